This is an optimization exercise on Yosys and OpenROAD, whose aim is small area, not a production implementation.
Only simulation tests tie the RTL to the original design; equivalence was not proved.
Order is by start time. A run may have started before the one above it ended, and the first run may already hold edits.
Some runs may be left out. An edit can pass the tests and still lose a function that they never use.
The flow treats the clock pin as an ideal source, which a real chip does not have.
Power figures rest on the tool's default switching activity, not on a simulated workload.

## flow/design.v

```verilog
`timescale 1ns / 1ps
module vga_ctl
	(
	input			pix_clk,
	input           reset_n,
	input  [23:0]   VGA_RGB,
	output          VGA_CLK,
	output [11:0]   hcount,
	output [11:0]   vcount,
	output [7:0]	VGA_R,
	output [7:0]	VGA_G,
	output [7:0]	VGA_B,
	output			VGA_HS,
	output			VGA_VS,
	output			VGA_DE,
	output          BLK
	);
        parameter H_Total        =    1056; 
        parameter H_Sync        =    128;  
        parameter H_Back        =    88; 
        parameter H_Active        =  800;          
        parameter H_Front        =   40;      
        parameter H_Start        =    216; 
        parameter H_End          =    1016; 
        parameter V_Total       =    628;
        parameter V_Sync        =    4;
        parameter V_Back        =    23;
        parameter V_Active      =    600;
        parameter V_Front       =    1;
        parameter V_Start       =    27; 
        parameter V_End         =    627; 
reg[11:0]	x_cnt;
reg[11:0]	y_cnt;
reg	        hsync_r;
reg	        hs_de;
reg	        vsync_r;
reg	        vs_de;
always @(posedge pix_clk or negedge reset_n)	  
begin
	if(!reset_n)
	  x_cnt	<=	1;
	else if(x_cnt==H_Total)
	  x_cnt	<=	1;
	else
	  x_cnt	<=	x_cnt+1;
end
always @(posedge pix_clk or negedge reset_n)  
begin
	if(!reset_n)
	  hsync_r	<=	1'b1;
	else if(x_cnt==1)
	  hsync_r	<=	1'b0;
	else if(x_cnt==H_Sync)
	  hsync_r	<=	1'b1;
end
always @(posedge pix_clk or negedge reset_n)  
begin
	if(!reset_n)
	  hs_de	<=	1'b0;
	else if(x_cnt==H_Start)
	  hs_de	<=	1'b1;
	else if(x_cnt==H_End)
	  hs_de	<=	1'b0;
end
always @(posedge pix_clk or negedge reset_n)  
begin
	if(!reset_n)
	  y_cnt	<=	1;
	else if(y_cnt==V_Total)
	  y_cnt	<=	1;
	else if(x_cnt==H_Total)
	  y_cnt	<=	y_cnt+1;
end
always @(posedge pix_clk or negedge reset_n)  
begin
	if(!reset_n)
	  vsync_r	<=	1'b1;
	else if(y_cnt==1)
	  vsync_r	<=	1'b0;
	else if(y_cnt==V_Sync)
	  vsync_r	<=	1'b1;
end
always @(posedge pix_clk or negedge reset_n)  
begin
	if(!reset_n)
	  vs_de	<=	1'b0;
	else if(y_cnt==V_Start)
	  vs_de	<=	1'b1;
	else if(y_cnt==V_End)
	  vs_de	<=	1'b0;
end
assign BLK      =   1'b1;
assign VGA_HS	=	hsync_r;
assign VGA_VS	=	vsync_r;
assign VGA_DE	=	hs_de & vs_de;
assign VGA_CLK  =   pix_clk;
assign VGA_R	=	(hs_de & vs_de)? VGA_RGB[23:16]:8'h0; 
assign VGA_G	=	(hs_de & vs_de)? VGA_RGB[15:8]:8'h0;  
assign VGA_B	=	(hs_de & vs_de)? VGA_RGB[7:0]:8'h0;   
assign hcount   =   (hs_de & vs_de)? (x_cnt - H_Start):12'd0;
assign vcount   =   (hs_de & vs_de)? (y_cnt - V_Start):12'd0;
endmodule
`timescale 1ns/1ps
module	rgb_to_ycbcr(
						input								clk,
						input				[7 : 0]		i_r_8b,
						input				[7 : 0]		i_g_8b,
						input				[7 : 0]		i_b_8b,
						input						      i_h_sync,
						input							   i_v_sync,
						input							   i_data_en,
						output			[7 : 0]		o_y_8b,
						output			[7 : 0]		o_cb_8b,
						output			[7 : 0]		o_cr_8b,
						output							o_h_sync,
						output							o_v_sync,                                                                                                  
						output						   o_data_en                                                                                                
						);
parameter	para_0183_10b = 10'd47;     
parameter	para_0614_10b = 10'd157;
parameter	para_0062_10b = 10'd16;
parameter	para_0101_10b = 10'd26;
parameter	para_0338_10b = 10'd86;
parameter	para_0439_10b = 10'd112;
parameter	para_0399_10b = 10'd102;
parameter	para_0040_10b = 10'd10;
parameter	para_16_18b = 18'd4096;
parameter	para_128_18b = 18'd32768;
wire				sign_cb;
wire				sign_cr;
reg[17: 0]	mult_r_for_y_18b;
reg[17: 0]	mult_r_for_cb_18b;
reg[17: 0]	mult_r_for_cr_18b;
reg[17: 0]	mult_g_for_y_18b;
reg[17: 0]	mult_g_for_cb_18b;
reg[17: 0]	mult_g_for_cr_18b;
reg[17: 0]	mult_b_for_y_18b;
reg[17: 0]	mult_b_for_cb_18b;
reg[17: 0]	mult_b_for_cr_18b;
reg[17: 0]	add_y_0_18b;
reg[17: 0]	add_cb_0_18b;
reg[17: 0]	add_cr_0_18b;
reg[17: 0]	add_y_1_18b;
reg[17: 0]	add_cb_1_18b;
reg[17: 0]	add_cr_1_18b;
reg[17: 0] 	result_y_18b;
reg[17: 0]	result_cb_18b;
reg[17: 0]	result_cr_18b;
reg[9:0] y_tmp;
reg[9:0] cb_tmp;
reg[9:0] cr_tmp;
reg					i_h_sync_delay_1;
reg					i_v_sync_delay_1;
reg					i_data_en_delay_1;
reg					i_h_sync_delay_2;
reg					i_v_sync_delay_2;
reg					i_data_en_delay_2;
reg					i_h_sync_delay_3;
reg					i_v_sync_delay_3;
reg					i_data_en_delay_3;
reg					i_h_sync_delay_4;
reg					i_v_sync_delay_4;
reg					i_data_en_delay_4;
always @ (posedge	clk)
begin
	mult_r_for_y_18b <= i_r_8b * para_0183_10b;
	mult_r_for_cb_18b <= i_r_8b * para_0101_10b;
	mult_r_for_cr_18b <= i_r_8b * para_0439_10b;
end
always @ (posedge	clk)
begin
	mult_g_for_y_18b <= i_g_8b * para_0614_10b;
	mult_g_for_cb_18b <= i_g_8b * para_0338_10b;
	mult_g_for_cr_18b <= i_g_8b * para_0399_10b;
end
always @ (posedge	clk)
begin
	mult_b_for_y_18b <= i_b_8b * para_0062_10b;
	mult_b_for_cb_18b <= i_b_8b * para_0439_10b;
	mult_b_for_cr_18b <= i_b_8b * para_0040_10b;
end
always @ (posedge	clk)
begin
	add_y_0_18b <= mult_r_for_y_18b + mult_g_for_y_18b;
	add_y_1_18b <= mult_b_for_y_18b + para_16_18b;
	add_cb_0_18b <= mult_b_for_cb_18b + para_128_18b;
	add_cb_1_18b <= mult_r_for_cb_18b + mult_g_for_cb_18b;
	add_cr_0_18b <= mult_r_for_cr_18b + para_128_18b;
	add_cr_1_18b <= mult_g_for_cr_18b + mult_b_for_cr_18b;
end
assign	sign_cb = (add_cb_0_18b >= add_cb_1_18b);
assign	sign_cr = (add_cr_0_18b >= add_cr_1_18b);
always @ (posedge	clk)
begin
	result_y_18b <= add_y_0_18b + add_y_1_18b;
	result_cb_18b <= sign_cb ? (add_cb_0_18b - add_cb_1_18b) : 18'd0;
	result_cr_18b <= sign_cr ? (add_cr_0_18b - add_cr_1_18b) : 18'd0;
end
always @ (posedge	clk)
begin
	y_tmp <= result_y_18b[17:8] + {9'd0,result_y_18b[7]};
	cb_tmp <= result_cb_18b[17:8] + {9'd0,result_cb_18b[7]};
	cr_tmp <= result_cr_18b[17:8] + {9'd0,result_cr_18b[7]};
end
assign	o_y_8b 	= (y_tmp[9:8] == 2'b00) ? y_tmp[7 : 0] : 8'hFF;
assign	o_cb_8b 	= (cb_tmp[9:8] == 2'b00) ? cb_tmp[7 : 0] : 8'hFF;
assign	o_cr_8b 	= (cr_tmp[9:8] == 2'b00) ? cr_tmp[7 : 0] : 8'hFF;
always @ (posedge	clk)
begin
	i_h_sync_delay_1 <= i_h_sync;
	i_v_sync_delay_1 <= i_v_sync;
	i_data_en_delay_1 <= i_data_en;
	i_h_sync_delay_2 <= i_h_sync_delay_1;
	i_v_sync_delay_2 <= i_v_sync_delay_1;
	i_data_en_delay_2 <= i_data_en_delay_1;
	i_h_sync_delay_3 <= i_h_sync_delay_2;
	i_v_sync_delay_3 <= i_v_sync_delay_2;
	i_data_en_delay_3 <= i_data_en_delay_2;
	i_h_sync_delay_4 <= i_h_sync_delay_3;
	i_v_sync_delay_4 <= i_v_sync_delay_3;
	i_data_en_delay_4 <= i_data_en_delay_3;
end	
assign	o_h_sync = i_h_sync_delay_4;
assign	o_v_sync = i_v_sync_delay_4;
assign 	o_data_en = i_data_en_delay_4;
endmodule 
`timescale 1ns / 1ps
module vga_ycbcr
	(
	input           clk,
	input           reset_n,
	input  [23:0]   i_rgb,
	output [11:0]   o_hcount,
	output [11:0]   o_vcount,
	output [7:0]    o_y,
	output [7:0]    o_cb,
	output [7:0]    o_cr,
	output          o_hs,
	output          o_vs,
	output          o_de
	);
wire [7:0] vga_r;
wire [7:0] vga_g;
wire [7:0] vga_b;
wire       vga_hs;
wire       vga_vs;
wire       vga_de;
wire       vga_clk;
wire       blk;
vga_ctl U_VGA(
	.pix_clk(clk),
	.reset_n(reset_n),
	.VGA_RGB(i_rgb),
	.VGA_CLK(vga_clk),
	.hcount(o_hcount),
	.vcount(o_vcount),
	.VGA_R(vga_r),
	.VGA_G(vga_g),
	.VGA_B(vga_b),
	.VGA_HS(vga_hs),
	.VGA_VS(vga_vs),
	.VGA_DE(vga_de),
	.BLK(blk)
	);
rgb_to_ycbcr U_YCBCR(
	.clk(clk),
	.i_r_8b(vga_r),
	.i_g_8b(vga_g),
	.i_b_8b(vga_b),
	.i_h_sync(vga_hs),
	.i_v_sync(vga_vs),
	.i_data_en(vga_de),
	.o_y_8b(o_y),
	.o_cb_8b(o_cb),
	.o_cr_8b(o_cr),
	.o_h_sync(o_hs),
	.o_v_sync(o_vs),
	.o_data_en(o_de)
	);
endmodule
```

## flow/run.sh

```bash
#!/bin/bash
# synth_recipe.tcl (not shown) runs the flow's synth.tcl, then flattens the netlist and writes it again
# the make line also repeats each setting of config.mk as NAME=value (left out here)
make -C /OpenROAD-flow-scripts/flow DESIGN_CONFIG=/design/flow/config.mk WORK_HOME=/design/flow/orfs CLKGATE_MAP_FILE= SYNTH_SCRIPT=/design/flow/synth_recipe.tcl finish
```

## flow/config.mk

```make
export PLATFORM = sky130hd
export DESIGN_NAME = vga_ycbcr
export DESIGN_NICKNAME = vga_ycbcr
export VERILOG_FILES = /design/flow/design.v
export SDC_FILE = /design/flow/constraint.sdc
export NUM_CORES = 4
export LEC_CHECK = 0
export CAP_MARGIN = 20
export CORE_MARGIN = 2
export CORE_UTILIZATION = 40
export SLEW_MARGIN = 20
```

## flow/constraint.sdc

```tcl
create_clock -name core_clock -period 10.0 [get_ports {clk}]
set_input_delay 2.0000 -clock core_clock [delete_from_list [all_inputs] [get_ports {clk}]]
set_output_delay 2.0000 -clock core_clock [all_outputs]
set_load 0.01 [all_outputs]
```

==> results of run 1 <==
-- final cells by class --
class,count,area (sq um)
inverters,183,687
fillers,3712,20700
clock inverters,12,148
repair buffers,77,768
flip-flops and latches,275,5650
clock buffers,44,906
well taps,518,648
multi-input cells,1129,9440
-- cell usage in the layout (no fill, tap or decap), types with 9 or more instances in the layout --
master,synthesis,routed
dfxtp_1,247,247
ha_1,238,238
inv_1,183,183
nor2_1,123,123
xnor2_1,115,115
clkdlybuf4s50_1,0,76
nand2_1,75,75
a21oi_1,74,74
fa_1,63,63
xor2_1,55,55
o21ai_0,52,52
nand3_1,36,36
or3_1,32,32
clkbuf_16,0,32
and3_1,29,29
dfrtp_1,24,24
a21o_1,20,20
nor3_1,19,19
and2_1,16,16
nand4_1,15,15
nor2b_1,14,14
nand2b_1,13,13
o21bai_1,12,12
o21a_1,10,10
or2_2,9,9
-- sequential cells by signal, indices dropped and copies added (netlist names), 8 cells and up --
signal,count
U_YCBCR.mult_r_for_y_18b,11
U_YCBCR.mult_g_for_cr_18b,11
U_YCBCR.add_y_1_18b,8
U_YCBCR.add_cr_1_18b,15
U_YCBCR.y_tmp,10
U_YCBCR.mult_g_for_y_18b,16
U_YCBCR.result_cr_18b,11
U_VGA.x_cnt,12
U_YCBCR.mult_b_for_cr_18b,9
U_YCBCR.add_cb_1_18b,14
U_YCBCR.add_y_0_18b,14
U_YCBCR.add_cr_0_18b,11
U_YCBCR.mult_b_for_y_18b,8
U_YCBCR.add_cb_0_18b,10
U_VGA.y_cnt,12
U_YCBCR.mult_b_for_cb_18b,10
U_YCBCR.result_y_18b,11
U_YCBCR.cr_tmp,10
U_YCBCR.result_cb_18b,11
U_YCBCR.mult_r_for_cb_18b,11
U_YCBCR.mult_r_for_cr_18b,11
U_YCBCR.cb_tmp,10
U_YCBCR.mult_g_for_cb_18b,13
-- worst register-to-register path: cells and delay by family (launching register included) --
family          cells  cell delay, ns
buf+inv             4            1.11
compound gates      4            0.97
flops               1            0.83
simple gates        2            0.93
fa+ha+maj           5            2.15
-- routing by layer --
| layer | track usage | up-vias |
|---|---|---|
| li1 | - | 5617 |
| met5 | 0 | - |
| met2 | 0.291 | 136 |
| met3 | 0.0214 | 35 |
| met1 | 0.204 | 5125 |
| met4 | 0.0417 | 0 |
-- worst paths after layout --
check                                                     from                                   end  slack (ns)
max in group asynchronous                              reset_n            U_VGA.y_cnt[0]$_DFFE_PN1P_        7.83
min in group asynchronous                              reset_n            U_VGA.y_cnt[4]$_DFFE_PN0P_        1.82
max                                    U_VGA.vs_de$_DFFE_PN0P_  U_YCBCR.mult_g_for_y_18b[14]$_DFF_P_        3.81
min                        U_YCBCR.mult_b_for_y_18b[6]$_DFF_P_        U_YCBCR.add_y_1_18b[6]$_DFF_P_        0.32
max reg2reg                            U_VGA.vs_de$_DFFE_PN0P_  U_YCBCR.mult_g_for_y_18b[14]$_DFF_P_        3.81
min reg2reg                U_YCBCR.mult_b_for_y_18b[6]$_DFF_P_        U_YCBCR.add_y_1_18b[6]$_DFF_P_        0.32
-- cell families after synthesis --
| family | after synthesis | share of synthesized area |
|---|---|---|
| compound gates | 244 | 0.102 |
| xor+xnor | 170 | 0.0938 |
| fa+ha+maj | 301 | 0.267 |
| buf+inv | 208 | 0.0494 |
| flops | 275 | 0.356 |
| mux | 3 | 0.00189 |
| other cells | 1 | 0.000236 |
| simple gates | 407 | 0.129 |
-- through the flow --
step                      hold WS, ns  cells   util  worst slack [ns]  area [sq um]
final                           0.325   2238  0.469              3.81         18300
after global routing            0.328   2238  0.469              3.37         18300
after global placement          0.310   2182  0.442              3.71         17200
after floorplan                 0.310   1612      -              4.42         15900
after CTS                       0.326   2238  0.469              3.77         18300
after detailed placement        0.312   2182  0.442              3.63         17200
==> impl_metrics.csv, run 1 <==
group,metric,value,unit
routing,dr_wl_met2,15.8,mm
setup_path,path_buf_inv,4,
setup_path,critPathLaunchType,"register",
outcome,status,"no timing/DRC/antenna violations",
hold_path,hold_path_class,"register to register",
setup_path,cpMostUsedCell,"inv_1",
floorplan,die_w,203,um
clocking,post-cts-setup-buffer-count,0,
synth,ys_seq_area_frac,0.356,
sta,fmax,162,MHz
routing,drc,0,
setup_path,cp.depth,15,
routing,wirelength,32.6,mm
sta,fin_crit_sh,0.619,
clocking,cts_resized,0,
clocking,cts_hold_buf,0,
global_routing,antenna_found_initial,0,
synth,synthMostInstantiatedCell,"dfxtp_1",
clocking,htreeDepth,1,
routing,highest_layer,"met4",
setup_path,crit_path_top_delay_cell,"dfrtp_1",
synth,synthesis.area,15900,sq um
setup_path,crit_arrival,6.57,ns
sta,hold_viol_final,0,
setup_path,ff2ff_path_depth,15,
setup_path,worstSetupEndpointType,"register",
sta,slew_headroom,0.445,
routing,wl_met3,1.02,mm
global_routing,grt_pass1_vias,11100,
clocking,clk_pin_slew,0.07,ns
synth,synth-main-ff-cell,"dfxtp_1",
sta,timing.final.crit_period,6.19,ns
hold_path,min_path_cells,0,
global_routing,grt_overflow,0,
floorplan,core_area,38900,sq um
synth,synth.top_cells.by_count,"247 x dfxtp_1, 238 x ha_1, 183 x inv_1",
routing,drtIter0Drc,337,
synth,async_flop_share,0.102,
routing,vias,10900,
layout,nNetsFinal,2024,
synth,syn_avg_cell_area,9.86,sq um
floorplan,placementRows,72,
setup_path,path_class,"register to register",
sta,slew_viol_final,0,
routing,drt.antenna.violating_nets,0,
layout,area_delta_synth_final,15.0,%
setup_path,worstPathMaxFanout,26,
routing,wl_per_cell,14.6,um
routing,vias_per_cell,4.88,
synth,synth-edff-count,0,
floorplan,die_height,203,um
synth,netlist_top_cells_area,"dfxtp_1 31%, ha_1 19%, fa_1 7.9%",
synth,synthDistinctLibCells,79,
job,cap_violations,0,
layout,antenna_cells,0,
clocking,clock_latency,0.57,ns
clocking,cts_buffers,31,
setup_path,worstPathRequired,10.39,ns
synth,netlist_instances,1609,
floorplan,start_util,0.408,
placed_design,dp.final_hpwl,26.5,mm
placed_design,io_buffers,76,
clocking,cts_tree,"done",
clocking,clock-sinks,275,
sta,rsz0062_at_grt,"false",
sta,finClkSkew,0.0421,ns
setup_path,path_cells,"nand2_1, inv_1, nand2_1, inv_1, fa_1, ha_1, inv_1, fa_1, fa_1, inv_1, ha_1, o21ai_0, a21oi_1, o41ai_1, o311ai_0",
sta,fin_tns_setup,0,ns
clocking,clock_path_buffers,3,
floorplan,die-area,41300,sq um
placed_design,gp_congestion,0.875,
synth,yosysTopAreaCell,"dfxtp_1",
sta,setup-violations-final,0,
routing,dr.pass1.iters,5,
layout,drive_gt1_frac,0.0500,
setup_path,critical-path-top-delay-family,"adder cells",
synth,ys_ff_latch,275,
sta,worst_slew_pin_slew,0.831,ns
global_routing,track_usage,0.162,
synth,yosysWarnings,2,
synth,yosysTopAreaCellShare,0.312,
global_routing,grt_pass1_wl,54.0,mm
global_routing,grt_max_degree,29,
floorplan,io-pin-count,77,
setup_path,slowest_delay,0.83,ns
clocking,ctsRootBufferMaster,"clkbuf_16",
routing,wl_met1,15.1,mm
Power of run 1 is not shown: the default activity estimate is doubtful for this run.
==> run 2, diff against run 1 <==
==> flow/design.v (replaced) <==
`timescale 1ns / 1ps
module vga_ctl
	(
	input         pix_clk,
	input         reset_n,
	output [11:0] hcount,
	output [11:0] vcount,
	output        VGA_HS,
	output        VGA_VS,
	output        VGA_DE
	);
reg [10:0] hc;    
reg [9:0]  vc;    
reg        hsync_r;
reg        hs_de;
reg        vsync_r;
reg        vs_de;
wire h_end = (hc == 11'd840);           
wire v_end = (vc == 10'd601);           
always @(posedge pix_clk or negedge reset_n)
	if (!reset_n)   hc <= 11'd1833;         
	else if (h_end) hc <= 11'd1833;
	else            hc <= hc + 11'd1;
always @(posedge pix_clk or negedge reset_n)
	if (!reset_n)   vc <= 10'd998;          
	else if (v_end) vc <= 10'd998;
	else if (h_end) vc <= vc + 10'd1;
always @(posedge pix_clk or negedge reset_n)
	if (!reset_n)               hsync_r <= 1'b1;
	else if (hc == 11'd1833)    hsync_r <= 1'b0;    
	else if (hc == 11'd1960)    hsync_r <= 1'b1;    
always @(posedge pix_clk or negedge reset_n)
	if (!reset_n)               hs_de <= 1'b0;
	else if (hc == 11'd0)       hs_de <= 1'b1;      
	else if (hc == 11'd800)     hs_de <= 1'b0;      
always @(posedge pix_clk or negedge reset_n)
	if (!reset_n)               vsync_r <= 1'b1;
	else if (vc == 10'd998)     vsync_r <= 1'b0;    
	else if (vc == 10'd1001)    vsync_r <= 1'b1;    
always @(posedge pix_clk or negedge reset_n)
	if (!reset_n)               vs_de <= 1'b0;
	else if (vc == 10'd0)       vs_de <= 1'b1;      
	else if (vc == 10'd600)     vs_de <= 1'b0;      
wire de = hs_de & vs_de;
assign VGA_HS = hsync_r;
assign VGA_VS = vsync_r;
assign VGA_DE = de;
assign hcount = {1'b0, de ? hc : 11'd0};
assign vcount = {2'b0, de ? vc : 10'd0};
endmodule
`timescale 1ns/1ps
module rgb_to_ycbcr(
	input         clk,
	input  [23:0] i_rgb,
	input         i_h_sync,
	input         i_v_sync,
	input         i_data_en,
	output [7:0]  o_y_8b,
	output [7:0]  o_cb_8b,
	output [7:0]  o_cr_8b,
	output        o_h_sync,
	output        o_v_sync,
	output        o_data_en
	);
reg [23:0] p1;
reg [8:0]  e1, e2;
reg [7:0]  gg;
reg [23:0] q3, q4;
reg [3:0]  hs_d, vs_d, de_d;
always @(posedge clk) begin
	hs_d <= {hs_d[2:0], i_h_sync};
	vs_d <= {vs_d[2:0], i_v_sync};
	de_d <= {de_d[2:0], i_data_en};
end
wire [7:0] r = de_d[0] ? p1[23:16] : 8'd0;
wire [7:0] g = de_d[0] ? p1[15:8]  : 8'd0;
wire [7:0] b = de_d[0] ? p1[7:0]   : 8'd0;
wire t1 = ~(r[0] ^ ~g[0]);
wire t2 = r[0] | ~g[0];
wire t3 = r[1] ^ ~g[1] ^ t2;
wire t4 = (r[1] & ~g[1]) | (r[1] & t2) | (~g[1] & t2);
wire t5 = r[2] ^ ~g[2] ^ t4;
wire t6 = (r[2] & ~g[2]) | (r[2] & t4) | (~g[2] & t4);
wire t7 = r[3] ^ ~g[3] ^ t6;
wire t8 = (r[3] & ~g[3]) | (r[3] & t6) | (~g[3] & t6);
wire t9 = r[4] ^ ~g[4] ^ t8;
wire t10 = (r[4] & ~g[4]) | (r[4] & t8) | (~g[4] & t8);
wire t11 = r[5] ^ ~g[5] ^ t10;
wire t12 = (r[5] & ~g[5]) | (r[5] & t10) | (~g[5] & t10);
wire t13 = r[6] ^ ~g[6] ^ t12;
wire t14 = (r[6] & ~g[6]) | (r[6] & t12) | (~g[6] & t12);
wire t15 = r[7] ^ ~g[7] ^ t14;
wire t16 = (r[7] & ~g[7]) | (r[7] & t14) | (~g[7] & t14);
wire t17 = ~(b[0] ^ ~g[0]);
wire t18 = b[0] | ~g[0];
wire t19 = b[1] ^ ~g[1] ^ t18;
wire t20 = (b[1] & ~g[1]) | (b[1] & t18) | (~g[1] & t18);
wire t21 = b[2] ^ ~g[2] ^ t20;
wire t22 = (b[2] & ~g[2]) | (b[2] & t20) | (~g[2] & t20);
wire t23 = b[3] ^ ~g[3] ^ t22;
wire t24 = (b[3] & ~g[3]) | (b[3] & t22) | (~g[3] & t22);
wire t25 = b[4] ^ ~g[4] ^ t24;
wire t26 = (b[4] & ~g[4]) | (b[4] & t24) | (~g[4] & t24);
wire t27 = b[5] ^ ~g[5] ^ t26;
wire t28 = (b[5] & ~g[5]) | (b[5] & t26) | (~g[5] & t26);
wire t29 = b[6] ^ ~g[6] ^ t28;
wire t30 = (b[6] & ~g[6]) | (b[6] & t28) | (~g[6] & t28);
wire t31 = b[7] ^ ~g[7] ^ t30;
wire t32 = (b[7] & ~g[7]) | (b[7] & t30) | (~g[7] & t30);
wire [8:0] e1_n = {t16, t15, t13, t11, t9, t7, t5, t3, t1};
wire [8:0] e2_n = {t32, t31, t29, t27, t25, t23, t21, t19, t17};
wire t33 = e1[1] ^ e1[0];
wire t34 = e1[1] & e1[0];
wire t35 = e1[2] ^ e1[1] ^ t34;
wire t36 = (e1[2] & e1[1]) | (e1[2] & t34) | (e1[1] & t34);
wire t37 = e1[3] ^ e1[2] ^ t36;
wire t38 = (e1[3] & e1[2]) | (e1[3] & t36) | (e1[2] & t36);
wire t39 = e1[4] ^ e1[3] ^ t38;
wire t40 = (e1[4] & e1[3]) | (e1[4] & t38) | (e1[3] & t38);
wire t41 = e1[5] ^ e1[4] ^ t40;
wire t42 = (e1[5] & e1[4]) | (e1[5] & t40) | (e1[4] & t40);
wire t43 = e1[6] ^ e1[5] ^ t42;
wire t44 = (e1[6] & e1[5]) | (e1[6] & t42) | (e1[5] & t42);
wire t45 = e1[7] ^ e1[6] ^ t44;
wire t46 = (e1[7] & e1[6]) | (e1[7] & t44) | (e1[6] & t44);
wire t47 = e1[8] ^ e1[7] ^ t46;
wire t48 = (e1[8] & e1[7]) | (e1[8] & t46) | (e1[7] & t46);
wire t49 = e1[8] ^ t48;
wire t50 = e1[8] & t48;
wire t51 = ~(~gg[0] ^ ~gg[3]);
wire t52 = ~gg[0] | ~gg[3];
wire t53 = ~gg[1] ^ ~gg[4] ^ t35;
wire t54 = (~gg[1] & ~gg[4]) | (~gg[1] & t35) | (~gg[4] & t35);
wire t55 = ~(~gg[2] ^ ~gg[5]);
wire t56 = ~gg[2] | ~gg[5];
wire t57 = t37 ^ ~e1[7];
wire t58 = t37 & ~e1[7];
wire t59 = ~gg[0] ^ ~gg[3] ^ ~gg[6];
wire t60 = (~gg[0] & ~gg[3]) | (~gg[0] & ~gg[6]) | (~gg[3] & ~gg[6]);
wire t61 = t39 ^ ~e1[8] ^ e2[4];
wire t62 = (t39 & ~e1[8]) | (t39 & e2[4]) | (~e1[8] & e2[4]);
wire t63 = gg[0] ^ ~gg[1] ^ ~gg[4];
wire t64 = (gg[0] & ~gg[1]) | (gg[0] & ~gg[4]) | (~gg[1] & ~gg[4]);
wire t65 = ~gg[7] ^ t41 ^ e2[5];
wire t66 = (~gg[7] & t41) | (~gg[7] & e2[5]) | (t41 & e2[5]);
wire t67 = gg[1] ^ gg[2] ^ ~gg[5];
wire t68 = (gg[1] & gg[2]) | (gg[1] & ~gg[5]) | (gg[2] & ~gg[5]);
wire t69 = t43 ^ e2[6];
wire t70 = t43 & e2[6];
wire t71 = ~(gg[3] ^ ~gg[6]);
wire t72 = gg[3] | ~gg[6];
wire t73 = t45 ^ e2[7];
wire t74 = t45 & e2[7];
wire t75 = gg[4] ^ ~gg[7] ^ t47;
wire t76 = (gg[4] & ~gg[7]) | (gg[4] & t47) | (~gg[7] & t47);
wire t77 = ~gg[2] ^ e1[0];
wire t78 = ~gg[2] & e1[0];
wire t79 = t51 ^ t33 ^ ~e1[5];
wire t80 = (t51 & t33) | (t51 & ~e1[5]) | (t33 & ~e1[5]);
wire t81 = t52 ^ t53 ^ ~e1[6];
wire t82 = (t52 & t53) | (t52 & ~e1[6]) | (t53 & ~e1[6]);
wire t83 = t54 ^ t55 ^ t57;
wire t84 = (t54 & t55) | (t54 & t57) | (t55 & t57);
wire t85 = t56 ^ t58 ^ t59;
wire t86 = (t56 & t58) | (t56 & t59) | (t58 & t59);
wire t87 = t60 ^ t62 ^ t63;
wire t88 = (t60 & t62) | (t60 & t63) | (t62 & t63);
wire t89 = t64 ^ t66 ^ t67;
wire t90 = (t64 & t66) | (t64 & t67) | (t66 & t67);
wire t91 = t68 ^ t70 ^ t71;
wire t92 = (t68 & t70) | (t68 & t71) | (t70 & t71);
wire t93 = t72 ^ t74 ^ t75;
wire t94 = (t72 & t74) | (t72 & t75) | (t74 & t75);
wire t95 = ~(t76 ^ gg[5]);
wire t96 = t76 | gg[5];
wire t97 = ~gg[1] ^ ~e1[3];
wire t98 = ~gg[1] & ~e1[3];
wire t99 = t77 ^ ~e1[4] ^ e2[0];
wire t100 = (t77 & ~e1[4]) | (t77 & e2[0]) | (~e1[4] & e2[0]);
wire t101 = t78 ^ t79 ^ e2[1];
wire t102 = (t78 & t79) | (t78 & e2[1]) | (t79 & e2[1]);
wire t103 = t80 ^ t81 ^ e2[2];
wire t104 = (t80 & t81) | (t80 & e2[2]) | (t81 & e2[2]);
wire t105 = t82 ^ t83 ^ e2[3];
wire t106 = (t82 & t83) | (t82 & e2[3]) | (t83 & e2[3]);
wire t107 = t84 ^ t85 ^ t61;
wire t108 = (t84 & t85) | (t84 & t61) | (t85 & t61);
wire t109 = t86 ^ t87 ^ t65;
wire t110 = (t86 & t87) | (t86 & t65) | (t87 & t65);
wire t111 = t88 ^ t89 ^ t69;
wire t112 = (t88 & t89) | (t88 & t69) | (t89 & t69);
wire t113 = t90 ^ t91 ^ t73;
wire t114 = (t90 & t91) | (t90 & t73) | (t91 & t73);
wire t115 = t92 ^ t93 ^ e2[8];
wire t116 = (t92 & t93) | (t92 & e2[8]) | (t93 & e2[8]);
wire t117 = t94 ^ t95 ^ t49;
wire t118 = (t94 & t95) | (t94 & t49) | (t95 & t49);
wire t119 = t96 ^ gg[6] ^ t50;
wire t120 = (t96 & gg[6]) | (t96 & t50) | (gg[6] & t50);
wire t121 = ~e1[1] & ~e1[0];
wire t122 = (gg[0] & ~e1[2]) | (gg[0] & t121) | (~e1[2] & t121);
wire t123 = (~gg[0] & t97) | (~gg[0] & t122) | (t97 & t122);
wire t124 = (t98 & t99) | (t98 & t123) | (t99 & t123);
wire t125 = (t100 & t101) | (t100 & t124) | (t101 & t124);
wire t126 = (t102 & t103) | (t102 & t125) | (t103 & t125);
wire t127 = (t104 & t105) | (t104 & t126) | (t105 & t126);
wire t128 = t106 ^ t107 ^ t127;
wire t129 = (t106 & t107) | (t106 & t127) | (t107 & t127);
wire t130 = t108 ^ t109 ^ t129;
wire t131 = (t108 & t109) | (t108 & t129) | (t109 & t129);
wire t132 = t110 ^ t111 ^ t131;
wire t133 = (t110 & t111) | (t110 & t131) | (t111 & t131);
wire t134 = t112 ^ t113 ^ t133;
wire t135 = (t112 & t113) | (t112 & t133) | (t113 & t133);
wire t136 = t114 ^ t115 ^ t135;
wire t137 = (t114 & t115) | (t114 & t135) | (t115 & t135);
wire t138 = t116 ^ t117 ^ t137;
wire t139 = (t116 & t117) | (t116 & t137) | (t117 & t137);
wire t140 = t118 ^ t119 ^ t139;
wire t141 = (t118 & t119) | (t118 & t139) | (t119 & t139);
wire t142 = t120 ^ ~gg[7] ^ t141;
wire t143 = e2[1] ^ ~e2[4];
wire t144 = e2[1] & ~e2[4];
wire t145 = ~(e2[2] ^ ~e2[5]);
wire t146 = e2[2] | ~e2[5];
wire t147 = e2[3] ^ ~e2[6];
wire t148 = e2[3] & ~e2[6];
wire t149 = ~(e2[4] ^ ~e2[7]);
wire t150 = e2[4] | ~e2[7];
wire t151 = ~e2[2] ^ t41;
wire t152 = ~e2[2] & t41;
wire t153 = ~e2[0] ^ ~e2[3] ^ t43;
wire t154 = (~e2[0] & ~e2[3]) | (~e2[0] & t43) | (~e2[3] & t43);
wire t155 = e2[0] ^ t143 ^ t45;
wire t156 = (e2[0] & t143) | (e2[0] & t45) | (t143 & t45);
wire t157 = t144 ^ t145 ^ t47;
wire t158 = (t144 & t145) | (t144 & t47) | (t145 & t47);
wire t159 = t146 ^ t147 ^ t49;
wire t160 = (t146 & t147) | (t146 & t49) | (t147 & t49);
wire t161 = t148 ^ t149 ^ t50;
wire t162 = (t148 & t149) | (t148 & t50) | (t149 & t50);
wire t163 = t150 ^ e2[5] ^ ~e2[8];
wire t164 = (t150 & e2[5]) | (t150 & ~e2[8]) | (e2[5] & ~e2[8]);
wire t165 = e2[1] ^ t39 ^ ~e1[0];
wire t166 = (e2[1] & t39) | (e2[1] & ~e1[0]) | (t39 & ~e1[0]);
wire t167 = ~e2[1] ^ t151 ^ ~e1[1];
wire t168 = (~e2[1] & t151) | (~e2[1] & ~e1[1]) | (t151 & ~e1[1]);
wire t169 = t152 ^ t153 ^ ~e1[2];
wire t170 = (t152 & t153) | (t152 & ~e1[2]) | (t153 & ~e1[2]);
wire t171 = t154 ^ t155 ^ ~e1[3];
wire t172 = (t154 & t155) | (t154 & ~e1[3]) | (t155 & ~e1[3]);
wire t173 = t156 ^ t157 ^ ~e1[4];
wire t174 = (t156 & t157) | (t156 & ~e1[4]) | (t157 & ~e1[4]);
wire t175 = t158 ^ t159 ^ ~e1[5];
wire t176 = (t158 & t159) | (t158 & ~e1[5]) | (t159 & ~e1[5]);
wire t177 = t160 ^ t161 ^ ~e1[6];
wire t178 = (t160 & t161) | (t160 & ~e1[6]) | (t161 & ~e1[6]);
wire t179 = t162 ^ t163 ^ ~e1[7];
wire t180 = (t162 & t163) | (t162 & ~e1[7]) | (t163 & ~e1[7]);
wire t181 = t164 ^ e2[6] ^ ~e1[8];
wire t182 = (t164 & e2[6]) | (t164 & ~e1[8]) | (e2[6] & ~e1[8]);
wire t183 = e2[0] & t37;
wire t184 = (~e2[0] & t165) | (~e2[0] & t183) | (t165 & t183);
wire t185 = (t166 & t167) | (t166 & t184) | (t167 & t184);
wire t186 = (t168 & t169) | (t168 & t185) | (t169 & t185);
wire t187 = t170 ^ t171 ^ t186;
wire t188 = (t170 & t171) | (t170 & t186) | (t171 & t186);
wire t189 = t172 ^ t173 ^ t188;
wire t190 = (t172 & t173) | (t172 & t188) | (t173 & t188);
wire t191 = t174 ^ t175 ^ t190;
wire t192 = (t174 & t175) | (t174 & t190) | (t175 & t190);
wire t193 = t176 ^ t177 ^ t192;
wire t194 = (t176 & t177) | (t176 & t192) | (t177 & t192);
wire t195 = t178 ^ t179 ^ t194;
wire t196 = (t178 & t179) | (t178 & t194) | (t179 & t194);
wire t197 = t180 ^ t181 ^ t196;
wire t198 = (t180 & t181) | (t180 & t196) | (t181 & t196);
wire t199 = t182 ^ ~e2[7] ^ t198;
wire t200 = (t182 & ~e2[7]) | (t182 & t198) | (~e2[7] & t198);
wire t201 = e2[7] ^ ~e2[8] ^ t200;
wire t202 = e1[1] ^ ~e1[4];
wire t203 = e1[1] & ~e1[4];
wire t204 = ~(e1[2] ^ ~e1[5]);
wire t205 = e1[2] | ~e1[5];
wire t206 = ~e1[1] ^ ~e2[2];
wire t207 = ~e1[1] & ~e2[2];
wire t208 = ~e1[2] ^ ~e2[3];
wire t209 = ~e1[2] & ~e2[3];
wire t210 = ~e1[0] ^ ~e1[3] ^ ~e2[4];
wire t211 = (~e1[0] & ~e1[3]) | (~e1[0] & ~e2[4]) | (~e1[3] & ~e2[4]);
wire t212 = e1[0] ^ t202 ^ ~e2[5];
wire t213 = (e1[0] & t202) | (e1[0] & ~e2[5]) | (t202 & ~e2[5]);
wire t214 = t203 ^ t204 ^ ~e2[6];
wire t215 = (t203 & t204) | (t203 & ~e2[6]) | (t204 & ~e2[6]);
wire t216 = t205 ^ ~e1[3] ^ ~e1[6];
wire t217 = (t205 & ~e1[3]) | (t205 & ~e1[6]) | (~e1[3] & ~e1[6]);
wire t218 = e1[3] ^ e1[4] ^ ~e1[7];
wire t219 = (e1[3] & e1[4]) | (e1[3] & ~e1[7]) | (e1[4] & ~e1[7]);
wire t220 = e1[0] ^ ~e2[1] ^ ~e2[3];
wire t221 = (e1[0] & ~e2[1]) | (e1[0] & ~e2[3]) | (~e2[1] & ~e2[3]);
wire t222 = ~e1[0] ^ t206 ^ ~e2[4];
wire t223 = (~e1[0] & t206) | (~e1[0] & ~e2[4]) | (t206 & ~e2[4]);
wire t224 = t207 ^ t208 ^ ~e2[5];
wire t225 = (t207 & t208) | (t207 & ~e2[5]) | (t208 & ~e2[5]);
wire t226 = t209 ^ t210 ^ ~e2[6];
wire t227 = (t209 & t210) | (t209 & ~e2[6]) | (t210 & ~e2[6]);
wire t228 = t211 ^ t212 ^ ~e2[7];
wire t229 = (t211 & t212) | (t211 & ~e2[7]) | (t212 & ~e2[7]);
wire t230 = t213 ^ t214 ^ ~e2[8];
wire t231 = (t213 & t214) | (t213 & ~e2[8]) | (t214 & ~e2[8]);
wire t232 = t215 ^ t216 ^ ~e2[7];
wire t233 = (t215 & t216) | (t215 & ~e2[7]) | (t216 & ~e2[7]);
wire t234 = t217 ^ t218 ^ ~e2[8];
wire t235 = (t217 & t218) | (t217 & ~e2[8]) | (t218 & ~e2[8]);
wire t236 = t219 ^ e1[5] ^ ~e1[8];
wire t237 = (t219 & e1[5]) | (t219 & ~e1[8]) | (e1[5] & ~e1[8]);
wire t238 = ~e2[1] & ~e2[0];
wire t239 = (e2[0] & ~e2[2]) | (e2[0] & t238) | (~e2[2] & t238);
wire t240 = (~e2[0] & t220) | (~e2[0] & t239) | (t220 & t239);
wire t241 = (t221 & t222) | (t221 & t240) | (t222 & t240);
wire t242 = (t223 & t224) | (t223 & t241) | (t224 & t241);
wire t243 = (t225 & t226) | (t225 & t242) | (t226 & t242);
wire t244 = t227 ^ t228 ^ t243;
wire t245 = (t227 & t228) | (t227 & t243) | (t228 & t243);
wire t246 = t229 ^ t230 ^ t245;
wire t247 = (t229 & t230) | (t229 & t245) | (t230 & t245);
wire t248 = t231 ^ t232 ^ t247;
wire t249 = (t231 & t232) | (t231 & t247) | (t232 & t247);
wire t250 = t233 ^ t234 ^ t249;
wire t251 = (t233 & t234) | (t233 & t249) | (t234 & t249);
wire t252 = t235 ^ t236 ^ t251;
wire t253 = (t235 & t236) | (t235 & t251) | (t236 & t251);
wire t254 = t237 ^ ~e1[6] ^ t253;
wire t255 = (t237 & ~e1[6]) | (t237 & t253) | (~e1[6] & t253);
wire t256 = e1[6] ^ ~e1[7] ^ t255;
wire t257 = (e1[6] & ~e1[7]) | (e1[6] & t255) | (~e1[7] & t255);
wire t258 = e1[7] ^ ~e1[8] ^ t257;
wire [23:0] ycc_n = {t142, t140, t138, t136, t134, t132, t130, t128, t201, t199, t197, t195, t193, t191, t189, t187, t258, t256, t254, t252, t250, t248, t246, t244};
always @(posedge clk) begin
	p1 <= i_rgb;
	e1 <= e1_n;
	e2 <= e2_n;
	gg <= g;
	q3 <= ycc_n;
	q4 <= q3;
end
assign o_y_8b    = q4[23:16];
assign o_cb_8b   = q4[15:8];
assign o_cr_8b   = q4[7:0];
assign o_h_sync  = hs_d[3];
assign o_v_sync  = vs_d[3];
assign o_data_en = de_d[3];
endmodule
`timescale 1ns / 1ps
module vga_ycbcr
	(
	input           clk,
	input           reset_n,
	input  [23:0]   i_rgb,
	output [11:0]   o_hcount,
	output [11:0]   o_vcount,
	output [7:0]    o_y,
	output [7:0]    o_cb,
	output [7:0]    o_cr,
	output          o_hs,
	output          o_vs,
	output          o_de
	);
wire vga_hs, vga_vs, vga_de;
vga_ctl U_VGA(
	.pix_clk(clk),
	.reset_n(reset_n),
	.hcount(o_hcount),
	.vcount(o_vcount),
	.VGA_HS(vga_hs),
	.VGA_VS(vga_vs),
	.VGA_DE(vga_de)
	);
rgb_to_ycbcr U_YCBCR(
	.clk(clk),
	.i_rgb(i_rgb),
	.i_h_sync(vga_hs),
	.i_v_sync(vga_vs),
	.i_data_en(vga_de),
	.o_y_8b(o_y),
	.o_cb_8b(o_cb),
	.o_cr_8b(o_cr),
	.o_h_sync(o_hs),
	.o_v_sync(o_vs),
	.o_data_en(o_de)
	);
endmodule
==> impl_metrics.csv, run 2 <==
group,metric,value,unit
outcome,status,"no timing/DRC/antenna violations",
setup_path,reg2reg_to,"U_YCBCR.q3[15]$_DFF_P_",
setup_path,ff2ff_path_depth,23,
layout,nFillCells,1471,
synth,synth.top_cells.by_count,"110 x dfxtp_1, 110 x inv_1, 95 x fa_1",
job,cap_violations,0,
synth,syn_avg_cell_area,12.1,sq um
routing,dr_wl_met2,6.29,mm
clocking,clock-sinks,135,
sta,slew_headroom,0.526,
floorplan,core_area,16500,sq um
layout,seq_area,2850,sq um
routing,highest_layer,"met4",
global_routing,grt_pass1_wl,22.0,mm
synth,ys_ff_latch,135,
synth,synthesis.area,6740,sq um
clocking,htreeDepth,4,
floorplan,placementRows,47,
sta,fin_crit_sh,0.744,
sta,fin_tns_setup,0,ns
clocking,cts_buffers,17,
setup_path,path_class,"register to register",
clocking,ctsRootBufferMaster,"clkbuf_16",
clocking,cts_hold_buf,0,
routing,dr.pass1.iters,4,
sta,timing.final.crit_period,7.44,ns
placed_design,place_inst,841,
layout,multi_input_area,3430,sq um
routing,wirelength,12.8,mm
clocking,clock_latency,0.42,ns
floorplan,die_w,134,um
layout,drive_gt1_frac,0.0781,
sta,setup-violations-final,0,
placed_design,io_buffers,73,
synth,yosysWarnings,2,
clocking,cts_tree,"done",
layout,nNetsFinal,798,
synth,netlist_instances,558,
synth,async_flop_share,0.185,
hold_path,hold_path_class,"register to register",
routing,wl_met3,484,um
layout,finalNonFillerCells,873,
layout,stdcell_area,8260,sq um
placed_design,dp.final_hpwl,10.1,mm
clocking,clk_pin_slew,0.06,ns
synth,synth-main-ff-cell,"dfxtp_1",
setup_path,reg2reg_slack,2.56,ns
setup_path,crit_arrival,7.73,ns
setup_path,crit_path_end,"U_YCBCR.q3[15]$_DFF_P_",
floorplan,die_height,134,um
setup_path,r2r-start,"U_YCBCR.e1[0]$_DFF_P_",
routing,vias,3956,
routing,drtIter0Drc,183,
setup_path,critPathLaunchType,"register",
sta,slew_viol_final,0,
layout,top_regs,"U_YCBCR.p1 (24), U_YCBCR.q3 (24), U_YCBCR.q4 (24)",
layout,area_delta_synth_final,22.5,%
clocking,clock_path_buffers,2,
floorplan,die-area,17900,sq um
routing,wl_met1,5.82,mm
power,power_density,313,nW/um^2
floorplan,start_util,0.408,
sta,worst_slew_pin_slew,0.710,ns
power,finalPower,2.58,mW
power,p_leak,3.73,nW
clocking,cts_resized,0,
setup_path,crit_path_start,"U_YCBCR.e1[0]$_DFF_P_",
global_routing,antenna_found_initial,0,
routing,drc,0,
setup_path,worstSetupEndpointType,"register",
setup_path,worstPathRequired,10.29,ns
sta,fmax,134,MHz
synth,yosysTopAreaCell,"dfxtp_1",
synth,ys_seq_area_frac,0.422,
sta,hold_viol_final,0,
global_routing,grt_max_degree,26,
synth,yosysTopAreaCellShare,0.327,
global_routing,grt_pass1_vias,4443,
sta,finClkSkew,0.00831,ns
placed_design,post_dp_cell_area,7680,sq um
layout,layout_common_cells,"110 x dfxtp_1, 110 x inv_1, 95 x fa_1",
layout,antenna_cells,0,
global_routing,grt_overflow,0,
routing,vias_per_cell,4.53,
floorplan,io-pin-count,77,
synth,netlist_top_cells_area,"dfxtp_1 33%, fa_1 28%, ha_1 6.9%",
global_routing,track_usage,0.160,
synth,synthDistinctLibCells,46,
power,peakVddDrop,143,uV
setup_path,worstPathMaxFanout,8,
placed_design,gp_congestion,0.868,
routing,wl_per_cell,14.6,um
sta,rsz0062_at_grt,"false",
synth,synth-edff-count,0,
routing,drt.antenna.violating_nets,0,
clocking,post-cts-setup-buffer-count,0,
## run 2: cell types whose count changed after synthesis, sizes merged, moves of 49 or more
| cell | delta |
|---|---|
| xor2 | -49 |
| dfxtp | -137 |
| ha | -201 |
| inv | -73 |
| nor2 | -111 |
| a21oi | -70 |
| xnor2 | -100 |
## run 2: area by class of cell
type / count / share of cell area
Clock inverter: 12 / 0.0159
Inverter: 110 / 0.0500
Sequential cell: 135 / 0.345
Clock buffer: 20 / 0.0529
Timing Repair Buffer: 73 / 0.0879
Tap cell: 220 / 0.0333
Multi-Input combinational cell: 303 / 0.415
## run 2: per-layer routing
layer,GRT usage,vias up
met3,0.0450,16
met2,0.264,73
met4,0.0473,0
met5,0,-
met1,0.207,1991
li1,-,1876
## run 2: worst min-delay path by stage
stage	start	to	slack [ns]	cells past startpoint
6_report	U_YCBCR.q3[12]$_DFF_P_	U_YCBCR.q4[12]$_DFF_P_	0.32	0
4_1_cts	U_YCBCR.q3[8]$_DFF_P_	U_YCBCR.q4[8]$_DFF_P_	0.32	0
5_1_grt	U_YCBCR.q3[21]$_DFF_P_	U_YCBCR.q4[21]$_DFF_P_	0.33	0
2_1_floorplan	U_YCBCR.de_d[1]$_DFF_P_	U_YCBCR.de_d[2]$_DFF_P_	0.31	0
3_5_place_dp	U_YCBCR.q3[22]$_DFF_P_	U_YCBCR.q4[22]$_DFF_P_	0.31	0
3_3_place_gp	U_YCBCR.q3[12]$_DFF_P_	U_YCBCR.q4[12]$_DFF_P_	0.31	0
## run 2: cells by family (layout without fill, tap and decap cells)
family                   Yosys count  after routing  synth area share
AO/OA/AOI/OAI                     35             35            0.0319
XOR/XNOR                          21             21            0.0273
adder cells (fa/ha/maj)          135            135             0.355
buffers and inverters            122            215            0.0713
flip-flops                       135            135             0.422
other                              1              3          0.000556
AND/OR/NAND/NOR                  109            109            0.0915
## run 2: per-stage QoR
stage,util,hold WS (ns),setup slack (ns)
floorplan,-,0.310,2.93
finish,0.500,0.319,2.56
CTS,0.499,0.322,2.52
global placement,0.465,0.309,2.71
detailed placement,0.465,0.312,2.53
global route,0.500,0.328,2.13
## run 2: worst max-delay path, stage by stage, from the launching register on
cell and delay (ns):
dfxtp_1 0.58, ha_1 0.27, a211oi_1 0.11, fa_1 0.46, fa_1 0.47, fa_1 0.47
fa_1 0.46, fa_1 0.43, inv_1 0.09, fa_1 0.38, inv_1 0.14, fa_1 0.41
inv_1 0.09, fa_1 0.44, fa_1 0.41, fa_1 0.39, fa_1 0.36, inv_1 0.07
fa_1 0.15, inv_1 0.05, fa_1 0.38, fa_1 0.41, xnor2_1 0.15, xnor2_1 0.13
## run 2: report_power, final
group          switching [mW]  internal, mW
Sequential             0.0529         0.700
Combinational           0.638         0.597
Clock                   0.229         0.366
Total                   0.919          1.66
==> run 3, diff against run 2 <==
--- a/flow/config.mk
+++ b/flow/config.mk
@@ -10,2 +10,5 @@
 export CORE_UTILIZATION = 40
+export CTS_BUF_LIST = sky130_fd_sc_hd__clkbuf_8
+export CTS_CLUSTER_DIAMETER = 100
+export CTS_CLUSTER_SIZE = 30
 export SLEW_MARGIN = 20
==> impl_metrics.csv, run 3 <==
group,metric,value,unit
floorplan,die_w,134,um
routing,drtIter0Drc,177,
sta,fmax,134,MHz
synth,ys_ff_latch,135,
layout,top_regs,"U_YCBCR.p1 (24), U_YCBCR.q3 (24), U_YCBCR.q4 (24)",
synth,synthDistinctLibCells,46,
clocking,post-cts-setup-buffer-count,0,
floorplan,die_height,134,um
layout,antenna_cells,0,
layout,drive_gt1_frac,0.0781,
synth,netlist_top_cells_area,"dfxtp_1 33%, fa_1 28%, ha_1 6.9%",
setup_path,critPathLaunchType,"register",
synth,async_flop_share,0.185,
sta,setup-violations-final,0,
clocking,clock_latency,0.44,ns
routing,drc,0,
clocking,cts_hold_buf,0,
synth,yosysWarnings,2,
floorplan,io-pin-count,77,
routing,vias,3975,
hold_path,hold_end,"U_YCBCR.q4[12]$_DFF_P_",
setup_path,crit_arrival,7.76,ns
power,finalPower,2.42,mW
layout,final_common_cell,"inv_1",
global_routing,grt_pass1_vias,4430,
global_routing,grt_pass1_wl,21.9,mm
synth,yosysTopAreaCell,"dfxtp_1",
layout,multi_input_area,3430,sq um
sta,hold_viol_final,0,
floorplan,placementRows,47,
layout,layout_common_cells,"113 x inv_1, 110 x dfxtp_1, 95 x fa_1",
global_routing,track_usage,0.159,
synth,netlist_instances,558,
sta,worst_slew_pin_slew,0.703,ns
clocking,ctsRootBufferMaster,"clkbuf_8",
routing,drt.antenna.violating_nets,0,
sta,fin_tns_setup,0,ns
synth,ys_seq_area_frac,0.422,
layout,nFillCells,1497,
layout,nNetsFinal,798,
layout,seq_area,2850,sq um
setup_path,reg2reg_slack,2.56,ns
setup_path,cpMostUsedCell,"fa_1",
layout,area_delta_synth_final,19.6,%
floorplan,die-area,17900,sq um
setup_path,worstPathRequired,10.32,ns
global_routing,grt_overflow,0,
synth,synth-main-ff-cell,"dfxtp_1",
routing,wirelength,12.8,mm
placed_design,io_buffers,73,
sta,slew_viol_final,0,
placed_design,dp.final_hpwl,10.1,mm
setup_path,path_cells,"ha_1, a211oi_1, fa_1, fa_1, fa_1, fa_1, fa_1, inv_1, fa_1, inv_1, fa_1, inv_1, fa_1, fa_1, fa_1, fa_1, inv_1, fa_1, inv_1, fa_1, fa_1, xnor2_1, xnor2_1",
global_routing,grt_max_degree,26,
hold_path,min-delay-start,"U_YCBCR.q3[12]$_DFF_P_",
sta,rsz0062_at_grt,"false",
synth,synth.top_cells.by_count,"110 x dfxtp_1, 110 x inv_1, 95 x fa_1",
outcome,status,"no timing/DRC/antenna violations",
routing,wl_per_cell,14.6,um
setup_path,slowest_delay,0.59,ns
routing,vias_per_cell,4.55,
floorplan,core_area,16500,sq um
clocking,clk_pin_slew,0.08,ns
sta,slew_headroom,0.528,
clocking,htreeDepth,4,
job,cap_violations,0,
setup_path,ff2ff_path_depth,23,
setup_path,crit_path_top_delay_cell,"dfxtp_1",
setup_path,path_class,"register to register",
setup_path,r2r-start,"U_YCBCR.e1[0]$_DFF_P_",
sta,fin_crit_sh,0.744,
synth,yosysTopAreaCellShare,0.327,
setup_path,reg2reg_to,"U_YCBCR.q3[15]$_DFF_P_",
synth,syn_avg_cell_area,12.1,sq um
hold_path,min_path_cells,0,
synth,synthesis.area,6740,sq um
global_routing,antenna_found_initial,0,
setup_path,worstSetupEndpointType,"register",
routing,dr.pass1.iters,4,
clocking,cts_buffers,17,
clocking,cts_tree,"done",
clocking,clock_path_buffers,2,
clocking,cts_resized,0,
power,peakVddDrop,140,uV
power,p_leak,3.66,nW
sta,finClkSkew,0.0123,ns
clocking,clock-sinks,135,
placed_design,gp_congestion,0.868,
setup_path,worstPathMaxFanout,8,
synth,synth-edff-count,0,
sta,timing.final.crit_period,7.44,ns
floorplan,start_util,0.408,
hold_path,hold_path_class,"register to register",
power,power_density,299,nW/um^2
-- run 3: cell count changes in the layout (fill, tap and decap cells not counted) --
cell       change
clkbuf_16     -17
clkbuf_8      +17
clkbuf_1       -3
inv_1          +3
-- run 3: worst max path at each step --
stage	depth (start not counted)	slack, ns	from	endpoint
after global routing	23	2.13	U_YCBCR.e1[0]$_DFF_P_	U_YCBCR.q3[15]$_DFF_P_
final	23	2.56	U_YCBCR.e1[0]$_DFF_P_	U_YCBCR.q3[15]$_DFF_P_
after floorplan	23	2.93	U_YCBCR.e1[0]$_DFF_P_	U_YCBCR.q3[15]$_DFF_P_
after detailed placement	23	2.53	U_YCBCR.e1[0]$_DFF_P_	U_YCBCR.q3[15]$_DFF_P_
after global placement	23	2.71	U_YCBCR.e1[0]$_DFF_P_	U_YCBCR.q3[15]$_DFF_P_
after CTS	23	2.51	U_YCBCR.e1[0]$_DFF_P_	U_YCBCR.q3[15]$_DFF_P_
-- run 3: logic make-up (layout without fill, tap and decap cells) --
| kind of cell | count (synthesis) | count (layout) | share of synthesized area |
|---|---|---|---|
| adders and majority gates | 135 | 135 | 0.355 |
| other | 1 | 3 | 0.000556 |
| DFF | 135 | 135 | 0.422 |
| buffers and inverters | 122 | 215 | 0.0713 |
| AOI/OAI and AO/OA | 35 | 35 | 0.0319 |
| xor gates and xnor gates | 21 | 21 | 0.0273 |
| and+or+nand+nor | 109 | 109 | 0.0915 |
-- run 3: cell type report --
type / instances / area share
inverters: 110 / 0.0512
flip-flops and latches: 135 / 0.353
well taps: 220 / 0.0341
repair buffers: 73 / 0.0900
multi-input cells: 303 / 0.425
clock buffers: 17 / 0.0290
clock inverters: 15 / 0.0177
-- run 3: routing by layer --
metal | global-route usage | vias up | share of wire
met1 | 0.205 | 1995 | 0.45
met2 | 0.263 | 85 | 0.49
met3 | 0.0416 | 17 | 0.042
met5 | 0 | - | 0
met4 | 0.0550 | 0 | 0.016
li1 | - | 1878 | -
-- run 3: critical path, delay by kind of cell, from the launching register on --
kind	cells	cell delay (ns)
fa+ha+maj	15	5.90
flops	1	0.59
buf+inv	5	0.43
xor+xnor	2	0.28
compound gates	1	0.11
-- run 3: where the power goes --
group          internal, mW  switching [mW]  leakage [nW]  total, mW
Combinational         0.598           0.640          2.26       1.24
Sequential            0.700          0.0528          1.20      0.752
Clock                 0.218           0.207         0.191      0.424
Total                  1.52           0.900          3.66       2.42
-- run 3: per-stage QoR --
step	cells	setup slack [ns]	util	area [sq um]	hold WS, ns
after floorplan	560	2.93	-	6750	0.310
after global routing	873	2.13	0.488	8070	0.330
after detailed placement	841	2.53	0.465	7680	0.312
after CTS	873	2.51	0.488	8060	0.322
after global placement	841	2.71	0.465	7690	0.309
final	873	2.56	0.488	8070	0.321
==> run 4, diff against run 3 <==
--- a/flow/config.mk
+++ b/flow/config.mk
@@ -10,5 +10,5 @@
 export CORE_UTILIZATION = 40
-export CTS_BUF_LIST = sky130_fd_sc_hd__clkbuf_8
-export CTS_CLUSTER_DIAMETER = 100
-export CTS_CLUSTER_SIZE = 30
+export CTS_BUF_LIST = sky130_fd_sc_hd__clkbuf_8 sky130_fd_sc_hd__clkbuf_4
+export CTS_CLUSTER_DIAMETER = 60
+export CTS_CLUSTER_SIZE = 20
 export SLEW_MARGIN = 20
==> impl_metrics.csv, run 4 <==
group,metric,value,unit
outcome,status,"no timing/DRC/antenna violations",
clocking,clk_pin_slew,0.08,ns
clocking,clock_path_buffers,2,
power,peakVddDrop,140,uV
floorplan,io-pin-count,77,
synth,synth.top_cells.by_count,"110 x dfxtp_1, 110 x inv_1, 95 x fa_1",
sta,fmax,134,MHz
clocking,ctsRootBufferMaster,"clkbuf_8",
routing,drtIter0Drc,191,
clocking,htreeDepth,4,
floorplan,placementRows,47,
sta,worst_slew_pin_slew,1.03,ns
floorplan,die_height,134,um
sta,timing.final.crit_period,7.44,ns
global_routing,track_usage,0.160,
placed_design,dpl_worst_slack,2.53,ns
placed_design,io_buffers,73,
sta,slew_headroom,0.301,
floorplan,die_w,134,um
routing,dr.pass1.iters,4,
synth,synth-edff-count,0,
synth,syn_avg_cell_area,12.1,sq um
setup_path,cpMostUsedCell,"fa_1",
setup_path,slowest_delay,0.59,ns
placed_design,place_inst,841,
layout,nNetsFinal,798,
setup_path,worstPathMaxFanout,8,
setup_path,crit_arrival,7.77,ns
hold_path,hold_path_class,"register to register",
clocking,cts_buffers,17,
clocking,cts_resized,0,
global_routing,grt_overflow,0,
synth,netlist_top_cells_area,"dfxtp_1 33%, fa_1 28%, ha_1 6.9%",
synth,ys_ff_latch,135,
setup_path,crit_path_top_delay_cell,"dfxtp_1",
power,p_leak,3.65,nW
clocking,clock_latency,0.44,ns
placed_design,gp_congestion,0.868,
job,cap_violations,0,
layout,antenna_cells,0,
power,finalPower,2.43,mW
power,power_density,301,nW/um^2
layout,final_util,0.488,
sta,fin_tns_setup,0,ns
sta,finClkSkew,0.0121,ns
global_routing,grt_max_degree,26,
sta,setup-violations-final,0,
sta,holdWs,0.321,ns
synth,yosysTopAreaCell,"dfxtp_1",
global_routing,grt_pass1_vias,4442,
sta,hold_viol_final,0,
synth,ys_seq_area_frac,0.422,
global_routing,grt_pass1_wl,21.9,mm
layout,finalNonFillerCells,873,
layout,drive_gt1_frac,0.0812,
synth,synthDistinctLibCells,46,
layout,layout_common_cells,"110 x dfxtp_1, 110 x inv_1, 95 x fa_1",
global_routing,antenna_found_initial,0,
layout,area_delta_synth_final,19.7,%
setup_path,worstPathRequired,10.32,ns
floorplan,start_util,0.408,
setup_path,path_class,"register to register",
synth,synthesis.area,6740,sq um
synth,async_flop_share,0.185,
routing,drt.antenna.violating_nets,0,
routing,vias_per_cell,4.56,
synth,netlist_instances,558,
synth,yosysTopAreaCellShare,0.327,
routing,vias,3982,
layout,stdcell_area,8070,sq um
setup_path,critPathLaunchType,"register",
placed_design,dp.final_hpwl,10.1,mm
clocking,post-cts-setup-buffer-count,0,
setup_path,worstSetupEndpointType,"register",
sta,setup_ws,2.56,ns
clocking,cts_hold_buf,0,
sta,rsz0062_at_grt,"false",
setup_path,path_cells,"ha_1, a211oi_1, fa_1, fa_1, fa_1, fa_1, fa_1, inv_1, fa_1, inv_1, fa_1, inv_1, fa_1, fa_1, fa_1, fa_1, inv_1, fa_1, inv_1, fa_1, fa_1, xnor2_1, xnor2_1",
clocking,cts_tree,"done",
floorplan,die-area,17900,sq um
synth,synth-main-ff-cell,"dfxtp_1",
clocking,clock-sinks,135,
sta,fin_crit_sh,0.744,
synth,yosysWarnings,2,
floorplan,core_area,16500,sq um
routing,drc,0,
sta,slew_viol_final,0,
routing,wirelength,12.8,mm
routing,wl_per_cell,14.6,um
layout,top_regs,"U_YCBCR.p1 (24), U_YCBCR.q3 (24), U_YCBCR.q4 (24)",
placed_design,post_dp_cell_area,7680,sq um
==> run 4: cell families (layout without fill, tap and decap cells) <==
logic type / Yosys count / count (layout) / share of synthesized area
adder cells (fa/ha/maj): 135 / 135 / 0.355
flip-flops: 135 / 135 / 0.422
buffers and inverters: 122 / 215 / 0.0713
AND/OR/NAND/NOR: 109 / 109 / 0.0915
AO/OA/AOI/OAI: 35 / 35 / 0.0319
XOR/XNOR: 21 / 21 / 0.0273
other: 1 / 3 / 0.000556
==> run 4: per-layer routing <==
metal | routed length [um] | GRT usage | up-vias
met5 | 0 | 0 | -
met4 | 206 | 0.0567 | 0
met2 | 6320 | 0.265 | 86
met3 | 536 | 0.0416 | 18
li1 | - | - | 1878
met1 | 5710 | 0.203 | 2000
==> run 4: area by class of cell <==
class                           count  area (sq um)
Tap cell                          220           275
Sequential cell                   135          2850
Clock buffer                       20           256
Clock inverter                     12           131
Fill cell                        1495          8450
Inverter                          110           413
Multi-Input combinational cell    303          3420
Timing Repair Buffer               73           726
==> run 4: path summary, 6_finish.rpt <==
kind	start	endpoint	slack, ns	cells past startpoint
hold reg to reg	U_YCBCR.q3[12]$_DFF_P_	U_YCBCR.q4[12]$_DFF_P_	0.32	0
min in group asynchronous	reset_n	U_VGA.vc[4]$_DFFE_PN0P_	1.53	1
max in group asynchronous	reset_n	U_VGA.hc[10]$_DFF_PN1_	8.08	1
setup / recovery	U_YCBCR.e1[0]$_DFF_P_	U_YCBCR.q3[15]$_DFF_P_	2.56	23
hold / removal	U_YCBCR.q3[12]$_DFF_P_	U_YCBCR.q4[12]$_DFF_P_	0.32	0
setup reg to reg	U_YCBCR.e1[0]$_DFF_P_	U_YCBCR.q3[15]$_DFF_P_	2.56	23
==> run 4: report_power, final <==
part	switching [mW]	internal, mW	total, mW
combinational	0.640	0.598	1.24
clock	0.207	0.229	0.436
sequential	0.0529	0.700	0.752
==> run 4: critical path: cells and delay by family (launching register included) <==
kind                       cells  cell delay, ns
AOI/OAI and AO/OA              1            0.11
DFF                            1            0.59
adders and majority gates     15            5.90
buffers and inverters          5            0.43
xor gates and xnor gates       2            0.28
==> run 5, diff against run 4 <==
==> flow/flow/run.sh (new file) <==
#!/bin/bash
# Layout flow: the standard synthesis, a netlist clean-up that removes
# inverters around full adders (flow/fixinv.py: same logic function, same
# registers), then the standard ORFS flow with the ports buffered by the
# smallest buffer and a clock tree without dummy loads.
set -euo pipefail
R=orfs/results/${FLOW_PLATFORM}/vga_ycbcr/base

bash standard.sh synth > synth.log 2>&1

cp $R/1_2_yosys.v yosys_netlist.v
python3 flow/fixinv.py yosys_netlist.v $R/1_2_yosys.v > fixinv.log 2>&1
rm -f $R/1_synth.odb $R/1_synth.sdc

export BUFFER_PORTS_ARGS="-buffer_cell sky130_fd_sc_hd__buf_1"
export CTS_ARGS="-sink_clustering_enable -repair_clock_nets -dont_use_dummy_load -buf_list ${CTS_LEAF_BUF:-sky130_fd_sc_hd__clkbuf_8} -root_buf sky130_fd_sc_hd__clkbuf_8"
bash standard.sh finish > layout.log 2>&1
==> flow/flow/fixinv.py (new file) <==
#!/usr/bin/env python3
"""Post-synthesis clean-up of a flat sky130hd netlist written by Yosys.

A full adder computes the same function with all inputs and both outputs
inverted, so each fa_1 cell may be "flipped": fed the complements of its
inputs, giving the complements of its outputs. Yosys's full-adder extraction
often leaves inverters around fa_1 cells; this script chooses, for every
fa_1, the polarity that needs the fewest inverters, then rebuilds the
inverters that are still needed. It also replaces half adders with one
unused output by a single gate, and deletes half adders with none used.
The logic function of the netlist is unchanged.

usage: fixinv.py IN.v OUT.v
"""
import re
import sys
from collections import defaultdict

INV_RE = re.compile(r'^sky130_fd_sc_hd__(clk)?inv_\d+$')
OUT_PINS = {'X', 'Y', 'Q', 'Q_N', 'SUM', 'COUT', 'HI', 'LO'}


def parse(text):
    m = re.search(r'\bmodule\b.*?;', text, re.S)
    head_end = m.end()
    end = text.rindex('endmodule')
    body = text[head_end:end]
    cell_re = re.compile(r'\s*(sky130_fd_sc_hd__\w+)\s+(\\\S+\s|\S+)\s*\((.*?)\);', re.S)
    decls = []
    cells = []
    pos = 0
    stmts = re.split(r'(?<=;)', body)
    for st in stmts:
        s = st.strip()
        if not s:
            continue
        if s.startswith('sky130_fd_sc_hd__'):
            cm = cell_re.match(st)
            assert cm, st
            typ, name, pins = cm.group(1), cm.group(2).strip(), cm.group(3)
            pd = {}
            for pm in re.finditer(r'\.(\w+)\(\s*(.*?)\s*\)(?=\s*,|\s*$)', pins, re.S):
                pd[pm.group(1)] = pm.group(2).strip()
            cells.append([typ, name, pd])
        else:
            decls.append(st)
    return text[:head_end], decls, cells, text[end:]


def main(inp, outp):
    text = open(inp).read()
    head, decls, cells, tail = parse(text)
    ports_out = set()
    ports_in = set()
    for d in decls:
        mm = re.match(r'\s*(input|output)\s+(\[(\d+):(\d+)\]\s*)?(\S+)\s*;', d)
        if mm:
            nm = mm.group(5)
            if mm.group(2):
                hi, lo = int(mm.group(3)), int(mm.group(4))
                bits = [f'{nm}[{i}]' for i in range(min(hi, lo), max(hi, lo) + 1)]
            else:
                bits = [nm]
            (ports_out if mm.group(1) == 'output' else ports_in).update(bits)
    driver = {}
    for ci, (typ, name, pd) in enumerate(cells):
        for p, n in pd.items():
            if p in OUT_PINS:
                driver[n] = (ci, p)
    users = defaultdict(list)
    for ci, (typ, name, pd) in enumerate(cells):
        for p, n in pd.items():
            if p not in OUT_PINS:
                users[n].append((ci, p))

    def is_inv(ci):
        typ, name, pd = cells[ci]
        return INV_RE.match(typ) and pd['Y'] not in ports_out

    # root literal of a net through inverter chains
    memo = {}
    def root(n):
        if n in memo:
            return memo[n]
        d = driver.get(n)
        if d is not None and is_inv(d[0]) and d[1] == 'Y':
            b, par = root(cells[d[0]][2]['A'])
            r = (b, par ^ 1)
        else:
            r = (n, 0)
        memo[n] = r
        return r

    fa_ids = [ci for ci, c in enumerate(cells) if c[0].startswith('sky130_fd_sc_hd__fa_')]
    # a fa may be flipped unless one of its output nets is a port
    flippable = set(ci for ci in fa_ids if not any(cells[ci][2][p] in ports_out for p in ('SUM', 'COUT')))
    flip = defaultdict(int)                       # ci -> 0/1
    base_owner = {}                               # base net -> fa ci whose output it is
    for ci in fa_ids:
        for p in ('SUM', 'COUT'):
            base_owner[cells[ci][2][p]] = ci
    # needs: list of (consumer ci or None, base, par) for every non-inverter input pin
    need = defaultdict(list)                       # base -> list of (ci, par) ; ci None = port
    for ci, (typ, name, pd) in enumerate(cells):
        if is_inv(ci):
            continue
        for p, n in pd.items():
            if p in OUT_PINS:
                continue
            b, par = root(n)
            need[b].append((ci, par))
    for n in ports_out:
        d = driver.get(n)
        if d is None:
            continue
        if is_inv(d[0]):
            pass
        # a port net driven by a non-inverter is its own base; consumers none
    # inverters driving ports are kept as cells (is_inv false), so their input is in need

    def phys(b):
        ci = base_owner.get(b)
        return flip[ci] if ci is not None else 0

    def cost_base(b):
        f = phys(b)
        pols = set()
        for ci, par in need[b]:
            q = par ^ (flip[ci] if ci in flippable and cells[ci][0].startswith('sky130_fd_sc_hd__fa_') else 0)
            pols.add(q)
        return 1 if (f ^ 1) in pols else 0

    def bases_of(ci):
        pd = cells[ci][2]
        s = set()
        for p in ('A', 'B', 'CIN'):
            s.add(root(pd[p])[0])
        for p in ('SUM', 'COUT'):
            s.add(pd[p])
        return s

    import random
    rng = random.Random(1)
    order = sorted(flippable)
    allb = set()
    for ci in order:
        allb |= bases_of(ci)
    bases_cache = {ci: bases_of(ci) for ci in order}

    def total():
        return sum(cost_base(b) for b in allb)

    def greedy():
        improved = True
        while improved:
            improved = False
            for ci in order:
                bs = bases_cache[ci]
                before = sum(cost_base(b) for b in bs)
                flip[ci] ^= 1
                if sum(cost_base(b) for b in bs) < before:
                    improved = True
                else:
                    flip[ci] ^= 1

    greedy()
    best = total()
    best_flip = {ci: flip[ci] for ci in order}
    if order:
        cur = best
        steps = 40000
        for k in range(steps):
            temp = 1.5 * (1 - k / steps) + 0.05
            ci = rng.choice(order)
            bs = bases_cache[ci]
            before = sum(cost_base(b) for b in bs)
            flip[ci] ^= 1
            d = sum(cost_base(b) for b in bs) - before
            if d <= 0 or rng.random() < pow(2.718, -d / temp):
                cur += d
                if cur < best:
                    best = cur
                    best_flip = {c: flip[c] for c in order}
            else:
                flip[ci] ^= 1
        for c in order:
            flip[c] = best_flip[c]
        greedy()

    # rebuild
    newdecl = []
    invnet = {}
    newcells = []
    cnt = [0]
    pname = {}
    for ci in fa_ids:
        if ci in flippable and flip[ci]:
            for p in ('SUM', 'COUT'):
                cnt[0] += 1
                nm = f'_fixflip_{cnt[0]}_'
                newdecl.append(f'  wire {nm};\n')
                pname[cells[ci][2][p]] = nm

    def lit_net(b, q):
        """net carrying base b xor q (q relative to the true base value)."""
        f = phys(b)
        if (q ^ f) == 0:
            return pname.get(b, b)
        if b not in invnet:
            cnt[0] += 1
            nm = f'_fixinv_{cnt[0]}_'
            newdecl.append(f'  wire {nm};\n')
            newcells.append(['sky130_fd_sc_hd__inv_1', f'_fixinv_cell_{cnt[0]}_', {'A': pname.get(b, b), 'Y': nm}])
            invnet[b] = nm
        return invnet[b]

    stats = defaultdict(int)
    for ci, (typ, name, pd) in enumerate(cells):
        if is_inv(ci):
            stats['inv_removed'] += 1
            continue
        isfa = typ.startswith('sky130_fd_sc_hd__fa_')
        fl = flip[ci] if (isfa and ci in flippable) else 0
        npd = {}
        for p, n in pd.items():
            if p in OUT_PINS:
                npd[p] = n
            else:
                b, par = root(n)
                npd[p] = lit_net(b, par ^ fl)
        if typ.startswith('sky130_fd_sc_hd__ha_'):
            su = pd['SUM']; co = pd['COUT']
            used_s = bool(users.get(su)) or su in ports_out
            used_c = bool(users.get(co)) or co in ports_out
            if not used_s and not used_c:
                stats['ha_deleted'] += 1
                continue
            if not used_s:
                newcells.append(['sky130_fd_sc_hd__and2_1', name, {'A': npd['A'], 'B': npd['B'], 'X': co}])
                stats['ha_to_and'] += 1
                continue
            if not used_c:
                newcells.append(['sky130_fd_sc_hd__xor2_1', name, {'A': npd['A'], 'B': npd['B'], 'X': su}])
                stats['ha_to_xor'] += 1
                continue
        if isfa and fl:
            stats['fa_flipped'] += 1
            for p in ('SUM', 'COUT'):
                npd[p] = pname[pd[p]]
        if npd != pd:
            name = (name[:-1] if name.endswith('_') else name) + '_fx'
        newcells.append([typ, name, npd])
    # sanity: every net used by a cell must be driven or be an input port
    driven = set(ports_in)
    for typ, name, pd in newcells:
        for p, n in pd.items():
            if p in OUT_PINS:
                driven.add(n)
    for typ, name, pd in newcells:
        for p, n in pd.items():
            if p not in OUT_PINS and n not in driven and not re.match(r"^\d+'", n):
                raise SystemExit(f'undriven net {n} at {name}.{p}')
    for n in ports_out:
        assert n in driven or n in ports_in, n
    stats['inv_added'] = len(invnet)
    out = [head]
    out.extend(decls)
    out.extend(newdecl)
    for typ, name, pd in newcells:
        pins = ',\n'.join(f'    .{p}({n}' + (' ' if n.startswith('\\') else '') + ')' for p, n in pd.items())
        nm = name if not name.startswith('\\') else name + ' '
        out.append(f'\n  {typ} {nm} (\n{pins}\n  );')
    out.append('\n')
    out.append(tail)
    open(outp, 'w').write(''.join(out))
    print(dict(stats), file=sys.stderr)


if __name__ == '__main__':
    main(sys.argv[1], sys.argv[2])
==> flow/standard.sh (new file) <==
#!/bin/bash
# synth_recipe.tcl (not shown) runs the flow's synth.tcl, then flattens the netlist and writes it again
# the make line also repeats each setting of config.mk as NAME=value (left out here)
make -C /OpenROAD-flow-scripts/flow DESIGN_CONFIG=/design/flow/config.mk WORK_HOME=/design/flow/orfs CLKGATE_MAP_FILE= SYNTH_SCRIPT=/design/flow/synth_recipe.tcl "${@:-finish}"
--- a/flow/config.mk
+++ b/flow/config.mk
@@ -10,5 +10,2 @@
 export CORE_UTILIZATION = 40
-export CTS_BUF_LIST = sky130_fd_sc_hd__clkbuf_8 sky130_fd_sc_hd__clkbuf_4
-export CTS_CLUSTER_DIAMETER = 60
-export CTS_CLUSTER_SIZE = 20
 export SLEW_MARGIN = 20
removed: flow/run.sh
==> impl_metrics.csv, run 5 <==
group,metric,value,unit
outcome,status,"no timing/DRC/antenna violations",
power,power_density,304,nW/um^2
floorplan,die_height,132,um
routing,drtIter0Drc,173,
layout,nNetsFinal,744,
clocking,htreeDepth,4,
sta,fmax,135,MHz
setup_path,path_class,"register to register",
sta,finClkSkew,0.0386,ns
sta,rsz0062_at_grt,"false",
clocking,cts_resized,0,
placed_design,dp.final_hpwl,9.81,mm
power,p_leak,3.12,nW
power,finalPower,2.20,mW
layout,antenna_cells,0,
sta,timing.final.crit_period,7.43,ns
routing,wirelength,12.2,mm
global_routing,grt_pass1_wl,20.8,mm
sta,worst_slew_pin_slew,0.880,ns
floorplan,die_w,132,um
clocking,cts_hold_buf,0,
sta,setup-violations-final,0,
sta,slew_headroom,0.405,
synth,synthesis.area,6510,sq um
setup_path,crit_arrival,7.75,ns
layout,final_common_cell,"dfxtp_1",
layout,final_util,0.456,
global_routing,antenna_found_initial,0,
global_routing,grt_pass1_vias,4247,
layout,layout_common_cells,"110 x dfxtp_1, 95 x fa_1, 73 x buf_1",
placed_design,gp_congestion,0.859,
layout,finalNonFillerCells,814,
clocking,ctsRootBufferMaster,"clkbuf_8",
placed_design,io_buffers,73,
synth,yosysWarnings,2,
routing,wl_per_cell,15.0,um
clocking,clk_pin_slew,0.07,ns
layout,top_regs,"U_YCBCR.p1 (24), U_YCBCR.q4 (24), U_YCBCR.q3 (22)",
placed_design,place_inst,797,
sta,fin_crit_sh,0.743,
synth,syn_avg_cell_area,12.6,sq um
global_routing,grt_max_degree,26,
setup_path,worstPathRequired,10.32,ns
sta,hold_viol_final,0,
floorplan,start_util,0.410,
routing,vias,3727,
floorplan,die-area,17300,sq um
sta,fin_tns_setup,0,ns
global_routing,grt_overflow,0,
hold_path,hold_path_class,"register to register",
layout,drive_gt1_frac,0.0652,
routing,dr.pass1.iters,4,
routing,drc,0,
job,cap_violations,0,
floorplan,core_area,15900,sq um
layout,nFillCells,1545,
sta,slew_viol_final,0,
routing,vias_per_cell,4.58,
routing,drt.antenna.violating_nets,0,
clocking,cts_tree,"done",
setup_path,worstSetupEndpointType,"register",
clocking,clock_path_buffers,2,
power,peakVddDrop,132,uV
setup_path,critPathLaunchType,"register",
floorplan,placementRows,46,
synth,netlist_instances,516,
global_routing,track_usage,0.156,
setup_path,worstPathMaxFanout,6,
clocking,clock-sinks,135,
clocking,post-cts-setup-buffer-count,0,
floorplan,io-pin-count,77,
clocking,clock_latency,0.45,ns
layout,area_delta_synth_final,11.3,%
clocking,cts_buffers,17,
==> run 5: worst paths after layout <==
path | cells past startpoint | from | slack (ns) | endpoint
min in group asynchronous | 2 | reset_n | 1.53 | U_VGA.vc[4]$_DFFE_PN0P_
worst max register to register | 19 | U_YCBCR.e1[0]$_DFF_P_fx | 2.57 | U_YCBCR.q3[15]$_DFF_P_
worst min-delay path | 0 | U_YCBCR.q3[8]$_DFF_P_ | 0.31 | U_YCBCR.q4[8]$_DFF_P_
worst max-delay path | 19 | U_YCBCR.e1[0]$_DFF_P_fx | 2.57 | U_YCBCR.q3[15]$_DFF_P_
max in group asynchronous | 2 | reset_n | 8.17 | U_VGA.hc[5]$_DFF_PN1_
worst min register to register | 0 | U_YCBCR.q3[8]$_DFF_P_ | 0.31 | U_YCBCR.q4[8]$_DFF_P_
==> run 5: cell type report <==
type                    count  area [sq um]  share of cell area
repair buffers             75           289              0.0399
inverters                  68           255              0.0353
well taps                 216           270              0.0373
clock buffers              17           234              0.0323
flip-flops and latches    135          2850               0.393
multi-input cells         303          3340               0.462
==> run 5: metal layers <==
metal | share of wire | vias up | GRT usage
met5 | 0 | - | 0
met4 | 0.022 | 0 | 0.0682
met3 | 0.031 | 17 | 0.0370
met2 | 0.50 | 68 | 0.262
met1 | 0.45 | 1856 | 0.191
li1 | - | 1786 | -
==> run 5: power by group <==
group	leakage, nW	internal [mW]	switching [mW]
registers	1.20	0.700	0.0505
clock network	0.122	0.149	0.171
logic	1.80	0.532	0.597
total	3.12	1.38	0.819
==> run 5: worst max-delay path: stages (launching register included) <==
cell and delay (ns):
dfxtp_1 0.38, and2_1 0.19, a211oi_1 0.34, fa_1 0.24, inv_1 0.06, fa_1 0.45
fa_1 0.46, fa_1 0.46, fa_1 0.46, fa_1 0.56, fa_1 0.58, fa_1 0.44
fa_1 0.42, fa_1 0.39, fa_1 0.38, fa_1 0.40, fa_1 0.40, fa_1 0.41
xnor2_1 0.14, xnor2_1 0.13
==> run 5: through the flow <==
stage          setup WS [ns]  cell area [sq um]  hold WS, ns
3_5_place_dp            2.54               7010        0.312
5_1_grt                 2.16               7240        0.326
2_1_floorplan           2.82               6510        0.310
3_3_place_gp            2.66               7010        0.311
4_1_cts                 2.51               7240        0.309
6_report                2.57               7240        0.310
==> run 6, diff against run 5 <==
==> flow/design.v (replaced) <==
`timescale 1ns / 1ps
module vga_ctl
	(
	input         pix_clk,
	input         reset_n,
	output [11:0] hcount,
	output [11:0] vcount,
	output        VGA_HS,
	output        VGA_VS,
	output        VGA_DE
	);
reg [10:0] hc;    
reg [9:0]  vc;    
reg        vsync_r;
wire h_end = ~hc[10] & hc[9] & hc[8] & hc[6] & hc[3];           
wire v_end = vc[9] & vc[6] & ~vc[5] & vc[4] & vc[3] & vc[0];      
wire y_1   = vc[9] & vc[6] & vc[5] & ~vc[4] & ~vc[3] & ~vc[0];    
wire y_4   = vc[9] & vc[6] & vc[5] & ~vc[4] & ~vc[2] & ~vc[1] & vc[0];  
wire [10:0] hn;
wire [10:0] hcy;
assign hn[0] = ~hc[0];
assign hcy[0] = hc[0];
genvar i;
generate for (i = 1; i < 11; i = i + 1) begin : g_hinc
	ycc_ha u_ha (.a(hc[i]), .b(hcy[i-1]), .s(hn[i]), .co(hcy[i]));
end endgenerate
wire [9:0] vn;
wire [9:0] vcy;
generate for (i = 0; i < 10; i = i + 1) begin : g_vinc
	ycc_ha u_ha (.a(vc[i]), .b(i == 0 ? h_end : vcy[i-1]), .s(vn[i]), .co(vcy[i]));
end endgenerate
always @(posedge pix_clk or negedge reset_n)
	if (!reset_n) hc <= 11'd1833;         
	else          hc <= {hn[10] | h_end, hn[9:7], hn[6] & ~h_end, hn[5] | h_end, hn[4:0]};
always @(posedge pix_clk or negedge reset_n)
	if (!reset_n)   vc <= 10'd998;        
	else if (v_end) vc <= 10'd998;
	else            vc <= vn;
always @(posedge pix_clk or negedge reset_n)
	if (!reset_n)  vsync_r <= 1'b1;
	else if (y_1)  vsync_r <= 1'b0;
	else if (y_4)  vsync_r <= 1'b1;
wire hs_low = hc[10] & (hc[9:0] > 10'd809) & (hc[9:0] < 10'd937);
wire hde = ~hc[10] & (|hc[9:0]) & ~(hc[9] & hc[8] & (hc[6] | (hc[5] & (|hc[4:0]))));
wire vde = ~(vc[9] & (vc[8] | (vc[6] & vc[4] & vc[3])));
wire de = hde & vde;
assign VGA_HS = ~hs_low;
assign VGA_VS = vsync_r;
assign VGA_DE = de;
assign hcount = {2'b0, hc[9:0] & {10{de}}};
assign vcount = {2'b0, vc[9:0] & {10{de}}};
endmodule
`timescale 1ns/1ps
module rgb_to_ycbcr(
	input         clk,
	input  [23:0] i_rgb,
	input         i_h_sync,
	input         i_v_sync,
	input         i_data_en,
	output [7:0]  o_y_8b,
	output [7:0]  o_cb_8b,
	output [7:0]  o_cr_8b,
	output        o_h_sync,
	output        o_v_sync,
	output        o_data_en
	);
reg [23:0] p1;
reg [8:0]  e1, e2;
reg [7:0]  gg;
reg [23:0] q3, q4;
reg [3:0]  hs_d, vs_d, de_d;
always @(posedge clk) begin
	hs_d <= {hs_d[2:0], i_h_sync};
	vs_d <= {vs_d[2:0], i_v_sync};
	de_d <= {de_d[2:0], i_data_en};
end
wire [7:0] r = de_d[0] ? p1[23:16] : 8'd0;
wire [7:0] g = de_d[0] ? p1[15:8]  : 8'd0;
wire [7:0] b = de_d[0] ? p1[7:0]   : 8'd0;
wire t1 = ~(r[0] ^ ~g[0]);
wire t2 = r[0] | ~g[0];
wire t3, t4;
ycc_fa u_t3 (.a(r[1]), .b(~g[1]), .c(t2), .s(t3), .co(t4));
wire t5, t6;
ycc_fa u_t5 (.a(r[2]), .b(~g[2]), .c(t4), .s(t5), .co(t6));
wire t7, t8;
ycc_fa u_t7 (.a(r[3]), .b(~g[3]), .c(t6), .s(t7), .co(t8));
wire t9, t10;
ycc_fa u_t9 (.a(r[4]), .b(~g[4]), .c(t8), .s(t9), .co(t10));
wire t11, t12;
ycc_fa u_t11 (.a(r[5]), .b(~g[5]), .c(t10), .s(t11), .co(t12));
wire t13, t14;
ycc_fa u_t13 (.a(r[6]), .b(~g[6]), .c(t12), .s(t13), .co(t14));
wire t15, t16;
ycc_fa u_t15 (.a(r[7]), .b(~g[7]), .c(t14), .s(t15), .co(t16));
wire t17 = ~(b[0] ^ ~g[0]);
wire t18 = b[0] | ~g[0];
wire t19, t20;
ycc_fa u_t19 (.a(b[1]), .b(~g[1]), .c(t18), .s(t19), .co(t20));
wire t21, t22;
ycc_fa u_t21 (.a(b[2]), .b(~g[2]), .c(t20), .s(t21), .co(t22));
wire t23, t24;
ycc_fa u_t23 (.a(b[3]), .b(~g[3]), .c(t22), .s(t23), .co(t24));
wire t25, t26;
ycc_fa u_t25 (.a(b[4]), .b(~g[4]), .c(t24), .s(t25), .co(t26));
wire t27, t28;
ycc_fa u_t27 (.a(b[5]), .b(~g[5]), .c(t26), .s(t27), .co(t28));
wire t29, t30;
ycc_fa u_t29 (.a(b[6]), .b(~g[6]), .c(t28), .s(t29), .co(t30));
wire t31, t32;
ycc_fa u_t31 (.a(b[7]), .b(~g[7]), .c(t30), .s(t31), .co(t32));
wire [8:0] e1_n = {t16, t15, t13, t11, t9, t7, t5, t3, t1};
wire [8:0] e2_n = {t32, t31, t29, t27, t25, t23, t21, t19, t17};
wire t33, t34;
ycc_ha u_t33 (.a(e1[1]), .b(e1[0]), .s(t33), .co(t34));
wire t35, t36;
ycc_fa u_t35 (.a(e1[2]), .b(e1[1]), .c(t34), .s(t35), .co(t36));
wire t37, t38;
ycc_fa u_t37 (.a(e1[3]), .b(e1[2]), .c(t36), .s(t37), .co(t38));
wire t39, t40;
ycc_fa u_t39 (.a(e1[4]), .b(e1[3]), .c(t38), .s(t39), .co(t40));
wire t41, t42;
ycc_fa u_t41 (.a(e1[5]), .b(e1[4]), .c(t40), .s(t41), .co(t42));
wire t43, t44;
ycc_fa u_t43 (.a(e1[6]), .b(e1[5]), .c(t42), .s(t43), .co(t44));
wire t45, t46;
ycc_fa u_t45 (.a(e1[7]), .b(e1[6]), .c(t44), .s(t45), .co(t46));
wire t47, t48;
ycc_fa u_t47 (.a(e1[8]), .b(e1[7]), .c(t46), .s(t47), .co(t48));
wire t49, t50;
ycc_ha u_t49 (.a(e1[8]), .b(t48), .s(t49), .co(t50));
wire t51 = ~(~gg[0] ^ ~gg[3]);
wire t52 = ~gg[0] | ~gg[3];
wire t53, t54;
ycc_fa u_t53 (.a(~gg[1]), .b(~gg[4]), .c(t35), .s(t53), .co(t54));
wire t55 = ~(~gg[2] ^ ~gg[5]);
wire t56 = ~gg[2] | ~gg[5];
wire t57, t58;
ycc_ha u_t57 (.a(t37), .b(~e1[7]), .s(t57), .co(t58));
wire t59, t60;
ycc_fa u_t59 (.a(~gg[0]), .b(~gg[3]), .c(~gg[6]), .s(t59), .co(t60));
wire t61, t62;
ycc_fa u_t61 (.a(t39), .b(~e1[8]), .c(e2[4]), .s(t61), .co(t62));
wire t63, t64;
ycc_fa u_t63 (.a(gg[0]), .b(~gg[1]), .c(~gg[4]), .s(t63), .co(t64));
wire t65, t66;
ycc_fa u_t65 (.a(~gg[7]), .b(t41), .c(e2[5]), .s(t65), .co(t66));
wire t67, t68;
ycc_fa u_t67 (.a(gg[1]), .b(gg[2]), .c(~gg[5]), .s(t67), .co(t68));
wire t69, t70;
ycc_ha u_t69 (.a(t43), .b(e2[6]), .s(t69), .co(t70));
wire t71 = ~(gg[3] ^ ~gg[6]);
wire t72 = gg[3] | ~gg[6];
wire t73, t74;
ycc_ha u_t73 (.a(t45), .b(e2[7]), .s(t73), .co(t74));
wire t75, t76;
ycc_fa u_t75 (.a(gg[4]), .b(~gg[7]), .c(t47), .s(t75), .co(t76));
wire t77, t78;
ycc_ha u_t77 (.a(~gg[2]), .b(e1[0]), .s(t77), .co(t78));
wire t79, t80;
ycc_fa u_t79 (.a(t51), .b(t33), .c(~e1[5]), .s(t79), .co(t80));
wire t81, t82;
ycc_fa u_t81 (.a(t52), .b(t53), .c(~e1[6]), .s(t81), .co(t82));
wire t83, t84;
ycc_fa u_t83 (.a(t54), .b(t55), .c(t57), .s(t83), .co(t84));
wire t85, t86;
ycc_fa u_t85 (.a(t56), .b(t58), .c(t59), .s(t85), .co(t86));
wire t87, t88;
ycc_fa u_t87 (.a(t60), .b(t62), .c(t63), .s(t87), .co(t88));
wire t89, t90;
ycc_fa u_t89 (.a(t64), .b(t66), .c(t67), .s(t89), .co(t90));
wire t91, t92;
ycc_fa u_t91 (.a(t68), .b(t70), .c(t71), .s(t91), .co(t92));
wire t93, t94;
ycc_fa u_t93 (.a(t72), .b(t74), .c(t75), .s(t93), .co(t94));
wire t95 = ~(t76 ^ gg[5]);
wire t96 = t76 | gg[5];
wire t97, t98;
ycc_ha u_t97 (.a(~gg[1]), .b(~e1[3]), .s(t97), .co(t98));
wire t99, t100;
ycc_fa u_t99 (.a(t77), .b(~e1[4]), .c(e2[0]), .s(t99), .co(t100));
wire t101, t102;
ycc_fa u_t101 (.a(t78), .b(t79), .c(e2[1]), .s(t101), .co(t102));
wire t103, t104;
ycc_fa u_t103 (.a(t80), .b(t81), .c(e2[2]), .s(t103), .co(t104));
wire t105, t106;
ycc_fa u_t105 (.a(t82), .b(t83), .c(e2[3]), .s(t105), .co(t106));
wire t107, t108;
ycc_fa u_t107 (.a(t84), .b(t85), .c(t61), .s(t107), .co(t108));
wire t109, t110;
ycc_fa u_t109 (.a(t86), .b(t87), .c(t65), .s(t109), .co(t110));
wire t111, t112;
ycc_fa u_t111 (.a(t88), .b(t89), .c(t69), .s(t111), .co(t112));
wire t113, t114;
ycc_fa u_t113 (.a(t90), .b(t91), .c(t73), .s(t113), .co(t114));
wire t115, t116;
ycc_fa u_t115 (.a(t92), .b(t93), .c(e2[8]), .s(t115), .co(t116));
wire t117, t118;
ycc_fa u_t117 (.a(t94), .b(t95), .c(t49), .s(t117), .co(t118));
wire t119, t120;
ycc_fa u_t119 (.a(t96), .b(gg[6]), .c(t50), .s(t119), .co(t120));
wire t121 = ~e1[1] & ~e1[0];
wire t122 = (gg[0] & ~e1[2]) | (gg[0] & t121) | (~e1[2] & t121);
wire t123 = (~gg[0] & t97) | (~gg[0] & t122) | (t97 & t122);
wire t124 = (t98 & t99) | (t98 & t123) | (t99 & t123);
wire t125 = (t100 & t101) | (t100 & t124) | (t101 & t124);
wire t126 = (t102 & t103) | (t102 & t125) | (t103 & t125);
wire t127 = (t104 & t105) | (t104 & t126) | (t105 & t126);
wire t128, t129;
ycc_fa u_t128 (.a(t106), .b(t107), .c(t127), .s(t128), .co(t129));
wire t130, t131;
ycc_fa u_t130 (.a(t108), .b(t109), .c(t129), .s(t130), .co(t131));
wire t132, t133;
ycc_fa u_t132 (.a(t110), .b(t111), .c(t131), .s(t132), .co(t133));
wire t134, t135;
ycc_fa u_t134 (.a(t112), .b(t113), .c(t133), .s(t134), .co(t135));
wire t136, t137;
ycc_fa u_t136 (.a(t114), .b(t115), .c(t135), .s(t136), .co(t137));
wire t138, t139;
ycc_fa u_t138 (.a(t116), .b(t117), .c(t137), .s(t138), .co(t139));
wire t140, t141;
ycc_fa u_t140 (.a(t118), .b(t119), .c(t139), .s(t140), .co(t141));
wire t142 = t120 ^ ~gg[7] ^ t141;
wire t143, t144;
ycc_ha u_t143 (.a(e2[1]), .b(~e2[4]), .s(t143), .co(t144));
wire t145 = ~(e2[2] ^ ~e2[5]);
wire t146 = e2[2] | ~e2[5];
wire t147, t148;
ycc_ha u_t147 (.a(e2[3]), .b(~e2[6]), .s(t147), .co(t148));
wire t149 = ~(e2[4] ^ ~e2[7]);
wire t150 = e2[4] | ~e2[7];
wire t151, t152;
ycc_ha u_t151 (.a(~e2[2]), .b(t41), .s(t151), .co(t152));
wire t153, t154;
ycc_fa u_t153 (.a(~e2[0]), .b(~e2[3]), .c(t43), .s(t153), .co(t154));
wire t155, t156;
ycc_fa u_t155 (.a(e2[0]), .b(t143), .c(t45), .s(t155), .co(t156));
wire t157, t158;
ycc_fa u_t157 (.a(t144), .b(t145), .c(t47), .s(t157), .co(t158));
wire t159, t160;
ycc_fa u_t159 (.a(t146), .b(t147), .c(t49), .s(t159), .co(t160));
wire t161, t162;
ycc_fa u_t161 (.a(t148), .b(t149), .c(t50), .s(t161), .co(t162));
wire t163, t164;
ycc_fa u_t163 (.a(t150), .b(e2[5]), .c(~e2[8]), .s(t163), .co(t164));
wire t165, t166;
ycc_fa u_t165 (.a(e2[1]), .b(t39), .c(~e1[0]), .s(t165), .co(t166));
wire t167, t168;
ycc_fa u_t167 (.a(~e2[1]), .b(t151), .c(~e1[1]), .s(t167), .co(t168));
wire t169, t170;
ycc_fa u_t169 (.a(t152), .b(t153), .c(~e1[2]), .s(t169), .co(t170));
wire t171, t172;
ycc_fa u_t171 (.a(t154), .b(t155), .c(~e1[3]), .s(t171), .co(t172));
wire t173, t174;
ycc_fa u_t173 (.a(t156), .b(t157), .c(~e1[4]), .s(t173), .co(t174));
wire t175, t176;
ycc_fa u_t175 (.a(t158), .b(t159), .c(~e1[5]), .s(t175), .co(t176));
wire t177, t178;
ycc_fa u_t177 (.a(t160), .b(t161), .c(~e1[6]), .s(t177), .co(t178));
wire t179, t180;
ycc_fa u_t179 (.a(t162), .b(t163), .c(~e1[7]), .s(t179), .co(t180));
wire t181, t182;
ycc_fa u_t181 (.a(t164), .b(e2[6]), .c(~e1[8]), .s(t181), .co(t182));
wire t183 = e2[0] & t37;
wire t184 = (~e2[0] & t165) | (~e2[0] & t183) | (t165 & t183);
wire t185 = (t166 & t167) | (t166 & t184) | (t167 & t184);
wire t186 = (t168 & t169) | (t168 & t185) | (t169 & t185);
wire t187, t188;
ycc_fa u_t187 (.a(t170), .b(t171), .c(t186), .s(t187), .co(t188));
wire t189, t190;
ycc_fa u_t189 (.a(t172), .b(t173), .c(t188), .s(t189), .co(t190));
wire t191, t192;
ycc_fa u_t191 (.a(t174), .b(t175), .c(t190), .s(t191), .co(t192));
wire t193, t194;
ycc_fa u_t193 (.a(t176), .b(t177), .c(t192), .s(t193), .co(t194));
wire t195, t196;
ycc_fa u_t195 (.a(t178), .b(t179), .c(t194), .s(t195), .co(t196));
wire t197, t198;
ycc_fa u_t197 (.a(t180), .b(t181), .c(t196), .s(t197), .co(t198));
wire t199, t200;
ycc_fa u_t199 (.a(t182), .b(~e2[7]), .c(t198), .s(t199), .co(t200));
wire t201 = e2[7] ^ ~e2[8] ^ t200;
wire t202, t203;
ycc_ha u_t202 (.a(e1[1]), .b(~e1[4]), .s(t202), .co(t203));
wire t204 = ~(e1[2] ^ ~e1[5]);
wire t205 = e1[2] | ~e1[5];
wire t206, t207;
ycc_ha u_t206 (.a(~e1[1]), .b(~e2[2]), .s(t206), .co(t207));
wire t208, t209;
ycc_ha u_t208 (.a(~e1[2]), .b(~e2[3]), .s(t208), .co(t209));
wire t210, t211;
ycc_fa u_t210 (.a(~e1[0]), .b(~e1[3]), .c(~e2[4]), .s(t210), .co(t211));
wire t212, t213;
ycc_fa u_t212 (.a(e1[0]), .b(t202), .c(~e2[5]), .s(t212), .co(t213));
wire t214, t215;
ycc_fa u_t214 (.a(t203), .b(t204), .c(~e2[6]), .s(t214), .co(t215));
wire t216, t217;
ycc_fa u_t216 (.a(t205), .b(~e1[3]), .c(~e1[6]), .s(t216), .co(t217));
wire t218, t219;
ycc_fa u_t218 (.a(e1[3]), .b(e1[4]), .c(~e1[7]), .s(t218), .co(t219));
wire t220, t221;
ycc_fa u_t220 (.a(e1[0]), .b(~e2[1]), .c(~e2[3]), .s(t220), .co(t221));
wire t222, t223;
ycc_fa u_t222 (.a(~e1[0]), .b(t206), .c(~e2[4]), .s(t222), .co(t223));
wire t224, t225;
ycc_fa u_t224 (.a(t207), .b(t208), .c(~e2[5]), .s(t224), .co(t225));
wire t226, t227;
ycc_fa u_t226 (.a(t209), .b(t210), .c(~e2[6]), .s(t226), .co(t227));
wire t228, t229;
ycc_fa u_t228 (.a(t211), .b(t212), .c(~e2[7]), .s(t228), .co(t229));
wire t230, t231;
ycc_fa u_t230 (.a(t213), .b(t214), .c(~e2[8]), .s(t230), .co(t231));
wire t232, t233;
ycc_fa u_t232 (.a(t215), .b(t216), .c(~e2[7]), .s(t232), .co(t233));
wire t234, t235;
ycc_fa u_t234 (.a(t217), .b(t218), .c(~e2[8]), .s(t234), .co(t235));
wire t236, t237;
ycc_fa u_t236 (.a(t219), .b(e1[5]), .c(~e1[8]), .s(t236), .co(t237));
wire t238 = ~e2[1] & ~e2[0];
wire t239 = (e2[0] & ~e2[2]) | (e2[0] & t238) | (~e2[2] & t238);
wire t240 = (~e2[0] & t220) | (~e2[0] & t239) | (t220 & t239);
wire t241 = (t221 & t222) | (t221 & t240) | (t222 & t240);
wire t242 = (t223 & t224) | (t223 & t241) | (t224 & t241);
wire t243 = (t225 & t226) | (t225 & t242) | (t226 & t242);
wire t244, t245;
ycc_fa u_t244 (.a(t227), .b(t228), .c(t243), .s(t244), .co(t245));
wire t246, t247;
ycc_fa u_t246 (.a(t229), .b(t230), .c(t245), .s(t246), .co(t247));
wire t248, t249;
ycc_fa u_t248 (.a(t231), .b(t232), .c(t247), .s(t248), .co(t249));
wire t250, t251;
ycc_fa u_t250 (.a(t233), .b(t234), .c(t249), .s(t250), .co(t251));
wire t252, t253;
ycc_fa u_t252 (.a(t235), .b(t236), .c(t251), .s(t252), .co(t253));
wire t254, t255;
ycc_fa u_t254 (.a(t237), .b(~e1[6]), .c(t253), .s(t254), .co(t255));
wire t256, t257;
ycc_fa u_t256 (.a(e1[6]), .b(~e1[7]), .c(t255), .s(t256), .co(t257));
wire t258 = e1[7] ^ ~e1[8] ^ t257;
wire [23:0] ycc_n = {t142, t140, t138, t136, t134, t132, t130, t128, t201, t199, t197, t195, t193, t191, t189, t187, t258, t256, t254, t252, t250, t248, t246, t244};
always @(posedge clk) begin
	p1 <= i_rgb;
	e1 <= e1_n;
	e2 <= e2_n;
	gg <= g;
	q3 <= ycc_n;
	q4 <= q3;
end
assign o_y_8b    = q4[23:16];
assign o_cb_8b   = q4[15:8];
assign o_cr_8b   = q4[7:0];
assign o_h_sync  = hs_d[3];
assign o_v_sync  = vs_d[3];
assign o_data_en = de_d[3];
endmodule
module ycc_fa(input a, input b, input c, output s, output co);
assign s = a ^ b ^ c;
assign co = (a & b) | (a & c) | (b & c);
endmodule
module ycc_ha(input a, input b, output s, output co);
assign s = a ^ b;
assign co = a & b;
endmodule
`timescale 1ns / 1ps
module vga_ycbcr
	(
	input           clk,
	input           reset_n,
	input  [23:0]   i_rgb,
	output [11:0]   o_hcount,
	output [11:0]   o_vcount,
	output [7:0]    o_y,
	output [7:0]    o_cb,
	output [7:0]    o_cr,
	output          o_hs,
	output          o_vs,
	output          o_de
	);
wire vga_hs, vga_vs, vga_de;
vga_ctl U_VGA(
	.pix_clk(clk),
	.reset_n(reset_n),
	.hcount(o_hcount),
	.vcount(o_vcount),
	.VGA_HS(vga_hs),
	.VGA_VS(vga_vs),
	.VGA_DE(vga_de)
	);
rgb_to_ycbcr U_YCBCR(
	.clk(clk),
	.i_rgb(i_rgb),
	.i_h_sync(vga_hs),
	.i_v_sync(vga_vs),
	.i_data_en(vga_de),
	.o_y_8b(o_y),
	.o_cb_8b(o_cb),
	.o_cr_8b(o_cr),
	.o_h_sync(o_hs),
	.o_v_sync(o_vs),
	.o_data_en(o_de)
	);
endmodule
--- a/flow/flow/run.sh
+++ b/flow/flow/run.sh
@@ -15,3 +15,3 @@
 export BUFFER_PORTS_ARGS="-buffer_cell sky130_fd_sc_hd__buf_1"
-export CTS_ARGS="-sink_clustering_enable -repair_clock_nets -dont_use_dummy_load -buf_list ${CTS_LEAF_BUF:-sky130_fd_sc_hd__clkbuf_8} -root_buf sky130_fd_sc_hd__clkbuf_8"
+export CTS_ARGS="-sink_clustering_enable -repair_clock_nets -dont_use_dummy_load -buf_list ${CTS_LEAF_BUF:-sky130_fd_sc_hd__clkbuf_4} -root_buf sky130_fd_sc_hd__clkbuf_8"
 bash standard.sh finish > layout.log 2>&1
--- a/flow/flow/fixinv.py
+++ b/flow/flow/fixinv.py
@@ -101,2 +101,9 @@
             base_owner[cells[ci][2][p]] = ci
+    ha_ids = [ci for ci, c in enumerate(cells) if c[0].startswith('sky130_fd_sc_hd__ha_')]
+    ha_base = {}                                  # ha output net -> ci (outputs that are not ports)
+    for ci in ha_ids:
+        for p in ('SUM', 'COUT'):
+            if cells[ci][2][p] not in ports_out:
+                ha_base[cells[ci][2][p]] = ci
+    hphys = {}                                    # ha output net -> 1 if it will carry the complement
     # needs: list of (consumer ci or None, base, par) for every non-inverter input pin
@@ -121,2 +128,4 @@
     def phys(b):
+        if b in hphys:
+            return hphys[b]
         ci = base_owner.get(b)
@@ -124,4 +133,3 @@
 
-    def cost_base(b):
-        f = phys(b)
+    def pols_of(b):
         pols = set()
@@ -130,2 +138,10 @@
             pols.add(q)
+        return pols
+
+    def cost_base(b):
+        pols = pols_of(b)
+        if b in ha_base:
+            # a half adder output can be made in either polarity (xnor2 / nand2)
+            return 1 if len(pols) == 2 else 0
+        f = phys(b)
         return 1 if (f ^ 1) in pols else 0
@@ -189,2 +205,6 @@
 
+    for b in ha_base:
+        if pols_of(b) == {1}:
+            hphys[b] = 1
+
     # rebuild
@@ -195,2 +215,7 @@
     pname = {}
+    for b in hphys:
+        cnt[0] += 1
+        nm = f'_fixha_{cnt[0]}_'
+        newdecl.append(f'  wire {nm};\n')
+        pname[b] = nm
     for ci in fa_ids:
@@ -237,10 +262,20 @@
                 continue
-            if not used_s:
-                newcells.append(['sky130_fd_sc_hd__and2_1', name, {'A': npd['A'], 'B': npd['B'], 'X': co}])
-                stats['ha_to_and'] += 1
+            ps = hphys.get(su, 0); pc = hphys.get(co, 0)
+            if used_s and used_c and ps == 0 and pc == 0:
+                newcells.append([typ, name if npd == pd else (name[:-1] if name.endswith('_') else name) + '_fx', npd])
                 continue
-            if not used_c:
-                newcells.append(['sky130_fd_sc_hd__xor2_1', name, {'A': npd['A'], 'B': npd['B'], 'X': su}])
-                stats['ha_to_xor'] += 1
-                continue
+            base = name[:-1] if name.endswith('_') else name
+            if used_s:
+                if ps:
+                    newcells.append(['sky130_fd_sc_hd__xnor2_1', base + '_fs', {'A': npd['A'], 'B': npd['B'], 'Y': pname[su]}])
+                else:
+                    newcells.append(['sky130_fd_sc_hd__xor2_1', base + '_fs', {'A': npd['A'], 'B': npd['B'], 'X': su}])
+                stats['ha_sum_gate'] += 1
+            if used_c:
+                if pc:
+                    newcells.append(['sky130_fd_sc_hd__nand2_1', base + '_fc', {'A': npd['A'], 'B': npd['B'], 'Y': pname[co]}])
+                else:
+                    newcells.append(['sky130_fd_sc_hd__and2_1', base + '_fc', {'A': npd['A'], 'B': npd['B'], 'X': co}])
+                stats['ha_carry_gate'] += 1
+            continue
         if isfa and fl:
@@ -249,3 +284,4 @@
                 npd[p] = pname[pd[p]]
-        if npd != pd:
+        if npd != pd and '__df' not in typ and '__sdf' not in typ and '__edf' not in typ:
+            # a changed combinational cell gets a new name; registers keep theirs
             name = (name[:-1] if name.endswith('_') else name) + '_fx'
--- a/flow/config.mk
+++ b/flow/config.mk
@@ -9,3 +9,4 @@
 export CORE_MARGIN = 2
-export CORE_UTILIZATION = 40
+export CORE_UTILIZATION = 65
 export SLEW_MARGIN = 20
+export SYNTH_HIERARCHICAL = 1
==> impl_metrics.csv, run 6 <==
group,metric,value,unit
outcome,status,"no timing/DRC/antenna violations",
global_routing,track_usage,0.230,
clocking,clk_pin_slew,0.12,ns
synth,yosysWarnings,8,
floorplan,start_util,0.671,
sta,fin_tns_setup,0,ns
floorplan,die_height,102,um
sta,setup_ws,2.85,ns
layout,drive_gt1_frac,0.0792,
global_routing,grt_pass1_wl,17.4,mm
sta,finClkSkew,0.0416,ns
sta,rsz0062_at_grt,"false",
hold_path,hold_path_class,"register to register",
routing,wirelength,10.4,mm
global_routing,grt_max_degree,26,
sta,holdWs,0.292,ns
sta,worst_slew_pin_slew,0.641,ns
floorplan,core_area,9280,sq um
power,power_density,314,nW/um^2
sta,fin_crit_sh,0.715,
setup_path,path_class,"register to register",
layout,layout_common_cells,"110 x dfxtp_1, 97 x fa_1, 72 x buf_1",
setup_path,worstPathMaxFanout,6,
power,p_leak,2.93,nW
clocking,cts_resized,0,
setup_path,crit_arrival,7.41,ns
layout,final_common_cell,"dfxtp_1",
clocking,clock-sinks,132,
job,cap_violations,0,
placed_design,dpl_worst_slack,2.81,ns
layout,nFillCells,665,
placed_design,gp_congestion,0.843,
clocking,cts_hold_buf,0,
routing,wl_per_cell,15.8,um
global_routing,grt_pass1_vias,3688,
routing,vias,3412,
placed_design,io_buffers,72,
clocking,post-cts-setup-buffer-count,0,
placed_design,dp.final_hpwl,8.37,mm
synth,netlist_instances,445,
global_routing,antenna_found_initial,0,
sta,setup-violations-final,0,
power,peakVddDrop,141,uV
clocking,cts_tree,"done",
floorplan,placementRows,35,
layout,nNetsFinal,686,
sta,timing.final.crit_period,7.15,ns
floorplan,io-pin-count,77,
routing,vias_per_cell,5.18,
clocking,cts_buffers,17,
setup_path,worstPathRequired,10.26,ns
sta,hold_viol_final,0,
sta,slew_viol_final,0,
sta,slew_headroom,0.572,
global_routing,grt_overflow,0,
sta,fmax,140,MHz
setup_path,critPathLaunchType,"register",
layout,multi_input_area,3260,sq um
routing,drtIter0Drc,95,
floorplan,die_w,102,um
layout,antenna_cells,0,
synth,synthesis.area,6230,sq um
setup_path,worstSetupEndpointType,"register",
clocking,clock_latency,0.41,ns
layout,top_regs,"U_YCBCR.p1 (24), U_YCBCR.q3 (24), U_YCBCR.q4 (24)",
routing,dr.pass1.iters,4,
clocking,htreeDepth,4,
hold_path,min_path_cells,0,
clocking,ctsRootBufferMaster,"clkbuf_8",
clocking,clock_path_buffers,2,
synth,syn_avg_cell_area,14.0,sq um
floorplan,die-area,10400,sq um
layout,seq_area,2770,sq um
setup_path,ff2ff_path_depth,18,
layout,area_delta_synth_final,8.42,%
routing,drc,0,
routing,drt.antenna.violating_nets,0,
## run 6: changes by cell type in the layout (fill, tap and decap cells not counted), moves of 9 or more
cell | previous run | this run
o21ai_0 | 12 | 1
and3_1 | 24 | 4
clkbuf_8 | 17 | 1
nand2_1 | 31 | 22
nor3_1 | 1 | 10
clkbuf_4 | 0 | 16
inv_1 | 68 | 40
## run 6: cell type report
| class | count | share of cell area |
|---|---|---|
| clock buffers | 17 | 0.0198 |
| inverters | 40 | 0.0222 |
| multi-input cells | 268 | 0.483 |
| flip-flops and latches | 132 | 0.410 |
| well taps | 129 | 0.0239 |
| repair buffers | 73 | 0.0411 |
## run 6: worst max-delay path, cell delays in order, from the launching register on
cell     delay (ns)
dfxtp_1        0.39
ha_1           0.23
fa_1           0.38
fa_1           0.39
fa_1           0.39
fa_1           0.39
fa_1           0.39
fa_1           0.39
fa_1           0.55
fa_1           0.45
fa_1           0.50
fa_1           0.42
fa_1           0.39
fa_1           0.38
fa_1           0.38
fa_1           0.38
fa_1           0.38
xnor2_1        0.15
xnor2_1        0.12
## run 6: report_power, final
group | switching (mW) | leakage, nW | internal [mW]
sequential | 0.0503 | 1.18 | 0.686
combinational | 0.597 | 1.67 | 0.546
clock | 0.156 | 0.0808 | 0.0835
total | 0.803 | 2.93 | 1.32
## run 6: through the flow
step / power [mW] / area [sq um] / util / instances
after global placement: 1.87 / 6620 / 0.713 / 642
after floorplan: 1.52 / 6240 / - / 448
after CTS: 2.15 / 6750 / 0.727 / 659
after detailed placement: 1.91 / 6620 / 0.713 / 642
final: 2.12 / 6750 / 0.727 / 659
after global routing: 2.35 / 6750 / 0.727 / 659
## run 6: metal layers
| layer | track usage | wire length (um) | vias up |
|---|---|---|---|
| met3 | 0.0547 | 493 | 17 |
| li1 | - | - | 1591 |
| met1 | 0.272 | 4140 | 1708 |
| met2 | 0.401 | 5530 | 96 |
| met5 | 0 | 0 | - |
| met4 | 0.104 | 225 | 0 |
## run 6: path summary, 6_finish.rpt
check,start,endpoint,slack (ns)
max in group asynchronous,reset_n,U_VGA.vc[9]$_DFF_PN1_,8.15
max,U_YCBCR.e1[0]$_DFF_P_,U_YCBCR.q3[15]$_DFF_P_,2.85
max reg2reg,U_YCBCR.e1[0]$_DFF_P_,U_YCBCR.q3[15]$_DFF_P_,2.85
min,U_YCBCR.q3[15]$_DFF_P_,U_YCBCR.q4[15]$_DFF_P_,0.29
min in group asynchronous,reset_n,U_VGA.vc[4]$_DFF_PN0_,1.54
min reg2reg,U_YCBCR.q3[15]$_DFF_P_,U_YCBCR.q4[15]$_DFF_P_,0.29
==> run 7, diff against run 6 <==
--- a/flow/design.v
+++ b/flow/design.v
@@ -76,37 +76,37 @@
 end
-wire [7:0] r = de_d[0] ? p1[23:16] : 8'd0;
-wire [7:0] g = de_d[0] ? p1[15:8]  : 8'd0;
-wire [7:0] b = de_d[0] ? p1[7:0]   : 8'd0;
-wire t1 = ~(r[0] ^ ~g[0]);
-wire t2 = r[0] | ~g[0];
+wire [7:0] nr = ~(p1[23:16] & {8{de_d[0]}});
+wire [7:0] g  = p1[15:8] & {8{de_d[0]}};
+wire [7:0] nb = ~(p1[7:0] & {8{de_d[0]}});
+wire t1, t2;
+ycc_ha u_t1 (.a(nr[0]), .b(g[0]), .s(t1), .co(t2));
 wire t3, t4;
-ycc_fa u_t3 (.a(r[1]), .b(~g[1]), .c(t2), .s(t3), .co(t4));
+ycc_fa u_t3 (.a(nr[1]), .b(g[1]), .c(t2), .s(t3), .co(t4));
 wire t5, t6;
-ycc_fa u_t5 (.a(r[2]), .b(~g[2]), .c(t4), .s(t5), .co(t6));
+ycc_fa u_t5 (.a(nr[2]), .b(g[2]), .c(t4), .s(t5), .co(t6));
 wire t7, t8;
-ycc_fa u_t7 (.a(r[3]), .b(~g[3]), .c(t6), .s(t7), .co(t8));
+ycc_fa u_t7 (.a(nr[3]), .b(g[3]), .c(t6), .s(t7), .co(t8));
 wire t9, t10;
-ycc_fa u_t9 (.a(r[4]), .b(~g[4]), .c(t8), .s(t9), .co(t10));
+ycc_fa u_t9 (.a(nr[4]), .b(g[4]), .c(t8), .s(t9), .co(t10));
 wire t11, t12;
-ycc_fa u_t11 (.a(r[5]), .b(~g[5]), .c(t10), .s(t11), .co(t12));
+ycc_fa u_t11 (.a(nr[5]), .b(g[5]), .c(t10), .s(t11), .co(t12));
 wire t13, t14;
-ycc_fa u_t13 (.a(r[6]), .b(~g[6]), .c(t12), .s(t13), .co(t14));
+ycc_fa u_t13 (.a(nr[6]), .b(g[6]), .c(t12), .s(t13), .co(t14));
 wire t15, t16;
-ycc_fa u_t15 (.a(r[7]), .b(~g[7]), .c(t14), .s(t15), .co(t16));
-wire t17 = ~(b[0] ^ ~g[0]);
-wire t18 = b[0] | ~g[0];
+ycc_fa u_t15 (.a(nr[7]), .b(g[7]), .c(t14), .s(t15), .co(t16));
+wire t17, t18;
+ycc_ha u_t17 (.a(nb[0]), .b(g[0]), .s(t17), .co(t18));
 wire t19, t20;
-ycc_fa u_t19 (.a(b[1]), .b(~g[1]), .c(t18), .s(t19), .co(t20));
+ycc_fa u_t19 (.a(nb[1]), .b(g[1]), .c(t18), .s(t19), .co(t20));
 wire t21, t22;
-ycc_fa u_t21 (.a(b[2]), .b(~g[2]), .c(t20), .s(t21), .co(t22));
+ycc_fa u_t21 (.a(nb[2]), .b(g[2]), .c(t20), .s(t21), .co(t22));
 wire t23, t24;
-ycc_fa u_t23 (.a(b[3]), .b(~g[3]), .c(t22), .s(t23), .co(t24));
+ycc_fa u_t23 (.a(nb[3]), .b(g[3]), .c(t22), .s(t23), .co(t24));
 wire t25, t26;
-ycc_fa u_t25 (.a(b[4]), .b(~g[4]), .c(t24), .s(t25), .co(t26));
+ycc_fa u_t25 (.a(nb[4]), .b(g[4]), .c(t24), .s(t25), .co(t26));
 wire t27, t28;
-ycc_fa u_t27 (.a(b[5]), .b(~g[5]), .c(t26), .s(t27), .co(t28));
+ycc_fa u_t27 (.a(nb[5]), .b(g[5]), .c(t26), .s(t27), .co(t28));
 wire t29, t30;
-ycc_fa u_t29 (.a(b[6]), .b(~g[6]), .c(t28), .s(t29), .co(t30));
+ycc_fa u_t29 (.a(nb[6]), .b(g[6]), .c(t28), .s(t29), .co(t30));
 wire t31, t32;
-ycc_fa u_t31 (.a(b[7]), .b(~g[7]), .c(t30), .s(t31), .co(t32));
+ycc_fa u_t31 (.a(nb[7]), .b(g[7]), .c(t30), .s(t31), .co(t32));
 wire [8:0] e1_n = {t16, t15, t13, t11, t9, t7, t5, t3, t1};
@@ -114,19 +114,19 @@
 wire t33, t34;
-ycc_ha u_t33 (.a(e1[1]), .b(e1[0]), .s(t33), .co(t34));
+ycc_ha u_t33 (.a(~e1[1]), .b(~e1[0]), .s(t33), .co(t34));
 wire t35, t36;
-ycc_fa u_t35 (.a(e1[2]), .b(e1[1]), .c(t34), .s(t35), .co(t36));
+ycc_fa u_t35 (.a(~e1[2]), .b(~e1[1]), .c(t34), .s(t35), .co(t36));
 wire t37, t38;
-ycc_fa u_t37 (.a(e1[3]), .b(e1[2]), .c(t36), .s(t37), .co(t38));
+ycc_fa u_t37 (.a(~e1[3]), .b(~e1[2]), .c(t36), .s(t37), .co(t38));
 wire t39, t40;
-ycc_fa u_t39 (.a(e1[4]), .b(e1[3]), .c(t38), .s(t39), .co(t40));
+ycc_fa u_t39 (.a(~e1[4]), .b(~e1[3]), .c(t38), .s(t39), .co(t40));
 wire t41, t42;
-ycc_fa u_t41 (.a(e1[5]), .b(e1[4]), .c(t40), .s(t41), .co(t42));
+ycc_fa u_t41 (.a(~e1[5]), .b(~e1[4]), .c(t40), .s(t41), .co(t42));
 wire t43, t44;
-ycc_fa u_t43 (.a(e1[6]), .b(e1[5]), .c(t42), .s(t43), .co(t44));
+ycc_fa u_t43 (.a(~e1[6]), .b(~e1[5]), .c(t42), .s(t43), .co(t44));
 wire t45, t46;
-ycc_fa u_t45 (.a(e1[7]), .b(e1[6]), .c(t44), .s(t45), .co(t46));
+ycc_fa u_t45 (.a(~e1[7]), .b(~e1[6]), .c(t44), .s(t45), .co(t46));
 wire t47, t48;
-ycc_fa u_t47 (.a(e1[8]), .b(e1[7]), .c(t46), .s(t47), .co(t48));
+ycc_fa u_t47 (.a(~e1[8]), .b(~e1[7]), .c(t46), .s(t47), .co(t48));
 wire t49, t50;
-ycc_ha u_t49 (.a(e1[8]), .b(t48), .s(t49), .co(t50));
+ycc_ha u_t49 (.a(~e1[8]), .b(t48), .s(t49), .co(t50));
 wire t51 = ~(~gg[0] ^ ~gg[3]);
@@ -138,3 +138,3 @@
 wire t57, t58;
-ycc_ha u_t57 (.a(t37), .b(~e1[7]), .s(t57), .co(t58));
+ycc_ha u_t57 (.a(t37), .b(e1[7]), .s(t57), .co(t58));
 wire t59, t60;
@@ -142,3 +142,3 @@
 wire t61, t62;
-ycc_fa u_t61 (.a(t39), .b(~e1[8]), .c(e2[4]), .s(t61), .co(t62));
+ycc_fa u_t61 (.a(t39), .b(e1[8]), .c(~e2[4]), .s(t61), .co(t62));
 wire t63, t64;
@@ -146,3 +146,3 @@
 wire t65, t66;
-ycc_fa u_t65 (.a(~gg[7]), .b(t41), .c(e2[5]), .s(t65), .co(t66));
+ycc_fa u_t65 (.a(~gg[7]), .b(t41), .c(~e2[5]), .s(t65), .co(t66));
 wire t67, t68;
@@ -150,3 +150,3 @@
 wire t69, t70;
-ycc_ha u_t69 (.a(t43), .b(e2[6]), .s(t69), .co(t70));
+ycc_ha u_t69 (.a(t43), .b(~e2[6]), .s(t69), .co(t70));
 wire t71 = ~(gg[3] ^ ~gg[6]);
@@ -154,3 +154,3 @@
 wire t73, t74;
-ycc_ha u_t73 (.a(t45), .b(e2[7]), .s(t73), .co(t74));
+ycc_ha u_t73 (.a(t45), .b(~e2[7]), .s(t73), .co(t74));
 wire t75, t76;
@@ -158,7 +158,7 @@
 wire t77, t78;
-ycc_ha u_t77 (.a(~gg[2]), .b(e1[0]), .s(t77), .co(t78));
+ycc_ha u_t77 (.a(~gg[2]), .b(~e1[0]), .s(t77), .co(t78));
 wire t79, t80;
-ycc_fa u_t79 (.a(t51), .b(t33), .c(~e1[5]), .s(t79), .co(t80));
+ycc_fa u_t79 (.a(t51), .b(t33), .c(e1[5]), .s(t79), .co(t80));
 wire t81, t82;
-ycc_fa u_t81 (.a(t52), .b(t53), .c(~e1[6]), .s(t81), .co(t82));
+ycc_fa u_t81 (.a(t52), .b(t53), .c(e1[6]), .s(t81), .co(t82));
 wire t83, t84;
@@ -178,11 +178,11 @@
 wire t97, t98;
-ycc_ha u_t97 (.a(~gg[1]), .b(~e1[3]), .s(t97), .co(t98));
+ycc_ha u_t97 (.a(~gg[1]), .b(e1[3]), .s(t97), .co(t98));
 wire t99, t100;
-ycc_fa u_t99 (.a(t77), .b(~e1[4]), .c(e2[0]), .s(t99), .co(t100));
+ycc_fa u_t99 (.a(t77), .b(e1[4]), .c(~e2[0]), .s(t99), .co(t100));
 wire t101, t102;
-ycc_fa u_t101 (.a(t78), .b(t79), .c(e2[1]), .s(t101), .co(t102));
+ycc_fa u_t101 (.a(t78), .b(t79), .c(~e2[1]), .s(t101), .co(t102));
 wire t103, t104;
-ycc_fa u_t103 (.a(t80), .b(t81), .c(e2[2]), .s(t103), .co(t104));
+ycc_fa u_t103 (.a(t80), .b(t81), .c(~e2[2]), .s(t103), .co(t104));
 wire t105, t106;
-ycc_fa u_t105 (.a(t82), .b(t83), .c(e2[3]), .s(t105), .co(t106));
+ycc_fa u_t105 (.a(t82), .b(t83), .c(~e2[3]), .s(t105), .co(t106));
 wire t107, t108;
@@ -196,3 +196,3 @@
 wire t115, t116;
-ycc_fa u_t115 (.a(t92), .b(t93), .c(e2[8]), .s(t115), .co(t116));
+ycc_fa u_t115 (.a(t92), .b(t93), .c(~e2[8]), .s(t115), .co(t116));
 wire t117, t118;
@@ -201,4 +201,4 @@
 ycc_fa u_t119 (.a(t96), .b(gg[6]), .c(t50), .s(t119), .co(t120));
-wire t121 = ~e1[1] & ~e1[0];
-wire t122 = (gg[0] & ~e1[2]) | (gg[0] & t121) | (~e1[2] & t121);
+wire t121 = e1[1] & e1[0];
+wire t122 = (gg[0] & e1[2]) | (gg[0] & t121) | (e1[2] & t121);
 wire t123 = (~gg[0] & t97) | (~gg[0] & t122) | (t97 & t122);
@@ -224,15 +224,15 @@
 wire t143, t144;
-ycc_ha u_t143 (.a(e2[1]), .b(~e2[4]), .s(t143), .co(t144));
-wire t145 = ~(e2[2] ^ ~e2[5]);
-wire t146 = e2[2] | ~e2[5];
+ycc_ha u_t143 (.a(~e2[1]), .b(e2[4]), .s(t143), .co(t144));
+wire t145 = ~(~e2[2] ^ e2[5]);
+wire t146 = ~e2[2] | e2[5];
 wire t147, t148;
-ycc_ha u_t147 (.a(e2[3]), .b(~e2[6]), .s(t147), .co(t148));
-wire t149 = ~(e2[4] ^ ~e2[7]);
-wire t150 = e2[4] | ~e2[7];
+ycc_ha u_t147 (.a(~e2[3]), .b(e2[6]), .s(t147), .co(t148));
+wire t149 = ~(~e2[4] ^ e2[7]);
+wire t150 = ~e2[4] | e2[7];
 wire t151, t152;
-ycc_ha u_t151 (.a(~e2[2]), .b(t41), .s(t151), .co(t152));
+ycc_ha u_t151 (.a(e2[2]), .b(t41), .s(t151), .co(t152));
 wire t153, t154;
-ycc_fa u_t153 (.a(~e2[0]), .b(~e2[3]), .c(t43), .s(t153), .co(t154));
+ycc_fa u_t153 (.a(e2[0]), .b(e2[3]), .c(t43), .s(t153), .co(t154));
 wire t155, t156;
-ycc_fa u_t155 (.a(e2[0]), .b(t143), .c(t45), .s(t155), .co(t156));
+ycc_fa u_t155 (.a(~e2[0]), .b(t143), .c(t45), .s(t155), .co(t156));
 wire t157, t158;
@@ -244,23 +244,23 @@
 wire t163, t164;
-ycc_fa u_t163 (.a(t150), .b(e2[5]), .c(~e2[8]), .s(t163), .co(t164));
+ycc_fa u_t163 (.a(t150), .b(~e2[5]), .c(e2[8]), .s(t163), .co(t164));
 wire t165, t166;
-ycc_fa u_t165 (.a(e2[1]), .b(t39), .c(~e1[0]), .s(t165), .co(t166));
+ycc_fa u_t165 (.a(~e2[1]), .b(t39), .c(e1[0]), .s(t165), .co(t166));
 wire t167, t168;
-ycc_fa u_t167 (.a(~e2[1]), .b(t151), .c(~e1[1]), .s(t167), .co(t168));
+ycc_fa u_t167 (.a(e2[1]), .b(t151), .c(e1[1]), .s(t167), .co(t168));
 wire t169, t170;
-ycc_fa u_t169 (.a(t152), .b(t153), .c(~e1[2]), .s(t169), .co(t170));
+ycc_fa u_t169 (.a(t152), .b(t153), .c(e1[2]), .s(t169), .co(t170));
 wire t171, t172;
-ycc_fa u_t171 (.a(t154), .b(t155), .c(~e1[3]), .s(t171), .co(t172));
+ycc_fa u_t171 (.a(t154), .b(t155), .c(e1[3]), .s(t171), .co(t172));
 wire t173, t174;
-ycc_fa u_t173 (.a(t156), .b(t157), .c(~e1[4]), .s(t173), .co(t174));
+ycc_fa u_t173 (.a(t156), .b(t157), .c(e1[4]), .s(t173), .co(t174));
 wire t175, t176;
-ycc_fa u_t175 (.a(t158), .b(t159), .c(~e1[5]), .s(t175), .co(t176));
+ycc_fa u_t175 (.a(t158), .b(t159), .c(e1[5]), .s(t175), .co(t176));
 wire t177, t178;
-ycc_fa u_t177 (.a(t160), .b(t161), .c(~e1[6]), .s(t177), .co(t178));
+ycc_fa u_t177 (.a(t160), .b(t161), .c(e1[6]), .s(t177), .co(t178));
 wire t179, t180;
-ycc_fa u_t179 (.a(t162), .b(t163), .c(~e1[7]), .s(t179), .co(t180));
+ycc_fa u_t179 (.a(t162), .b(t163), .c(e1[7]), .s(t179), .co(t180));
 wire t181, t182;
-ycc_fa u_t181 (.a(t164), .b(e2[6]), .c(~e1[8]), .s(t181), .co(t182));
-wire t183 = e2[0] & t37;
-wire t184 = (~e2[0] & t165) | (~e2[0] & t183) | (t165 & t183);
+ycc_fa u_t181 (.a(t164), .b(~e2[6]), .c(e1[8]), .s(t181), .co(t182));
+wire t183 = ~e2[0] & t37;
+wire t184 = (e2[0] & t165) | (e2[0] & t183) | (t165 & t183);
 wire t185 = (t166 & t167) | (t166 & t184) | (t167 & t184);
@@ -280,43 +280,43 @@
 wire t199, t200;
-ycc_fa u_t199 (.a(t182), .b(~e2[7]), .c(t198), .s(t199), .co(t200));
-wire t201 = e2[7] ^ ~e2[8] ^ t200;
+ycc_fa u_t199 (.a(t182), .b(e2[7]), .c(t198), .s(t199), .co(t200));
+wire t201 = ~e2[7] ^ e2[8] ^ t200;
 wire t202, t203;
-ycc_ha u_t202 (.a(e1[1]), .b(~e1[4]), .s(t202), .co(t203));
-wire t204 = ~(e1[2] ^ ~e1[5]);
-wire t205 = e1[2] | ~e1[5];
+ycc_ha u_t202 (.a(~e1[1]), .b(e1[4]), .s(t202), .co(t203));
+wire t204 = ~(~e1[2] ^ e1[5]);
+wire t205 = ~e1[2] | e1[5];
 wire t206, t207;
-ycc_ha u_t206 (.a(~e1[1]), .b(~e2[2]), .s(t206), .co(t207));
+ycc_ha u_t206 (.a(e1[1]), .b(e2[2]), .s(t206), .co(t207));
 wire t208, t209;
-ycc_ha u_t208 (.a(~e1[2]), .b(~e2[3]), .s(t208), .co(t209));
+ycc_ha u_t208 (.a(e1[2]), .b(e2[3]), .s(t208), .co(t209));
 wire t210, t211;
-ycc_fa u_t210 (.a(~e1[0]), .b(~e1[3]), .c(~e2[4]), .s(t210), .co(t211));
+ycc_fa u_t210 (.a(e1[0]), .b(e1[3]), .c(e2[4]), .s(t210), .co(t211));
 wire t212, t213;
-ycc_fa u_t212 (.a(e1[0]), .b(t202), .c(~e2[5]), .s(t212), .co(t213));
+ycc_fa u_t212 (.a(~e1[0]), .b(t202), .c(e2[5]), .s(t212), .co(t213));
 wire t214, t215;
-ycc_fa u_t214 (.a(t203), .b(t204), .c(~e2[6]), .s(t214), .co(t215));
+ycc_fa u_t214 (.a(t203), .b(t204), .c(e2[6]), .s(t214), .co(t215));
 wire t216, t217;
-ycc_fa u_t216 (.a(t205), .b(~e1[3]), .c(~e1[6]), .s(t216), .co(t217));
+ycc_fa u_t216 (.a(t205), .b(e1[3]), .c(e1[6]), .s(t216), .co(t217));
 wire t218, t219;
-ycc_fa u_t218 (.a(e1[3]), .b(e1[4]), .c(~e1[7]), .s(t218), .co(t219));
+ycc_fa u_t218 (.a(~e1[3]), .b(~e1[4]), .c(e1[7]), .s(t218), .co(t219));
 wire t220, t221;
-ycc_fa u_t220 (.a(e1[0]), .b(~e2[1]), .c(~e2[3]), .s(t220), .co(t221));
+ycc_fa u_t220 (.a(~e1[0]), .b(e2[1]), .c(e2[3]), .s(t220), .co(t221));
 wire t222, t223;
-ycc_fa u_t222 (.a(~e1[0]), .b(t206), .c(~e2[4]), .s(t222), .co(t223));
+ycc_fa u_t222 (.a(e1[0]), .b(t206), .c(e2[4]), .s(t222), .co(t223));
 wire t224, t225;
-ycc_fa u_t224 (.a(t207), .b(t208), .c(~e2[5]), .s(t224), .co(t225));
+ycc_fa u_t224 (.a(t207), .b(t208), .c(e2[5]), .s(t224), .co(t225));
 wire t226, t227;
-ycc_fa u_t226 (.a(t209), .b(t210), .c(~e2[6]), .s(t226), .co(t227));
+ycc_fa u_t226 (.a(t209), .b(t210), .c(e2[6]), .s(t226), .co(t227));
 wire t228, t229;
-ycc_fa u_t228 (.a(t211), .b(t212), .c(~e2[7]), .s(t228), .co(t229));
+ycc_fa u_t228 (.a(t211), .b(t212), .c(e2[7]), .s(t228), .co(t229));
 wire t230, t231;
-ycc_fa u_t230 (.a(t213), .b(t214), .c(~e2[8]), .s(t230), .co(t231));
+ycc_fa u_t230 (.a(t213), .b(t214), .c(e2[8]), .s(t230), .co(t231));
 wire t232, t233;
-ycc_fa u_t232 (.a(t215), .b(t216), .c(~e2[7]), .s(t232), .co(t233));
+ycc_fa u_t232 (.a(t215), .b(t216), .c(e2[7]), .s(t232), .co(t233));
 wire t234, t235;
-ycc_fa u_t234 (.a(t217), .b(t218), .c(~e2[8]), .s(t234), .co(t235));
+ycc_fa u_t234 (.a(t217), .b(t218), .c(e2[8]), .s(t234), .co(t235));
 wire t236, t237;
-ycc_fa u_t236 (.a(t219), .b(e1[5]), .c(~e1[8]), .s(t236), .co(t237));
-wire t238 = ~e2[1] & ~e2[0];
-wire t239 = (e2[0] & ~e2[2]) | (e2[0] & t238) | (~e2[2] & t238);
-wire t240 = (~e2[0] & t220) | (~e2[0] & t239) | (t220 & t239);
+ycc_fa u_t236 (.a(t219), .b(~e1[5]), .c(e1[8]), .s(t236), .co(t237));
+wire t238 = e2[1] & e2[0];
+wire t239 = (~e2[0] & e2[2]) | (~e2[0] & t238) | (e2[2] & t238);
+wire t240 = (e2[0] & t220) | (e2[0] & t239) | (t220 & t239);
 wire t241 = (t221 & t222) | (t221 & t240) | (t222 & t240);
@@ -335,6 +335,6 @@
 wire t254, t255;
-ycc_fa u_t254 (.a(t237), .b(~e1[6]), .c(t253), .s(t254), .co(t255));
+ycc_fa u_t254 (.a(t237), .b(e1[6]), .c(t253), .s(t254), .co(t255));
 wire t256, t257;
-ycc_fa u_t256 (.a(e1[6]), .b(~e1[7]), .c(t255), .s(t256), .co(t257));
-wire t258 = e1[7] ^ ~e1[8] ^ t257;
+ycc_fa u_t256 (.a(~e1[6]), .b(e1[7]), .c(t255), .s(t256), .co(t257));
+wire t258 = ~e1[7] ^ e1[8] ^ t257;
 wire [23:0] ycc_n = {t142, t140, t138, t136, t134, t132, t130, t128, t201, t199, t197, t195, t193, t191, t189, t187, t258, t256, t254, t252, t250, t248, t246, t244};
==> impl_metrics.csv, run 7 <==
group,metric,value,unit
clocking,post-cts-setup-buffer-count,0,
clocking,cts_resized,0,
power,finalPower,2.06,mW
clocking,htreeDepth,4,
setup_path,critPathLaunchType,"register",
sta,slew_headroom,0.510,
sta,fin_tns_setup,0,ns
synth,synthesis.area,6180,sq um
synth,syn_avg_cell_area,14.2,sq um
layout,stdcell_area,6700,sq um
placed_design,post_dp_cell_area,6570,sq um
layout,top_regs,"U_YCBCR.p1 (24), U_YCBCR.q3 (24), U_YCBCR.q4 (24)",
setup_path,worstSetupEndpointType,"register",
routing,drtIter0Drc,111,
global_routing,track_usage,0.228,
setup_path,worstPathRequired,10.26,ns
routing,drc,0,
sta,worst_slew_pin_slew,0.729,ns
clocking,cts_tree,"done",
power,power_density,307,nW/um^2
sta,fmax,133,MHz
sta,rsz0062_at_grt,"false",
synth,netlist_instances,434,
sta,hold_viol_final,0,
setup_path,ff2ff_path_depth,19,
layout,layout_common_cells,"110 x dfxtp_1, 97 x fa_1, 72 x buf_1",
floorplan,core_area,9240,sq um
clocking,cts_buffers,17,
sta,holdWs,0.294,ns
placed_design,dp.final_hpwl,8.68,mm
placed_design,gp_congestion,0.922,
job,cap_violations,0,
layout,final_util,0.725,
layout,drive_gt1_frac,0.0829,
setup_path,worstPathMaxFanout,5,
global_routing,grt_pass1_wl,17.1,mm
routing,wirelength,10.4,mm
floorplan,die_height,101,um
floorplan,placementRows,35,
routing,vias,3331,
floorplan,die_w,101,um
global_routing,grt_max_degree,26,
setup_path,crit_arrival,7.79,ns
global_routing,grt_overflow,0,
clocking,clock_path_buffers,2,
routing,dr.pass1.iters,4,
power,peakVddDrop,163,uV
floorplan,io-pin-count,77,
power,p_leak,2.91,nW
layout,final_common_cell,"dfxtp_1",
synth,yosysWarnings,8,
clocking,clock-sinks,132,
placed_design,io_buffers,72,
layout,area_delta_synth_final,8.49,%
global_routing,grt_pass1_vias,3525,
layout,nNetsFinal,677,
floorplan,die-area,10300,sq um
sta,setup-violations-final,0,
clocking,cts_hold_buf,0,
clocking,ctsRootBufferMaster,"clkbuf_8",
routing,vias_per_cell,5.14,
sta,fin_crit_sh,0.753,
clocking,clk_pin_slew,0.10,ns
layout,antenna_cells,0,
setup_path,path_class,"register to register",
clocking,clock_latency,0.39,ns
sta,finClkSkew,0.0326,ns
hold_path,min_path_cells,0,
hold_path,hold_path_class,"register to register",
sta,timing.final.crit_period,7.53,ns
floorplan,start_util,0.669,
routing,wl_per_cell,16.0,um
routing,drt.antenna.violating_nets,0,
sta,slew_viol_final,0,
outcome,status,"no timing/DRC/antenna violations",
global_routing,antenna_found_initial,0,
-- run 7: power breakdown --
| group | total (mW) | leakage (nW) | internal (mW) | switching, mW |
|---|---|---|---|---|
| logic | 1.09 | 1.65 | 0.521 | 0.566 |
| clock network | 0.228 | 0.0808 | 0.0833 | 0.144 |
| registers | 0.743 | 1.18 | 0.686 | 0.0561 |
| total | 2.06 | 2.91 | 1.29 | 0.767 |
-- run 7: per-stage QoR --
stage | worst slack (ns) | cells
floorplan | 2.80 | 437
global placement | 2.59 | 631
detailed placement | 2.51 | 631
CTS | 2.46 | 648
global route | 2.12 | 648
finish | 2.47 | 648
-- run 7: metal layers --
layer	vias to the layer above	wire length [um]	GRT usage
met5	-	0	0
met4	0	191	0.0894
met3	18	582	0.0745
met2	107	4830	0.335
met1	1649	4800	0.320
li1	1557	-	-
-- run 7: critical path, cell delays in order, from the launching register on --
cell and delay (ns):
dfxtp_1 0.49, inv_1 0.18, ha_1 0.23, fa_1 0.38, fa_1 0.40, fa_1 0.40
fa_1 0.39, fa_1 0.39, fa_1 0.40, fa_1 0.55, fa_1 0.44, fa_1 0.49
fa_1 0.42, fa_1 0.39, fa_1 0.42, fa_1 0.40, fa_1 0.39, fa_1 0.39
xnor2_1 0.15, xnor2_1 0.13
-- run 7: layout make-up --
| cell class | instances | area [sq um] |
|---|---|---|
| repair buffers | 73 | 278 |
| inverters | 33 | 124 |
| flip-flops and latches | 132 | 2770 |
| fillers | 618 | 2540 |
| clock buffers | 17 | 134 |
| well taps | 129 | 161 |
| multi-input cells | 264 | 3240 |
-- run 7: path summary, 6_finish.rpt --
| path | from | to | slack, ns |
|---|---|---|---|
| min in group asynchronous | reset_n | U_VGA.hc[4]$_DFF_PN0_ | 1.55 |
| hold reg to reg | U_YCBCR.q3[20]$_DFF_P_ | U_YCBCR.q4[20]$_DFF_P_ | 0.29 |
| max in group asynchronous | reset_n | U_VGA.hc[9]$_DFF_PN1_ | 8.16 |
| setup / recovery | U_YCBCR.e1[0]$_DFF_P_ | U_YCBCR.q3[15]$_DFF_P_ | 2.47 |
| hold / removal | U_YCBCR.q3[20]$_DFF_P_ | U_YCBCR.q4[20]$_DFF_P_ | 0.29 |
| setup reg to reg | U_YCBCR.e1[0]$_DFF_P_ | U_YCBCR.q3[15]$_DFF_P_ | 2.47 |
==> run 8, diff against run 7 <==
==> flow/flow/run.sh (replaced) <==
#!/bin/bash
# Layout flow: the standard synthesis, a netlist clean-up (flow/fixinv.py:
# same logic function, same registers) that removes inverters around full
# adders and gives combinational cells their smallest drive strength, then
# the standard ORFS flow with the ports buffered by the smallest buffer and a
# clock tree without dummy loads.
set -euo pipefail
R=orfs/results/${FLOW_PLATFORM}/vga_ycbcr/base
LIB=$FLOW_HOME/platforms/${FLOW_PLATFORM}/lib/sky130_fd_sc_hd__tt_025C_1v80.lib

bash standard.sh synth > synth.log 2>&1

cp $R/1_2_yosys.v yosys_netlist.v
python3 flow/fixinv.py yosys_netlist.v $R/1_2_yosys.v $LIB > fixinv.log 2>&1
rm -f $R/1_synth.odb $R/1_synth.sdc

export BUFFER_PORTS_ARGS="-buffer_cell sky130_fd_sc_hd__buf_1"
export CTS_ARGS="-sink_clustering_enable -repair_clock_nets -dont_use_dummy_load -buf_list sky130_fd_sc_hd__clkbuf_4 -root_buf sky130_fd_sc_hd__clkbuf_8"
bash standard.sh finish > layout.log 2>&1
--- a/flow/flow/fixinv.py
+++ b/flow/flow/fixinv.py
@@ -12,3 +12,6 @@
 
-usage: fixinv.py IN.v OUT.v
+usage: fixinv.py IN.v OUT.v [LIBERTY]
+
+With the liberty file it also gives every combinational cell its smallest
+drive strength.
 """
@@ -49,2 +52,17 @@
 
+LIB = {}
+
+
+def read_lib(path):
+    text = open(path).read()
+    for m in re.finditer(r'\bcell\s*\(\s*"?(sky130_fd_sc_hd__\w+)"?\s*\)\s*\{', text):
+        start = m.end()
+        nxt = text.find('cell (', start)
+        body = text[start:nxt if nxt > 0 else len(text)]
+        am = re.search(r'\barea\s*:\s*([\d.]+)', body)
+        pins = tuple(sorted(re.findall(r'\bpin\s*\(\s*"?(\w+)"?\s*\)', body)))
+        if am:
+            LIB[m.group(1)] = (float(am.group(1)), pins)
+
+
 def main(inp, outp):
@@ -301,2 +319,15 @@
     stats['inv_added'] = len(invnet)
+    # smallest drive strength of each combinational cell; the layout flow's
+    # repair steps size up again where a net needs it
+    if LIB:
+        for c in newcells:
+            typ = c[0]
+            m = re.match(r'^(sky130_fd_sc_hd__[a-z0-9]+)_(\d+)$', typ)
+            if not m or re.search(r'__(df|sdf|edf|dl|sdl|buf|clk|conb|tap|fill|decap|diode|probe|lpflow|ha|fa)', typ):
+                continue
+            fam = [t for t in LIB if re.match('^' + re.escape(m.group(1)) + r'_\d+$', t) and LIB[t][1] == LIB[typ][1]]
+            best = min(fam, key=lambda t: (LIB[t][0], t != m.group(1) + '_1'))
+            if LIB[best][0] < LIB[typ][0]:
+                c[0] = best
+                stats['downsized'] += 1
     out = [head]
@@ -315,2 +346,4 @@
 if __name__ == '__main__':
+    if len(sys.argv) > 3:
+        read_lib(sys.argv[3])
     main(sys.argv[1], sys.argv[2])
==> impl_metrics.csv, run 8 <==
group,metric,value,unit
layout,final_common_cell,"dfxtp_1",
global_routing,antenna_found_initial,0,
routing,vias_per_cell,5.23,
floorplan,start_util,0.664,
layout,finalNonFillerCells,630,
clocking,ctsRootBufferMaster,"clkbuf_8",
sta,holdWs,0.289,ns
clocking,cts_buffers,17,
placed_design,post_dp_cell_area,6480,sq um
layout,area_delta_synth_final,8.31,%
layout,antenna_cells,0,
global_routing,grt_pass1_vias,3534,
setup_path,path_cells,"inv_1, ha_1, fa_1, fa_1, fa_1, fa_1, fa_1, fa_1, fa_1, fa_1, fa_1, fa_1, fa_1, fa_1, fa_1, fa_1, fa_1, xnor2_1, xnor2_1",
layout,final_util,0.720,
floorplan,io-pin-count,77,
setup_path,path_class,"register to register",
clocking,clock_path_buffers,2,
routing,drt.antenna.violating_nets,0,
sta,fin_tns_setup,0,ns
global_routing,met2_usage,0.371,
routing,dr.pass1.iters,4,
routing,wirelength,10.1,mm
layout,stdcell_area,6620,sq um
power,p_clk_frac,0.114,
placed_design,gp_congestion,0.883,
setup_path,crit_path_top_delay_cell,"fa_1",
setup_path,cpMostUsedCell,"fa_1",
global_routing,use_met3,0.0485,
global_routing,grt_pass1_wl,17.3,mm
global_routing,grt_overflow,0,
setup_path,slowest_delay,0.56,ns
clocking,cts_tree,"done",
routing,vias,3296,
floorplan,placementRows,35,
clocking,clk_pin_slew,0.12,ns
layout,layout_common_cells,"110 x dfxtp_1, 97 x fa_1, 72 x buf_1",
power,p_leak,2.88,nW
power,switching_share,0.372,
routing,drtIter0Drc,128,
sta,finClkSkew,0.0503,ns
routing,drc,0,
sta,fmax,132,MHz
floorplan,die_height,101,um
synth,synthesis.area,6110,sq um
global_routing,grt_util_met1,0.325,
hold_path,hold_path_class,"register to register",
routing,wl_per_cell,16.1,um
setup_path,worstSetupEndpointType,"register",
floorplan,die_w,101,um
clocking,post-cts-setup-buffer-count,0,
synth,syn_avg_cell_area,14.1,sq um
outcome,status,"no timing/DRC/antenna violations",
sta,timing.final.crit_period,7.60,ns
global_routing,track_usage,0.233,
global_routing,top_usage_layer,"met2",
sta,fin_crit_sh,0.760,
sta,hold_viol_final,0,
sta,slew_headroom,0.451,
floorplan,die-area,10200,sq um
sta,setup-violations-final,0,
placed_design,dp.final_hpwl,8.23,mm
power,peakVddDrop,142,uV
sta,rsz0062_at_grt,"false",
power,combPwrFrac,0.521,
setup_path,worstPathRequired,10.26,ns
clocking,clock-sinks,132,
placed_design,place_inst,613,
power,p_int,1.28,mW
floorplan,core_area,9200,sq um
layout,nNetsFinal,677,
global_routing,grt_max_degree,26,
clocking,htreeDepth,4,
placed_design,io_buffers,72,
layout,drive_gt1_frac,0.0674,
setup_path,worstPathMaxFanout,5,
sta,slew_viol_final,0,
synth,netlist_instances,434,
power,p_sw,758,uW
sta,worst_slew_pin_slew,0.817,ns
power,pwr-share-seq,0.365,
clocking,clock_latency,0.41,ns
setup_path,critPathLaunchType,"register",
synth,yosysWarnings,8,
power,power_density,307,nW/um^2
setup_path,crit_arrival,7.86,ns
clocking,cts_resized,0,
job,cap_violations,0,
layout,top_regs,"U_YCBCR.p1 (24), U_YCBCR.q3 (24), U_YCBCR.q4 (24)",
clocking,cts_hold_buf,0,
==> run 8: worst max-delay path, delay by kind of cell, from the launching register on <==
family     cells  cell delay (ns)
buf+inv        1             0.19
fa+ha+maj     16             6.48
flops          1             0.49
xor+xnor       2             0.27
==> run 8: worst paths after layout <==
path | start | to | slack (ns) | cells after the start
setup reg to reg | U_YCBCR.e1[0]$_DFF_P_ | U_YCBCR.q3[15]$_DFF_P_ | 2.40 | 19
max in group asynchronous | reset_n | U_VGA.vc[1]$_DFF_PN1_ | 8.14 | 2
hold reg to reg | U_YCBCR.q3[22]$_DFF_P_ | U_YCBCR.q4[22]$_DFF_P_ | 0.29 | 0
min in group asynchronous | reset_n | U_VGA.vc[3]$_DFF_PN0_ | 1.55 | 2
hold / removal | U_YCBCR.q3[22]$_DFF_P_ | U_YCBCR.q4[22]$_DFF_P_ | 0.29 | 0
setup / recovery | U_YCBCR.e1[0]$_DFF_P_ | U_YCBCR.q3[15]$_DFF_P_ | 2.40 | 19
==> run 8: area by class of cell <==
class	count	area (sq um)
Fill cell	674	2580
Sequential cell	132	2770
Clock buffer	17	134
Tap cell	111	139
Multi-Input combinational cell	264	3170
Timing Repair Buffer	73	278
Inverter	33	124
==> run 8: stage by stage <==
stage,setup slack (ns),power [mW]
floorplan,2.80,1.51
global placement,2.58,1.77
detailed placement,2.53,1.83
CTS,2.45,2.07
global route,2.04,2.28
finish,2.40,2.03
==> run 8: layer usage <==
metal / routed length (um) / share of wire / vias up
met5: 0 / 0 / -
met3: 469 / 0.046 / 15
met1: 4650 / 0.46 / 1615
met2: 4840 / 0.48 / 109
li1: - / - / 1557
met4: 172 / 0.017 / 0
==> run 8: power groups by stage <==
stage / Sequential [mW] / Clock, mW / Combinational [mW]
after floorplan: 0.765 / 0 / 0.746
after global placement: 0.751 / 0 / 1.02
after detailed placement: 0.757 / 0 / 1.07
after CTS: 0.745 / 0.243 / 1.08
after global routing: 0.758 / 0.266 / 1.26
final: 0.743 / 0.232 / 1.06
==> run 9, diff against run 8 <==
--- a/flow/design.v
+++ b/flow/design.v
@@ -67,3 +67,3 @@
 reg [23:0] p1;
-reg [8:0]  e1, e2;
+reg [7:0]  nr2, nb2;
 reg [7:0]  gg;
@@ -80,53 +80,51 @@
 wire t1, t2;
-ycc_ha u_t1 (.a(nr[0]), .b(g[0]), .s(t1), .co(t2));
+ycc_ha u_t1 (.a(nr2[0]), .b(gg[0]), .s(t1), .co(t2));
 wire t3, t4;
-ycc_fa u_t3 (.a(nr[1]), .b(g[1]), .c(t2), .s(t3), .co(t4));
+ycc_fa u_t3 (.a(nr2[1]), .b(gg[1]), .c(t2), .s(t3), .co(t4));
 wire t5, t6;
-ycc_fa u_t5 (.a(nr[2]), .b(g[2]), .c(t4), .s(t5), .co(t6));
+ycc_fa u_t5 (.a(nr2[2]), .b(gg[2]), .c(t4), .s(t5), .co(t6));
 wire t7, t8;
-ycc_fa u_t7 (.a(nr[3]), .b(g[3]), .c(t6), .s(t7), .co(t8));
+ycc_fa u_t7 (.a(nr2[3]), .b(gg[3]), .c(t6), .s(t7), .co(t8));
 wire t9, t10;
-ycc_fa u_t9 (.a(nr[4]), .b(g[4]), .c(t8), .s(t9), .co(t10));
+ycc_fa u_t9 (.a(nr2[4]), .b(gg[4]), .c(t8), .s(t9), .co(t10));
 wire t11, t12;
-ycc_fa u_t11 (.a(nr[5]), .b(g[5]), .c(t10), .s(t11), .co(t12));
+ycc_fa u_t11 (.a(nr2[5]), .b(gg[5]), .c(t10), .s(t11), .co(t12));
 wire t13, t14;
-ycc_fa u_t13 (.a(nr[6]), .b(g[6]), .c(t12), .s(t13), .co(t14));
+ycc_fa u_t13 (.a(nr2[6]), .b(gg[6]), .c(t12), .s(t13), .co(t14));
 wire t15, t16;
-ycc_fa u_t15 (.a(nr[7]), .b(g[7]), .c(t14), .s(t15), .co(t16));
+ycc_fa u_t15 (.a(nr2[7]), .b(gg[7]), .c(t14), .s(t15), .co(t16));
 wire t17, t18;
-ycc_ha u_t17 (.a(nb[0]), .b(g[0]), .s(t17), .co(t18));
+ycc_ha u_t17 (.a(nb2[0]), .b(gg[0]), .s(t17), .co(t18));
 wire t19, t20;
-ycc_fa u_t19 (.a(nb[1]), .b(g[1]), .c(t18), .s(t19), .co(t20));
+ycc_fa u_t19 (.a(nb2[1]), .b(gg[1]), .c(t18), .s(t19), .co(t20));
 wire t21, t22;
-ycc_fa u_t21 (.a(nb[2]), .b(g[2]), .c(t20), .s(t21), .co(t22));
+ycc_fa u_t21 (.a(nb2[2]), .b(gg[2]), .c(t20), .s(t21), .co(t22));
 wire t23, t24;
-ycc_fa u_t23 (.a(nb[3]), .b(g[3]), .c(t22), .s(t23), .co(t24));
+ycc_fa u_t23 (.a(nb2[3]), .b(gg[3]), .c(t22), .s(t23), .co(t24));
 wire t25, t26;
-ycc_fa u_t25 (.a(nb[4]), .b(g[4]), .c(t24), .s(t25), .co(t26));
+ycc_fa u_t25 (.a(nb2[4]), .b(gg[4]), .c(t24), .s(t25), .co(t26));
 wire t27, t28;
-ycc_fa u_t27 (.a(nb[5]), .b(g[5]), .c(t26), .s(t27), .co(t28));
+ycc_fa u_t27 (.a(nb2[5]), .b(gg[5]), .c(t26), .s(t27), .co(t28));
 wire t29, t30;
-ycc_fa u_t29 (.a(nb[6]), .b(g[6]), .c(t28), .s(t29), .co(t30));
+ycc_fa u_t29 (.a(nb2[6]), .b(gg[6]), .c(t28), .s(t29), .co(t30));
 wire t31, t32;
-ycc_fa u_t31 (.a(nb[7]), .b(g[7]), .c(t30), .s(t31), .co(t32));
-wire [8:0] e1_n = {t16, t15, t13, t11, t9, t7, t5, t3, t1};
-wire [8:0] e2_n = {t32, t31, t29, t27, t25, t23, t21, t19, t17};
+ycc_fa u_t31 (.a(nb2[7]), .b(gg[7]), .c(t30), .s(t31), .co(t32));
 wire t33, t34;
-ycc_ha u_t33 (.a(~e1[1]), .b(~e1[0]), .s(t33), .co(t34));
+ycc_ha u_t33 (.a(~t3), .b(~t1), .s(t33), .co(t34));
 wire t35, t36;
-ycc_fa u_t35 (.a(~e1[2]), .b(~e1[1]), .c(t34), .s(t35), .co(t36));
+ycc_fa u_t35 (.a(~t5), .b(~t3), .c(t34), .s(t35), .co(t36));
 wire t37, t38;
-ycc_fa u_t37 (.a(~e1[3]), .b(~e1[2]), .c(t36), .s(t37), .co(t38));
+ycc_fa u_t37 (.a(~t7), .b(~t5), .c(t36), .s(t37), .co(t38));
 wire t39, t40;
-ycc_fa u_t39 (.a(~e1[4]), .b(~e1[3]), .c(t38), .s(t39), .co(t40));
+ycc_fa u_t39 (.a(~t9), .b(~t7), .c(t38), .s(t39), .co(t40));
 wire t41, t42;
-ycc_fa u_t41 (.a(~e1[5]), .b(~e1[4]), .c(t40), .s(t41), .co(t42));
+ycc_fa u_t41 (.a(~t11), .b(~t9), .c(t40), .s(t41), .co(t42));
 wire t43, t44;
-ycc_fa u_t43 (.a(~e1[6]), .b(~e1[5]), .c(t42), .s(t43), .co(t44));
+ycc_fa u_t43 (.a(~t13), .b(~t11), .c(t42), .s(t43), .co(t44));
 wire t45, t46;
-ycc_fa u_t45 (.a(~e1[7]), .b(~e1[6]), .c(t44), .s(t45), .co(t46));
+ycc_fa u_t45 (.a(~t15), .b(~t13), .c(t44), .s(t45), .co(t46));
 wire t47, t48;
-ycc_fa u_t47 (.a(~e1[8]), .b(~e1[7]), .c(t46), .s(t47), .co(t48));
+ycc_fa u_t47 (.a(~t16), .b(~t15), .c(t46), .s(t47), .co(t48));
 wire t49, t50;
-ycc_ha u_t49 (.a(~e1[8]), .b(t48), .s(t49), .co(t50));
+ycc_ha u_t49 (.a(~t16), .b(t48), .s(t49), .co(t50));
 wire t51 = ~(~gg[0] ^ ~gg[3]);
@@ -138,3 +136,3 @@
 wire t57, t58;
-ycc_ha u_t57 (.a(t37), .b(e1[7]), .s(t57), .co(t58));
+ycc_ha u_t57 (.a(t37), .b(t15), .s(t57), .co(t58));
 wire t59, t60;
@@ -142,3 +140,3 @@
 wire t61, t62;
-ycc_fa u_t61 (.a(t39), .b(e1[8]), .c(~e2[4]), .s(t61), .co(t62));
+ycc_fa u_t61 (.a(t39), .b(t16), .c(~t25), .s(t61), .co(t62));
 wire t63, t64;
@@ -146,3 +144,3 @@
 wire t65, t66;
-ycc_fa u_t65 (.a(~gg[7]), .b(t41), .c(~e2[5]), .s(t65), .co(t66));
+ycc_fa u_t65 (.a(~gg[7]), .b(t41), .c(~t27), .s(t65), .co(t66));
 wire t67, t68;
@@ -150,3 +148,3 @@
 wire t69, t70;
-ycc_ha u_t69 (.a(t43), .b(~e2[6]), .s(t69), .co(t70));
+ycc_ha u_t69 (.a(t43), .b(~t29), .s(t69), .co(t70));
 wire t71 = ~(gg[3] ^ ~gg[6]);
@@ -154,3 +152,3 @@
 wire t73, t74;
-ycc_ha u_t73 (.a(t45), .b(~e2[7]), .s(t73), .co(t74));
+ycc_ha u_t73 (.a(t45), .b(~t31), .s(t73), .co(t74));
 wire t75, t76;
@@ -158,7 +156,7 @@
 wire t77, t78;
-ycc_ha u_t77 (.a(~gg[2]), .b(~e1[0]), .s(t77), .co(t78));
+ycc_ha u_t77 (.a(~gg[2]), .b(~t1), .s(t77), .co(t78));
 wire t79, t80;
-ycc_fa u_t79 (.a(t51), .b(t33), .c(e1[5]), .s(t79), .co(t80));
+ycc_fa u_t79 (.a(t51), .b(t33), .c(t11), .s(t79), .co(t80));
 wire t81, t82;
-ycc_fa u_t81 (.a(t52), .b(t53), .c(e1[6]), .s(t81), .co(t82));
+ycc_fa u_t81 (.a(t52), .b(t53), .c(t13), .s(t81), .co(t82));
 wire t83, t84;
@@ -178,11 +176,11 @@
 wire t97, t98;
-ycc_ha u_t97 (.a(~gg[1]), .b(e1[3]), .s(t97), .co(t98));
+ycc_ha u_t97 (.a(~gg[1]), .b(t7), .s(t97), .co(t98));
 wire t99, t100;
-ycc_fa u_t99 (.a(t77), .b(e1[4]), .c(~e2[0]), .s(t99), .co(t100));
+ycc_fa u_t99 (.a(t77), .b(t9), .c(~t17), .s(t99), .co(t100));
 wire t101, t102;
-ycc_fa u_t101 (.a(t78), .b(t79), .c(~e2[1]), .s(t101), .co(t102));
+ycc_fa u_t101 (.a(t78), .b(t79), .c(~t19), .s(t101), .co(t102));
 wire t103, t104;
-ycc_fa u_t103 (.a(t80), .b(t81), .c(~e2[2]), .s(t103), .co(t104));
+ycc_fa u_t103 (.a(t80), .b(t81), .c(~t21), .s(t103), .co(t104));
 wire t105, t106;
-ycc_fa u_t105 (.a(t82), .b(t83), .c(~e2[3]), .s(t105), .co(t106));
+ycc_fa u_t105 (.a(t82), .b(t83), .c(~t23), .s(t105), .co(t106));
 wire t107, t108;
@@ -196,3 +194,3 @@
 wire t115, t116;
-ycc_fa u_t115 (.a(t92), .b(t93), .c(~e2[8]), .s(t115), .co(t116));
+ycc_fa u_t115 (.a(t92), .b(t93), .c(~t32), .s(t115), .co(t116));
 wire t117, t118;
@@ -201,4 +199,4 @@
 ycc_fa u_t119 (.a(t96), .b(gg[6]), .c(t50), .s(t119), .co(t120));
-wire t121 = e1[1] & e1[0];
-wire t122 = (gg[0] & e1[2]) | (gg[0] & t121) | (e1[2] & t121);
+wire t121 = t3 & t1;
+wire t122 = (gg[0] & t5) | (gg[0] & t121) | (t5 & t121);
 wire t123 = (~gg[0] & t97) | (~gg[0] & t122) | (t97 & t122);
@@ -224,15 +222,15 @@
 wire t143, t144;
-ycc_ha u_t143 (.a(~e2[1]), .b(e2[4]), .s(t143), .co(t144));
-wire t145 = ~(~e2[2] ^ e2[5]);
-wire t146 = ~e2[2] | e2[5];
+ycc_ha u_t143 (.a(~t19), .b(t25), .s(t143), .co(t144));
+wire t145 = ~(~t21 ^ t27);
+wire t146 = ~t21 | t27;
 wire t147, t148;
-ycc_ha u_t147 (.a(~e2[3]), .b(e2[6]), .s(t147), .co(t148));
-wire t149 = ~(~e2[4] ^ e2[7]);
-wire t150 = ~e2[4] | e2[7];
+ycc_ha u_t147 (.a(~t23), .b(t29), .s(t147), .co(t148));
+wire t149 = ~(~t25 ^ t31);
+wire t150 = ~t25 | t31;
 wire t151, t152;
-ycc_ha u_t151 (.a(e2[2]), .b(t41), .s(t151), .co(t152));
+ycc_ha u_t151 (.a(t21), .b(t41), .s(t151), .co(t152));
 wire t153, t154;
-ycc_fa u_t153 (.a(e2[0]), .b(e2[3]), .c(t43), .s(t153), .co(t154));
+ycc_fa u_t153 (.a(t17), .b(t23), .c(t43), .s(t153), .co(t154));
 wire t155, t156;
-ycc_fa u_t155 (.a(~e2[0]), .b(t143), .c(t45), .s(t155), .co(t156));
+ycc_fa u_t155 (.a(~t17), .b(t143), .c(t45), .s(t155), .co(t156));
 wire t157, t158;
@@ -244,23 +242,23 @@
 wire t163, t164;
-ycc_fa u_t163 (.a(t150), .b(~e2[5]), .c(e2[8]), .s(t163), .co(t164));
+ycc_fa u_t163 (.a(t150), .b(~t27), .c(t32), .s(t163), .co(t164));
 wire t165, t166;
-ycc_fa u_t165 (.a(~e2[1]), .b(t39), .c(e1[0]), .s(t165), .co(t166));
+ycc_fa u_t165 (.a(~t19), .b(t39), .c(t1), .s(t165), .co(t166));
 wire t167, t168;
-ycc_fa u_t167 (.a(e2[1]), .b(t151), .c(e1[1]), .s(t167), .co(t168));
+ycc_fa u_t167 (.a(t19), .b(t151), .c(t3), .s(t167), .co(t168));
 wire t169, t170;
-ycc_fa u_t169 (.a(t152), .b(t153), .c(e1[2]), .s(t169), .co(t170));
+ycc_fa u_t169 (.a(t152), .b(t153), .c(t5), .s(t169), .co(t170));
 wire t171, t172;
-ycc_fa u_t171 (.a(t154), .b(t155), .c(e1[3]), .s(t171), .co(t172));
+ycc_fa u_t171 (.a(t154), .b(t155), .c(t7), .s(t171), .co(t172));
 wire t173, t174;
-ycc_fa u_t173 (.a(t156), .b(t157), .c(e1[4]), .s(t173), .co(t174));
+ycc_fa u_t173 (.a(t156), .b(t157), .c(t9), .s(t173), .co(t174));
 wire t175, t176;
-ycc_fa u_t175 (.a(t158), .b(t159), .c(e1[5]), .s(t175), .co(t176));
+ycc_fa u_t175 (.a(t158), .b(t159), .c(t11), .s(t175), .co(t176));
 wire t177, t178;
-ycc_fa u_t177 (.a(t160), .b(t161), .c(e1[6]), .s(t177), .co(t178));
+ycc_fa u_t177 (.a(t160), .b(t161), .c(t13), .s(t177), .co(t178));
 wire t179, t180;
-ycc_fa u_t179 (.a(t162), .b(t163), .c(e1[7]), .s(t179), .co(t180));
+ycc_fa u_t179 (.a(t162), .b(t163), .c(t15), .s(t179), .co(t180));
 wire t181, t182;
-ycc_fa u_t181 (.a(t164), .b(~e2[6]), .c(e1[8]), .s(t181), .co(t182));
-wire t183 = ~e2[0] & t37;
-wire t184 = (e2[0] & t165) | (e2[0] & t183) | (t165 & t183);
+ycc_fa u_t181 (.a(t164), .b(~t29), .c(t16), .s(t181), .co(t182));
+wire t183 = ~t17 & t37;
+wire t184 = (t17 & t165) | (t17 & t183) | (t165 & t183);
 wire t185 = (t166 & t167) | (t166 & t184) | (t167 & t184);
@@ -280,43 +278,43 @@
 wire t199, t200;
-ycc_fa u_t199 (.a(t182), .b(e2[7]), .c(t198), .s(t199), .co(t200));
-wire t201 = ~e2[7] ^ e2[8] ^ t200;
+ycc_fa u_t199 (.a(t182), .b(t31), .c(t198), .s(t199), .co(t200));
+wire t201 = ~t31 ^ t32 ^ t200;
 wire t202, t203;
-ycc_ha u_t202 (.a(~e1[1]), .b(e1[4]), .s(t202), .co(t203));
-wire t204 = ~(~e1[2] ^ e1[5]);
-wire t205 = ~e1[2] | e1[5];
+ycc_ha u_t202 (.a(~t3), .b(t9), .s(t202), .co(t203));
+wire t204 = ~(~t5 ^ t11);
+wire t205 = ~t5 | t11;
 wire t206, t207;
-ycc_ha u_t206 (.a(e1[1]), .b(e2[2]), .s(t206), .co(t207));
+ycc_ha u_t206 (.a(t3), .b(t21), .s(t206), .co(t207));
 wire t208, t209;
-ycc_ha u_t208 (.a(e1[2]), .b(e2[3]), .s(t208), .co(t209));
+ycc_ha u_t208 (.a(t5), .b(t23), .s(t208), .co(t209));
 wire t210, t211;
-ycc_fa u_t210 (.a(e1[0]), .b(e1[3]), .c(e2[4]), .s(t210), .co(t211));
+ycc_fa u_t210 (.a(t1), .b(t7), .c(t25), .s(t210), .co(t211));
 wire t212, t213;
-ycc_fa u_t212 (.a(~e1[0]), .b(t202), .c(e2[5]), .s(t212), .co(t213));
+ycc_fa u_t212 (.a(~t1), .b(t202), .c(t27), .s(t212), .co(t213));
 wire t214, t215;
-ycc_fa u_t214 (.a(t203), .b(t204), .c(e2[6]), .s(t214), .co(t215));
+ycc_fa u_t214 (.a(t203), .b(t204), .c(t29), .s(t214), .co(t215));
 wire t216, t217;
-ycc_fa u_t216 (.a(t205), .b(e1[3]), .c(e1[6]), .s(t216), .co(t217));
+ycc_fa u_t216 (.a(t205), .b(t7), .c(t13), .s(t216), .co(t217));
 wire t218, t219;
-ycc_fa u_t218 (.a(~e1[3]), .b(~e1[4]), .c(e1[7]), .s(t218), .co(t219));
+ycc_fa u_t218 (.a(~t7), .b(~t9), .c(t15), .s(t218), .co(t219));
 wire t220, t221;
-ycc_fa u_t220 (.a(~e1[0]), .b(e2[1]), .c(e2[3]), .s(t220), .co(t221));
+ycc_fa u_t220 (.a(~t1), .b(t19), .c(t23), .s(t220), .co(t221));
 wire t222, t223;
-ycc_fa u_t222 (.a(e1[0]), .b(t206), .c(e2[4]), .s(t222), .co(t223));
+ycc_fa u_t222 (.a(t1), .b(t206), .c(t25), .s(t222), .co(t223));
 wire t224, t225;
-ycc_fa u_t224 (.a(t207), .b(t208), .c(e2[5]), .s(t224), .co(t225));
+ycc_fa u_t224 (.a(t207), .b(t208), .c(t27), .s(t224), .co(t225));
 wire t226, t227;
-ycc_fa u_t226 (.a(t209), .b(t210), .c(e2[6]), .s(t226), .co(t227));
+ycc_fa u_t226 (.a(t209), .b(t210), .c(t29), .s(t226), .co(t227));
 wire t228, t229;
-ycc_fa u_t228 (.a(t211), .b(t212), .c(e2[7]), .s(t228), .co(t229));
+ycc_fa u_t228 (.a(t211), .b(t212), .c(t31), .s(t228), .co(t229));
 wire t230, t231;
-ycc_fa u_t230 (.a(t213), .b(t214), .c(e2[8]), .s(t230), .co(t231));
+ycc_fa u_t230 (.a(t213), .b(t214), .c(t32), .s(t230), .co(t231));
 wire t232, t233;
-ycc_fa u_t232 (.a(t215), .b(t216), .c(e2[7]), .s(t232), .co(t233));
+ycc_fa u_t232 (.a(t215), .b(t216), .c(t31), .s(t232), .co(t233));
 wire t234, t235;
-ycc_fa u_t234 (.a(t217), .b(t218), .c(e2[8]), .s(t234), .co(t235));
+ycc_fa u_t234 (.a(t217), .b(t218), .c(t32), .s(t234), .co(t235));
 wire t236, t237;
-ycc_fa u_t236 (.a(t219), .b(~e1[5]), .c(e1[8]), .s(t236), .co(t237));
-wire t238 = e2[1] & e2[0];
-wire t239 = (~e2[0] & e2[2]) | (~e2[0] & t238) | (e2[2] & t238);
-wire t240 = (e2[0] & t220) | (e2[0] & t239) | (t220 & t239);
+ycc_fa u_t236 (.a(t219), .b(~t11), .c(t16), .s(t236), .co(t237));
+wire t238 = t19 & t17;
+wire t239 = (~t17 & t21) | (~t17 & t238) | (t21 & t238);
+wire t240 = (t17 & t220) | (t17 & t239) | (t220 & t239);
 wire t241 = (t221 & t222) | (t221 & t240) | (t222 & t240);
@@ -335,6 +333,6 @@
 wire t254, t255;
-ycc_fa u_t254 (.a(t237), .b(e1[6]), .c(t253), .s(t254), .co(t255));
+ycc_fa u_t254 (.a(t237), .b(t13), .c(t253), .s(t254), .co(t255));
 wire t256, t257;
-ycc_fa u_t256 (.a(~e1[6]), .b(e1[7]), .c(t255), .s(t256), .co(t257));
-wire t258 = ~e1[7] ^ e1[8] ^ t257;
+ycc_fa u_t256 (.a(~t13), .b(t15), .c(t255), .s(t256), .co(t257));
+wire t258 = ~t15 ^ t16 ^ t257;
 wire [23:0] ycc_n = {t142, t140, t138, t136, t134, t132, t130, t128, t201, t199, t197, t195, t193, t191, t189, t187, t258, t256, t254, t252, t250, t248, t246, t244};
@@ -342,4 +340,4 @@
 	p1 <= i_rgb;
-	e1 <= e1_n;
-	e2 <= e2_n;
+	nr2 <= nr;
+	nb2 <= nb;
 	gg <= g;
--- a/flow/flow/run.sh
+++ b/flow/flow/run.sh
@@ -5,3 +5,4 @@
 # the standard ORFS flow with the ports buffered by the smallest buffer and a
-# clock tree without dummy loads.
+# clock tree without dummy loads whose slow leaf buffers are strengthened
+# (flow/post_cts.tcl).
 set -euo pipefail
@@ -18,2 +19,3 @@
 export CTS_ARGS="-sink_clustering_enable -repair_clock_nets -dont_use_dummy_load -buf_list sky130_fd_sc_hd__clkbuf_4 -root_buf sky130_fd_sc_hd__clkbuf_8"
+export POST_CTS_TCL=$PWD/flow/post_cts.tcl
 bash standard.sh finish > layout.log 2>&1
==> flow/flow/post_cts.tcl (new file) <==
set_propagated_clock [all_clocks]
# After clock tree synthesis: a clock buffer whose flip-flop clock pins see a
# slew over 115 ps (estimated from placement) is replaced by the next
# stronger clkbuf, and the placement legalized again.
proc upsize_slow_clock_buffers { limit } {
  estimate_parasitics -placement
  set bufs {}
  foreach pin [get_pins -hierarchical */CLK] {
    if { [get_property $pin slew_max] <= $limit } { continue }
    set net [get_nets -of_objects $pin]
    foreach drv [get_pins -of_objects $net -filter "direction==output"] {
      set inst [get_cells -of_objects $drv]
      dict set bufs [get_full_name $inst] [get_property $inst ref_name]
    }
  }
  set n 0
  dict for {name ref} $bufs {
    set next [dict get {sky130_fd_sc_hd__clkbuf_1 sky130_fd_sc_hd__clkbuf_2 sky130_fd_sc_hd__clkbuf_2 sky130_fd_sc_hd__clkbuf_4 sky130_fd_sc_hd__clkbuf_4 sky130_fd_sc_hd__clkbuf_8 sky130_fd_sc_hd__clkbuf_8 sky130_fd_sc_hd__clkbuf_16 sky130_fd_sc_hd__clkbuf_16 sky130_fd_sc_hd__clkbuf_16} $ref]
    if { $next ne $ref } {
      replace_cell [get_cells $name] $next
      incr n
    }
  }
  return $n
}
for {set i 0} {$i < 3} {incr i} {
  set n [upsize_slow_clock_buffers 0.115]
  puts "upsized $n clock buffers"
  if { $n == 0 } { break }
  detailed_placement
}
estimate_parasitics -placement
==> impl_metrics.csv, run 9 <==
group,metric,value,unit
floorplan,io-pin-count,77,
hold_path,min_path_cells,0,
setup_path,crit_path_start,"U_YCBCR.gg[0]$_DFF_P_",
synth,syn_avg_cell_area,14.0,sq um
setup_path,slowest_delay,0.68,ns
sta,setup-violations-final,0,
power,peakVddDrop,266,uV
layout,antenna_cells,0,
synth,netlist_instances,432,
power,p_leak,2.87,nW
setup_path,worstSetupEndpointType,"register",
outcome,status,"no timing/DRC/antenna violations",
routing,wirelength,10.6,mm
layout,nFillCells,648,
setup_path,cp.depth,21,
routing,wl_per_cell,16.9,um
global_routing,track_usage,0.240,
global_routing,grt_pass1_vias,3555,
power,power_density,320,nW/um^2
clocking,clock-sinks,130,
placed_design,gp_congestion,0.919,
sta,fin_tns_setup,0,ns
sta,slew_headroom,0.424,
layout,final_common_cell,"dfxtp_1",
layout,top_regs,"U_YCBCR.p1 (24), U_YCBCR.q3 (24), U_YCBCR.q4 (24)",
layout,seq_area,2730,sq um
sta,timing.final.crit_period,8.56,ns
setup_path,r2r-start,"U_YCBCR.gg[0]$_DFF_P_",
layout,area_delta_synth_final,8.58,%
global_routing,grt_max_degree,26,
routing,drtIter0Drc,103,
global_routing,antenna_found_initial,0,
routing,vias,3320,
clocking,cts_tree,"done",
clocking,clock_latency,0.40,ns
layout,drive_gt1_frac,0.0677,
routing,drc,0,
sta,hold_viol_final,0,
routing,drt.antenna.violating_nets,0,
setup_path,worstPathMaxFanout,6,
setup_path,critical-path-top-delay-family,"adder cells",
setup_path,path_cells,"ha_1, fa_1, fa_1, fa_1, inv_1, fa_1, fa_1, fa_1, fa_1, fa_1, fa_1, fa_1, fa_1, fa_1, fa_1, fa_1, fa_1, fa_1, fa_1, xnor2_1, xnor2_1",
setup_path,path_class,"register to register",
global_routing,grt_overflow,0,
sta,finClkSkew,0.0338,ns
layout,multi_input_area,3170,sq um
clocking,clk_pin_slew,0.09,ns
sta,setup_ws,1.44,ns
floorplan,die-area,10100,sq um
setup_path,reg2reg_to,"U_YCBCR.q3[15]$_DFF_P_",
setup_path,cpMostUsedCell,"fa_1",
setup_path,crit_arrival,8.88,ns
setup_path,crit_path_end,"U_YCBCR.q3[15]$_DFF_P_",
synth,synthesis.area,6070,sq um
floorplan,die_w,101,um
floorplan,die_height,101,um
job,cap_violations,0,
sta,rsz0062_at_grt,"false",
floorplan,core_area,9150,sq um
sta,slew_viol_final,0,
sta,fin_crit_sh,0.856,
synth,yosysWarnings,8,
placed_design,io_buffers,72,
sta,worst_slew_pin_slew,0.857,ns
hold_path,hold_path_class,"register to register",
routing,vias_per_cell,5.29,
placed_design,dpl_worst_slack,1.42,ns
setup_path,crit_path_top_delay_cell,"fa_1",
layout,nNetsFinal,675,
setup_path,reg2reg_slack,1.44,ns
setup_path,ff2ff_path_depth,21,
setup_path,worstPathRequired,10.31,ns
layout,finalNonFillerCells,628,
floorplan,start_util,0.663,
placed_design,dp.final_hpwl,8.60,mm
layout,layout_common_cells,"108 x dfxtp_1, 97 x fa_1, 72 x buf_1",
placed_design,place_inst,611,
setup_path,critPathLaunchType,"register",
sta,fmax,117,MHz
routing,dr.pass1.iters,4,
global_routing,grt_pass1_wl,17.7,mm
floorplan,placementRows,35,
setup_path,path_buf_inv,1,
-- run 9: worst min-delay path by stage --
| stage | from | endpoint | slack, ns |
|---|---|---|---|
| 6_report | U_YCBCR.q3[23]$_DFF_P_ | U_YCBCR.q4[23]$_DFF_P_ | 0.31 |
| 5_1_grt | U_YCBCR.q3[23]$_DFF_P_ | U_YCBCR.q4[23]$_DFF_P_ | 0.32 |
| 3_5_place_dp | U_YCBCR.de_d[2]$_DFF_P_ | U_YCBCR.de_d[3]$_DFF_P_ | 0.31 |
| 3_3_place_gp | U_YCBCR.q3[16]$_DFF_P_ | U_YCBCR.q4[16]$_DFF_P_ | 0.31 |
| 2_1_floorplan | U_YCBCR.de_d[1]$_DFF_P_ | U_YCBCR.de_d[2]$_DFF_P_ | 0.31 |
-- run 9: cell type report --
| class | instances | share of cell area |
|---|---|---|
| multi-input combinational | 264 | 0.481 |
| sequential | 130 | 0.414 |
| timing repair buffer | 73 | 0.0421 |
| clock buffer | 17 | 0.0222 |
| tap | 111 | 0.0211 |
| inverter | 33 | 0.0188 |
-- run 9: through the flow --
stage	area, sq um	utilization	hold slack, ns	power (mW)
5_1_grt	6590	0.720	0.315	2.34
3_5_place_dp	6440	0.703	0.312	1.91
6_report	6590	0.720	0.312	2.11
2_1_floorplan	6080	-	0.310	1.50
3_3_place_gp	6440	0.703	0.310	1.90
-- run 9: worst register-to-register path, delay by kind of cell, from the launching register on --
family | cells | cell delay (ns)
xor gates and xnor gates | 2 | 0.35
adders and majority gates | 18 | 7.55
buffers and inverters | 1 | 0.19
DFF | 1 | 0.40
-- run 9: metal layers --
metal	wire [um]	up-vias	GRT usage
met5	0	-	0
met4	116	0	0.0685
met3	537	12	0.0472
met2	5190	85	0.378
met1	4780	1665	0.344
li1	-	1558	-
-- run 9: power by group --
part | internal [mW] | switching [mW]
logic | 0.547 | 0.620
registers | 0.669 | 0.0323
clock network | 0.0919 | 0.148
total | 1.31 | 0.801
==> run 10, diff against run 9 <==
--- a/flow/flow/run.sh
+++ b/flow/flow/run.sh
@@ -5,3 +5,3 @@
 # the standard ORFS flow with the ports buffered by the smallest buffer and a
-# clock tree without dummy loads whose slow leaf buffers are strengthened
+# clock tree without dummy loads whose leaf buffers are sized to the slew
 # (flow/post_cts.tcl).
@@ -18,3 +18,3 @@
 export BUFFER_PORTS_ARGS="-buffer_cell sky130_fd_sc_hd__buf_1"
-export CTS_ARGS="-sink_clustering_enable -repair_clock_nets -dont_use_dummy_load -buf_list sky130_fd_sc_hd__clkbuf_4 -root_buf sky130_fd_sc_hd__clkbuf_8"
+export CTS_ARGS="-sink_clustering_enable -repair_clock_nets -dont_use_dummy_load -buf_list sky130_fd_sc_hd__clkbuf_4 -root_buf sky130_fd_sc_hd__clkbuf_4"
 export POST_CTS_TCL=$PWD/flow/post_cts.tcl
==> flow/flow/post_cts.tcl (replaced) <==
set_propagated_clock [all_clocks]
# After clock tree synthesis: every clock buffer that drives flip-flops
# starts at clkbuf_2; one whose flip-flop clock pins see a slew over 115 ps
# (estimated from placement) is replaced by the next stronger clkbuf, and
# the placement legalized again.
set clkbuf_next {sky130_fd_sc_hd__clkbuf_1 sky130_fd_sc_hd__clkbuf_2 sky130_fd_sc_hd__clkbuf_2 sky130_fd_sc_hd__clkbuf_4 sky130_fd_sc_hd__clkbuf_4 sky130_fd_sc_hd__clkbuf_8 sky130_fd_sc_hd__clkbuf_8 sky130_fd_sc_hd__clkbuf_16 sky130_fd_sc_hd__clkbuf_16 sky130_fd_sc_hd__clkbuf_16}
proc leaf_clock_buffers { } {
  set bufs {}
  foreach pin [get_pins -hierarchical */CLK] {
    set net [get_nets -of_objects $pin]
    foreach drv [get_pins -of_objects $net -filter "direction==output"] {
      set inst [get_cells -of_objects $drv]
      if { [string match "sky130_fd_sc_hd__clkbuf_*" [get_property $inst ref_name]] } {
        dict set bufs [get_full_name $inst] 1
      }
    }
  }
  return [dict keys $bufs]
}
proc upsize_slow_clock_buffers { limit } {
  global clkbuf_next
  estimate_parasitics -placement
  set bufs {}
  foreach pin [get_pins -hierarchical */CLK] {
    if { [get_property $pin slew_max] <= $limit } { continue }
    set net [get_nets -of_objects $pin]
    foreach drv [get_pins -of_objects $net -filter "direction==output"] {
      set inst [get_cells -of_objects $drv]
      dict set bufs [get_full_name $inst] [get_property $inst ref_name]
    }
  }
  set n 0
  dict for {name ref} $bufs {
    if { ![dict exists $clkbuf_next $ref] } { continue }
    set next [dict get $clkbuf_next $ref]
    if { $next ne $ref } {
      replace_cell [get_cells $name] $next
      incr n
    }
  }
  return $n
}
foreach name [leaf_clock_buffers] {
  replace_cell [get_cells $name] sky130_fd_sc_hd__clkbuf_2
}
for {set i 0} {$i < 4} {incr i} {
  set n [upsize_slow_clock_buffers 0.115]
  puts "upsized $n clock buffers"
  if { $n == 0 } { break }
}
detailed_placement
estimate_parasitics -placement
==> impl_metrics.csv, run 10 <==
group,metric,value,unit
placed_design,place_inst,611,
floorplan,die_height,101,um
placed_design,io_buffers,72,
synth,yosysWarnings,8,
floorplan,start_util,0.663,
outcome,status,"stopped before the end",
outcome,haltStage,"4_1_cts",
synth,synthesis.area,6070,sq um
floorplan,die_w,101,um
floorplan,io-pin-count,77,
synth,syn_avg_cell_area,14.0,sq um
synth,netlist_instances,432,
placed_design,gp_congestion,0.919,
placed_design,dp.final_hpwl,8.60,mm
outcome,tool.error,"Error: cts.tcl, 90 can't read \"clkbuf_next\": no such variable",
floorplan,placementRows,35,
## run 10: stage by stage
stage,setup slack (ns),cell area (sq um)
floorplan,1.81,6080
global placement,1.57,6440
detailed placement,1.42,6440
## run 10: worst max path at each step
stage / endpoint / depth (start not counted) / slack (ns) / from
floorplan: U_YCBCR.q3[15]$_DFF_P_ / 21 / 1.81 / U_YCBCR.gg[0]$_DFF_P_
global placement: U_YCBCR.q3[15]$_DFF_P_ / 21 / 1.57 / U_YCBCR.gg[0]$_DFF_P_
detailed placement: U_YCBCR.q3[15]$_DFF_P_ / 21 / 1.42 / U_YCBCR.gg[0]$_DFF_P_
## run 10: power groups by stage
stage                     combinational, mW  clock [mW]  sequential [mW]
after detailed placement               1.19           0            0.714
after global placement                 1.18           0            0.712
after floorplan                       0.767           0            0.732
==> run 11, diff against run 10 <==
--- a/flow/flow/post_cts.tcl
+++ b/flow/flow/post_cts.tcl
@@ -5,3 +5,3 @@
 # the placement legalized again.
-set clkbuf_next {sky130_fd_sc_hd__clkbuf_1 sky130_fd_sc_hd__clkbuf_2 sky130_fd_sc_hd__clkbuf_2 sky130_fd_sc_hd__clkbuf_4 sky130_fd_sc_hd__clkbuf_4 sky130_fd_sc_hd__clkbuf_8 sky130_fd_sc_hd__clkbuf_8 sky130_fd_sc_hd__clkbuf_16 sky130_fd_sc_hd__clkbuf_16 sky130_fd_sc_hd__clkbuf_16}
+set ::clkbuf_next {sky130_fd_sc_hd__clkbuf_1 sky130_fd_sc_hd__clkbuf_2 sky130_fd_sc_hd__clkbuf_2 sky130_fd_sc_hd__clkbuf_4 sky130_fd_sc_hd__clkbuf_4 sky130_fd_sc_hd__clkbuf_8 sky130_fd_sc_hd__clkbuf_8 sky130_fd_sc_hd__clkbuf_16 sky130_fd_sc_hd__clkbuf_16 sky130_fd_sc_hd__clkbuf_16}
 proc leaf_clock_buffers { } {
@@ -20,3 +20,3 @@
 proc upsize_slow_clock_buffers { limit } {
-  global clkbuf_next
+
   estimate_parasitics -placement
@@ -33,4 +33,4 @@
   dict for {name ref} $bufs {
-    if { ![dict exists $clkbuf_next $ref] } { continue }
-    set next [dict get $clkbuf_next $ref]
+    if { ![dict exists $::clkbuf_next $ref] } { continue }
+    set next [dict get $::clkbuf_next $ref]
     if { $next ne $ref } {
==> impl_metrics.csv, run 11 <==
group,metric,value,unit
hold_path,hold_path_class,"register to register",
routing,wl_per_cell,16.9,um
synth,syn_avg_cell_area,14.0,sq um
routing,dr.pass1.iters,4,
layout,drive_gt1_frac,0.0677,
power,combPwrFrac,0.557,
floorplan,die_height,101,um
synth,yosysWarnings,8,
sta,rsz0062_at_grt,"false",
global_routing,track_usage,0.240,
outcome,status,"no timing/DRC/antenna violations",
clocking,cts_tree,"done",
placed_design,io_buffers,72,
sta,fin_tns_setup,0,ns
setup_path,worstSetupEndpointType,"register",
sta,slew_viol_final,0,
power,pwr-share-seq,0.335,
layout,nNetsFinal,675,
sta,holdWs,0.315,ns
global_routing,grt_overflow,0,
synth,netlist_instances,432,
sta,hold_viol_final,0,
routing,vias_per_cell,5.29,
setup_path,worstPathMaxFanout,6,
power,p_sw,801,uW
floorplan,placementRows,35,
power,power_density,319,nW/um^2
floorplan,start_util,0.663,
power,peakVddDrop,265,uV
clocking,clk_pin_slew,0.11,ns
power,switching_share,0.383,
floorplan,die_w,101,um
layout,final_common_cell,"dfxtp_1",
layout,nFillCells,654,
placed_design,dp.final_hpwl,8.60,mm
floorplan,core_area,9150,sq um
layout,seq_area,2730,sq um
routing,drtIter0Drc,138,
setup_path,critPathLaunchType,"register",
sta,fmax,117,MHz
sta,fin_crit_sh,0.857,
sta,slew_headroom,0.422,
routing,vias,3323,
power,p_int,1.29,mW
placed_design,gp_congestion,0.919,
sta,setup-violations-final,0,
sta,worst_slew_pin_slew,0.861,ns
routing,wirelength,10.6,mm
setup_path,path_class,"register to register",
power,p_leak,2.87,nW
clocking,clock_latency,0.50,ns
routing,drc,0,
sta,timing.final.crit_period,8.57,ns
sta,setup_ws,1.43,ns
power,p_clk_frac,0.108,
setup_path,crit_arrival,8.98,ns
global_routing,grt_max_degree,26,
synth,synthesis.area,6070,sq um
global_routing,antenna_found_initial,0,
layout,layout_common_cells,"108 x dfxtp_1, 97 x fa_1, 72 x buf_1",
layout,antenna_cells,0,
floorplan,io-pin-count,77,
routing,drt.antenna.violating_nets,0,
layout,multi_input_area,3170,sq um
sta,finClkSkew,0.0472,ns
global_routing,grt_pass1_wl,17.7,mm
layout,area_delta_synth_final,8.27,%
clocking,clock-sinks,130,
floorplan,die-area,10100,sq um
global_routing,grt_pass1_vias,3549,
layout,top_regs,"U_YCBCR.p1 (24), U_YCBCR.q3 (24), U_YCBCR.q4 (24)",
placed_design,dpl_worst_slack,1.42,ns
setup_path,worstPathRequired,10.42,ns
job,cap_violations,0,
==> run 11: final timing paths <==
| kind | start | to | slack (ns) | cells past startpoint |
|---|---|---|---|---|
| worst max-delay path | U_YCBCR.gg[0]$_DFF_P_ | U_YCBCR.q3[15]$_DFF_P_ | 1.43 | 21 |
| worst min-delay path | U_YCBCR.q3[23]$_DFF_P_ | U_YCBCR.q4[23]$_DFF_P_ | 0.31 | 0 |
| worst max register to register | U_YCBCR.gg[0]$_DFF_P_ | U_YCBCR.q3[15]$_DFF_P_ | 1.43 | 21 |
| worst min register to register | U_YCBCR.q3[23]$_DFF_P_ | U_YCBCR.q4[23]$_DFF_P_ | 0.31 | 0 |
| max in group asynchronous | reset_n | U_VGA.hc[0]$_DFF_PN1_ | 8.24 | 2 |
| min in group asynchronous | reset_n | U_VGA.hc[7]$_DFF_PN0_ | 1.45 | 2 |
==> run 11: stage by stage <==
step | total power, mW | cell area, sq um | instances | util
after floorplan | 1.50 | 6080 | 435 | -
after global placement | 1.90 | 6440 | 611 | 0.703
after detailed placement | 1.91 | 6440 | 611 | 0.703
after global routing | 2.33 | 6570 | 628 | 0.718
final | 2.09 | 6570 | 628 | 0.718
==> run 11: power by group through the flow <==
stage	clock network (mW)	logic, mW	registers (mW)
finish	0.226	1.17	0.701
global route	0.260	1.35	0.714
detailed placement	0	1.19	0.714
global placement	0	1.18	0.712
floorplan	0	0.767	0.732
==> run 11: area by class of cell <==
class / instances / area share
timing repair buffer: 73 / 0.0423
multi-input combinational: 264 / 0.483
tap: 111 / 0.0211
sequential: 130 / 0.415
inverter: 33 / 0.0188
clock buffer: 17 / 0.0194
==> run 11: layer usage <==
layer	track usage	share of wire	up-vias	wire, um
li1	-	-	1556	-
met1	0.344	0.45	1672	4770
met2	0.378	0.49	84	5210
met3	0.0472	0.049	11	518
met4	0.0685	0.012	0	123
met5	0	0	-	0
==> run 11: critical path, stage by stage, from the launching register on <==
cell     delay [ns]
dfxtp_1        0.40
ha_1           0.23
fa_1           0.38
fa_1           0.39
fa_1           0.68
inv_1          0.19
fa_1           0.47
fa_1           0.39
fa_1           0.39
fa_1           0.39
fa_1           0.54
fa_1           0.45
fa_1           0.50
fa_1           0.42
fa_1           0.39
fa_1           0.39
fa_1           0.38
fa_1           0.38
fa_1           0.38
fa_1           0.40
xnor2_1        0.20
xnor2_1        0.15
==> run 12, diff against run 11 <==
--- a/flow/design.v
+++ b/flow/design.v
@@ -49,4 +49,12 @@
 assign VGA_DE = de;
-assign hcount = {2'b0, hc[9:0] & {10{de}}};
-assign vcount = {2'b0, vc[9:0] & {10{de}}};
+wire [9:0] hq, vq;
+generate for (i = 0; i < 10; i = i + 1) begin : g_out
+	ycc_and u_h (.a(hc[i]), .b(de), .y(hq[i]));
+	ycc_and u_v (.a(vc[i]), .b(de), .y(vq[i]));
+end endgenerate
+assign hcount = {2'b0, hq};
+assign vcount = {2'b0, vq};
+endmodule
+module ycc_and(input a, input b, output y);
+assign y = a & b;
 endmodule
--- a/flow/flow/run.sh
+++ b/flow/flow/run.sh
@@ -14,3 +14,3 @@
 cp $R/1_2_yosys.v yosys_netlist.v
-python3 flow/fixinv.py yosys_netlist.v $R/1_2_yosys.v $LIB > fixinv.log 2>&1
+python3 flow/fixinv.py yosys_netlist.v $R/1_2_yosys.v $LIB > fixinv.log 2>&1 || cp yosys_netlist.v $R/1_2_yosys.v
 rm -f $R/1_synth.odb $R/1_synth.sdc
--- a/flow/flow/fixinv.py
+++ b/flow/flow/fixinv.py
@@ -67,2 +67,52 @@
 
+def expand(sig, widths):
+    """bit names (MSB first) of a signal expression: name, name[i], name[h:l] or {a, b, ...}."""
+    sig = sig.strip()
+    if sig.startswith('{'):
+        out = []
+        for part in re.split(r',(?![^\[]*\])', sig[1:-1]):
+            out.extend(expand(part, widths))
+        return out
+    m = re.match(r'^(\\\S+|[A-Za-z_][\w$]*)\s*(\[(\d+)(:(\d+))?\])?$', sig)
+    if not m:
+        return None
+    nm = m.group(1)
+    if m.group(2):
+        hi = int(m.group(3)); lo = int(m.group(5)) if m.group(5) else hi
+        return [f'{nm}[{i}]' for i in range(hi, lo - 1, -1)]
+    if nm in widths:
+        hi, lo = widths[nm]
+        return [f'{nm}[{i}]' for i in range(hi, lo - 1, -1)]
+    return [nm]
+
+
+def resolve_assigns(decls, cells):
+    """Replaces nets that assign statements alias to ports by the port bits; returns the other declarations."""
+    widths = {}
+    for d in decls:
+        mm = re.match(r'\s*(input|output|wire)\s+\[(\d+):(\d+)\]\s*(\S+)\s*;', d)
+        if mm:
+            widths[mm.group(4)] = (int(mm.group(2)), int(mm.group(3)))
+    keep = []
+    alias = {}
+    for d in decls:
+        mm = re.match(r'\s*assign\s+(.*?)\s*=\s*(.*?)\s*;\s*$', d, re.S)
+        if not mm:
+            keep.append(d)
+            continue
+        lhs = expand(mm.group(1), widths)
+        rhs = expand(mm.group(2), widths)
+        if lhs is None or rhs is None or len(lhs) != len(rhs) or any("'" in r for r in rhs):
+            raise SystemExit(f'cannot handle: {d.strip()}')
+        for l, r in zip(lhs, rhs):
+            alias[r] = l
+    for c in cells:
+        for p in c[2]:
+            n = c[2][p]
+            key = n if not n.startswith('\\') else n
+            if key in alias:
+                c[2][p] = alias[key]
+    return keep
+
+
 def main(inp, outp):
@@ -70,2 +120,3 @@
     head, decls, cells, tail = parse(text)
+    decls = resolve_assigns(decls, cells)
     ports_out = set()
==> impl_metrics.csv, run 12 <==
group,metric,value,unit
outcome,status,"no timing/DRC/antenna violations",
global_routing,use_met3,0.0467,
global_routing,grt_pass1_vias,3450,
layout,area_delta_synth_final,8.81,%
sta,fin_tns_setup,0,ns
setup_path,crit_arrival,8.96,ns
setup_path,critical-path-top-delay-family,"adder cells",
setup_path,slowest_delay,0.69,ns
global_routing,grt_overflow,0,
layout,drive_gt1_frac,0.0777,
power,combPwrFrac,0.544,
synth,yosysWarnings,8,
power,p_leak,2.87,nW
setup_path,critPathLaunchType,"register",
setup_path,worstPathMaxFanout,6,
sta,slew_viol_final,0,
floorplan,placementRows,35,
global_routing,met2_usage,0.358,
placed_design,io_buffers,72,
sta,fin_crit_sh,0.858,
sta,finClkSkew,0.0346,ns
routing,drt.antenna.violating_nets,0,
floorplan,die_w,100,um
power,finalPower,2.05,mW
placed_design,gp_congestion,0.920,
global_routing,grt_pass1_wl,17.0,mm
job,cap_violations,0,
floorplan,die_height,100,um
placed_design,dp.final_hpwl,8.14,mm
power,p_int,1.27,mW
floorplan,core_area,9110,sq um
layout,finalNonFillerCells,613,
layout,nFillCells,676,
clocking,clock_latency,0.48,ns
setup_path,worstPathRequired,10.37,ns
routing,wirelength,9.96,mm
sta,hold_viol_final,0,
power,peakVddDrop,162,uV
setup_path,path_buf_inv,1,
synth,netlist_instances,414,
power,pwr-share-seq,0.342,
clocking,clock-sinks,130,
setup_path,path_cells,"ha_1, fa_1, fa_1, fa_1, inv_1, fa_1, fa_1, fa_1, fa_1, fa_1, fa_1, fa_1, fa_1, fa_1, fa_1, fa_1, fa_1, fa_1, fa_1, xnor2_1, xnor2_1",
routing,wl_per_cell,16.2,um
power,p_sw,772,uW
sta,slew_headroom,0.344,
floorplan,io-pin-count,77,
global_routing,top_usage_layer,"met2",
setup_path,path_class,"register to register",
global_routing,grt_util_met1,0.328,
synth,syn_avg_cell_area,14.5,sq um
global_routing,grt_max_degree,26,
layout,layout_common_cells,"108 x dfxtp_1, 97 x fa_1, 72 x buf_1",
sta,fmax,117,MHz
layout,final_util,0.716,
layout,top_regs,"U_YCBCR.p1 (24), U_YCBCR.q3 (24), U_YCBCR.q4 (24)",
placed_design,place_inst,596,
power,p_clk_frac,0.114,
hold_path,hold_path_class,"register to register",
layout,antenna_cells,0,
routing,dr.pass1.iters,4,
sta,timing.final.crit_period,8.58,ns
routing,drtIter0Drc,70,
floorplan,die-area,10000,sq um
clocking,clk_pin_slew,0.10,ns
floorplan,start_util,0.658,
power,power_density,314,nW/um^2
sta,worst_slew_pin_slew,0.981,ns
clocking,cts_tree,"done",
layout,nNetsFinal,660,
global_routing,antenna_found_initial,0,
synth,synthesis.area,5990,sq um
routing,vias,3152,
sta,rsz0062_at_grt,"false",
power,switching_share,0.377,
sta,setup-violations-final,0,
setup_path,crit_path_top_delay_cell,"fa_1",
layout,final_common_cell,"dfxtp_1",
routing,drc,0,
sta,holdWs,0.313,ns
setup_path,cpMostUsedCell,"fa_1",
routing,vias_per_cell,5.14,
global_routing,track_usage,0.228,
setup_path,worstSetupEndpointType,"register",
run 12: metal layers:
metal | up-vias | share of wire
met3 | 8 | 0.052
met2 | 88 | 0.48
met4 | 0 | 0.0096
met1 | 1574 | 0.46
met5 | - | 0
li1 | 1482 | -
run 12: through the flow:
stage,instance area (sq um),worst slack [ns]
2_1_floorplan,6000,1.81
3_3_place_gp,6390,1.54
3_5_place_dp,6390,1.41
5_1_grt,6520,1.05
6_report,6520,1.42
run 12: cell type report:
cell class,instances,area (sq um),area share
inverter,29,109,0.0167
tap,111,139,0.0213
sequential,130,2730,0.419
multi-input combinational,252,3130,0.479
clock buffer,17,130,0.0200
timing repair buffer,74,285,0.0438
run 12: final timing paths:
| check | cells past startpoint | from | endpoint | slack [ns] |
|---|---|---|---|---|
| max | 21 | U_YCBCR.gg[0]$_DFF_P_ | U_YCBCR.q3[15]$_DFF_P_ | 1.42 |
| min | 0 | U_YCBCR.q3[21]$_DFF_P_ | U_YCBCR.q4[21]$_DFF_P_ | 0.31 |
| max reg2reg | 21 | U_YCBCR.gg[0]$_DFF_P_ | U_YCBCR.q3[15]$_DFF_P_ | 1.42 |
| min reg2reg | 0 | U_YCBCR.q3[21]$_DFF_P_ | U_YCBCR.q4[21]$_DFF_P_ | 0.31 |
| max in group asynchronous | 2 | reset_n | U_VGA.vsync_r$_DFFE_PN1P_ | 8.23 |
| min in group asynchronous | 2 | reset_n | U_VGA.hc[4]$_DFF_PN0_ | 1.47 |
run 12: power groups by stage:
stage                     Sequential (mW)  Clock [mW]  Combinational [mW]
final                               0.700       0.232                1.11
after floorplan                     0.732           0               0.767
after global placement              0.713           0                1.12
after detailed placement            0.716           0                1.15
after global routing                0.714       0.264                1.30
==> run 13, diff against run 12 <==
--- a/flow/flow/post_cts.tcl
+++ b/flow/flow/post_cts.tcl
@@ -2,3 +2,3 @@
 # After clock tree synthesis: every clock buffer that drives flip-flops
-# starts at clkbuf_2; one whose flip-flop clock pins see a slew over 115 ps
+# starts at clkbuf_2; one whose flip-flop clock pins see a slew over 105 ps
 # (estimated from placement) is replaced by the next stronger clkbuf, and
@@ -46,3 +46,3 @@
 for {set i 0} {$i < 4} {incr i} {
-  set n [upsize_slow_clock_buffers 0.115]
+  set n [upsize_slow_clock_buffers 0.105]
   puts "upsized $n clock buffers"
--- a/flow/config.mk
+++ b/flow/config.mk
@@ -9,3 +9,3 @@
 export CORE_MARGIN = 2
-export CORE_UTILIZATION = 65
+export CORE_UTILIZATION = 75
 export SLEW_MARGIN = 20
==> impl_metrics.csv, run 13 <==
group,metric,value,unit
power,peakVddDrop,199,uV
global_routing,use_met3,0.0862,
layout,antenna_cells,0,
global_routing,antenna_found_initial,0,
routing,vias,3362,
sta,fmax,115,MHz
layout,nFillCells,423,
global_routing,track_usage,0.299,
routing,wirelength,11.1,mm
routing,drt.antenna.violating_nets,0,
job,cap_violations,0,
routing,wl_per_cell,18.4,um
routing,vias_per_cell,5.57,
global_routing,grt_util_met1,0.337,
sta,fin_crit_sh,0.868,
clocking,clock_latency,0.53,ns
synth,netlist_instances,414,
setup_path,path_class,"register to register",
sta,fin_tns_setup,0,ns
floorplan,die-area,8720,sq um
routing,drc,0,
power,p_leak,2.88,nW
routing,dr.pass1.iters,5,
sta,slew_viol_final,0,
sta,timing.final.crit_period,8.68,ns
setup_path,ff2ff_path_depth,21,
floorplan,die_height,93.4,um
sta,finClkSkew,0.0482,ns
setup_path,worstPathMaxFanout,6,
floorplan,io-pin-count,77,
setup_path,critPathLaunchType,"register",
synth,syn_avg_cell_area,14.5,sq um
global_routing,top_usage_layer,"met2",
floorplan,placementRows,32,
placed_design,place_inst,587,
setup_path,reg2reg_to,"U_YCBCR.q3[15]$_DFF_P_",
outcome,status,"no timing/DRC/antenna violations",
hold_path,min-delay-start,"U_YCBCR.vs_d[1]$_DFF_P_",
layout,drive_gt1_frac,0.0777,
hold_path,hold_path_class,"register to register",
sta,hold_viol_final,0,
layout,final_util,0.844,
layout,layout_common_cells,"108 x dfxtp_1, 97 x fa_1, 72 x buf_1",
setup_path,worstSetupEndpointType,"register",
global_routing,grt_pass1_vias,3827,
sta,rsz0062_at_grt,"false",
clocking,cts_tree,"done",
setup_path,crit_arrival,9.12,ns
layout,nNetsFinal,660,
synth,synthesis.area,5990,sq um
global_routing,grt_pass1_wl,18.7,mm
floorplan,die_w,93.4,um
setup_path,worstPathRequired,10.44,ns
global_routing,grt_overflow,0,
power,power_density,326,nW/um^2
clocking,clock-sinks,130,
placed_design,dp.final_hpwl,8.92,mm
power,finalPower,2.13,mW
placed_design,gp_congestion,0.913,
global_routing,grt_max_degree,26,
hold_path,min_path_cells,0,
hold_path,hold_end,"U_YCBCR.vs_d[2]$_DFF_P_",
floorplan,core_area,7730,sq um
clocking,clk_pin_slew,0.12,ns
layout,final_common_cell,"dfxtp_1",
layout,top_regs,"U_YCBCR.p1 (24), U_YCBCR.q3 (24), U_YCBCR.q4 (24)",
global_routing,met2_usage,0.535,
layout,finalNonFillerCells,604,
layout,area_delta_synth_final,8.81,%
sta,worst_slew_pin_slew,0.883,ns
floorplan,start_util,0.775,
sta,setup-violations-final,0,
routing,drtIter0Drc,182,
synth,yosysWarnings,8,
setup_path,r2r-start,"U_YCBCR.gg[0]$_DFF_P_",
setup_path,reg2reg_slack,1.32,ns
placed_design,io_buffers,72,
sta,slew_headroom,0.410,
run 13: cell types whose count changed in the layout (fill, tap and decap cells not counted):
cell and change:
clkbuf_4 +1, clkbuf_2 -2, clkbuf_8 +1
run 13: worst max-delay path by stage:
stage / from / end / cells after the start
after floorplan: U_YCBCR.gg[0]$_DFF_P_ / U_YCBCR.q3[15]$_DFF_P_ / 21
after global placement: U_YCBCR.gg[0]$_DFF_P_ / U_YCBCR.q3[15]$_DFF_P_ / 21
after detailed placement: U_YCBCR.gg[0]$_DFF_P_ / U_YCBCR.q3[15]$_DFF_P_ / 21
after global routing: U_YCBCR.gg[0]$_DFF_P_ / U_YCBCR.q3[15]$_DFF_P_ / 21
final: U_YCBCR.gg[0]$_DFF_P_ / U_YCBCR.q3[15]$_DFF_P_ / 21
run 13: area by class of cell:
class	instances	area, sq um	share of cell area
multi-input cells	252	3130	0.479
flip-flops and latches	130	2730	0.419
repair buffers	74	285	0.0438
clock buffers	17	141	0.0217
well taps	102	128	0.0196
inverters	29	109	0.0167
run 13: metrics by stage:
stage / instance area (sq um) / hold slack [ns] / setup slack [ns]
detailed placement: 6380 / 0.312 / 1.30
global route: 6520 / 0.301 / 0.981
global placement: 6380 / 0.310 / 1.58
finish: 6520 / 0.297 / 1.32
floorplan: 6000 / 0.310 / 1.81
run 13: critical path, stage by stage (launching register included):
cell and delay, ns:
dfxtp_1 0.38, ha_1 0.23, fa_1 0.38, fa_1 0.39
fa_1 0.39, fa_1 0.39, fa_1 0.38, fa_1 0.67
inv_1 0.19, fa_1 0.48, fa_1 0.56, fa_1 0.45
fa_1 0.49, fa_1 0.45, fa_1 0.40, fa_1 0.42
fa_1 0.42, fa_1 0.40, fa_1 0.39, fa_1 0.39
xnor2_1 0.20, xnor2_1 0.14
run 13: report_power, final:
| group | internal [mW] | switching (mW) | leakage [nW] | total (mW) |
|---|---|---|---|---|
| registers | 0.669 | 0.0335 | 1.16 | 0.702 |
| logic | 0.548 | 0.631 | 1.63 | 1.18 |
| clock network | 0.0862 | 0.157 | 0.0851 | 0.244 |
run 13: layer usage:
metal  up-vias  routed length (um)
li1       1478                   -
met1      1704                3900
met2       145                6190
met3        35                 694
met4         0                 307
met5         -                   0

==> what the ideal ports hide <==
The flow's constraints put no driver on any port. The routed layouts listed below were extracted and timed again, unchanged, in two steps. Step 1 (the two cells are an assumption about what drives the block):
set clk [get_ports {clk}]
set_driving_cell -lib_cell sky130_fd_sc_hd__clkbuf_16 $clk
set_driving_cell -lib_cell sky130_fd_sc_hd__buf_2 [delete_from_list [all_inputs] $clk]
Step 2 adds t to the input delays and takes it off the output delays; t is the mean of the earliest and latest rising clock arrival at the registers after step 1. Input paths then give back, and output paths get back, about the clock's delay inside the block. Three values: ideal, step 1, step 2; two values: the first two.
run	t (ns)	slack for setup (ns)	latest minus earliest clock arrival (ns)	worst slew at a driven data input, ns
run 1	0.603	3.812 / 3.812 / 3.636	0.043 / 0.043	0.04
run 2	0.455	2.564 / 2.564 / 2.564	0.009 / 0.010	0.04
run 3	0.475	2.557 / 2.557 / 2.557	0.012 / 0.013	0.04
run 4	0.477	2.557 / 2.557 / 2.557	0.012 / 0.013	0.04
run 5	0.471	2.568 / 2.568 / 2.568	0.039 / 0.039	0.03
run 6	0.421	2.851 / 2.851 / 2.851	0.042 / 0.041	0.03
run 7	0.408	2.467 / 2.467 / 2.467	0.040 / 0.040	0.03
run 8	0.415	2.398 / 2.398 / 2.398	0.051 / 0.051	0.03
run 9	0.416	1.438 / 1.438 / 1.438	0.034 / 0.034	0.03
run 11	0.512	1.434 / 1.434 / 1.434	0.047 / 0.047	0.03
run 12	0.497	1.417 / 1.417 / 1.417	0.035 / 0.035	0.03
run 13	0.543	1.322 / 1.322 / 1.322	0.063 / 0.063	0.05
After both steps setup and hold are still met in every run listed. The setup slack of run 1, which loses most, moves by 0.000 ns with the drivers and by -0.176 ns with both steps.
